This is an optimization exercise on Yosys and OpenROAD, whose aim is small area, not a production implementation.
At most, simulation tests tie the RTL to the original design; equivalence was not proved.
The runs stand in the order in which they began. Some may have run side by side, so a run need not build on the results above it, and the first need not be the original design.
The series may have gaps, and a smaller design here may also do less where the tests do not look.
Function not checked in runs 2, 11 and 13 to 17: the RTL went through the layout flow alone.
Power and IR drop assume default switching activity.

**design/flow/config.mk**
```make
export PLATFORM = sky130hd
export DESIGN_NAME = reaction_main
export DESIGN_NICKNAME = reaction_main
export VERILOG_FILES = /design/flow/design.v
export SDC_FILE = /design/flow/constraint.sdc
export NUM_CORES = 4
export LEC_CHECK = 0
export CAP_MARGIN = 20
export CORE_MARGIN = 2
export CORE_UTILIZATION = 40
export SLEW_MARGIN = 20
```
**design/flow/constraint.sdc**
```tcl
create_clock -name core_clock -period 6.0 [get_ports {clock}]
set_input_delay 1.2000 -clock core_clock [delete_from_list [all_inputs] [get_ports {clock}]]
set_output_delay 1.2000 -clock core_clock [all_outputs]
set_load 0.01 [all_outputs]
```
**design/flow/design.v**
```verilog
`timescale 1ns / 1ps
module muxer(
    input clock,
    input reset,
    input [3:0] fourth,
    input [3:0] third,
    input [3:0] second,
    input [3:0] first,
    output a_m,
    output b_m,
    output c_m,
    output d_m,
    output e_m,
    output f_m,
    output g_m,
    output dp_m,
    output [3:0] an_m
    );
localparam N = 18; 
reg [N-1:0]count;  
always @ (posedge clock or posedge reset)
 begin
  if (reset)
   count <= 0;
  else
   count <= count + 1;
 end
reg [3:0]sseg;  
reg [3:0]an_temp;  
reg reg_dp;
always @ (*)
 begin
  case(count[N-1:N-2])  
   2'b00 : 
    begin
     sseg = first;
     an_temp = 4'b1110;
     reg_dp = 1'b1;
    end
   2'b01:
    begin
     sseg = second;
     an_temp = 4'b1101;
     reg_dp = 1'b0;
    end
   2'b10:
    begin
     sseg = third;
     an_temp = 4'b1011;
     reg_dp = 1'b0;
    end
   2'b11:
    begin
     sseg = fourth;
     an_temp = 4'b0111;
     reg_dp = 1'b1;
    end
  endcase
 end
assign an_m = an_temp;
reg [6:0] sseg_temp; 
always @ (*)
 begin
  case(sseg)
   4'd0 : sseg_temp = 7'b1000000;  
   4'd1 : sseg_temp = 7'b1111001;  
   4'd2 : sseg_temp = 7'b0100100;  
   4'd3 : sseg_temp = 7'b0110000;  
   4'd4 : sseg_temp = 7'b0011001;  
   4'd5 : sseg_temp = 7'b0010010;  
   4'd6 : sseg_temp = 7'b0000010;  
   4'd7 : sseg_temp = 7'b1111000;  
   4'd8 : sseg_temp = 7'b0000000;  
   4'd9 : sseg_temp = 7'b0010000;  
   4'd10 : sseg_temp = 7'b0001001;  
   4'd11 : sseg_temp = 7'b1001111;  
   default : sseg_temp = 7'b0111111;  
  endcase
 end
assign {g_m, f_m, e_m, d_m, c_m, b_m, a_m} = sseg_temp; 
assign dp_m = reg_dp;
endmodule
`timescale 1ns / 1ps
module reaction_main(
  input clock, reset, start, stop, ave, ave2,
  output led,
  output [3:0] an,
  output a, b, c, d, e, f, g, dp
  );
reg [3:0] regd3, regd2, regd1, regd0;  
wire db_start, db_stop;
reg dffstr1, dffstr2, dffstp1, dffstp2;
always @ (posedge clock) dffstr1 <= start;
always @ (posedge clock) dffstr2 <= dffstr1;
assign db_start = ~dffstr1 & dffstr2;  
always @ (posedge clock) dffstp1 <= stop;
always @ (posedge clock) dffstp2 <= dffstp1;
assign db_stop = ~dffstp1 & dffstp2;  
muxer display (
    .clock(clock), 
    .reset(reset), 
    .fourth(regd3), 
    .third(regd2), 
    .second(regd1), 
    .first(regd0), 
    .a_m(a), 
    .b_m(b), 
    .c_m(c), 
    .d_m(d), 
    .e_m(e), 
    .f_m(f), 
    .g_m(g), 
    .dp_m(dp), 
    .an_m(an)
    );
reg [28:0] random, random_next, random_done;  
reg [4:0] count_r, count_next_r;  
wire feedback = random[28] ^ random[26]; 
always @ (posedge clock or posedge reset)
begin
 if (reset)
 begin
  random <= 29'hF;  
  count_r <= 0;
 end
 else
 begin
  random <= random_next;
  count_r <= count_next_r;
 end
end
always @ (*)
begin
 random_next = random;  
 count_next_r = count_r;
  random_next = {random[27:0], feedback};  
 if (count_r == 29) 
 begin
  count_next_r = 0;
  random_done = random;  
 end
 else
 begin
  count_next_r = count_r + 1;
  random_done = random;  
 end
end
reg [3:0] reg_d0, reg_d1, reg_d2, reg_d3;  
(* KEEP = "TRUE" *)reg [1:0] sel, sel_next;  
localparam [1:0]
      idle = 2'b00,
      starting = 2'b01,
      time_it = 2'b10,
      done = 2'b11;
reg [1:0] state_reg, state_next;
reg [28:0] count_reg, count_next; 
always @ (posedge clock or posedge reset)
begin
 if(reset)
  begin
   state_reg <= idle;
   count_reg <= 0;
   sel <=0;
  end
 else
  begin
   state_reg <= state_next;
   count_reg <= count_next;
   sel <= sel_next;
  end
end
reg go_start;
always @ (*)
begin
 state_next = state_reg;  
 count_next = count_reg;
 sel_next = sel;
 case(state_reg)
  idle:
   begin
    sel_next = 2'b00;
    if(ave)
    begin
    sel_next = 2'b11;
    end
    if(db_start)
    begin
     count_next = random_done;  
     state_next = starting;  
    end
   end
  starting:
   begin
    if(count_next == 500000000)  
    begin 
     state_next = time_it;  
    end
    else
    begin
     count_next = count_reg + 1; 
    end
   end 
  time_it:
   begin
     sel_next = 2'b01;  
     state_next = done;     
   end
  done:
   begin
    if(db_stop)
     begin
      sel_next = 2'b10;  
     end
   end
  endcase
 case(sel_next)  
  2'b00:  
  begin
   go_start = 0;  
   regd0 = 4'd12; 
   regd1 = 4'd11;
   regd2 = 4'd10;
   regd3 = 4'd12;
  end
  2'b01:  
  begin
   go_start = 1'b1;  
   regd0 = reg_d0;
   regd1 = reg_d1;
   regd2 = reg_d2;
   regd3 = reg_d3;
  end
  2'b10:  
  begin
   go_start = 1'b0;
   regd0 = reg_d0;
   regd1 = reg_d1;
   regd2 = reg_d2;
   regd3 = reg_d3;
  end
  2'b11:  
  begin
   regd0 = 4'd3;  
   regd1 = 4'd6;
   regd2 = 4'd12;
   regd3 = 4'd12;
   go_start = 1'b0;
  end
  default:
  begin
   regd0 = 4'd12;
   regd1 = 4'd12;
   regd2 = 4'd12;
   regd3 = 4'd12;
   go_start = 1'b0;
  end
 endcase  
end
reg [8:0] ticker;  
wire click;
always @ (posedge clock or posedge reset)
begin
 if(reset)
  ticker <= 0;
 else if(ticker == 500)  
  ticker <= 0;
 else if(go_start)  
  ticker <= ticker + 1;
end
assign click = ((ticker == 500)?1'b1:1'b0);  
always @ (posedge clock or posedge reset)
begin
 if (reset)
  begin
   reg_d0 <= 0;
   reg_d1 <= 0;
   reg_d2 <= 0;
   reg_d3 <= 0;
  end
 else if (click)  
  begin
   if(reg_d0 == 9)  
   begin   
    reg_d0 <= 0;
    if (reg_d1 == 9)  
    begin   
     reg_d1 <= 0;
     if (reg_d2 == 5)  
     begin  
      reg_d2 <= 0;
      if(reg_d3 == 9)  
       reg_d3 <= 0;
      else
       reg_d3 <= reg_d3 + 1;
     end
     else  
      reg_d2 <= reg_d2 + 1;
    end
    else  
     reg_d1 <= reg_d1 + 1;
   end
   else  
    reg_d0 <= reg_d0 + 1;
  end
end
assign led = ((count_reg == 500000000)?((db_stop == 1)?1'b0:1'b1):1'b0);
endmodule
```
**design/flow/run.sh**
```bash
#!/bin/bash
# synth_recipe.tcl (not shown) runs the flow's synth.tcl, then flattens the netlist and writes it again
# the make line also repeats each setting of config.mk as NAME=value (left out here)
make -C /OpenROAD-flow-scripts/flow DESIGN_CONFIG=/design/flow/config.mk WORK_HOME=/design/flow/orfs CLKGATE_MAP_FILE= SYNTH_SCRIPT=/design/flow/synth_recipe.tcl finish
```
==> results of run 1 <==
[critical path, cell delays in order]
cell and delay (ns):
clkdlybuf4s50_1 0.52, nand2_1 0.06, o31ai_1 0.13, inv_1 0.13
ha_1 0.46, a211o_1 0.32, a22o_1 0.18, o31a_1 0.35
ha_1 0.25, inv_1 0.10, o21ai_0 0.09, a21boi_0 0.16
clkdlybuf4s50_1 0.52
[layer usage]
| layer | wire length [um] | global-route usage [%] |
|---|---|---|
| met1 | 5610 | 23.5 |
| met2 | 5160 | 25.3 |
| met3 | 328 | 3.56 |
| met4 | 159 | 5.10 |
| met5 | 0 | 0 |
[cells in the final DEF (no fill, tap or decap), types with 3 or more instances in the layout]
master,n
a211oi_1,3
a21o_1,5
a21oi_1,35
a221oi_1,3
a22oi_1,7
a2bb2oi_1,7
and2_1,5
and3_1,9
and4_1,7
buf_4,3
clkbuf_16,9
clkdlybuf4s50_1,17
dfrtp_1,101
dfstp_2,4
dfxtp_1,4
ha_1,23
inv_1,32
mux2_2,4
mux2i_1,10
nand2_1,41
nand2b_1,4
nand3_1,32
nand4_1,22
nand4b_1,4
nor2_1,24
nor2b_1,6
nor3_1,9
nor4b_1,4
o21ai_0,24
o22ai_1,19
o31ai_1,5
or3_1,4
or4_1,4
xnor2_1,26
xor2_1,7
[cell type report]
class	count	area [um^2]	share of cell area, %
sequential	109	2710	44.0
multi-input combinational	386	2610	42.4
clock inverter	5	52.6	0.853
inverter	33	126	2.05
timing repair buffer	20	193	3.13
clock buffer	11	243	3.94
tap	176	220	3.58
[report_power, final]
group | total [mW] | leakage [nW] | switching, mW | internal (mW)
clock network | 0.590 | 0.141 | 0.287 | 0.303
registers | 0.960 | 1.42 | 0.130 | 0.830
logic | 0.708 | 1.08 | 0.411 | 0.297
total | 2.26 | 2.65 | 0.828 | 1.43
[metrics by stage]
stage	cells	cell area, um^2	setup slack (ns)	hold WS [ns]	util, %
detailed placement	724	5860	0.337	0.355	43.7
CTS	740	6150	0.282	0.365	45.9
global route	740	6160	0.106	0.375	46.0
floorplan	552	5540	1.67	0.323	-
finish	740	6160	0.332	0.361	46.0
global placement	724	5860	0.417	0.359	43.7
[what timing repair did]
action                                  4_1_cts  5_1_grt
gates resized for setup                       0        1
endpoints found under the setup margin        0        3
hold buffers                                  0        0
hold endpoints to repair                      0        0
[worst paths after layout]
path | endpoint | slack, ns | cells past startpoint
max in group asynchronous | count_reg[15] | 3.64 | 3
setup / recovery | b | 0.33 | 13
hold / removal | dffstp2 | 0.36 | 0
setup reg to reg | count_reg[27] | 3.43 | 7
min in group asynchronous | display.count[11] | 1.37 | 2
hold reg to reg | dffstp2 | 0.36 | 0
[kinds of logic after synthesis]
| logic type | Yosys count |
|---|---|
| AND/OR/NAND/NOR | 183 |
| AO/OA/AOI/OAI | 132 |
| flip-flops | 109 |
| buffers and inverters | 57 |
| XOR/XNOR | 33 |
| adder cells (fa/ha/maj) | 23 |
| multiplexers | 15 |
==> flow_summary.yaml, run 1 <==
logic_synthesis:
  ys_ff_latch: 109
  synth-simple-area-share_pct: 18.1
  synthAdderAreaFrac_pct: 5.20
  synth_top_family_by_area: "simple AND/OR/NAND/NOR gates"
  async_flop_share_pct: 96.3
  yosysMostFrequentCell: "dfrtp_1"
  synth_area_leaders: "dfrtp_1 46%, ha_1 5.2%, xnor2_1 4.1%"
  yosys_warnings: 2
  yosysTopAreaCell: "dfrtp_1"
  synthTopCellsByCount: "101 x dfrtp_1, 41 x nand2_1, 35 x a21oi_1"
  synth_xor_area_share_pct: 5.22
  muxShareOfSynthArea_pct: 2.82
  synth-edff-count: 0
  syn_area_mm2: 0.00554
  synth_cell_types: 61
  yosysSeqAreaShare_pct: 49.0
  synth_compound_area_share_pct: 15.5
  synth.net_count: 581
  synth_top_area_share_pct: 45.6
  synth_cells: 552
  ys.flop_type: "dfrtp_1"
  avgSynthCellArea_um2: 10.0
timing:
  finalHoldViolations: 0
  relSlewSlack_pct: 44.8
  fin_skew_ns: 0.0123
  tightestPinTransition_ns: 0.828
  slew_violations: 0
  period_minus_slack_ns: 5.67
  timing.fmax_mhz: 176
  fin_setup_tns_ns: 0
  finalCritPeriodShare_pct: 94.5
  rsz0062_at_grt: "false"
  final-setup-viol-count: 0
floorplanning:
  fp.coreArea_mm2: 0.0134
  fp.dieH_um: 122
  die_x_um: 122
  start_util_pct: 41.3
  io_pins: 19
  fp.dieArea_mm2: 0.0148
  rows: 42
power:
  total_power_mw: 2.26
  total_leakage_power_nw: 2.65
  powerDensity_mw_per_mm2: 367
  ir_drop_v: 0.000213
hold_path:
  holdCritPathClass: "flip-flop to flip-flop"
  worstHoldStart: "dffstp1"
cts:
  ctsHtreeMaxLevel: 3
  cts_inserted_buffers: 9
  clkSlewWorstSetupHoldPaths_ns: 0.07
  worstSkewPairLatency_ns: 0.36
  cts_tree: "done"
  clk_path_buf_depth: 2
  cts_root_buffer: "clkbuf_16"
  cts_sinks: 109
  postCtsSetupRepairBufs: 0
setup_path:
  cp-start-kind: "input pin"
  critPathArrivalTime_ns: 4.47
  startpoint: "ave"
  critPathRequiredTime_ns: 4.80
  worstReg2RegStart: "count_reg[0]"
  cp-end-kind: "primary output"
  worstSetupPathType: "input pin to primary output"
  crit_fanout: 13
finish:
  fillCellCount: 1254
  nets: 588
  areaGrowthSynthToFinish_pct: 11.2
  drive_gt1_share_pct: 5.85
  antenna_cells: 0
placement:
  dp_hpwl_mm: 7.51
  io_buffers: 17
  gp_congestion: 0.888
routing:
  drcViolationCount: 0
  avgRoutedWirePerCell_um: 15.2
  dr_total_vias: 4115
  routed_via_density: 5.56
  drt_iter0_markers: 372
  drt_pass1_iterations: 7
  ant_nets: 0
  wirelength_mm: 11.3
global_route:
  first_global_vias: 3981
  grt_pass1_wl_mm: 19.6
  grt_use_total_pct: 16.5
  grt_overflow: 0
  antenna_found_initial: 0
  grt_max_degree: 70
run:
  drv_cap: 0
status:
  status: "timing/DRC/antenna clean"
==> run 2, diff against run 1 <==
==> design/flow/design.v (replaced) <==
`timescale 1ns / 1ps
module muxer(
  input clock,
  input reset,
  input digits,           
  input dash63,           
  input [3:0] d0,
  input [3:0] d1,
  input [2:0] d2,
  input [3:0] d3,
  output a_m, b_m, c_m, d_m, e_m, f_m, g_m, dp_m,
  output [3:0] an_m
  );
reg [15:0] s;
reg [1:0] g;    
wire z = ~|s[14:0];
wire fb = s[15] ^ s[14] ^ s[12] ^ s[3] ^ z;
wire wrap = s[15] & z;
always @(posedge clock or posedge reset) begin
  if (reset) begin
    s <= 16'd0;
    g <= 2'd0;
  end else begin
    s <= {s[14:0], fb};
    g <= wrap ? {g[0], ~g[1]} : g;
  end
end
reg [3:0] v;
always @(*) begin
  if (digits)
    case (g)
      2'b00: v = d0;
      2'b01: v = d1;
      2'b11: v = {d2[2], ~d2[2], d2[1:0]};
      default: v = d3;
    endcase
  else if (dash63)
    case (g)
      2'b00: v = 4'd9;
      2'b01: v = 4'd12;
      2'b11: v = 4'd0;
      2'b10: v = 4'd0;
    endcase
  else
    case (g)
      2'b00: v = 4'd0;
      2'b01: v = 4'd2;
      2'b11: v = 4'd1;
      2'b10: v = 4'd0;
    endcase
end
reg [6:0] seg;
always @(*) begin
  case (v)
    4'd0: seg = 7'b0111111;
    4'd1: seg = 7'b0001001;
    4'd2: seg = 7'b1001111;
    4'd3: seg = 7'b0111111;
    4'd4: seg = 7'b0111111;
    4'd5: seg = 7'b0111111;
    4'd6: seg = 7'b1000000;
    4'd7: seg = 7'b1111001;
    4'd8: seg = 7'b0100100;
    4'd9: seg = 7'b0110000;
    4'd10: seg = 7'b0011001;
    4'd11: seg = 7'b0010010;
    4'd12: seg = 7'b0000010;
    4'd13: seg = 7'b1111000;
    4'd14: seg = 7'b0000000;
    4'd15: seg = 7'b0010000;
  endcase
end
assign {g_m, f_m, e_m, d_m, c_m, b_m, a_m} = seg;
assign an_m = {~(g[1] & ~g[0]), ~(g[1] & g[0]), ~(~g[1] & g[0]), ~(~g[1] & ~g[0])};
assign dp_m = ~g[0];
endmodule
`timescale 1ns / 1ps
module reaction_main(
  input clock, reset, start, stop, ave, ave2,
  output led,
  output [3:0] an,
  output a, b, c, d, e, f, g, dp
  );
reg dffstr1, dffstr2, dffstp1, dffstp2;
always @(posedge clock) begin
  dffstr1 <= start;
  dffstr2 <= dffstr1;
  dffstp1 <= stop;
  dffstp2 <= dffstp1;
end
wire db_start = ~dffstr1 & dffstr2;
wire db_stop  = ~dffstp1 & dffstp2;
reg q0, q1, q2;
reg [28:0] r;
localparam [28:0] TERM = 29'd500000000;
localparam [28:0] INIT = (TERM & 29'h1F000000) | (29'd6 << 20) | (29'd2 << 17)
                       | (29'd6 << 13) | (29'd6 << 9) | 29'd11;
localparam [28:0] SETM = INIT & ~TERM;
localparam [28:0] CLRM = ~INIT & TERM;
wire eq      = (r == TERM);
wire idle    = ~q0 & ~q1;
wire startng = q0 & ~q1;
wire run     = q1 & (q0 | ~q2);
wire shift   = idle & ~db_start;
wire load    = startng & eq;
wire [29:0] cy;
assign cy[0] = (startng & ~eq) | run;
genvar i;
generate for (i = 0; i < 29; i = i + 1) begin : chain
  assign cy[i+1] = cy[i] & r[i];
end endgenerate
wire wt = q1 & cy[9];
wire w0 = q1 & cy[13];
wire w1 = q1 & cy[17];
wire w2 = q1 & cy[20];
wire w3 = q1 & cy[24];
wire [28:0] corr = {5'b0, 1'b0, w3, w3, 1'b0, 1'b0, w2, 1'b0,
                    1'b0, w1, w1, 1'b0, 1'b0, w0, w0, 1'b0,
                    5'b0, wt, 1'b0, wt, wt};
wire [28:0] inc = ((r ^ cy[28:0]) | corr | (SETM & {29{load}})) & ~(CLRM & {29{load}});
always @(posedge clock or posedge reset) begin
  if (reset) begin
    r  <= 29'hF;
    q0 <= 1'b0;
    q1 <= 1'b0;
    q2 <= 1'b0;
  end else begin
    r  <= shift ? {r[27:0], r[28] ^ r[26]} : inc;
    q0 <= ~q1 & (q0 | db_start);
    q1 <= q1 | (q0 & eq);
    q2 <= idle ? ave : (q1 ? (~q0 & (q2 | db_stop)) : q2);
  end
end
assign led = (q1 | (q0 & eq)) & ~db_stop;
muxer display (
  .clock(clock), .reset(reset),
  .digits(q1), .dash63(q0 ? q2 : ave),
  .d0(r[12:9]), .d1(r[16:13]), .d2(r[19:17]), .d3(r[23:20]),
  .a_m(a), .b_m(b), .c_m(c), .d_m(d), .e_m(e), .f_m(f), .g_m(g),
  .dp_m(dp), .an_m(an)
);
endmodule
==> flow_summary.yaml, run 2 <==
status:
  status: "timing/DRC/antenna clean"
timing:
  relSlewSlack_pct: 34.7
  finalCritPeriodShare_pct: 98.8
  timing.fmax_mhz: 169
  finalHoldViolations: 0
  rsz0062_at_grt: "true"
  whs_ns: 0.362
  fin_skew_ns: 0.00810
  slew_violations: 0
  final-setup-viol-count: 0
  period_minus_slack_ns: 5.93
  tightestPinTransition_ns: 0.976
setup_path:
  rr_endpoint: "r[28]"
  crit_top_cell: "ha_4"
  critPathTopFamily: "adder cells"
  cp-start-kind: "flip-flop"
  critPathRequiredTime_ns: 6.16
  cp_slowest_cell: "dfrtp_1"
  slowest_delay_ns: 0.42
  critPathArrivalTime_ns: 6.09
  worstReg2RegStart: "r[9]"
  reg2reg_depth: 34
  cp-end-kind: "flip-flop"
  crit_fanout: 2
  crit_buf_inv: 0
  ff2ff_setup_slack_ns: 0.07
  worstSetupPathType: "flip-flop to flip-flop"
cts:
  clkSlewWorstSetupHoldPaths_ns: 0.11
  cts_inserted_buffers: 5
  cts_sinks: 54
  cts_hold_buf: 0
  cts_root_buffer: "clkbuf_8"
  cts_tree: "done"
  ctsHtreeMaxLevel: 2
  clk_path_buf_depth: 2
  worstSkewPairLatency_ns: 0.31
routing:
  wirelength_mm: 6.18
  ant_nets: 0
  drcViolationCount: 0
  drt_pass1_iterations: 4
  routed_via_density: 5.03
  drt_iter0_markers: 137
  dr_total_vias: 2122
  avgRoutedWirePerCell_um: 14.6
floorplanning:
  rows: 30
  io_pins: 19
  fp.dieArea_mm2: 0.00780
  fp.coreArea_mm2: 0.00683
  fp.dieH_um: 88.3
  start_util_pct: 41.6
  die_x_um: 88.3
hold_path:
  whs_path_depth: 0
  holdCritPathClass: "flip-flop to flip-flop"
  hold_end: "dffstr2"
  worstHoldStart: "dffstr1"
global_route:
  grt_overflow: 0
  grt_use_total_pct: 17.1
  grt_pass1_wl_mm: 10.3
  first_global_vias: 2105
  grt_max_degree: 51
  antenna_found_initial: 0
power:
  clock_power_share_pct: 21.1
  intPower_uw: 709
  swShare_pct: 32.2
  powerDensity_mw_per_mm2: 271
  pwr-share-comb_pct: 34.7
  ir_drop_v: 0.000198
  power_frac_seq_pct: 44.2
  power.switching_uw: 337
  total_leakage_power_nw: 1.68
logic_synthesis:
  synth_top_area_share_pct: 40.5
  yosys_warnings: 2
  yosysSeqAreaShare_pct: 47.0
  yosysTopAreaCell: "dfrtp_1"
  synth_cell_types: 44
  synth_cells: 274
  yosysMostFrequentCell: "nand2_1"
  synthTopCellsByCount: "61 x nand2_1, 46 x dfrtp_1, 35 x ha_1"
  synth.net_count: 315
  avgSynthCellArea_um2: 10.4
  ys.flop_type: "dfrtp_1"
  async_flop_share_pct: 92.6
  ys_ff_latch: 54
  synth_area_leaders: "dfrtp_1 40%, ha_1 15%, nand2_1 8.1%"
  syn_area_mm2: 0.00284
  synth-edff-count: 0
finish:
  largest_reg_flops: 29
  fin_util_pct: 56.4
  drive_gt1_share_pct: 30.4
  antenna_cells: 0
  nets: 366
  reg_top3: "r x29, display.s x16, display.g x2"
  fillCellCount: 612
  final_common_cell: "nand2_1"
  layout_common_cells: "60 x nand2_1, 46 x dfrtp_1, 38 x buf_4, 27 x ha_4, 17 x clkdlybuf4s50_1"
  areaGrowthSynthToFinish_pct: 35.6
  top_register: "r"
run:
  drv_cap: 0
placement:
  dp_hpwl_mm: 4.39
  gp_congestion: 0.793
  io_buffers: 17
==> run 2: changes by cell type after synthesis, moves of 7 or more <==
cell and change:
o22ai_1 -17, and4_1 -7, inv_1 -22, a21oi_1 -26, nor2_1 -14, nand4_1 -19, clkbuf_1 -13, nand3_1 -28
dfrtp_1 -55, o21ai_0 -16, ha_1 +12, and3_1 -8, xnor2_1 -21, nand2_1 +20
==> run 2: metrics by stage <==
stage | area (um^2) | setup TNS [ns] | instances | power (mW) | setup slack, ns
global placement | 3540 | -0.949 | 411 | 0.774 | -0.416
detailed placement | 3540 | -0.955 | 411 | 0.789 | -0.424
global route | 3850 | -0.216 | 422 | 1.12 | -0.156
CTS | 3820 | 0 | 420 | 1.06 | 0.00129
floorplan | 3030 | 0 | 274 | 0.632 | 0.00808
finish | 3850 | 0 | 422 | 1.05 | 0.0717
==> run 2: kinds of logic after synthesis <==
group	count (synthesis)	share of synthesized area (%)
xor+xnor	6	1.85
fa+ha+maj	35	15.4
flops	54	47.0
mux	11	4.80
compound gates	39	10.1
buf+inv	23	3.52
simple gates	106	17.3
==> run 2: worst reg2reg max path, delay by kind of cell (launching register included) <==
kind / cells / cell delay, ns
xor+xnor: 1 / 0.13
simple gates: 3 / 0.62
compound gates: 2 / 0.15
flops: 1 / 0.42
fa+ha+maj: 28 / 4.48
==> run 2: worst max path at each step <==
stage	from	to	cells after the start
CTS	r[12]	r[28]	34
finish	r[9]	r[28]	34
global placement	r[0]	r[28]	34
detailed placement	r[9]	r[28]	34
global route	r[9]	r[28]	34
floorplan	r[9]	r[28]	34
==> run 2: layout make-up <==
class	count	area, um^2	share of cell area, %
multi-input combinational	197	1800	46.7
sequential	54	1340	34.7
timing repair buffer	55	455	11.8
tap	96	120	3.12
inverter	12	46.3	1.20
clock inverter	3	28.8	0.747
clock buffer	5	68.8	1.79
==> run 2: power by group through the flow <==
stage          registers, mW  logic [mW]  clock network [mW]
3_3_place_gp           0.464       0.310                   0
3_5_place_dp           0.466       0.323                   0
2_1_floorplan          0.476       0.156                   0
4_1_cts                0.459       0.366               0.230
5_1_grt                0.467       0.411               0.241
6_report               0.462       0.363               0.221
==> run 2: per-layer routing <==
metal  track usage, %  up-vias  routed length, um  part of all wire [%]
li1                 -     1062                  -                     -
met5                0        -                  0                     0
met4             3.31        0                 38                  0.61
met3             3.26        6                185                   3.0
met2             28.2       32               3030                    49
met1             23.8     1022               2930                    47
==> run 2: what timing repair did <==
action                                  CTS  global route
endpoints found under the setup margin    4             3
resized for setup                        26             4
buffers inserted                          1             2
pin swaps                                30             6
==> run 3, diff against run 2 <==
--- a/design/flow/design.v
+++ b/design/flow/design.v
@@ -44,8 +44,8 @@
   else
     case (g)
       2'b00: v = 4'd0;
-      2'b01: v = 4'd2;
-      2'b11: v = 4'd1;
+      2'b01: v = 4'd5;
+      2'b11: v = 4'd4;
       2'b10: v = 4'd0;
     endcase
 end
@@ -53,11 +53,11 @@
 always @(*) begin
   case (v)
     4'd0: seg = 7'b0111111;
-    4'd1: seg = 7'b0001001;
-    4'd2: seg = 7'b1001111;
+    4'd1: seg = 7'b0111111;
+    4'd2: seg = 7'b0111111;
     4'd3: seg = 7'b0111111;
-    4'd4: seg = 7'b0111111;
-    4'd5: seg = 7'b0111111;
+    4'd4: seg = 7'b0001001;
+    4'd5: seg = 7'b1001111;
     4'd6: seg = 7'b1000000;
     4'd7: seg = 7'b1111001;
     4'd8: seg = 7'b0100100;
@@ -95,8 +95,8 @@
 localparam [28:0] TERM = 29'd500000000;
 localparam [28:0] INIT = (TERM & 29'h1F000000) | (29'd6 << 20) | (29'd2 << 17)
                        | (29'd6 << 13) | (29'd6 << 9) | 29'd11;
-localparam [28:0] SETM = INIT & ~TERM;
-localparam [28:0] CLRM = ~INIT & TERM;
+localparam [28:0] SETM = INIT & ~(TERM + 29'd1);
+localparam [28:0] CLRM = ~INIT & (TERM + 29'd1);
 wire eq      = (r == TERM);
 wire idle    = ~q0 & ~q1;
 wire startng = q0 & ~q1;
@@ -104,11 +104,19 @@
 wire shift   = idle & ~db_start;
 wire load    = startng & eq;
 wire [29:0] cy;
-assign cy[0] = (startng & ~eq) | run;
-genvar i;
-generate for (i = 0; i < 29; i = i + 1) begin : chain
-  assign cy[i+1] = cy[i] & r[i];
+wire [7:0] gc;
+assign gc[0] = startng | run;
+genvar i, j;
+generate for (j = 0; j < 8; j = j + 1) begin : grp
+  if (j < 7) begin : skip
+    assign gc[j+1] = gc[j] & (&r[4*j+3:4*j]);
+  end
+  assign cy[4*j] = gc[j];
+  for (i = 4*j; i < 4*j+3 && i < 28; i = i + 1) begin : rip
+    assign cy[i+1] = cy[i] & r[i];
+  end
 end endgenerate
+assign cy[29] = cy[28] & r[28];
 wire wt = q1 & cy[9];
 wire w0 = q1 & cy[13];
 wire w1 = q1 & cy[17];
--- a/design/flow/config.mk
+++ b/design/flow/config.mk
@@ -8,4 +8,5 @@
 export CAP_MARGIN = 20
 export CORE_MARGIN = 2
 export CORE_UTILIZATION = 40
+export GPL_TIMING_DRIVEN = 0
 export SLEW_MARGIN = 20
==> flow_summary.yaml, run 3 <==
hold_path:
  hold_end: "dffstr2"
  worstHoldStart: "dffstr1"
  whs_path_depth: 0
  holdCritPathClass: "flip-flop to flip-flop"
logic_synthesis:
  synth_top_family_by_area: "simple AND/OR/NAND/NOR gates"
  synth-simple-area-share_pct: 19.9
  synth_compound_area_share_pct: 14.1
  synth_top_area_share_pct: 40.1
  synth.net_count: 311
  synth_area_leaders: "dfrtp_1 40%, ha_1 9.2%, nand2_1 6.3%"
  async_flop_share_pct: 92.6
  yosysSeqAreaShare_pct: 46.6
  synth_xor_area_share_pct: 3.97
  muxShareOfSynthArea_pct: 3.01
  synth_cell_types: 59
  synth_cells: 284
  yosys_warnings: 2
  ys.flop_type: "dfrtp_1"
  synthAdderAreaFrac_pct: 9.16
  synthTopCellsByCount: "48 x nand2_1, 46 x dfrtp_1, 21 x ha_1"
  synth-edff-count: 0
  yosysTopAreaCell: "dfrtp_1"
  yosysMostFrequentCell: "nand2_1"
  syn_area_mm2: 0.00287
  ys_ff_latch: 54
  avgSynthCellArea_um2: 10.1
placement:
  io_buffers: 17
  gp_congestion: 0.826
  placedCellCount: 398
  dp_hpwl_mm: 4.67
finish:
  areaGrowthSynthToFinish_pct: 14.9
  layout_common_cells: "48 x nand2_1, 46 x dfrtp_1, 21 x ha_1, 17 x a21oi_1, 17 x clkdlybuf4s50_1"
  fin_cells: 406
  seqCellArea_mm2: 0.00134
  nets: 336
  multi_input_area_mm2: 0.00144
  final_common_cell: "nand2_1"
  antenna_cells: 0
  largest_reg_flops: 29
  fillCellCount: 653
  drive_gt1_share_pct: 8.71
  reg_top3: "r x29, display.s x16, display.g x2"
  top_register: "r"
routing:
  dr_total_vias: 2173
  drt_pass1_iterations: 4
  drt_iter0_markers: 71
  avgRoutedWirePerCell_um: 15.6
  drcViolationCount: 0
  ant_nets: 0
  wirelength_mm: 6.35
  routed_via_density: 5.35
cts:
  postCtsSetupRepairBufs: 0
  worstSkewPairLatency_ns: 0.32
  clk_path_buf_depth: 2
  ctsHtreeMaxLevel: 2
  cts_hold_buf: 0
  cts_resized: 0
  cts_tree: "done"
  cts_root_buffer: "clkbuf_8"
  cts_inserted_buffers: 5
  cts_sinks: 54
  clkSlewWorstSetupHoldPaths_ns: 0.10
setup_path:
  ff2ff_setup_slack_ns: 3.00
  worstReg2RegStart: "q1"
  reg2reg_depth: 11
  cp-end-kind: "primary output"
  critPathArrivalTime_ns: 3.51
  rr_endpoint: "r[10]"
  crit_fanout: 10
  cp-start-kind: "input pin"
  critPathRequiredTime_ns: 4.80
  worstSetupPathType: "input pin to primary output"
timing:
  relSlewSlack_pct: 51.5
  final-setup-viol-count: 0
  finalHoldViolations: 0
  finalCritPeriodShare_pct: 78.4
  period_minus_slack_ns: 4.71
  timing.fmax_mhz: 212
  rsz0062_at_grt: "false"
  slew_violations: 0
  fin_setup_tns_ns: 0
  tightestPinTransition_ns: 0.725
  fin_skew_ns: 0.0115
floorplanning:
  fp.dieArea_mm2: 0.00786
  rows: 30
  io_pins: 19
  die_x_um: 88.7
  fp.coreArea_mm2: 0.00687
  fp.dieH_um: 88.7
  start_util_pct: 41.7
power:
  total_leakage_power_nw: 1.52
  ir_drop_v: 0.000117
  powerDensity_mw_per_mm2: 294
global_route:
  grt_use_total_pct: 18.6
  grt_pass1_wl_mm: 11.1
  first_global_vias: 2167
  antenna_found_initial: 0
  grt_max_degree: 29
  grt_overflow: 0
run:
  drv_cap: 0
status:
  status: "timing/DRC/antenna clean"
run 3: cell types whose count changed in the layout (fill, tap and decap cells not counted), sizes merged, moves of 4 or more:
cell,change
nand2,-13
nor2,+4
nand4,+4
mux2i,-5
a21oi,+8
nand2b,+4
xor2,+5
ha,-14
clkbuf,+8
a22oi,-4
o21ai,+7
buf,-32
run 3: worst max path at each step:
stage	start	endpoint	slack, ns	cells past startpoint
finish	ave	b	1.29	7
global route	ave	b	1.17	7
CTS	ave	b	1.27	7
detailed placement	ave	b	1.27	7
global placement	ave	b	1.29	7
floorplan	ave	b	2.43	5
run 3: metrics by stage:
stage          util (%)  hold slack [ns]  worst slack (ns)  cell area [um^2]  total power [mW]
2_1_floorplan         -            0.331              2.43              2870             0.651
3_3_place_gp       46.0            0.334              1.29              3160             0.722
3_5_place_dp       46.4            0.342              1.27              3190             0.730
4_1_cts            48.0            0.360              1.27              3300             0.979
5_1_grt            48.0            0.368              1.17              3300              1.04
6_report           48.0            0.357              1.29              3300             0.969
run 3: cells by family after synthesis:
logic type / count (synthesis)
AOI/OAI and AO/OA: 58
xor gates and xnor gates: 13
adders and majority gates: 21
buffers and inverters: 22
DFF: 54
muxes: 7
and+or+nand+nor: 109
run 3: final cells by class:
class                   instances  area share [%]
multi-input cells             208            43.6
flip-flops and latches         54            40.5
repair buffers                 18            6.00
well taps                      96            3.64
clock buffers                   6            2.20
plain buffers                  12            1.75
clock inverters                 2            1.14
inverters                      10            1.14
run 3: worst max-delay path, stage by stage:
cell,delay (ns)
clkdlybuf4s50_1,0.49
mux2i_1,0.15
or3_1,0.38
a32oi_4,0.39
nor2_1,0.13
a211oi_2,0.22
clkdlybuf4s50_1,0.56
run 3: where the power goes:
| group | switching, mW | internal, mW |
|---|---|---|
| Combinational | 0.101 | 0.118 |
| Sequential | 0.0731 | 0.429 |
| Clock | 0.123 | 0.125 |
run 3: routing by layer:
layer  vias to the layer above  part of all wire, %  track usage (%)
met3                         8                  3.7             3.45
met2                        38                   48             29.5
met1                      1062                   47             25.4
met5                         -                    0                0
met4                         0                  1.3             6.61
li1                       1065                    -                -
==> run 4, diff against run 3 <==
--- a/design/flow/config.mk
+++ b/design/flow/config.mk
@@ -8,5 +8,4 @@
 export CAP_MARGIN = 20
 export CORE_MARGIN = 2
 export CORE_UTILIZATION = 40
-export GPL_TIMING_DRIVEN = 0
 export SLEW_MARGIN = 20
==> flow_summary.yaml, run 4 <==
finish:
  reg_top3: "r x29, display.s x16, display.g x2"
  fin_area_mm2: 0.00323
  final_common_cell: "nand2_1"
  fin_util_pct: 47.1
  top_register: "r"
  nets: 326
  areaGrowthSynthToFinish_pct: 12.8
  layout_common_cells: "48 x nand2_1, 46 x dfrtp_1, 21 x ha_1, 17 x a21oi_1, 17 x clkdlybuf4s50_1"
  largest_reg_flops: 29
  fillCellCount: 663
  antenna_cells: 0
  drive_gt1_share_pct: 8.67
logic_synthesis:
  yosysSeqAreaShare_pct: 46.6
  ys.flop_type: "dfrtp_1"
  synth_cells: 284
  avgSynthCellArea_um2: 10.1
  yosysMostFrequentCell: "nand2_1"
  ys_ff_latch: 54
  synth_top_area_share_pct: 40.1
  synth_cell_types: 59
  syn_area_mm2: 0.00287
  synth.net_count: 311
  synthTopCellsByCount: "48 x nand2_1, 46 x dfrtp_1, 21 x ha_1"
  yosys_warnings: 2
  synth-edff-count: 0
  async_flop_share_pct: 92.6
  synth_area_leaders: "dfrtp_1 40%, ha_1 9.2%, nand2_1 6.3%"
  yosysTopAreaCell: "dfrtp_1"
floorplanning:
  start_util_pct: 41.7
  die_x_um: 88.7
  rows: 30
  fp.coreArea_mm2: 0.00687
  io_pins: 19
  fp.dieArea_mm2: 0.00786
  fp.dieH_um: 88.7
setup_path:
  ff2ff_setup_slack_ns: 3.28
  worstSetupPathType: "input pin to primary output"
  cp-start-kind: "input pin"
  critPathArrivalTime_ns: 3.49
  critPathRequiredTime_ns: 4.80
  startpoint: "ave"
  crit_top_cell: "clkdlybuf4s50_1"
  slowest_delay_ns: 0.56
  cp-end-kind: "primary output"
  crit_fanout: 10
  worstReg2RegStart: "q1"
  cp_slowest_cell: "clkdlybuf4s50_1"
  path_cells: "clkdlybuf4s50_1, mux2i_1, or3_1, a32oi_4, nor2_1, a211oi_2, clkdlybuf4s50_1"
timing:
  slew_violations: 0
  final-setup-viol-count: 0
  rsz0062_at_grt: "false"
  finalCritPeriodShare_pct: 78.1
  timing.fmax_mhz: 213
  period_minus_slack_ns: 4.69
  finalHoldViolations: 0
  fin_setup_tns_ns: 0
  fin_skew_ns: 0.00829
  tightestPinTransition_ns: 0.867
  fin_ws_ns: 1.31
  relSlewSlack_pct: 42.1
cts:
  cts_hold_buf: 0
  cts_sinks: 54
  clkSlewWorstSetupHoldPaths_ns: 0.10
  cts_inserted_buffers: 5
  ctsHtreeMaxLevel: 2
  cts_root_buffer: "clkbuf_8"
  clk_path_buf_depth: 2
  postCtsSetupRepairBufs: 0
  cts_resized: 0
  cts_tree: "done"
  worstSkewPairLatency_ns: 0.31
power:
  ir_drop_v: 0.000126
  powerDensity_mw_per_mm2: 297
  total_leakage_power_nw: 1.49
global_route:
  grt_pass1_wl_mm: 10.3
  grt_use_total_pct: 16.7
  first_global_vias: 2065
  antenna_found_initial: 0
  grt_max_degree: 51
  grt_overflow: 0
placement:
  dp_slack_ns: 1.27
  io_buffers: 17
  place_area_mm2: 0.00312
  dp_hpwl_mm: 4.06
  gp_congestion: 0.775
run:
  drv_cap: 0
routing:
  ant_nets: 0
  drt_iter0_markers: 107
  routed_via_density: 5.22
  drt_pass1_iterations: 4
  drcViolationCount: 0
  dr_total_vias: 2066
  avgRoutedWirePerCell_um: 14.6
  wirelength_mm: 5.77
status:
  status: "timing/DRC/antenna clean"
hold_path:
  worstHoldStart: "dffstp1"
  holdCritPathClass: "flip-flop to flip-flop"
[run 4: final timing paths]
path                           endpoint  cells past startpoint
setup / recovery                      b                      7
hold / removal                  dffstp2                      0
setup reg to reg                  r[22]                     10
hold reg to reg                 dffstp2                      0
max in group asynchronous          r[8]                      2
min in group asynchronous  display.s[8]                      2
[run 4: per-stage QoR]
step	power [mW]	std cells	hold WS (ns)
2_1_floorplan	0.651	284	0.331
3_3_place_gp	0.718	388	0.335
3_5_place_dp	0.726	388	0.340
4_1_cts	0.975	396	0.359
5_1_grt	1.04	396	0.376
6_report	0.961	396	0.357
[run 4: cells by family (layout without fill, tap and decap cells)]
kind of cell | after synthesis | in the layout | share of synthesized area, %
AOI/OAI and AO/OA | 58 | 58 | 14.1
xor gates and xnor gates | 13 | 13 | 3.97
adders and majority gates | 21 | 21 | 9.16
buffers and inverters | 22 | 38 | 3.32
DFF | 54 | 54 | 46.6
muxes | 7 | 7 | 3.01
and+or+nand+nor | 109 | 109 | 19.9
[run 4: per-layer routing]
| layer | vias to the layer above | share of wire, % | global-route usage [%] |
|---|---|---|---|
| met5 | - | 0 | 0 |
| met4 | 0 | 0.85 | 4.13 |
| met3 | 4 | 2.3 | 2.52 |
| met2 | 22 | 46 | 26.3 |
| met1 | 996 | 51 | 24.2 |
| li1 | 1044 | - | - |
[run 4: cell type report]
type | count | area (um^2) | share of cell area (%)
timing repair buffer | 20 | 193 | 5.96
tap | 96 | 120 | 3.71
multi-input combinational | 208 | 1440 | 44.4
sequential | 54 | 1340 | 41.3
clock buffer | 6 | 72.6 | 2.24
clock inverter | 2 | 37.5 | 1.16
inverter | 10 | 38.8 | 1.20
[run 4: critical path: cells and delay by family]
kind                   cells  cell delay (ns)
buffers and inverters      2             1.04
muxes                      1             0.14
and+or+nand+nor            2             0.51
AOI/OAI and AO/OA          2             0.59
[run 4: where the power goes]
part	leakage, nW	internal (mW)	total (mW)	switching (mW)
sequential	0.657	0.429	0.500	0.0711
clock	0.0514	0.125	0.245	0.120
combinational	0.787	0.116	0.216	0.100
==> run 5, diff against run 4 <==
--- a/design/flow/config.mk
+++ b/design/flow/config.mk
@@ -7,5 +7,5 @@
 export LEC_CHECK = 0
 export CAP_MARGIN = 20
 export CORE_MARGIN = 2
-export CORE_UTILIZATION = 40
+export CORE_UTILIZATION = 65
 export SLEW_MARGIN = 20
==> flow_summary.yaml, run 5 <==
placement:
  dp_hpwl_mm: 3.99
  gp_congestion: 0.809
  io_buffers: 17
  dp_slack_ns: 1.32
logic_synthesis:
  async_flop_share_pct: 92.6
  ys_ff_latch: 54
  yosysSeqAreaShare_pct: 46.6
  synthTopCellsByCount: "48 x nand2_1, 46 x dfrtp_1, 21 x ha_1"
  yosysMostFrequentCell: "nand2_1"
  ys.flop_type: "dfrtp_1"
  synth_area_leaders: "dfrtp_1 40%, ha_1 9.2%, nand2_1 6.3%"
  synth-edff-count: 0
  yosys_warnings: 2
  synth_top_area_share_pct: 40.1
  synth_cells: 284
  synth_cell_types: 59
  syn_area_mm2: 0.00287
  yosysTopAreaCell: "dfrtp_1"
  avgSynthCellArea_um2: 10.1
  synth.net_count: 311
power:
  powerDensity_mw_per_mm2: 296
  swShare_pct: 31.8
  pwr-share-comb_pct: 23.4
  ir_drop_v: 0.000233
  intPower_uw: 640
  power_frac_seq_pct: 53.5
  clock_power_share_pct: 23.1
  total_leakage_power_nw: 1.49
  power.switching_uw: 298
timing:
  timing.fmax_mhz: 214
  relSlewSlack_pct: 43.3
  finalHoldViolations: 0
  slew_violations: 0
  fin_ws_ns: 1.32
  fin_skew_ns: 0.0112
  rsz0062_at_grt: "false"
  final-setup-viol-count: 0
  fin_setup_tns_ns: 0
  whs_ns: 0.361
  finalCritPeriodShare_pct: 77.9
  period_minus_slack_ns: 4.68
  tightestPinTransition_ns: 0.849
finish:
  areaGrowthSynthToFinish_pct: 10.5
  antenna_cells: 0
  drive_gt1_share_pct: 9.00
  largest_reg_flops: 29
  multi_input_area_mm2: 0.00144
  reg_top3: "r x29, display.s x16, display.g x2"
  nets: 326
  top_register: "r"
  fillCellCount: 330
  layout_common_cells: "48 x nand2_1, 46 x dfrtp_1, 21 x ha_1, 17 x a21oi_1, 17 x clkdlybuf4s50_1"
  seqCellArea_mm2: 0.00134
  final_common_cell: "nand2_1"
floorplanning:
  start_util_pct: 66.8
  fp.dieArea_mm2: 0.00496
  fp.dieH_um: 70.4
  die_x_um: 70.4
  fp.coreArea_mm2: 0.00429
  io_pins: 19
  rows: 24
run:
  drv_cap: 0
setup_path:
  cp-end-kind: "primary output"
  cp-start-kind: "input pin"
  crit_fanout: 10
  critPathRequiredTime_ns: 4.80
  critPathArrivalTime_ns: 3.48
  worstSetupPathType: "input pin to primary output"
global_route:
  grt_max_degree: 51
  grt_overflow: 0
  first_global_vias: 2052
  antenna_found_initial: 0
  grt_use_total_pct: 25.7
  grt_pass1_wl_mm: 9.88
hold_path:
  holdCritPathClass: "flip-flop to flip-flop"
status:
  status: "timing/DRC/antenna clean"
routing:
  wirelength_mm: 5.66
  ant_nets: 0
  drt_pass1_iterations: 4
  drcViolationCount: 0
  routed_via_density: 6.01
  avgRoutedWirePerCell_um: 16.1
  dr_total_vias: 2117
  drt_iter0_markers: 195
cts:
  cts_tree: "done"
  ctsHtreeMaxLevel: 2
  worstSkewPairLatency_ns: 0.32
  cts_hold_buf: 0
  cts_inserted_buffers: 5
  clkSlewWorstSetupHoldPaths_ns: 0.10
  cts_sinks: 54
  cts_root_buffer: "clkbuf_8"
  cts_resized: 0
  clk_path_buf_depth: 2
  postCtsSetupRepairBufs: 0
run 5: cell counts after synthesis:
No cell type changed its count.
run 5: worst max-delay path, cell delays in order:
cell and delay [ns]:
clkdlybuf4s50_1 0.48, mux2i_1 0.14, or3_1 0.37, a32oi_4 0.38
nor2_1 0.13, a211oi_2 0.22, clkdlybuf4s50_1 0.55
run 5: layout make-up:
class	instances	share of cell area, %
multi-input cells	208	45.3
flip-flops and latches	54	42.2
repair buffers	20	6.08
clock buffers	6	2.61
well taps	52	2.05
inverters	10	1.22
clock inverters	2	0.513
run 5: path summary, 6_finish.rpt:
check | start | endpoint | slack, ns | depth (start not counted)
max in group asynchronous | reset | r[5] | 4.13 | 2
hold reg to reg | dffstr1 | dffstr2 | 0.36 | 0
setup reg to reg | q1 | r[22] | 3.26 | 10
hold / removal | dffstr1 | dffstr2 | 0.36 | 0
setup / recovery | ave | b | 1.32 | 7
min in group asynchronous | reset | display.s[12] | 1.36 | 2
run 5: cells by family after synthesis:
kind of cell | count (synthesis) | share of synthesized area [%]
multiplexers | 7 | 3.01
buffers and inverters | 22 | 3.32
flip-flops | 54 | 46.6
XOR/XNOR | 13 | 3.97
AND/OR/NAND/NOR | 109 | 19.9
AO/OA/AOI/OAI | 58 | 14.1
adder cells (fa/ha/maj) | 21 | 9.16
run 5: metrics by stage:
stage	util (%)	cells	power, mW	area (um^2)
4_1_cts	73.7	352	0.943	3170
3_3_place_gp	71.4	344	0.718	3070
6_report	73.8	352	0.939	3170
3_5_place_dp	71.4	344	0.728	3070
2_1_floorplan	-	284	0.651	2870
5_1_grt	73.8	352	0.996	3170
run 5: routing by layer:
metal	up-vias	GRT usage, %	part of all wire [%]
met5	-	0	0
met2	49	39.4	47
li1	1050	-	-
met4	0	7.26	1.2
met1	1012	37.5	48
met3	6	4.76	4.0
run 5: power groups by stage:
stage               registers [mW]  logic [mW]  clock network (mW)
finish                       0.502       0.220               0.216
detailed placement           0.508       0.219                   0
CTS                          0.500       0.222               0.220
global placement             0.506       0.212                   0
global route                 0.510       0.251               0.236
floorplan                    0.483       0.167                   0
==> run 6, diff against run 5 <==
==> design/flow/flow/run.sh (new file) <==
#!/bin/bash
# Standard layout, with the port buffers made from the smallest buffer cell.
set -e
cp standard.sh standard.sh.txt
cp config.mk config.mk.orig.txt
echo 'export BUFFER_PORTS_ARGS = -buffer_cell sky130_fd_sc_hd__buf_1' >> config.mk
bash standard.sh > standard.log 2>&1
==> design/flow/standard.sh (new file) <==
#!/bin/bash
# synth_recipe.tcl (not shown) runs the flow's synth.tcl, then flattens the netlist and writes it again
# the make line also repeats each setting of config.mk as NAME=value (left out here)
make -C /OpenROAD-flow-scripts/flow DESIGN_CONFIG=/design/flow/config.mk WORK_HOME=/design/flow/orfs CLKGATE_MAP_FILE= SYNTH_SCRIPT=/design/flow/synth_recipe.tcl "${@:-finish}"
--- a/design/flow/config.mk
+++ b/design/flow/config.mk
@@ -7,5 +7,6 @@
 export LEC_CHECK = 0
 export CAP_MARGIN = 20
 export CORE_MARGIN = 2
-export CORE_UTILIZATION = 65
+export CORE_UTILIZATION = 40
 export SLEW_MARGIN = 20
+export BUFFER_PORTS_ARGS = -buffer_cell sky130_fd_sc_hd__buf_1
removed: design/flow/run.sh
==> flow_summary.yaml, run 6 <==
setup_path:
  rr_endpoint: "r[22]"
  crit_top_cell: "buf_1"
  critPathArrivalTime_ns: 2.74
  worstReg2RegStart: "q1"
  slowest_delay_ns: 0.38
  cp_slowest_cell: "or3_1"
  cp-start-kind: "input pin"
  critPathRequiredTime_ns: 4.80
  reg2reg_depth: 10
  cp-end-kind: "primary output"
  path_cells: "buf_1, mux2i_1, or3_1, a32oi_4, nor2_1, a211oi_2, buf_1"
  crit_fanout: 10
  worstSetupPathType: "input pin to primary output"
  ff2ff_setup_slack_ns: 3.29
power:
  total_leakage_power_nw: 1.45
  ir_drop_v: 0.0000979
  powerDensity_mw_per_mm2: 297
logic_synthesis:
  synthTopCellsByCount: "48 x nand2_1, 46 x dfrtp_1, 21 x ha_1"
  synth-edff-count: 0
  synth_cell_types: 59
  yosysSeqAreaShare_pct: 46.6
  yosysMostFrequentCell: "nand2_1"
  synth_top_area_share_pct: 40.1
  synth_cells: 284
  async_flop_share_pct: 92.6
  yosys_warnings: 2
  synth.net_count: 311
  synth_area_leaders: "dfrtp_1 40%, ha_1 9.2%, nand2_1 6.3%"
  ys.flop_type: "dfrtp_1"
  ys_ff_latch: 54
  yosysTopAreaCell: "dfrtp_1"
  avgSynthCellArea_um2: 10.1
  syn_area_mm2: 0.00287
finish:
  areaGrowthSynthToFinish_pct: 8.64
  largest_reg_flops: 29
  nets: 326
  layout_common_cells: "48 x nand2_1, 46 x dfrtp_1, 21 x ha_1, 17 x a21oi_1, 17 x buf_1"
  fin_area_mm2: 0.00312
  final_common_cell: "nand2_1"
  antenna_cells: 0
  drive_gt1_share_pct: 9.00
  reg_top3: "r x29, display.s x16, display.g x2"
  top_register: "r"
timing:
  timing.fmax_mhz: 254
  fin_skew_ns: 0.00683
  rsz0062_at_grt: "false"
  period_minus_slack_ns: 3.94
  whs_ns: 0.359
  finalHoldViolations: 0
  relSlewSlack_pct: 41.6
  slew_violations: 0
  fin_setup_tns_ns: 0
  finalCritPeriodShare_pct: 65.7
  final-setup-viol-count: 0
  tightestPinTransition_ns: 0.876
hold_path:
  holdCritPathClass: "flip-flop to flip-flop"
  whs_path_depth: 0
  worstHoldStart: "dffstr1"
  hold_end: "dffstr2"
global_route:
  grt_use_total_pct: 16.5
  grt_max_degree: 51
  antenna_found_initial: 0
  first_global_vias: 2036
  grt_overflow: 0
  grt_pass1_wl_mm: 10.1
placement:
  io_buffers: 17
  dp_hpwl_mm: 4.09
  place_area_mm2: 0.00302
  gp_congestion: 0.773
floorplanning:
  fp.coreArea_mm2: 0.00687
  die_x_um: 88.7
  fp.dieArea_mm2: 0.00786
  start_util_pct: 41.7
  io_pins: 19
  rows: 30
  fp.dieH_um: 88.7
routing:
  routed_via_density: 5.28
  drt_pass1_iterations: 4
  drcViolationCount: 0
  avgRoutedWirePerCell_um: 14.9
  drt_iter0_markers: 141
  wirelength_mm: 5.92
  dr_total_vias: 2089
  ant_nets: 0
status:
  status: "timing/DRC/antenna clean"
cts:
  cts_hold_buf: 0
  ctsHtreeMaxLevel: 2
  cts_sinks: 54
  cts_tree: "done"
  worstSkewPairLatency_ns: 0.31
  cts_resized: 0
  postCtsSetupRepairBufs: 0
  cts_inserted_buffers: 5
  clk_path_buf_depth: 2
  cts_root_buffer: "clkbuf_8"
  clkSlewWorstSetupHoldPaths_ns: 0.10
run:
  drv_cap: 0
[run 6: cell counts after synthesis]
No cell type changed its count.
[run 6: metrics by stage]
step / power [mW] / setup slack [ns] / utilization [%] / instances
global placement: 0.702 / 2.06 / 43.9 / 388
floorplan: 0.651 / 2.43 / - / 284
finish: 0.925 / 2.06 / 45.4 / 396
CTS: 0.932 / 2.04 / 45.3 / 396
global route: 0.989 / 1.93 / 45.4 / 396
detailed placement: 0.711 / 2.05 / 43.9 / 388
[run 6: logic make-up after synthesis]
logic type / synth area share [%]
simple gates: 19.9
compound gates: 14.1
flops: 46.6
buf+inv: 3.32
fa+ha+maj: 9.16
xor+xnor: 3.97
mux: 3.01
[run 6: layer usage]
metal	global-route usage, %	share of wire, %	wire [um]	vias to the layer above
met4	4.13	1.0	61	0
met3	2.80	2.4	142	7
met2	25.0	46	2720	27
li1	-	-	-	1039
met1	24.6	51	2990	1016
met5	0	0	0	-
[run 6: report_power, final]
part           internal (mW)  switching [mW]  leakage (nW)  total [mW]
sequential             0.429          0.0725         0.657       0.501
clock                 0.0869           0.135        0.0502       0.222
combinational         0.0998           0.102         0.739       0.201
[run 6: worst max path at each step]
stage	slack, ns	from	cells past startpoint	endpoint
6_report	2.06	ave	7	b
3_3_place_gp	2.06	ave	7	b
2_1_floorplan	2.43	ave	5	b
3_5_place_dp	2.05	ave	7	b
5_1_grt	1.93	ave	7	b
4_1_cts	2.04	ave	7	b
[run 6: critical path: cells and delay by family]
| family | cells | cell delay (ns) |
|---|---|---|
| AO/OA/AOI/OAI | 2 | 0.60 |
| buffers and inverters | 2 | 0.27 |
| multiplexers | 1 | 0.15 |
| AND/OR/NAND/NOR | 2 | 0.51 |
[run 6: layout make-up]
cell class	instances	area (um^2)
Clock buffer	5	68.8
Clock inverter	3	28.8
Fill cell	668	3750
Inverter	10	38.8
Multi-Input combinational cell	208	1440
Sequential cell	54	1340
Tap cell	96	120
Timing Repair Buffer	20	86.3
==> run 7, diff against run 6 <==
==> design/flow/run.sh (new file) <==
#!/bin/bash
# synth_recipe.tcl (not shown) runs the flow's synth.tcl, then flattens the netlist and writes it again
# the make line also repeats each setting of config.mk as NAME=value (left out here)
make -C /OpenROAD-flow-scripts/flow DESIGN_CONFIG=/design/flow/config.mk WORK_HOME=/design/flow/orfs CLKGATE_MAP_FILE= SYNTH_SCRIPT=/design/flow/synth_recipe.tcl finish
--- a/design/flow/config.mk
+++ b/design/flow/config.mk
@@ -7,6 +7,8 @@
 export LEC_CHECK = 0
 export CAP_MARGIN = 20
 export CORE_MARGIN = 2
-export CORE_UTILIZATION = 40
+export CORE_UTILIZATION = 65
+export CTS_BUF_LIST = sky130_fd_sc_hd__clkbuf_16
+export CTS_CLUSTER_DIAMETER = 500
+export CTS_CLUSTER_SIZE = 100
 export SLEW_MARGIN = 20
-export BUFFER_PORTS_ARGS = -buffer_cell sky130_fd_sc_hd__buf_1
removed: design/flow/flow/run.sh
removed: design/flow/standard.sh
==> flow_summary.yaml, run 7 <==
logic_synthesis:
  ys.flop_type: "dfrtp_1"
  avgSynthCellArea_um2: 10.1
  muxShareOfSynthArea_pct: 3.01
  syn_area_mm2: 0.00287
  synth.net_count: 311
  async_flop_share_pct: 92.6
  yosysTopAreaCell: "dfrtp_1"
  synth_area_leaders: "dfrtp_1 40%, ha_1 9.2%, nand2_1 6.3%"
  synth_xor_area_share_pct: 3.97
  synth-edff-count: 0
  yosysMostFrequentCell: "nand2_1"
  synth_top_family_by_area: "simple AND/OR/NAND/NOR gates"
  synth_cells: 284
  ys_ff_latch: 54
  yosys_warnings: 2
  synth_compound_area_share_pct: 14.1
  synth_top_area_share_pct: 40.1
  synthAdderAreaFrac_pct: 9.16
  synthTopCellsByCount: "48 x nand2_1, 46 x dfrtp_1, 21 x ha_1"
  synth_cell_types: 59
  synth-simple-area-share_pct: 19.9
  yosysSeqAreaShare_pct: 46.6
placement:
  dp_hpwl_mm: 3.99
  place_area_mm2: 0.00307
  gp_congestion: 0.809
  io_buffers: 17
floorplanning:
  fp.dieArea_mm2: 0.00496
  io_pins: 19
  rows: 24
  fp.dieH_um: 70.4
  start_util_pct: 66.8
  fp.coreArea_mm2: 0.00429
  die_x_um: 70.4
timing:
  finalHoldViolations: 0
  finalCritPeriodShare_pct: 78.0
  timing.fmax_mhz: 214
  fin_setup_tns_ns: 0
  fin_skew_ns: 0.00456
  rsz0062_at_grt: "false"
  relSlewSlack_pct: 43.2
  tightestPinTransition_ns: 0.852
  slew_violations: 0
  whs_ns: 0.355
  period_minus_slack_ns: 4.68
  final-setup-viol-count: 0
power:
  swShare_pct: 30.6
  clock_power_share_pct: 28.2
  ir_drop_v: 0.000231
  powerDensity_mw_per_mm2: 314
  pwr-share-comb_pct: 21.9
  total_leakage_power_nw: 1.51
  total_power_mw: 1.01
  intPower_uw: 700
  power.switching_uw: 309
  power_frac_seq_pct: 49.9
finish:
  final_common_cell: "nand2_1"
  antenna_cells: 0
  nets: 326
  layout_common_cells: "48 x nand2_1, 46 x dfrtp_1, 21 x ha_1, 17 x a21oi_1, 17 x clkdlybuf4s50_1"
  top_register: "r"
  fin_area_mm2: 0.00321
  reg_top3: "r x29, display.s x16, display.g x2"
  largest_reg_flops: 29
  fillCellCount: 312
  drive_gt1_share_pct: 8.67
  areaGrowthSynthToFinish_pct: 12.1
cts:
  cts_resized: 0
  clk_path_buf_depth: 2
  clkSlewWorstSetupHoldPaths_ns: 0.07
  cts_tree: "done"
  postCtsSetupRepairBufs: 0
  cts_hold_buf: 0
  worstSkewPairLatency_ns: 0.29
  cts_sinks: 54
  cts_root_buffer: "clkbuf_16"
  ctsHtreeMaxLevel: 2
  cts_inserted_buffers: 5
setup_path:
  cp_slowest_cell: "clkdlybuf4s50_1"
  critPathRequiredTime_ns: 4.80
  critPathArrivalTime_ns: 3.48
  path_cells: "clkdlybuf4s50_1, mux2i_1, or3_1, a32oi_4, nor2_1, a211oi_2, clkdlybuf4s50_1"
  worstSetupPathType: "input pin to primary output"
  crit_fanout: 10
  slowest_delay_ns: 0.55
  crit_buf_inv: 2
  cp-end-kind: "primary output"
  critPathTopFamily: "buffers and inverters"
  cp-start-kind: "input pin"
  ff2ff_setup_slack_ns: 3.23
  crit_top_cell: "clkdlybuf4s50_1"
routing:
  drt_pass1_iterations: 4
  wirelength_mm: 5.81
  drcViolationCount: 0
  routed_via_density: 6.06
  drt_iter0_markers: 131
  avgRoutedWirePerCell_um: 16.5
  ant_nets: 0
  dr_total_vias: 2133
global_route:
  first_global_vias: 2088
  met3_usage_pct: 3.90
  grt_max_degree: 51
  grt.busiest_layer: "met2"
  antenna_found_initial: 0
  met2_usage_pct: 39.8
  global_route.usage.met1_pct: 37.8
  grt_use_total_pct: 25.7
  grt_pass1_wl_mm: 9.99
  grt_overflow: 0
hold_path:
  holdCritPathClass: "flip-flop to flip-flop"
run:
  drv_cap: 0
status:
  status: "timing/DRC/antenna clean"
[run 7: cell counts after synthesis]
No cell type changed its count.
[run 7: area by class of cell]
| class | instances | area [um^2] | area share [%] |
|---|---|---|---|
| inverters | 10 | 38.8 | 1.21 |
| clock inverters | 3 | 20.0 | 0.623 |
| clock buffers | 5 | 125 | 3.89 |
| repair buffers | 20 | 193 | 5.99 |
| multi-input cells | 208 | 1440 | 44.7 |
| well taps | 52 | 65.1 | 2.02 |
| flip-flops and latches | 54 | 1340 | 41.6 |
[run 7: power by group through the flow]
stage / registers [mW] / clock network, mW / logic [mW]
after floorplan: 0.483 / 0 / 0.167
after global placement: 0.506 / 0 / 0.212
after detailed placement: 0.508 / 0 / 0.219
after CTS: 0.502 / 0.288 / 0.222
after global routing: 0.510 / 0.304 / 0.251
final: 0.503 / 0.285 / 0.221
[run 7: layer usage]
metal  part of all wire [%]  wire length [um]
met4                    1.2                69
met2                     48              2790
met5                      0                 0
met3                    4.6               267
met1                     46              2690
[run 7: kinds of logic (layout without fill, tap and decap cells)]
family | count (synthesis) | after routing
and+or+nand+nor | 109 | 109
adders and majority gates | 21 | 21
xor gates and xnor gates | 13 | 13
DFF | 54 | 54
buffers and inverters | 22 | 38
muxes | 7 | 7
AOI/OAI and AO/OA | 58 | 58
[run 7: stage by stage]
stage | utilization (%) | setup WS, ns | std cells
CTS | 74.8 | 1.32 | 352
detailed placement | 71.4 | 1.32 | 344
finish | 74.9 | 1.32 | 352
global route | 74.9 | 1.21 | 352
floorplan | - | 2.43 | 284
global placement | 71.4 | 1.33 | 344
[run 7: worst paths after layout]
path                       endpoint    start  cells past startpoint
setup / recovery                  b      ave                      7
hold / removal              dffstr2  dffstr1                      0
setup reg to reg              r[22]       q1                     10
hold reg to reg             dffstr2  dffstr1                      0
max in group asynchronous     r[19]    reset                      2
min in group asynchronous     r[24]    reset                      2
==> run 8, diff against run 7 <==
==> design/flow/flow/run.sh (new file) <==
#!/bin/bash
# The standard layout (standard.sh) with two changes:
#  - the port buffers are the smallest buffer cell (buf_1);
#  - clock tree synthesis adds no dummy loads.
# Each tool's output stays in the ORFS logs under orfs/logs; make's own
# output goes to standard.log.
set -e
echo 'export BUFFER_PORTS_ARGS = -buffer_cell sky130_fd_sc_hd__buf_1' >> config.mk
echo 'export CTS_ARGS = -sink_clustering_enable -repair_clock_nets -dont_use_dummy_load' >> config.mk
bash standard.sh > standard.log 2>&1
==> design/flow/standard.sh (new file) <==
#!/bin/bash
# synth_recipe.tcl (not shown) runs the flow's synth.tcl, then flattens the netlist and writes it again
# the make line also repeats each setting of config.mk as NAME=value (left out here)
make -C /OpenROAD-flow-scripts/flow DESIGN_CONFIG=/design/flow/config.mk WORK_HOME=/design/flow/orfs CLKGATE_MAP_FILE= SYNTH_SCRIPT=/design/flow/synth_recipe.tcl "${@:-finish}"
--- a/design/flow/config.mk
+++ b/design/flow/config.mk
@@ -8,7 +8,6 @@
 export CAP_MARGIN = 20
 export CORE_MARGIN = 2
 export CORE_UTILIZATION = 65
-export CTS_BUF_LIST = sky130_fd_sc_hd__clkbuf_16
-export CTS_CLUSTER_DIAMETER = 500
-export CTS_CLUSTER_SIZE = 100
 export SLEW_MARGIN = 20
+export BUFFER_PORTS_ARGS = -buffer_cell sky130_fd_sc_hd__buf_1
+export CTS_ARGS = -sink_clustering_enable -repair_clock_nets -dont_use_dummy_load
removed: design/flow/run.sh
==> flow_summary.yaml, run 8 <==
cts:
  cts_root_buffer: "clkbuf_8"
  cts_sinks: 54
  clkSlewWorstSetupHoldPaths_ns: 0.09
  cts_resized: 0
  ctsHtreeMaxLevel: 2
  cts_inserted_buffers: 5
  cts_hold_buf: 0
  clk_path_buf_depth: 2
  postCtsSetupRepairBufs: 0
  cts_tree: "done"
  worstSkewPairLatency_ns: 0.30
finish:
  antenna_cells: 0
  top_register: "r"
  drive_gt1_share_pct: 8.08
  nets: 326
  final_common_cell: "nand2_1"
  reg_top3: "r x29, display.s x16, display.g x2"
  layout_common_cells: "48 x nand2_1, 46 x dfrtp_1, 21 x ha_1, 17 x a21oi_1, 17 x buf_1"
  largest_reg_flops: 29
  areaGrowthSynthToFinish_pct: 5.72
  fin_util_pct: 70.6
timing:
  relSlewSlack_pct: 44.1
  fin_setup_tns_ns: 0
  rsz0062_at_grt: "false"
  timing.fmax_mhz: 257
  finalCritPeriodShare_pct: 64.9
  final-setup-viol-count: 0
  slew_violations: 0
  tightestPinTransition_ns: 0.838
  finalHoldViolations: 0
  fin_skew_ns: 0.0150
  period_minus_slack_ns: 3.90
routing:
  wirelength_mm: 5.69
  dr_total_vias: 2131
  avgRoutedWirePerCell_um: 16.3
  routed_via_density: 6.11
  drt_pass1_iterations: 4
  drcViolationCount: 0
  drt_iter0_markers: 162
  ant_nets: 0
global_route:
  grt_max_degree: 51
  grt_pass1_wl_mm: 9.89
  first_global_vias: 2074
  grt_use_total_pct: 25.4
  antenna_found_initial: 0
  grt_overflow: 0
logic_synthesis:
  syn_area_mm2: 0.00287
  yosys_warnings: 2
  synthAdderAreaFrac_pct: 9.16
  synth_cells: 284
  synth_cell_types: 59
  synth_top_family_by_area: "simple AND/OR/NAND/NOR gates"
  synth-simple-area-share_pct: 19.9
  muxShareOfSynthArea_pct: 3.01
  synth.net_count: 311
  yosysMostFrequentCell: "nand2_1"
  ys.flop_type: "dfrtp_1"
  avgSynthCellArea_um2: 10.1
  ys_ff_latch: 54
  yosysTopAreaCell: "dfrtp_1"
  synth_compound_area_share_pct: 14.1
  yosysSeqAreaShare_pct: 46.6
  synth_xor_area_share_pct: 3.97
  synthTopCellsByCount: "48 x nand2_1, 46 x dfrtp_1, 21 x ha_1"
  synth-edff-count: 0
  async_flop_share_pct: 92.6
  synth_top_area_share_pct: 40.1
  synth_area_leaders: "dfrtp_1 40%, ha_1 9.2%, nand2_1 6.3%"
setup_path:
  critPathRequiredTime_ns: 4.80
  crit_fanout: 10
  critPathArrivalTime_ns: 2.70
  worstSetupPathType: "input pin to primary output"
  cp-start-kind: "input pin"
  cp-end-kind: "primary output"
placement:
  dp_hpwl_mm: 4.03
  gp_congestion: 0.821
  io_buffers: 17
power:
  ir_drop_v: 0.000241
  intPower_uw: 605
  pwr-share-comb_pct: 23.1
  clock_power_share_pct: 20.1
  swShare_pct: 31.7
  powerDensity_mw_per_mm2: 292
  total_leakage_power_nw: 1.43
  power.switching_uw: 280
  power_frac_seq_pct: 56.8
floorplanning:
  start_util_pct: 66.8
  io_pins: 19
  rows: 24
  die_x_um: 70.4
  fp.coreArea_mm2: 0.00429
  fp.dieH_um: 70.4
  fp.dieArea_mm2: 0.00496
hold_path:
  holdCritPathClass: "flip-flop to flip-flop"
status:
  status: "timing/DRC/antenna clean"
run:
  drv_cap: 0
-- run 8: changes by cell type in the layout (fill, tap and decap cells not counted) --
cell	before	now
clkinvlp_4	1	0
clkbuf_8	0	5
inv_6	1	0
buf_1	0	17
clkdlybuf4s50_1	17	0
clkbuf_16	5	0
clkinv_1	1	0
-- run 8: path summary, 6_finish.rpt --
path	start	to	slack, ns	cells past startpoint
max in group asynchronous	reset	r[19]	4.48	2
worst min-delay path	dffstr1	dffstr2	0.36	0
worst max register to register	q1	r[22]	3.21	10
min in group asynchronous	reset	display.s[8]	1.01	2
worst min register to register	dffstr1	dffstr2	0.36	0
worst max-delay path	ave	d	2.10	7
-- run 8: area by class of cell --
class,instances,area [um^2]
clock buffer,5,68.8
sequential,54,1340
fill,344,1260
multi-input combinational,208,1440
timing repair buffer,20,86.3
tap,52,65.1
inverter,10,38.8
-- run 8: metrics by stage --
stage | hold WS, ns | setup slack, ns | std cells | area, um^2 | power (mW)
5_1_grt | 0.365 | 1.96 | 349 | 3030 | 0.942
3_3_place_gp | 0.334 | 2.10 | 344 | 2960 | 0.702
3_5_place_dp | 0.345 | 2.09 | 344 | 2960 | 0.714
2_1_floorplan | 0.331 | 2.43 | 284 | 2870 | 0.651
4_1_cts | 0.359 | 2.08 | 349 | 3030 | 0.891
6_report | 0.356 | 2.10 | 349 | 3030 | 0.885
-- run 8: cells by family (layout without fill, tap and decap cells) --
| group | after synthesis | after routing |
|---|---|---|
| simple gates | 109 | 109 |
| compound gates | 58 | 58 |
| flops | 54 | 54 |
| buf+inv | 22 | 35 |
| fa+ha+maj | 21 | 21 |
| xor+xnor | 13 | 13 |
| mux | 7 | 7 |
-- run 8: per-layer routing --
metal	global-route usage (%)	part of all wire (%)
met4	8.76	1.3
met5	0	0
met1	35.9	47
met3	4.04	4.5
met2	40.0	47
-- run 8: power by group through the flow --
stage | Sequential [mW] | Clock (mW) | Combinational (mW)
6_report | 0.503 | 0.178 | 0.205
5_1_grt | 0.511 | 0.197 | 0.235
4_1_cts | 0.501 | 0.183 | 0.207
3_5_place_dp | 0.509 | 0 | 0.205
3_3_place_gp | 0.506 | 0 | 0.196
2_1_floorplan | 0.483 | 0 | 0.167
-- run 8: critical path, stage by stage --
cell and delay, ns:
buf_1 0.09, mux2i_1 0.14, or3_1 0.38, a32oi_4 0.37
nor3b_1 0.11, a221o_1 0.27, buf_1 0.13
==> run 9, diff against run 8 <==
--- a/design/flow/config.mk
+++ b/design/flow/config.mk
@@ -7,7 +7,7 @@
 export LEC_CHECK = 0
 export CAP_MARGIN = 20
 export CORE_MARGIN = 2
-export CORE_UTILIZATION = 65
+export CORE_UTILIZATION = 40
 export SLEW_MARGIN = 20
 export BUFFER_PORTS_ARGS = -buffer_cell sky130_fd_sc_hd__buf_1
 export CTS_ARGS = -sink_clustering_enable -repair_clock_nets -dont_use_dummy_load
==> flow_summary.yaml, run 9 <==
routing:
  wirelength_mm: 5.87
  ant_nets: 0
  drt_pass1_iterations: 4
  drcViolationCount: 0
  drt_iter0_markers: 118
  routed_via_density: 5.35
  avgRoutedWirePerCell_um: 14.9
  dr_total_vias: 2101
power:
  total_leakage_power_nw: 1.43
  powerDensity_mw_per_mm2: 288
  ir_drop_v: 0.0000936
finish:
  drive_gt1_share_pct: 8.08
  layout_common_cells: "48 x nand2_1, 46 x dfrtp_1, 21 x ha_1, 17 x a21oi_1, 17 x buf_1"
  nets: 326
  final_common_cell: "nand2_1"
  fin_util_pct: 44.9
  reg_top3: "r x29, display.s x16, display.g x2"
  antenna_cells: 0
  largest_reg_flops: 29
  fin_area_mm2: 0.00309
  areaGrowthSynthToFinish_pct: 7.64
  fillCellCount: 665
  top_register: "r"
setup_path:
  worstSetupPathType: "input pin to primary output"
  crit_top_cell: "buf_1"
  ff2ff_setup_slack_ns: 3.32
  slowest_delay_ns: 0.39
  path_cells: "buf_1, mux2i_1, or3_1, a32oi_4, nor2_1, a211oi_2, buf_1"
  critPathRequiredTime_ns: 4.80
  cp_slowest_cell: "a32oi_4"
  startpoint: "ave"
  crit_buf_inv: 2
  critPathArrivalTime_ns: 2.73
  critPathTopFamily: "compound AO/OA/AOI/OAI gates"
  cp-start-kind: "input pin"
  cp-end-kind: "primary output"
  crit_fanout: 10
  worstReg2RegStart: "q1"
timing:
  whs_ns: 0.355
  period_minus_slack_ns: 3.93
  finalCritPeriodShare_pct: 65.5
  fin_setup_tns_ns: 0
  relSlewSlack_pct: 41.7
  slew_violations: 0
  finalHoldViolations: 0
  fin_skew_ns: 0.0263
  timing.fmax_mhz: 254
  tightestPinTransition_ns: 0.873
  final-setup-viol-count: 0
  rsz0062_at_grt: "false"
logic_synthesis:
  yosysSeqAreaShare_pct: 46.6
  ys_ff_latch: 54
  yosysTopAreaCell: "dfrtp_1"
  yosys_warnings: 2
  synth.net_count: 311
  syn_area_mm2: 0.00287
  synth_area_leaders: "dfrtp_1 40%, ha_1 9.2%, nand2_1 6.3%"
  synth_top_area_share_pct: 40.1
  synthTopCellsByCount: "48 x nand2_1, 46 x dfrtp_1, 21 x ha_1"
  async_flop_share_pct: 92.6
  synth-edff-count: 0
  avgSynthCellArea_um2: 10.1
  yosysMostFrequentCell: "nand2_1"
  synth_cells: 284
  ys.flop_type: "dfrtp_1"
  synth_cell_types: 59
floorplanning:
  fp.coreArea_mm2: 0.00687
  io_pins: 19
  die_x_um: 88.7
  start_util_pct: 41.7
  rows: 30
  fp.dieArea_mm2: 0.00786
  fp.dieH_um: 88.7
cts:
  cts_root_buffer: "clkbuf_8"
  cts_sinks: 54
  ctsHtreeMaxLevel: 2
  postCtsSetupRepairBufs: 0
  cts_resized: 0
  cts_hold_buf: 0
  cts_inserted_buffers: 5
  cts_tree: "done"
  clkSlewWorstSetupHoldPaths_ns: 0.08
  clk_path_buf_depth: 2
  worstSkewPairLatency_ns: 0.31
placement:
  dp_hpwl_mm: 4.09
  io_buffers: 17
  gp_congestion: 0.773
  place_area_mm2: 0.00302
hold_path:
  worstHoldStart: "dffstr1"
  holdCritPathClass: "flip-flop to flip-flop"
global_route:
  first_global_vias: 2011
  grt_pass1_wl_mm: 10.0
  grt_use_total_pct: 16.4
  grt_overflow: 0
  antenna_found_initial: 0
  grt_max_degree: 51
run:
  drv_cap: 0
status:
  status: "timing/DRC/antenna clean"
## run 9: cell counts in the layout (fill, tap and decap cells not counted)
Identical to the previous run, type by type.
## run 9: layout make-up
cell class	count	area, um^2	area share [%]
Timing Repair Buffer	20	86.3	2.80
Inverter	10	38.8	1.26
Sequential cell	54	1340	43.3
Tap cell	96	120	3.89
Multi-Input combinational cell	208	1440	46.5
Clock buffer	5	68.8	2.23
## run 9: kinds of logic (layout without fill, tap and decap cells)
family / after synthesis / after routing / share of synthesized area (%)
and+or+nand+nor: 109 / 109 / 19.9
AOI/OAI and AO/OA: 58 / 58 / 14.1
DFF: 54 / 54 / 46.6
buffers and inverters: 22 / 35 / 3.32
adders and majority gates: 21 / 21 / 9.16
xor gates and xnor gates: 13 / 13 / 3.97
muxes: 7 / 7 / 3.01
## run 9: layer usage
layer | global-route usage [%] | up-vias | routed length, um
li1 | - | 1034 | -
met1 | 24.5 | 1021 | 2950
met2 | 24.8 | 39 | 2650
met3 | 2.80 | 7 | 221
met4 | 4.13 | 0 | 61
met5 | 0 | - | 0
## run 9: final timing paths
check	to	depth (start not counted)
worst max register to register	r[22]	10
worst min-delay path	dffstr2	0
min in group asynchronous	r[20]	2
worst min register to register	dffstr2	0
worst max-delay path	b	7
max in group asynchronous	r[9]	2
## run 9: where the power goes
part / internal (mW) / total, mW / switching (mW)
combinational: 0.0998 / 0.201 / 0.102
sequential: 0.429 / 0.501 / 0.0722
clock: 0.0758 / 0.188 / 0.112
total: 0.604 / 0.890 / 0.286
## run 9: per-stage QoR
| step | worst slack [ns] | power [mW] | instances |
|---|---|---|---|
| final | 2.07 | 0.890 | 393 |
| after global routing | 1.93 | 0.954 | 393 |
| after CTS | 2.04 | 0.898 | 393 |
| after detailed placement | 2.05 | 0.711 | 388 |
| after global placement | 2.06 | 0.702 | 388 |
| after floorplan | 2.43 | 0.651 | 284 |
==> run 10, diff against run 9 <==
==> design/flow/flow/run.sh (replaced) <==
#!/bin/bash
# The standard layout (standard.sh) with three changes:
#  - after floorplanning, each combinational cell that synthesis sized up is
#    swapped for the smallest cell of its family (flow/downsize.tcl); the
#    placement and CTS repair steps size up again where timing needs it;
#  - the port buffers are the smallest buffer cell (buf_1);
#  - clock tree synthesis adds no dummy loads.
# Each tool's output stays in the ORFS logs under orfs/logs; make's own
# output goes to standard.log.
set -e
echo "export POST_FLOORPLAN_TCL = $PWD/flow/downsize.tcl" >> config.mk
echo 'export BUFFER_PORTS_ARGS = -buffer_cell sky130_fd_sc_hd__buf_1' >> config.mk
echo 'export CTS_ARGS = -sink_clustering_enable -repair_clock_nets -dont_use_dummy_load' >> config.mk
bash standard.sh > standard.log 2>&1
==> design/flow/flow/downsize.tcl (new file) <==
# Swap each combinational standard cell for the smallest cell of its family
# (same function and pins, another drive strength).  Registers, clock
# cells, tie cells and physical cells keep theirs.  Later repair steps
# upsize again where timing, slew or capacitance need it.
proc ds_dont_use { name } {
  foreach pat $::env(DONT_USE_CELLS) {
    if { [string match $pat $name] } { return 1 }
  }
  return 0
}
set ds_db [ord::get_db]
set ds_count 0
set ds_saved 0
foreach ds_inst [[ord::get_db_block] getInsts] {
  set ds_master [$ds_inst getMaster]
  set ds_name [$ds_master getName]
  if { ![regexp {^(sky130_fd_sc_hd__)([a-z0-9]+)_([0-9]+)$} $ds_name -> ds_pfx ds_base ds_drv] } { continue }
  if { [regexp {^(df|edf|sdf|sedf|dl|tap|fill|decap|conb|clk|lpflow|probe|diode)} $ds_base] } { continue }
  set ds_best $ds_master
  foreach ds_d {0 1 2 3 4 6 8 12 16} {
    set ds_cand [$ds_db findMaster "${ds_pfx}${ds_base}_${ds_d}"]
    if { $ds_cand == "NULL" || $ds_cand == "" } { continue }
    if { [ds_dont_use [$ds_cand getName]] } { continue }
    if { [$ds_cand getWidth] < [$ds_best getWidth] } { set ds_best $ds_cand }
  }
  if { $ds_best != $ds_master } {
    set ds_saved [expr { $ds_saved + [$ds_master getWidth] - [$ds_best getWidth] }]
    $ds_inst swapMaster $ds_best
    incr ds_count
  }
}
puts "downsize: swapped $ds_count cells, width saved [expr { $ds_saved / 1000.0 }] um"
--- a/design/flow/config.mk
+++ b/design/flow/config.mk
@@ -9,5 +9,6 @@
 export CORE_MARGIN = 2
 export CORE_UTILIZATION = 40
 export SLEW_MARGIN = 20
+export POST_FLOORPLAN_TCL = /design/flow/flow/downsize.tcl
 export BUFFER_PORTS_ARGS = -buffer_cell sky130_fd_sc_hd__buf_1
 export CTS_ARGS = -sink_clustering_enable -repair_clock_nets -dont_use_dummy_load
==> flow_summary.yaml, run 10 <==
status:
  status: "timing/DRC/antenna clean"
setup_path:
  critPathRequiredTime_ns: 4.80
  worstSetupPathType: "input pin to primary output"
  cp-start-kind: "input pin"
  ff2ff_setup_slack_ns: 3.08
  worstReg2RegStart: "q1"
  cp-end-kind: "primary output"
  rr_endpoint: "r[22]"
  reg2reg_depth: 10
  crit_fanout: 10
  critPathArrivalTime_ns: 3.06
floorplanning:
  rows: 30
  fp.coreArea_mm2: 0.00687
  die_x_um: 88.7
  start_util_pct: 41.7
  fp.dieArea_mm2: 0.00786
  io_pins: 19
  fp.dieH_um: 88.7
cts:
  cts_inserted_buffers: 5
  worstSkewPairLatency_ns: 0.31
  cts_resized: 0
  clk_path_buf_depth: 2
  cts_sinks: 54
  cts_root_buffer: "clkbuf_8"
  cts_hold_buf: 0
  postCtsSetupRepairBufs: 0
  cts_tree: "done"
  clkSlewWorstSetupHoldPaths_ns: 0.10
  ctsHtreeMaxLevel: 2
logic_synthesis:
  synthTopCellsByCount: "48 x nand2_1, 46 x dfrtp_1, 21 x ha_1"
  synth_top_area_share_pct: 40.1
  ys.flop_type: "dfrtp_1"
  yosys_warnings: 2
  yosysMostFrequentCell: "nand2_1"
  ys_ff_latch: 54
  yosysTopAreaCell: "dfrtp_1"
  avgSynthCellArea_um2: 10.1
  yosysSeqAreaShare_pct: 46.6
  synth_cells: 284
  async_flop_share_pct: 92.6
  synth.net_count: 311
  synth_area_leaders: "dfrtp_1 40%, ha_1 9.2%, nand2_1 6.3%"
  synth_cell_types: 59
  synth-edff-count: 0
  syn_area_mm2: 0.00287
finish:
  top_register: "r"
  largest_reg_flops: 29
  final_common_cell: "nand2_1"
  seqCellArea_mm2: 0.00134
  reg_top3: "r x29, display.s x16, display.g x2"
  layout_common_cells: "48 x nand2_1, 46 x dfrtp_1, 21 x ha_1, 18 x a21oi_1, 17 x buf_1"
  fillCellCount: 685
  drive_gt1_share_pct: 5.70
  areaGrowthSynthToFinish_pct: 5.54
  multi_input_area_mm2: 0.00137
  antenna_cells: 0
  nets: 327
routing:
  drcViolationCount: 0
  dr_total_vias: 2064
  avgRoutedWirePerCell_um: 14.2
  routed_via_density: 5.24
  ant_nets: 0
  drt_iter0_markers: 156
  drt_pass1_iterations: 4
  wirelength_mm: 5.61
timing:
  slew_violations: 0
  finalCritPeriodShare_pct: 70.9
  tightestPinTransition_ns: 0.875
  finalHoldViolations: 0
  rsz0062_at_grt: "false"
  final-setup-viol-count: 0
  fin_ws_ns: 1.74
  timing.fmax_mhz: 235
  period_minus_slack_ns: 4.26
  fin_setup_tns_ns: 0
  relSlewSlack_pct: 41.6
  fin_skew_ns: 0.0208
hold_path:
  worstHoldStart: "dffstp1"
  whs_path_depth: 0
  holdCritPathClass: "flip-flop to flip-flop"
  hold_end: "dffstp2"
global_route:
  grt_max_degree: 51
  first_global_vias: 1936
  grt_use_total_pct: 16.0
  antenna_found_initial: 0
  grt_overflow: 0
  grt_pass1_wl_mm: 9.80
run:
  drv_cap: 0
placement:
  dp_hpwl_mm: 3.88
  gp_congestion: 0.788
  io_buffers: 17
  dp_slack_ns: 1.75
power:
  total_leakage_power_nw: 1.39
  ir_drop_v: 0.0000917
  powerDensity_mw_per_mm2: 288
==> run 10: cell counts after synthesis <==
No cell type changed its count.
==> run 10: layout make-up <==
cell class,count,area share (%)
well taps,96,3.97
clock buffers,5,2.27
inverters,10,1.28
multi-input cells,208,45.2
flip-flops and latches,54,44.2
repair buffers,21,3.10
==> run 10: how the worst max path moves through the flow <==
| stage | depth (start not counted) | end | slack, ns | startpoint |
|---|---|---|---|---|
| finish | 7 | b | 1.74 | ave |
| global route | 7 | b | 1.57 | ave |
| CTS | 7 | b | 1.74 | ave |
| detailed placement | 7 | b | 1.75 | ave |
| global placement | 7 | b | 1.82 | ave |
| floorplan | 5 | b | 2.43 | ave |
==> run 10: kinds of logic (layout without fill, tap and decap cells) <==
group                    Yosys count  in the layout  synth area share (%)
AO/OA/AOI/OAI                     58             58                  14.1
adder cells (fa/ha/maj)           21             21                  9.16
AND/OR/NAND/NOR                  109            109                  19.9
flip-flops                        54             54                  46.6
XOR/XNOR                          13             13                  3.97
buffers and inverters             22             36                  3.32
multiplexers                       7              7                  3.01
==> run 10: metal layers <==
metal | track usage (%) | part of all wire [%]
met1 | 25.2 | 54
met2 | 21.8 | 42
met3 | 2.80 | 2.4
met4 | 5.79 | 1.6
met5 | 0 | 0
==> run 10: power breakdown <==
| group | internal (mW) | switching (mW) |
|---|---|---|
| Combinational | 0.0949 | 0.0981 |
| Clock | 0.0756 | 0.106 |
| Sequential | 0.429 | 0.0677 |
==> run 10: worst max-delay path, cell delays in order <==
cell and delay, ns:
buf_1 0.09, mux2i_1 0.14, or3_1 0.34, a32oi_1 0.65, nor2_1 0.15, a211oi_1 0.30, buf_1 0.18
==> run 10: through the flow <==
stage	hold WS [ns]	util (%)	cells	total power [mW]	cell area [um^2]
after floorplan	0.331	-	284	0.651	2870
after global placement	0.334	43.0	389	0.691	2960
after detailed placement	0.338	43.0	389	0.698	2960
after CTS	0.357	44.0	394	0.880	3030
after global routing	0.379	44.1	394	0.935	3030
final	0.356	44.1	394	0.871	3030
==> run 11, diff against run 10 <==
--- a/design/flow/design.v
+++ b/design/flow/design.v
@@ -11,42 +11,30 @@
   output a_m, b_m, c_m, d_m, e_m, f_m, g_m, dp_m,
   output [3:0] an_m
   );
-reg [15:0] s;
-reg [1:0] g;    
-wire z = ~|s[14:0];
-wire fb = s[15] ^ s[14] ^ s[12] ^ s[3] ^ z;
-wire wrap = s[15] & z;
+reg [14:0] s;
+reg b;
+reg [1:0] g;
+wire z = ~|s[13:0];
+wire fb = s[14] ^ s[13] ^ z;
+wire wrap = s[14] & z;      
 always @(posedge clock or posedge reset) begin
   if (reset) begin
-    s <= 16'd0;
+    s <= 15'd0;
+    b <= 1'b0;
     g <= 2'd0;
   end else begin
-    s <= {s[14:0], fb};
-    g <= wrap ? {g[0], ~g[1]} : g;
+    s <= {s[13:0], fb};
+    b <= b ^ wrap;
+    g <= (wrap & b) ? {g[0], ~g[1]} : g;
   end
 end
 reg [3:0] v;
 always @(*) begin
-  if (digits)
     case (g)
       2'b00: v = d0;
       2'b01: v = d1;
       2'b11: v = {d2[2], ~d2[2], d2[1:0]};
       default: v = d3;
-    endcase
-  else if (dash63)
-    case (g)
-      2'b00: v = 4'd9;
-      2'b01: v = 4'd12;
-      2'b11: v = 4'd0;
-      2'b10: v = 4'd0;
-    endcase
-  else
-    case (g)
-      2'b00: v = 4'd0;
-      2'b01: v = 4'd5;
-      2'b11: v = 4'd4;
-      2'b10: v = 4'd0;
     endcase
 end
 reg [6:0] seg;
@@ -56,8 +44,8 @@
     4'd1: seg = 7'b0111111;
     4'd2: seg = 7'b0111111;
     4'd3: seg = 7'b0111111;
-    4'd4: seg = 7'b0001001;
-    4'd5: seg = 7'b1001111;
+    4'd4: seg = 7'b0111111;
+    4'd5: seg = 7'b0111111;
     4'd6: seg = 7'b1000000;
     4'd7: seg = 7'b1111001;
     4'd8: seg = 7'b0100100;
@@ -70,7 +58,24 @@
     4'd15: seg = 7'b0010000;
   endcase
 end
-assign {g_m, f_m, e_m, d_m, c_m, b_m, a_m} = seg;
+reg [6:0] sp;
+always @(*) begin
+  if (dash63)
+    case (g)
+      2'b00: sp = 7'b0110000;
+      2'b01: sp = 7'b0000010;
+      2'b11: sp = 7'b0111111;
+      2'b10: sp = 7'b0111111;
+    endcase
+  else
+    case (g)
+      2'b00: sp = 7'b0111111;
+      2'b01: sp = 7'b1001111;
+      2'b11: sp = 7'b0001001;
+      2'b10: sp = 7'b0111111;
+    endcase
+end
+assign {g_m, f_m, e_m, d_m, c_m, b_m, a_m} = digits ? seg : sp;
 assign an_m = {~(g[1] & ~g[0]), ~(g[1] & g[0]), ~(~g[1] & g[0]), ~(~g[1] & ~g[0])};
 assign dp_m = ~g[0];
 endmodule
==> flow_summary.yaml, run 11 <==
status:
  status: "timing/DRC/antenna clean"
finish:
  seqCellArea_mm2: 0.00134
  fin_area_mm2: 0.00303
  fillCellCount: 691
  final_common_cell: "dfrtp_1"
  fin_util_pct: 44.3
  nets: 324
  drive_gt1_share_pct: 8.50
  multi_input_area_mm2: 0.00137
  top_register: "r"
  layout_common_cells: "46 x dfrtp_1, 41 x nand2_1, 25 x nor2_1, 22 x ha_1, 18 x a21oi_1"
  fin_cells: 390
  antenna_cells: 0
  areaGrowthSynthToFinish_pct: 7.22
  largest_reg_flops: 29
  reg_top3: "r x29, display.s x15, display.g x2"
logic_synthesis:
  ys.flop_type: "dfrtp_1"
  syn_area_mm2: 0.00282
  synth.net_count: 308
  synth_top_area_share_pct: 40.8
  avgSynthCellArea_um2: 10.1
  synth_cells: 280
  synth-edff-count: 0
  ys_ff_latch: 54
  synth_cell_types: 43
  synthTopCellsByCount: "46 x dfrtp_1, 41 x nand2_1, 25 x nor2_1"
  yosys_warnings: 2
  async_flop_share_pct: 92.6
  synth_area_leaders: "dfrtp_1 41%, ha_1 9.7%, nand2_1 5.4%"
  yosysMostFrequentCell: "dfrtp_1"
  yosysSeqAreaShare_pct: 47.3
  yosysTopAreaCell: "dfrtp_1"
timing:
  period_minus_slack_ns: 3.57
  tightestPinTransition_ns: 0.860
  whs_ns: 0.354
  finalHoldViolations: 0
  fin_skew_ns: 0.0169
  finalCritPeriodShare_pct: 59.6
  final-setup-viol-count: 0
  slew_violations: 0
  rsz0062_at_grt: "false"
  relSlewSlack_pct: 42.7
  fin_setup_tns_ns: 0
  timing.fmax_mhz: 280
routing:
  routed_via_density: 5.31
  ant_nets: 0
  drt-met1-wl_mm: 2.85
  avgRoutedWirePerCell_um: 14.4
  dr.max_layer_used: "met4"
  wirelength_mm: 5.61
  drcViolationCount: 0
  drt_iter0_markers: 95
  dr_total_vias: 2069
  wl_met3_um: 132
  drt_pass1_iterations: 4
  wl_met2_mm: 2.57
floorplanning:
  rows: 30
  fp.dieH_um: 88.0
  start_util_pct: 41.3
  fp.dieArea_mm2: 0.00775
  io_pins: 19
  fp.coreArea_mm2: 0.00683
  die_x_um: 88.0
power:
  total_leakage_power_nw: 1.41
  powerDensity_mw_per_mm2: 285
  ir_drop_v: 0.000125
cts:
  ctsHtreeMaxLevel: 2
  cts_tree: "done"
  clkSlewWorstSetupHoldPaths_ns: 0.09
  cts_sinks: 54
  postCtsSetupRepairBufs: 0
  cts_hold_buf: 0
  clk_path_buf_depth: 2
  cts_resized: 0
  cts_root_buffer: "clkbuf_8"
  worstSkewPairLatency_ns: 0.31
  cts_inserted_buffers: 5
placement:
  io_buffers: 17
  placedCellCount: 385
  dp_hpwl_mm: 3.92
  gp_congestion: 0.800
  place_area_mm2: 0.00296
setup_path:
  critPathArrivalTime_ns: 2.37
  critPathRequiredTime_ns: 4.80
  worstSetupPathType: "flip-flop to primary output"
  cp-end-kind: "primary output"
  ff2ff_setup_slack_ns: 3.24
  crit_fanout: 12
  cp-start-kind: "flip-flop"
hold_path:
  holdCritPathClass: "flip-flop to flip-flop"
global_route:
  grt_use_total_pct: 16.1
  antenna_found_initial: 0
  grt_pass1_wl_mm: 9.69
  grt_overflow: 0
  first_global_vias: 1954
  grt_max_degree: 51
run:
  drv_cap: 0
==> run 11: changes by cell type after synthesis, moves of 3 or more <==
cell	previous run	this run
o21ai_1	5	1
mux4_2	1	4
nor2_1	14	25
buf_2	1	4
nand2_1	48	41
xnor2_1	7	4
==> run 11: final timing paths <==
path | cells after the start | startpoint | to
max reg2reg | 10 | q1 | r[18]
max in group asynchronous | 2 | reset | r[15]
min reg2reg | 0 | dffstr1 | dffstr2
max | 5 | display.g[1] | a
min in group asynchronous | 2 | reset | q0
min | 0 | dffstr1 | dffstr2
==> run 11: metrics by stage <==
step	total power, mW	setup slack [ns]
2_1_floorplan	0.637	2.71
4_1_cts	0.875	2.38
3_5_place_dp	0.690	2.48
3_3_place_gp	0.685	2.48
5_1_grt	0.928	2.30
6_report	0.862	2.43
==> run 11: area by class of cell <==
type	count	share of cell area [%]
inverter	10	1.28
multi-input combinational	204	45.2
clock buffer	5	2.27
sequential	54	44.1
timing repair buffer	21	3.10
tap	96	3.97
==> run 11: logic make-up (layout without fill, tap and decap cells) <==
group                    count (synthesis)  in the layout  synth area share (%)
adder cells (fa/ha/maj)                 22             22                  9.75
AND/OR/NAND/NOR                        112            112                  20.0
multiplexers                            11             11                  5.85
XOR/XNOR                                10             10                  3.10
flip-flops                              54             54                  47.3
buffers and inverters                   22             36                  3.10
AO/OA/AOI/OAI                           49             49                  10.9
==> run 11: routing by layer <==
metal | up-vias | track usage, %
li1 | 1022 | -
met1 | 1015 | 23.1
met2 | 27 | 25.1
met3 | 5 | 2.83
met4 | 0 | 4.96
met5 | - | 0
==> run 11: power breakdown <==
group          switching (mW)  leakage (nW)  internal [mW]
clock network           0.106        0.0359         0.0756
registers              0.0662         0.671          0.427
logic                  0.0952         0.703         0.0927
total                   0.267          1.41          0.595
==> run 11: worst max-delay path: stages, from the launching register on <==
cell,delay [ns]
dfrtp_1,0.61
mux4_2,0.70
nand2_1,0.14
mux2_1,0.32
a21oi_1,0.15
buf_1,0.16
==> run 12, diff against run 11 <==
--- a/design/flow/design.v
+++ b/design/flow/design.v
@@ -11,30 +11,42 @@
   output a_m, b_m, c_m, d_m, e_m, f_m, g_m, dp_m,
   output [3:0] an_m
   );
-reg [14:0] s;
-reg b;
-reg [1:0] g;
-wire z = ~|s[13:0];
-wire fb = s[14] ^ s[13] ^ z;
-wire wrap = s[14] & z;      
+reg [15:0] s;
+reg [1:0] g;    
+wire z = ~|s[14:0];
+wire fb = s[15] ^ s[14] ^ s[12] ^ s[3] ^ z;
+wire wrap = s[15] & z;
 always @(posedge clock or posedge reset) begin
   if (reset) begin
-    s <= 15'd0;
-    b <= 1'b0;
+    s <= 16'd0;
     g <= 2'd0;
   end else begin
-    s <= {s[13:0], fb};
-    b <= b ^ wrap;
-    g <= (wrap & b) ? {g[0], ~g[1]} : g;
+    s <= {s[14:0], fb};
+    g <= wrap ? {g[0], ~g[1]} : g;
   end
 end
 reg [3:0] v;
 always @(*) begin
+  if (digits)
     case (g)
       2'b00: v = d0;
       2'b01: v = d1;
       2'b11: v = {d2[2], ~d2[2], d2[1:0]};
       default: v = d3;
+    endcase
+  else if (dash63)
+    case (g)
+      2'b00: v = 4'd9;
+      2'b01: v = 4'd12;
+      2'b11: v = 4'd0;
+      2'b10: v = 4'd0;
+    endcase
+  else
+    case (g)
+      2'b00: v = 4'd0;
+      2'b01: v = 4'd5;
+      2'b11: v = 4'd4;
+      2'b10: v = 4'd0;
     endcase
 end
 reg [6:0] seg;
@@ -44,8 +56,8 @@
     4'd1: seg = 7'b0111111;
     4'd2: seg = 7'b0111111;
     4'd3: seg = 7'b0111111;
-    4'd4: seg = 7'b0111111;
-    4'd5: seg = 7'b0111111;
+    4'd4: seg = 7'b0001001;
+    4'd5: seg = 7'b1001111;
     4'd6: seg = 7'b1000000;
     4'd7: seg = 7'b1111001;
     4'd8: seg = 7'b0100100;
@@ -58,24 +70,7 @@
     4'd15: seg = 7'b0010000;
   endcase
 end
-reg [6:0] sp;
-always @(*) begin
-  if (dash63)
-    case (g)
-      2'b00: sp = 7'b0110000;
-      2'b01: sp = 7'b0000010;
-      2'b11: sp = 7'b0111111;
-      2'b10: sp = 7'b0111111;
-    endcase
-  else
-    case (g)
-      2'b00: sp = 7'b0111111;
-      2'b01: sp = 7'b1001111;
-      2'b11: sp = 7'b0001001;
-      2'b10: sp = 7'b0111111;
-    endcase
-end
-assign {g_m, f_m, e_m, d_m, c_m, b_m, a_m} = digits ? seg : sp;
+assign {g_m, f_m, e_m, d_m, c_m, b_m, a_m} = seg;
 assign an_m = {~(g[1] & ~g[0]), ~(g[1] & g[0]), ~(~g[1] & g[0]), ~(~g[1] & ~g[0])};
 assign dp_m = ~g[0];
 endmodule
--- a/design/flow/config.mk
+++ b/design/flow/config.mk
@@ -8,6 +8,7 @@
 export CAP_MARGIN = 20
 export CORE_MARGIN = 2
 export CORE_UTILIZATION = 40
+export GPL_TIMING_DRIVEN = 0
 export SLEW_MARGIN = 20
 export POST_FLOORPLAN_TCL = /design/flow/flow/downsize.tcl
 export BUFFER_PORTS_ARGS = -buffer_cell sky130_fd_sc_hd__buf_1
==> flow_summary.yaml, run 12 <==
power:
  pwr-share-comb_pct: 22.4
  swShare_pct: 31.6
  total_leakage_power_nw: 1.40
  clock_power_share_pct: 20.8
  power.switching_uw: 278
  intPower_uw: 600
  power_frac_seq_pct: 56.7
  total_power_uw: 878
  ir_drop_v: 0.000106
  powerDensity_mw_per_mm2: 287
routing:
  drcViolationCount: 0
  drt_pass1_iterations: 4
  routed_via_density: 5.30
  ant_nets: 0
  wirelength_mm: 6.15
  drt_iter0_markers: 88
  avgRoutedWirePerCell_um: 15.3
  dr_total_vias: 2137
setup_path:
  critPathArrivalTime_ns: 3.04
  reg2reg_depth: 11
  critPathRequiredTime_ns: 4.80
  crit_path_end: "b"
  cp-end-kind: "primary output"
  startpoint: "ave"
  rr_endpoint: "r[10]"
  ff2ff_setup_slack_ns: 2.88
  cp-start-kind: "input pin"
  worstSetupPathType: "input pin to primary output"
  worstReg2RegStart: "q1"
  crit_fanout: 10
finish:
  final_common_cell: "nand2_1"
  antenna_cells: 0
  nets: 336
  largest_reg_flops: 29
  fillCellCount: 686
  areaGrowthSynthToFinish_pct: 6.72
  drive_gt1_share_pct: 4.56
  layout_common_cells: "48 x nand2_1, 46 x dfrtp_1, 22 x buf_1, 21 x ha_1, 18 x a21oi_1"
  reg_top3: "r x29, display.s x16, display.g x2"
  fin_util_pct: 44.6
  top_register: "r"
logic_synthesis:
  avgSynthCellArea_um2: 10.1
  yosysMostFrequentCell: "nand2_1"
  synth_cells: 284
  synth.net_count: 311
  ys.flop_type: "dfrtp_1"
  synth_top_area_share_pct: 40.1
  synth-edff-count: 0
  yosys_warnings: 2
  synth_area_leaders: "dfrtp_1 40%, ha_1 9.2%, nand2_1 6.3%"
  synth_cell_types: 59
  yosysTopAreaCell: "dfrtp_1"
  async_flop_share_pct: 92.6
  syn_area_mm2: 0.00287
  yosysSeqAreaShare_pct: 46.6
  ys_ff_latch: 54
  synthTopCellsByCount: "48 x nand2_1, 46 x dfrtp_1, 21 x ha_1"
timing:
  whs_ns: 0.360
  fin_skew_ns: 0.0207
  finalHoldViolations: 0
  rsz0062_at_grt: "false"
  fin_ws_ns: 1.76
  timing.fmax_mhz: 236
  slew_violations: 0
  relSlewSlack_pct: 34.2
  fin_setup_tns_ns: 0
  final-setup-viol-count: 0
  period_minus_slack_ns: 4.24
  tightestPinTransition_ns: 0.978
  finalCritPeriodShare_pct: 70.7
cts:
  cts_sinks: 54
  clkSlewWorstSetupHoldPaths_ns: 0.10
  ctsHtreeMaxLevel: 2
  cts_hold_buf: 0
  postCtsSetupRepairBufs: 0
  cts_root_buffer: "clkbuf_8"
  worstSkewPairLatency_ns: 0.31
  cts_resized: 0
  cts_inserted_buffers: 5
  cts_tree: "done"
  clk_path_buf_depth: 2
floorplanning:
  io_pins: 19
  fp.dieArea_mm2: 0.00786
  rows: 30
  die_x_um: 88.7
  start_util_pct: 41.7
  fp.dieH_um: 88.7
  fp.coreArea_mm2: 0.00687
status:
  status: "timing/DRC/antenna clean"
placement:
  dp_hpwl_mm: 4.49
  gp_congestion: 0.859
  dp_slack_ns: 1.77
  io_buffers: 17
global_route:
  grt_overflow: 0
  grt_max_degree: 28
  first_global_vias: 2102
  antenna_found_initial: 0
  grt_use_total_pct: 17.4
  grt_pass1_wl_mm: 10.4
hold_path:
  holdCritPathClass: "flip-flop to flip-flop"
run:
  drv_cap: 0
## run 12: worst min path at each step
stage	slack (ns)	cells after the start	start	endpoint
floorplan	0.33	0	dffstr1	dffstr2
global placement	0.34	0	dffstp1	dffstp2
detailed placement	0.35	0	dffstp1	dffstp2
CTS	0.36	0	dffstp1	dffstp2
global route	0.38	0	dffstp1	dffstp2
finish	0.36	0	dffstp1	dffstp2
## run 12: cell type report
| class | instances | area, um^2 | area share (%) |
|---|---|---|---|
| timing repair buffer | 18 | 83.8 | 2.74 |
| buffer | 12 | 45.0 | 1.47 |
| sequential | 54 | 1340 | 43.7 |
| tap | 96 | 120 | 3.92 |
| clock buffer | 5 | 68.8 | 2.25 |
| inverter | 10 | 37.5 | 1.23 |
| multi-input combinational | 208 | 1370 | 44.7 |
## run 12: logic make-up after synthesis
kind of cell	after synthesis	synth area share (%)
AND/OR/NAND/NOR	109	19.9
AO/OA/AOI/OAI	58	14.1
flip-flops	54	46.6
buffers and inverters	22	3.32
adder cells (fa/ha/maj)	21	9.16
XOR/XNOR	13	3.97
multiplexers	7	3.01
## run 12: worst max-delay path, cell delays in order
cell and delay, ns:
buf_1 0.10, mux2i_1 0.14, or3_1 0.33, a32oi_1 0.64
nor2_1 0.16, a211oi_1 0.29, buf_1 0.18
## run 12: per-layer routing
| metal | part of all wire [%] | global-route usage [%] |
|---|---|---|
| met5 | 0 | 0 |
| met4 | 2.0 | 7.58 |
| met3 | 3.7 | 2.61 |
| met2 | 44 | 26.2 |
| met1 | 50 | 24.9 |
## run 12: per-stage QoR
step                      instances  area [um^2]
after CTS                       403         3060
final                           403         3060
after global placement          397         2970
after floorplan                 284         2870
after detailed placement        398         2990
after global routing            403         3060
## run 12: power by group through the flow
stage | Clock [mW] | Combinational, mW | Sequential, mW
2_1_floorplan | 0 | 0.167 | 0.483
3_5_place_dp | 0 | 0.197 | 0.504
5_1_grt | 0.205 | 0.228 | 0.508
6_report | 0.183 | 0.197 | 0.498
3_3_place_gp | 0 | 0.190 | 0.503
4_1_cts | 0.191 | 0.198 | 0.497
==> run 13, diff against run 12 <==
--- a/design/flow/design.v
+++ b/design/flow/design.v
@@ -11,42 +11,30 @@
   output a_m, b_m, c_m, d_m, e_m, f_m, g_m, dp_m,
   output [3:0] an_m
   );
-reg [15:0] s;
-reg [1:0] g;    
-wire z = ~|s[14:0];
-wire fb = s[15] ^ s[14] ^ s[12] ^ s[3] ^ z;
-wire wrap = s[15] & z;
+reg [14:0] s;
+reg b;
+reg [1:0] g;
+wire z = ~|s[13:0];
+wire fb = s[14] ^ s[13] ^ z;
+wire wrap = s[14] & z;      
 always @(posedge clock or posedge reset) begin
   if (reset) begin
-    s <= 16'd0;
+    s <= 15'd0;
+    b <= 1'b0;
     g <= 2'd0;
   end else begin
-    s <= {s[14:0], fb};
-    g <= wrap ? {g[0], ~g[1]} : g;
+    s <= {s[13:0], fb};
+    b <= b ^ wrap;
+    g <= (wrap & b) ? {g[0], ~g[1]} : g;
   end
 end
 reg [3:0] v;
 always @(*) begin
-  if (digits)
     case (g)
       2'b00: v = d0;
       2'b01: v = d1;
       2'b11: v = {d2[2], ~d2[2], d2[1:0]};
       default: v = d3;
-    endcase
-  else if (dash63)
-    case (g)
-      2'b00: v = 4'd9;
-      2'b01: v = 4'd12;
-      2'b11: v = 4'd0;
-      2'b10: v = 4'd0;
-    endcase
-  else
-    case (g)
-      2'b00: v = 4'd0;
-      2'b01: v = 4'd5;
-      2'b11: v = 4'd4;
-      2'b10: v = 4'd0;
     endcase
 end
 reg [6:0] seg;
@@ -56,8 +44,8 @@
     4'd1: seg = 7'b0111111;
     4'd2: seg = 7'b0111111;
     4'd3: seg = 7'b0111111;
-    4'd4: seg = 7'b0001001;
-    4'd5: seg = 7'b1001111;
+    4'd4: seg = 7'b0111111;
+    4'd5: seg = 7'b0111111;
     4'd6: seg = 7'b1000000;
     4'd7: seg = 7'b1111001;
     4'd8: seg = 7'b0100100;
@@ -70,7 +58,24 @@
     4'd15: seg = 7'b0010000;
   endcase
 end
-assign {g_m, f_m, e_m, d_m, c_m, b_m, a_m} = seg;
+reg [6:0] sp;
+always @(*) begin
+  if (dash63)
+    case (g)
+      2'b00: sp = 7'b0110000;
+      2'b01: sp = 7'b0000010;
+      2'b11: sp = 7'b0111111;
+      2'b10: sp = 7'b0111111;
+    endcase
+  else
+    case (g)
+      2'b00: sp = 7'b0111111;
+      2'b01: sp = 7'b1001111;
+      2'b11: sp = 7'b0001001;
+      2'b10: sp = 7'b0111111;
+    endcase
+end
+assign {g_m, f_m, e_m, d_m, c_m, b_m, a_m} = digits ? seg : sp;
 assign an_m = {~(g[1] & ~g[0]), ~(g[1] & g[0]), ~(~g[1] & g[0]), ~(~g[1] & ~g[0])};
 assign dp_m = ~g[0];
 endmodule
@@ -104,19 +109,11 @@
 wire shift   = idle & ~db_start;
 wire load    = startng & eq;
 wire [29:0] cy;
-wire [7:0] gc;
-assign gc[0] = startng | run;
-genvar i, j;
-generate for (j = 0; j < 8; j = j + 1) begin : grp
-  if (j < 7) begin : skip
-    assign gc[j+1] = gc[j] & (&r[4*j+3:4*j]);
-  end
-  assign cy[4*j] = gc[j];
-  for (i = 4*j; i < 4*j+3 && i < 28; i = i + 1) begin : rip
-    assign cy[i+1] = cy[i] & r[i];
-  end
+assign cy[0] = startng | run;
+genvar i;
+generate for (i = 0; i < 29; i = i + 1) begin : chain
+  assign cy[i+1] = cy[i] & r[i];
 end endgenerate
-assign cy[29] = cy[28] & r[28];
 wire wt = q1 & cy[9];
 wire w0 = q1 & cy[13];
 wire w1 = q1 & cy[17];
--- a/design/flow/config.mk
+++ b/design/flow/config.mk
@@ -8,7 +8,6 @@
 export CAP_MARGIN = 20
 export CORE_MARGIN = 2
 export CORE_UTILIZATION = 40
-export GPL_TIMING_DRIVEN = 0
 export SLEW_MARGIN = 20
 export POST_FLOORPLAN_TCL = /design/flow/flow/downsize.tcl
 export BUFFER_PORTS_ARGS = -buffer_cell sky130_fd_sc_hd__buf_1
==> flow_summary.yaml, run 13 <==
power:
  total_power_uw: 837
  clock_power_share_pct: 21.4
  power_frac_seq_pct: 57.5
  power.switching_uw: 250
  intPower_uw: 587
  pwr-share-comb_pct: 21.0
  total_leakage_power_nw: 1.41
  swShare_pct: 29.9
  ir_drop_v: 0.000116
  powerDensity_mw_per_mm2: 277
placement:
  dp_hpwl_mm: 3.56
  gp_congestion: 0.829
  placedCellCount: 356
  io_buffers: 17
  place_area_mm2: 0.00288
setup_path:
  cp-start-kind: "flip-flop"
  cp.depth: 31
  cp-end-kind: "flip-flop"
  ff2ff_setup_slack_ns: 0.21
  crit_buf_inv: 0
  reg2reg_depth: 31
  slowest_delay_ns: 0.39
  critPathArrivalTime_ns: 5.96
  crit_top_cell: "ha_2"
  worstSetupPathType: "flip-flop to flip-flop"
  crit_fanout: 2
  rr_endpoint: "r[28]"
  critPathTopFamily: "adder cells"
  critPathRequiredTime_ns: 6.17
  worstReg2RegStart: "q0"
  cp_slowest_cell: "dfrtp_1"
cts:
  worstSkewPairLatency_ns: 0.30
  clk_path_buf_depth: 2
  cts_inserted_buffers: 5
  cts_tree: "done"
  ctsHtreeMaxLevel: 2
  cts_hold_buf: 0
  cts_sinks: 54
  cts_root_buffer: "clkbuf_8"
  clkSlewWorstSetupHoldPaths_ns: 0.09
logic_synthesis:
  syn_area_mm2: 0.00276
  yosysMostFrequentCell: "nand2_1"
  ys_ff_latch: 54
  synth.net_count: 296
  synth_cells: 261
  synth-edff-count: 0
  avgSynthCellArea_um2: 10.6
  yosysTopAreaCell: "dfrtp_1"
  async_flop_share_pct: 92.6
  ys.flop_type: "dfrtp_1"
  synthTopCellsByCount: "58 x nand2_1, 46 x dfrtp_1, 29 x ha_1"
  synth_top_area_share_pct: 41.7
  synth_cell_types: 46
  synth_area_leaders: "dfrtp_1 42%, ha_1 13%, nand2_1 7.9%"
  yosys_warnings: 2
  yosysSeqAreaShare_pct: 48.4
finish:
  antenna_cells: 0
  nets: 320
  multi_input_area_mm2: 0.00134
  final_common_cell: "nand2_1"
  fin_area_mm2: 0.00302
  areaGrowthSynthToFinish_pct: 9.28
  fillCellCount: 642
  reg_top3: "r x29, display.s x15, display.g x2"
  layout_common_cells: "58 x nand2_1, 46 x dfrtp_1, 19 x a21oi_1, 17 x buf_1, 16 x nor2_1"
  drive_gt1_share_pct: 17.0
  top_register: "r"
  largest_reg_flops: 29
  fin_cells: 363
  seqCellArea_mm2: 0.00134
timing:
  whs_ns: 0.350
  timing.fmax_mhz: 173
  finalHoldViolations: 0
  finalCritPeriodShare_pct: 96.5
  slew_violations: 0
  final-setup-viol-count: 0
  fin_skew_ns: 0.0216
  relSlewSlack_pct: 37.1
  period_minus_slack_ns: 5.79
  tightestPinTransition_ns: 0.944
routing:
  drt_iter0_markers: 99
  wirelength_mm: 5.29
  routed_via_density: 5.34
  drt_pass1_iterations: 4
  ant_nets: 0
  avgRoutedWirePerCell_um: 14.6
  dr_total_vias: 1940
  drcViolationCount: 0
global_route:
  grt_max_degree: 51
  grt_use_total_pct: 14.9
  grt_pass1_wl_mm: 8.83
  antenna_found_initial: 0
  first_global_vias: 1783
  grt_overflow: 0
hold_path:
  holdCritPathClass: "flip-flop to flip-flop"
  worstHoldStart: "dffstp1"
  whs_path_depth: 0
  hold_end: "dffstp2"
run:
  drv_cap: 0
floorplanning:
  rows: 30
  io_pins: 19
  die_x_um: 87.1
  fp.coreArea_mm2: 0.00676
  fp.dieH_um: 87.1
  fp.dieArea_mm2: 0.00759
  start_util_pct: 40.9
status:
  status: "timing/DRC/antenna clean"
-- run 13: cell types whose count changed after synthesis, moves of 3 or more --
cell | before | now
xor2_1 | 6 | 1
inv_1 | 10 | 6
xnor2_1 | 7 | 3
o21ai_0 | 10 | 6
nand2b_1 | 7 | 2
clkbuf_8 | 0 | 3
o21ai_1 | 5 | 0
ha_1 | 21 | 29
nand2_1 | 48 | 58
-- run 13: final cells by class --
| type | instances | share of cell area (%) |
|---|---|---|
| well taps | 80 | 3.32 |
| multi-input cells | 189 | 44.3 |
| repair buffers | 29 | 5.10 |
| inverters | 6 | 0.787 |
| flip-flops and latches | 54 | 44.3 |
| clock buffers | 5 | 2.28 |
-- run 13: logic make-up after synthesis --
group	count (synthesis)	synth area share, %
buffers and inverters	18	4.21
flip-flops	54	48.4
multiplexers	9	5.30
XOR/XNOR	4	1.27
AND/OR/NAND/NOR	107	18.3
AO/OA/AOI/OAI	39	9.01
adder cells (fa/ha/maj)	30	13.5
-- run 13: worst max path at each step --
stage,from,end,slack (ns)
final,q0,r[28],0.21
after global routing,q0,r[28],-0.02
after CTS,q0,r[28],0.01
after detailed placement,q0,r[28],-0.09
after global placement,q0,r[28],-0.09
after floorplan,q1,r[28],0.03
-- run 13: metal layers --
layer / global-route usage, % / vias to the layer above / part of all wire, %
met5: 0 / - / 0
met2: 22.7 / 50 / 46
met1: 21.5 / 936 / 49
li1: - / 950 / -
met3: 3.32 / 4 / 4.2
met4: 4.48 / 0 / 0.91
-- run 13: power groups by stage --
stage | registers, mW | clock network [mW] | logic [mW]
after global routing | 0.487 | 0.203 | 0.208
final | 0.481 | 0.179 | 0.176
after CTS | 0.478 | 0.190 | 0.176
after global placement | 0.483 | 0 | 0.165
after floorplan | 0.466 | 0 | 0.142
after detailed placement | 0.484 | 0 | 0.173
-- run 13: repair_timing --
| item | CTS | global route |
|---|---|---|
| gates resized for setup | 10 | 10 |
| setup endpoints to repair | 2 | 3 |
| buffers inserted | 0 | 2 |
| pin swaps | 1 | 1 |
-- run 13: metrics by stage --
stage	setup TNS, ns	worst slack (ns)	util, %
after floorplan	0	0.0310	-
after global placement	-0.158	-0.0943	42.6
after detailed placement	-0.145	-0.0883	42.6
after CTS	0	0.0101	43.9
after global routing	-0.0275	-0.0174	44.7
final	0	0.210	44.7
==> run 14, diff against run 13 <==
--- a/design/flow/design.v
+++ b/design/flow/design.v
@@ -108,12 +108,21 @@
 wire run     = q1 & (q0 | ~q2);
 wire shift   = idle & ~db_start;
 wire load    = startng & eq;
+localparam G = 8;
 wire [29:0] cy;
-assign cy[0] = startng | run;
-genvar i;
-generate for (i = 0; i < 29; i = i + 1) begin : chain
-  assign cy[i+1] = cy[i] & r[i];
+wire [3:0] gc;
+assign gc[0] = startng | run;
+genvar i, j;
+generate for (j = 0; j < 4; j = j + 1) begin : grp
+  if (j < 3) begin : skip
+    assign gc[j+1] = gc[j] & (&r[G*j+G-1:G*j]);
+  end
+  assign cy[G*j] = gc[j];
+  for (i = G*j; i < G*j+G-1 && i < 28; i = i + 1) begin : rip
+    assign cy[i+1] = cy[i] & r[i];
+  end
 end endgenerate
+assign cy[29] = cy[28] & r[28];
 wire wt = q1 & cy[9];
 wire w0 = q1 & cy[13];
 wire w1 = q1 & cy[17];
==> flow_summary.yaml, run 14 <==
timing:
  slew_violations: 0
  final-setup-viol-count: 0
  fin_ws_ns: 2.38
  fin_setup_tns_ns: 0
  finalHoldViolations: 0
  finalCritPeriodShare_pct: 60.4
  whs_ns: 0.357
  tightestPinTransition_ns: 0.979
  rsz0062_at_grt: "false"
  period_minus_slack_ns: 3.62
  fin_skew_ns: 0.0166
  timing.fmax_mhz: 276
  relSlewSlack_pct: 34.7
setup_path:
  reg2reg_depth: 12
  worstReg2RegStart: "q1"
  crit_buf_inv: 1
  critPathRequiredTime_ns: 4.80
  worstSetupPathType: "flip-flop to primary output"
  crit_fanout: 11
  slowest_delay_ns: 0.66
  rr_endpoint: "r[22]"
  cp-start-kind: "flip-flop"
  cp-end-kind: "primary output"
  path_cells: "mux4_2, nor2b_1, maj3_1, a21oi_1, buf_1"
  ff2ff_setup_slack_ns: 2.53
  cp_slowest_cell: "mux4_2"
  critPathArrivalTime_ns: 2.42
  critPathTopFamily: "multiplexers"
floorplanning:
  rows: 30
  fp.coreArea_mm2: 0.00679
  fp.dieH_um: 87.7
  io_pins: 19
  fp.dieArea_mm2: 0.00770
  die_x_um: 87.7
  start_util_pct: 41.3
cts:
  cts_hold_buf: 0
  cts_tree: "done"
  cts_inserted_buffers: 5
  cts_root_buffer: "clkbuf_8"
  worstSkewPairLatency_ns: 0.31
  postCtsSetupRepairBufs: 0
  ctsHtreeMaxLevel: 2
  clkSlewWorstSetupHoldPaths_ns: 0.10
  cts_sinks: 54
  clk_path_buf_depth: 2
  cts_resized: 0
finish:
  antenna_cells: 0
  layout_common_cells: "53 x nand2_1, 46 x dfrtp_1, 26 x ha_1, 17 x nor2_1, 17 x buf_1"
  fin_area_mm2: 0.00294
  drive_gt1_share_pct: 6.79
  fin_cells: 376
  areaGrowthSynthToFinish_pct: 4.73
  reg_top3: "r x29, display.s x15, display.g x2"
  nets: 314
  largest_reg_flops: 29
  final_common_cell: "nand2_1"
  fin_util_pct: 43.2
  fillCellCount: 656
  top_register: "r"
logic_synthesis:
  ys.flop_type: "dfrtp_1"
  synth-simple-area-share_pct: 19.3
  avgSynthCellArea_um2: 10.4
  synth.net_count: 301
  synth_cells: 269
  synth_cell_types: 48
  synthTopCellsByCount: "53 x nand2_1, 46 x dfrtp_1, 26 x ha_1"
  synth_top_area_share_pct: 41.1
  synth-edff-count: 0
  yosysTopAreaCell: "dfrtp_1"
  ys_ff_latch: 54
  syn_area_mm2: 0.00280
  yosysMostFrequentCell: "nand2_1"
  yosys_warnings: 2
  synth_compound_area_share_pct: 9.15
  synth_xor_area_share_pct: 2.19
  synth_top_family_by_area: "simple AND/OR/NAND/NOR gates"
  yosysSeqAreaShare_pct: 47.7
  async_flop_share_pct: 92.6
  muxShareOfSynthArea_pct: 5.22
  synthAdderAreaFrac_pct: 12.0
  synth_area_leaders: "dfrtp_1 41%, ha_1 12%, nand2_1 7.1%"
global_route:
  antenna_found_initial: 0
  grt_pass1_wl_mm: 9.39
  grt_max_degree: 51
  grt_use_total_pct: 15.7
  grt_overflow: 0
  first_global_vias: 1940
power:
  powerDensity_mw_per_mm2: 289
  total_power_uw: 849
  ir_drop_v: 0.000118
  total_leakage_power_nw: 1.39
status:
  status: "timing/DRC/antenna clean"
hold_path:
  worstHoldStart: "dffstr1"
  whs_path_depth: 0
  holdCritPathClass: "flip-flop to flip-flop"
  hold_end: "dffstr2"
placement:
  dp_hpwl_mm: 3.76
  place_area_mm2: 0.00287
  placedCellCount: 371
  io_buffers: 17
  gp_congestion: 0.820
  dp_slack_ns: 2.58
routing:
  drt_iter0_markers: 155
  drt_pass1_iterations: 4
  drcViolationCount: 0
  routed_via_density: 5.27
  ant_nets: 0
  avgRoutedWirePerCell_um: 15.0
  wirelength_mm: 5.64
  dr_total_vias: 1980
run:
  drv_cap: 0
==> run 14: cells by family (layout without fill, tap and decap cells) <==
| group | after synthesis | after routing |
|---|---|---|
| adders and majority gates | 27 | 27 |
| and+or+nand+nor | 110 | 110 |
| muxes | 9 | 9 |
| buffers and inverters | 22 | 33 |
| DFF | 54 | 54 |
| xor gates and xnor gates | 7 | 7 |
| AOI/OAI and AO/OA | 40 | 40 |
==> run 14: per-layer routing <==
metal	global-route usage [%]	part of all wire [%]	vias to the layer above
met5	0	0	-
met4	4.76	1.4	0
met3	3.20	3.2	9
met2	25.0	46	34
met1	21.8	49	977
li1	-	-	960
==> run 14: power breakdown <==
group	switching (mW)	internal [mW]
Clock	0.110	0.0756
Combinational	0.0887	0.0825
Sequential	0.0657	0.426
Total	0.265	0.585
==> run 14: how the worst max path moves through the flow <==
stage / start / end / slack, ns / cells past startpoint
3_5_place_dp: ave / b / 2.58 / 7
6_report: display.g[0] / f / 2.38 / 5
4_1_cts: display.g[0] / f / 2.35 / 5
5_1_grt: display.g[0] / f / 2.21 / 5
3_3_place_gp: ave / b / 2.58 / 7
2_1_floorplan: ave / b / 2.81 / 5
==> run 14: worst register-to-register path: cells and delay by family, from the launching register on <==
family | cells | cell delay [ns]
AO/OA/AOI/OAI | 2 | 0.75
adder cells (fa/ha/maj) | 7 | 1.18
flip-flops | 1 | 0.90
AND/OR/NAND/NOR | 3 | 0.52
==> run 14: cell type report <==
type                            instances  area, um^2  area share, %
Multi-Input combinational cell        193        1300           44.3
Timing Repair Buffer                   18        71.3           2.43
Clock buffer                            5        68.8           2.34
Sequential cell                        54        1340           45.5
Tap cell                               96         120           4.09
Inverter                               10        38.8           1.32
==> run 15, diff against run 14 <==
--- a/design/flow/design.v
+++ b/design/flow/design.v
@@ -108,13 +108,13 @@
 wire run     = q1 & (q0 | ~q2);
 wire shift   = idle & ~db_start;
 wire load    = startng & eq;
-localparam G = 8;
+localparam G = 6;
 wire [29:0] cy;
-wire [3:0] gc;
+wire [4:0] gc;
 assign gc[0] = startng | run;
 genvar i, j;
-generate for (j = 0; j < 4; j = j + 1) begin : grp
-  if (j < 3) begin : skip
+generate for (j = 0; j < 5; j = j + 1) begin : grp
+  if (j < 4) begin : skip
     assign gc[j+1] = gc[j] & (&r[G*j+G-1:G*j]);
   end
   assign cy[G*j] = gc[j];
==> flow_summary.yaml, run 15 <==
status:
  status: "timing/DRC/antenna clean"
finish:
  antenna_cells: 0
  fin_util_pct: 43.6
  areaGrowthSynthToFinish_pct: 5.60
  final_common_cell: "nand2_1"
  fillCellCount: 643
  drive_gt1_share_pct: 7.91
  top_register: "r"
  layout_common_cells: "51 x nand2_1, 46 x dfrtp_1, 25 x ha_1, 17 x buf_1"
  multi_input_area_mm2: 0.00133
  seqCellArea_mm2: 0.00134
  reg_top3: "r x29, display.s x15, display.g x2"
  nets: 311
  largest_reg_flops: 29
setup_path:
  worstSetupPathType: "flip-flop to primary output"
  critPathRequiredTime_ns: 4.80
  ff2ff_setup_slack_ns: 2.91
  cp-end-kind: "primary output"
  cp-start-kind: "flip-flop"
  worstReg2RegStart: "q1"
  reg2reg_depth: 10
  crit_fanout: 9
  startpoint: "display.g[0]"
  critPathArrivalTime_ns: 2.40
  crit_path_end: "f"
  rr_endpoint: "r[15]"
global_route:
  grt_use_total_pct: 15.2
  grt_max_degree: 51
  grt_overflow: 0
  antenna_found_initial: 0
  first_global_vias: 1858
  grt_pass1_wl_mm: 9.18
logic_synthesis:
  syn_area_mm2: 0.00279
  yosysMostFrequentCell: "nand2_1"
  synth-edff-count: 0
  ys_ff_latch: 54
  synth_area_leaders: "dfrtp_1 41%, ha_1 11%, nand2_1 6.9%"
  synth.net_count: 298
  ys.flop_type: "dfrtp_1"
  yosysSeqAreaShare_pct: 47.8
  async_flop_share_pct: 92.6
  yosys_warnings: 2
  synthTopCellsByCount: "51 x nand2_1, 46 x dfrtp_1, 25 x ha_1"
  avgSynthCellArea_um2: 10.5
  synth_cells: 267
  synth_top_area_share_pct: 41.2
  synth_cell_types: 49
  yosysTopAreaCell: "dfrtp_1"
power:
  total_power_uw: 850
  powerDensity_mw_per_mm2: 288
  total_leakage_power_nw: 1.36
  ir_drop_v: 0.000146
timing:
  period_minus_slack_ns: 3.60
  tightestPinTransition_ns: 0.931
  slew_violations: 0
  fin_ws_ns: 2.40
  fin_setup_tns_ns: 0
  finalHoldViolations: 0
  rsz0062_at_grt: "false"
  fin_skew_ns: 0.0211
  relSlewSlack_pct: 37.2
  timing.fmax_mhz: 278
  finalCritPeriodShare_pct: 60.0
  final-setup-viol-count: 0
routing:
  drt_pass1_iterations: 4
  routed_via_density: 5.32
  drcViolationCount: 0
  drt_iter0_markers: 122
  ant_nets: 0
  wirelength_mm: 5.34
  dr_total_vias: 1906
  avgRoutedWirePerCell_um: 14.9
cts:
  cts_root_buffer: "clkbuf_8"
  cts_hold_buf: 0
  postCtsSetupRepairBufs: 0
  cts_sinks: 54
  worstSkewPairLatency_ns: 0.31
  cts_resized: 0
  ctsHtreeMaxLevel: 2
  cts_tree: "done"
  cts_inserted_buffers: 5
  clk_path_buf_depth: 2
  clkSlewWorstSetupHoldPaths_ns: 0.10
placement:
  gp_congestion: 0.749
  dp_hpwl_mm: 3.73
  dp_slack_ns: 2.57
  io_buffers: 17
floorplanning:
  fp.coreArea_mm2: 0.00676
  fp.dieArea_mm2: 0.00767
  fp.dieH_um: 87.6
  rows: 30
  io_pins: 19
  die_x_um: 87.6
  start_util_pct: 41.3
hold_path:
  holdCritPathClass: "flip-flop to flip-flop"
run:
  drv_cap: 0
run 15: changes by cell type after synthesis, moves of 3 or more:
cell,change
a22o_1,-5
a21oi_1,-4
nor2_1,-4
nand3_1,-3
o21ai_0,+3
run 15: routing by layer:
metal  up-vias  track usage (%)  share of wire [%]  wire length [um]
met4         0             4.20                1.2                65
met3         7             2.83                2.4               130
met2        20             24.4                 47              2490
met1       919             21.3                 50              2650
li1        960                -                  -                 -
met5         -                0                  0                 0
run 15: power by group:
part           leakage (nW)  switching [mW]  internal, mW  total (mW)
sequential            0.668          0.0652         0.429       0.494
combinational         0.655          0.0874        0.0853       0.173
clock                0.0359           0.108        0.0756       0.183
total                  1.36           0.260         0.590       0.850
run 15: worst max-delay path: stages (launching register included):
cell and delay [ns]:
dfrtp_1 0.55, mux4_2 0.67, nor2b_1 0.20, maj3_1 0.35, a21oi_1 0.15, buf_1 0.18
run 15: cells by family after synthesis:
family / share of synthesized area, %
simple gates: 18.5
buf+inv: 3.76
mux: 6.00
compound gates: 9.72
fa+ha+maj: 11.6
xor+xnor: 2.51
flops: 47.8
run 15: worst min-delay path by stage:
stage	start	endpoint	slack, ns	cells after the start
after global routing	dffstp1	dffstp2	0.36	0
after floorplan	dffstp1	dffstp2	0.32	0
after detailed placement	dffstp1	dffstp2	0.34	0
after global placement	dffstp1	dffstp2	0.33	0
final	dffstp1	dffstp2	0.35	0
after CTS	dffstp1	dffstp2	0.35	0
run 15: stage by stage:
step	hold slack, ns	std cells	area, um^2
6_report	0.350	358	2950
5_1_grt	0.362	358	2950
4_1_cts	0.353	358	2950
3_5_place_dp	0.336	353	2880
3_3_place_gp	0.330	353	2880
2_1_floorplan	0.323	267	2790
run 15: area by class of cell:
class | count | share of cell area (%)
Timing Repair Buffer | 18 | 2.42
Multi-Input combinational cell | 189 | 45.0
Sequential cell | 54 | 45.3
Clock buffer | 5 | 2.33
Inverter | 12 | 1.57
Tap cell | 80 | 3.39
==> run 16, diff against run 15 <==
--- a/design/flow/design.v
+++ b/design/flow/design.v
@@ -108,13 +108,13 @@
 wire run     = q1 & (q0 | ~q2);
 wire shift   = idle & ~db_start;
 wire load    = startng & eq;
-localparam G = 6;
+localparam G = 10;
 wire [29:0] cy;
-wire [4:0] gc;
+wire [2:0] gc;
 assign gc[0] = startng | run;
 genvar i, j;
-generate for (j = 0; j < 5; j = j + 1) begin : grp
-  if (j < 4) begin : skip
+generate for (j = 0; j < 3; j = j + 1) begin : grp
+  if (j < 2) begin : skip
     assign gc[j+1] = gc[j] & (&r[G*j+G-1:G*j]);
   end
   assign cy[G*j] = gc[j];
==> flow_summary.yaml, run 16 <==
finish:
  final_common_cell: "nand2_1"
  top_register: "r"
  nets: 306
  largest_reg_flops: 29
  fin_util_pct: 43.6
  fin_area_mm2: 0.00291
  drive_gt1_share_pct: 7.75
  layout_common_cells: "54 x nand2_1, 46 x dfrtp_1, 27 x ha_1, 17 x buf_1, 14 x nor2_1"
  reg_top3: "r x29, display.s x15, display.g x2"
  antenna_cells: 0
  areaGrowthSynthToFinish_pct: 7.09
logic_synthesis:
  synth-edff-count: 0
  yosysTopAreaCell: "dfrtp_1"
  yosys_warnings: 2
  synthTopCellsByCount: "54 x nand2_1, 46 x dfrtp_1, 27 x ha_1"
  synth_top_area_share_pct: 42.4
  ys_ff_latch: 54
  synth_cell_types: 45
  synth_area_leaders: "dfrtp_1 42%, ha_1 12%, nand2_1 7.5%"
  yosysSeqAreaShare_pct: 49.2
  async_flop_share_pct: 92.6
  synth.net_count: 293
  syn_area_mm2: 0.00272
  avgSynthCellArea_um2: 10.5
  ys.flop_type: "dfrtp_1"
  synth_cells: 260
  yosysMostFrequentCell: "nand2_1"
setup_path:
  worstReg2RegStart: "q1"
  worstSetupPathType: "flip-flop to primary output"
  slowest_delay_ns: 0.65
  startpoint: "display.g[0]"
  rr_endpoint: "r[18]"
  critPathTopFamily: "multiplexers"
  reg2reg_depth: 13
  cp-start-kind: "flip-flop"
  crit_fanout: 12
  cp.depth: 5
  cp_slowest_cell: "mux4_2"
  crit_buf_inv: 1
  critPathRequiredTime_ns: 4.80
  critPathArrivalTime_ns: 2.44
  crit_path_end: "f"
  path_cells: "mux4_2, and2_1, maj3_1, a21oi_1, buf_1"
  cp-end-kind: "primary output"
  ff2ff_setup_slack_ns: 2.60
placement:
  gp_congestion: 0.763
  io_buffers: 17
  dp_hpwl_mm: 3.69
  place_area_mm2: 0.00284
run:
  drv_cap: 0
floorplanning:
  fp.coreArea_mm2: 0.00668
  rows: 30
  fp.dieH_um: 86.4
  die_x_um: 86.4
  io_pins: 19
  start_util_pct: 40.7
  fp.dieArea_mm2: 0.00747
cts:
  cts_resized: 0
  cts_hold_buf: 0
  cts_root_buffer: "clkbuf_8"
  clk_path_buf_depth: 2
  cts_inserted_buffers: 5
  ctsHtreeMaxLevel: 2
  worstSkewPairLatency_ns: 0.31
  postCtsSetupRepairBufs: 0
  clkSlewWorstSetupHoldPaths_ns: 0.10
  cts_tree: "done"
  cts_sinks: 54
power:
  total_leakage_power_nw: 1.37
  powerDensity_mw_per_mm2: 294
  ir_drop_v: 0.000155
timing:
  period_minus_slack_ns: 3.64
  tightestPinTransition_ns: 0.884
  fin_skew_ns: 0.0355
  finalCritPeriodShare_pct: 60.6
  finalHoldViolations: 0
  rsz0062_at_grt: "false"
  fin_setup_tns_ns: 0
  timing.fmax_mhz: 275
  slew_violations: 0
  final-setup-viol-count: 0
  relSlewSlack_pct: 40.4
hold_path:
  holdCritPathClass: "flip-flop to flip-flop"
routing:
  ant_nets: 0
  drt_iter0_markers: 148
  routed_via_density: 5.29
  drcViolationCount: 0
  dr_total_vias: 1856
  avgRoutedWirePerCell_um: 14.7
  drt_pass1_iterations: 4
  wirelength_mm: 5.16
status:
  status: "timing/DRC/antenna clean"
global_route:
  grt_max_degree: 51
  antenna_found_initial: 0
  grt_pass1_wl_mm: 8.76
  grt_overflow: 0
  first_global_vias: 1738
  grt_use_total_pct: 14.9
## run 16: final cells by class
| cell class | instances | area, um^2 |
|---|---|---|
| inverter | 8 | 31.3 |
| clock buffer | 5 | 68.8 |
| sequential | 54 | 1340 |
| timing repair buffer | 18 | 71.3 |
| tap | 80 | 100 |
| fill | 663 | 3770 |
| multi-input combinational | 186 | 1300 |
## run 16: layer usage
layer  global-route usage (%)  part of all wire [%]
met1                     21.0                    49
met5                        0                     0
met4                     3.84                  0.74
met2                     23.8                    47
met3                     2.57                   2.4
## run 16: power by group
part / internal, mW / switching [mW] / total (mW)
combinational: 0.0923 / 0.0861 / 0.178
sequential: 0.432 / 0.0681 / 0.501
clock: 0.0755 / 0.102 / 0.178
## run 16: how the worst min path moves through the flow
| stage | startpoint | to | slack [ns] | depth (start not counted) |
|---|---|---|---|---|
| finish | dffstr1 | dffstr2 | 0.36 | 0 |
| global route | dffstr1 | dffstr2 | 0.38 | 0 |
| CTS | dffstr1 | dffstr2 | 0.37 | 0 |
| detailed placement | dffstp1 | dffstp2 | 0.33 | 0 |
| global placement | dffstp1 | dffstp2 | 0.33 | 0 |
| floorplan | dffstp1 | dffstp2 | 0.32 | 0 |
## run 16: logic make-up after synthesis
kind of cell	Yosys count	share of synthesized area [%]
and+or+nand+nor	109	19.3
DFF	54	49.2
AOI/OAI and AO/OA	35	9.07
adders and majority gates	28	12.8
buffers and inverters	20	2.81
muxes	9	5.25
xor gates and xnor gates	5	1.61
## run 16: per-stage QoR
step / total power, mW / hold WS [ns] / setup slack, ns / cells
after floorplan: 0.632 / 0.323 / 2.79 / 260
after global placement: 0.681 / 0.328 / 2.48 / 346
after detailed placement: 0.689 / 0.334 / 2.45 / 346
after CTS: 0.868 / 0.366 / 2.35 / 351
after global routing: 0.920 / 0.382 / 2.19 / 351
final: 0.857 / 0.364 / 2.36 / 351
==> run 17, diff against run 16 <==
--- a/design/flow/design.v
+++ b/design/flow/design.v
@@ -108,13 +108,13 @@
 wire run     = q1 & (q0 | ~q2);
 wire shift   = idle & ~db_start;
 wire load    = startng & eq;
-localparam G = 10;
+localparam G = 15;
 wire [29:0] cy;
-wire [2:0] gc;
+wire [1:0] gc;
 assign gc[0] = startng | run;
 genvar i, j;
-generate for (j = 0; j < 3; j = j + 1) begin : grp
-  if (j < 2) begin : skip
+generate for (j = 0; j < 2; j = j + 1) begin : grp
+  if (j < 1) begin : skip
     assign gc[j+1] = gc[j] & (&r[G*j+G-1:G*j]);
   end
   assign cy[G*j] = gc[j];
==> flow_summary.yaml, run 17 <==
logic_synthesis:
  avgSynthCellArea_um2: 10.5
  synth_compound_area_share_pct: 9.24
  yosysMostFrequentCell: "nand2_1"
  synth-simple-area-share_pct: 18.4
  ys.flop_type: "dfrtp_1"
  yosysSeqAreaShare_pct: 48.4
  synth_cell_types: 43
  synthTopCellsByCount: "55 x nand2_1, 46 x dfrtp_1, 28 x ha_1"
  async_flop_share_pct: 92.6
  synth_top_area_share_pct: 41.7
  ys_ff_latch: 54
  synth_area_leaders: "dfrtp_1 42%, ha_1 13%, nand2_1 7.5%"
  syn_area_mm2: 0.00276
  synth_xor_area_share_pct: 1.59
  muxShareOfSynthArea_pct: 5.30
  synthAdderAreaFrac_pct: 13.1
  synth.net_count: 296
  synth-edff-count: 0
  synth_cells: 262
  yosysTopAreaCell: "dfrtp_1"
  yosys_warnings: 2
  synth_top_family_by_area: "simple AND/OR/NAND/NOR gates"
placement:
  place_area_mm2: 0.00282
  dp_hpwl_mm: 3.64
  placedCellCount: 349
  io_buffers: 17
  gp_congestion: 0.798
  dp_slack_ns: 1.70
timing:
  fin_skew_ns: 0.0148
  fin_ws_ns: 1.65
  final-setup-viol-count: 0
  slew_violations: 0
  timing.fmax_mhz: 230
  whs_ns: 0.349
  finalHoldViolations: 0
  period_minus_slack_ns: 4.35
  tightestPinTransition_ns: 0.948
  finalCritPeriodShare_pct: 72.5
  relSlewSlack_pct: 36.8
  rsz0062_at_grt: "false"
  fin_setup_tns_ns: 0
power:
  total_leakage_power_nw: 1.39
  power.switching_uw: 262
  total_power_uw: 847
  swShare_pct: 31.0
  power_frac_seq_pct: 57.8
  ir_drop_v: 0.000104
  powerDensity_mw_per_mm2: 293
  pwr-share-comb_pct: 20.3
  intPower_uw: 585
  clock_power_share_pct: 21.9
routing:
  routed_via_density: 5.40
  drcViolationCount: 0
  drt_pass1_iterations: 4
  drt_iter0_markers: 100
  ant_nets: 0
  avgRoutedWirePerCell_um: 15.2
  wirelength_mm: 5.37
  dr_total_vias: 1910
status:
  status: "timing/DRC/antenna clean"
finish:
  areaGrowthSynthToFinish_pct: 4.76
  top_register: "r"
  multi_input_area_mm2: 0.00129
  largest_reg_flops: 29
  fillCellCount: 690
  seqCellArea_mm2: 0.00134
  nets: 310
  drive_gt1_share_pct: 7.30
  layout_common_cells: "55 x nand2_1, 46 x dfrtp_1, 28 x ha_1, 20 x a21oi_1, 17 x buf_1"
  fin_cells: 354
  reg_top3: "r x29, display.s x15, display.g x2"
  fin_util_pct: 42.8
  antenna_cells: 0
  fin_area_mm2: 0.00289
  final_common_cell: "nand2_1"
hold_path:
  whs_path_depth: 0
  holdCritPathClass: "flip-flop to flip-flop"
cts:
  worstSkewPairLatency_ns: 0.31
  clkSlewWorstSetupHoldPaths_ns: 0.08
  cts_resized: 0
  ctsHtreeMaxLevel: 2
  cts_inserted_buffers: 5
  cts_hold_buf: 0
  clk_path_buf_depth: 2
  postCtsSetupRepairBufs: 0
  cts_root_buffer: "clkbuf_8"
  cts_sinks: 54
  cts_tree: "done"
setup_path:
  cp-end-kind: "flip-flop"
  cp-start-kind: "flip-flop"
  reg2reg_depth: 19
  critPathRequiredTime_ns: 6.17
  crit_fanout: 27
  critPathArrivalTime_ns: 4.53
  worstSetupPathType: "flip-flop to flip-flop"
global_route:
  first_global_vias: 1837
  antenna_found_initial: 0
  grt_overflow: 0
  grt_pass1_wl_mm: 9.25
  grt_max_degree: 51
  grt_use_total_pct: 15.8
floorplanning:
  fp.dieArea_mm2: 0.00759
  io_pins: 19
  start_util_pct: 40.9
  fp.coreArea_mm2: 0.00676
  rows: 30
  die_x_um: 87.1
  fp.dieH_um: 87.1
run:
  drv_cap: 0
-- run 17: area by class of cell --
| cell class | count | area share, % |
|---|---|---|
| inverters | 6 | 0.821 |
| well taps | 80 | 3.46 |
| flip-flops and latches | 54 | 46.2 |
| multi-input cells | 191 | 44.7 |
| repair buffers | 18 | 2.46 |
| clock buffers | 5 | 2.38 |
-- run 17: worst paths after layout --
path / end / slack (ns) / from
max: r[14] / 1.65 / q1
min reg2reg: dffstp2 / 0.35 / dffstp1
min: dffstp2 / 0.35 / dffstp1
min in group asynchronous: r[17] / 1.02 / reset
max reg2reg: r[14] / 1.65 / q1
max in group asynchronous: r[14] / 4.47 / reset
-- run 17: power by group through the flow --
stage	clock network (mW)	logic, mW	registers, mW
2_1_floorplan	0	0.144	0.473
3_3_place_gp	0	0.166	0.495
3_5_place_dp	0	0.172	0.496
4_1_cts	0.191	0.175	0.489
5_1_grt	0.208	0.207	0.498
6_report	0.186	0.172	0.490
-- run 17: per-layer routing --
metal / share of wire, % / up-vias / track usage [%]
met5: 0 / - / 0
met3: 3.9 / 6 / 3.22
met1: 51 / 916 / 23.6
li1: - / 948 / -
met4: 1.4 / 0 / 5.17
met2: 43 / 40 / 23.1
-- run 17: critical path, cell delays in order, from the launching register on --
cell,delay [ns]
dfrtp_1,0.73
inv_1,0.26
o21bai_1,0.13
ha_1,0.21
ha_1,0.19
ha_1,0.18
ha_1,0.19
ha_1,0.18
ha_1,0.18
ha_1,0.18
ha_1,0.18
ha_1,0.24
ha_1,0.22
ha_1,0.20
ha_1,0.19
ha_1,0.22
ha_1,0.21
xor2_1,0.14
a21oi_1,0.11
o21ai_0,0.08
-- run 17: logic make-up (layout without fill, tap and decap cells) --
logic type	count (synthesis)	in the layout
buffers and inverters	17	29
DFF	54	54
muxes	9	9
AOI/OAI and AO/OA	41	41
and+or+nand+nor	107	107
xor gates and xnor gates	5	5
adders and majority gates	29	29

-- re-timing with driven ports --
Ports are ideal in the flow. The routed layouts listed here were re-timed in OpenROAD.
Step 1 (the two cells are an assumption about what drives the block):
set clk [get_ports {clock}]
set_driving_cell -lib_cell sky130_fd_sc_hd__clkbuf_16 $clk
set_driving_cell -lib_cell sky130_fd_sc_hd__buf_2 [delete_from_list [all_inputs] $clk]
Step 2 times the ports against the registers' clock, not the clock port: input delays grow and output delays shrink by t, the midpoint of the rising clock arrivals with the driver on.
Three values: ideal, step 1, step 2; two values: the first two.
run | t, ns | slack for setup (ns) | hold WS [ns] | worst setup path after step 2 | worst register clock-pin slew, ns
run 1 | 0.389 | 0.332 / 0.306 / 0.306 | 0.361 / 0.361 / 0.361 | input to output | 0.08 / 0.08
run 2 | 0.335 | 0.072 / 0.072 / 0.072 | 0.362 / 0.362 / 0.362 | register to register | 0.11 / 0.11
run 3 | 0.340 | 1.293 / 1.271 / 1.271 | 0.357 / 0.357 / 0.357 | input to output | 0.10 / 0.10
run 4 | 0.330 | 1.313 / 1.291 / 1.291 | 0.357 / 0.357 / 0.357 | input to output | 0.10 / 0.10
run 5 | 0.338 | 1.324 / 1.298 / 1.298 | 0.361 / 0.361 / 0.361 | input to output | 0.10 / 0.10
run 6 | 0.341 | 2.060 / 2.037 / 2.037 | 0.359 / 0.359 / 0.359 | input to output | 0.11 / 0.11
run 7 | 0.322 | 1.323 / 1.298 / 1.298 | 0.355 / 0.355 / 0.355 | input to output | 0.07 / 0.07
run 8 | 0.323 | 2.103 / 2.079 / 2.079 | 0.356 / 0.356 / 0.356 | input to output | 0.09 / 0.09
run 9 | 0.331 | 2.070 / 2.047 / 2.047 | 0.355 / 0.355 / 0.355 | input to output | 0.11 / 0.11
run 10 | 0.329 | 1.744 / 1.723 / 1.723 | 0.356 / 0.356 / 0.356 | input to output | 0.10 / 0.10
run 11 | 0.325 | 2.426 / 2.398 / 2.455 | 0.354 / 0.354 / 0.354 | input to output | 0.09 / 0.09
run 12 | 0.333 | 1.759 / 1.737 / 1.737 | 0.360 / 0.360 / 0.360 | input to output | 0.10 / 0.10
run 13 | 0.322 | 0.210 / 0.210 / 0.210 | 0.350 / 0.350 / 0.350 | register to register | 0.10 / 0.10
run 14 | 0.332 | 2.379 / 2.349 / 2.523 | 0.357 / 0.357 / 0.357 | input to output | 0.10 / 0.10
run 15 | 0.329 | 2.398 / 2.373 / 2.549 | 0.350 / 0.350 / 0.350 | input to output | 0.10 / 0.10
run 16 | 0.314 | 2.365 / 2.338 / 2.421 | 0.364 / 0.364 / 0.364 | input to output | 0.10 / 0.10
run 17 | 0.331 | 1.647 / 1.647 / 1.647 | 0.349 / 0.349 / 0.349 | register to register | 0.10 / 0.10
After both steps every run listed still meets setup and hold.
